Background: an optimization exercise with open tools, aiming at small area. Do not read the settings as production practice. At most, simulation tests tie the RTL to the original design; equivalence was not proved. Runs are listed by start time; runs that overlapped did not see each other's results, and the first one shown may already differ from the original design. Not every run is shown, and edits may drop behaviour that the tests do not exercise. No functional check of the RTL was part of runs 1, 5 to 8, 32 and 34. The clock cells of runs 13 to 20 and 23 to 34 come from the design's own scripts or RTL, not from TritonCTS. The flow treats the clock pin as an ideal source. Dropping or thinning the clock tree relies on that and would not hold on a real chip.

==> design/flow/design.v <==
`timescale 1ns / 1ps
module Baud_Rate_Generator(
    input clk,
    input reset,
    output reg tx_clk,
    output reg rx_clk
    );
    reg [12:0] Counter_tx;
    reg [8:0] Counter_rx;
    always@(posedge clk)
    begin
        if(reset)
        begin
            Counter_tx <= 0;
            tx_clk <= 0;
        end
        else
        begin
            if(Counter_tx == 13'd5208)
            begin
                Counter_tx <= 0;
                tx_clk <= 1;
            end
            else
            begin
                Counter_tx <= Counter_tx + 1;
                tx_clk <= 0;
            end
        end
    end
    always@(posedge clk)
    begin
        if(reset)
        begin
            Counter_rx <= 0;
            rx_clk <= 0;
        end
        else
        begin
            if(Counter_rx == 9'd324)
            begin
                Counter_rx <= 0;
                rx_clk <= 1;
            end
            else
            begin
                Counter_rx <= Counter_rx + 1;
                rx_clk <= 0;
            end
        end
    end
endmodule
`timescale 1ns / 1ps
module synchronizer #(parameter width = 5)(
    input [width-1:0] data_in,
    input clk,
    input ce,
    input reset,
    output reg [width-1:0] data_out
    );
    reg [width-1:0] sync0;
    always@(posedge clk)
    begin
        if(reset)
        begin
            sync0 <= 0;
            data_out <= 0;
        end
        else if(ce)
        begin
            sync0 <= data_in;
            data_out <= sync0;
        end
    end
endmodule
`timescale 1ns / 1ps
module FIFO_wptr #(parameter FIFO_addr = 5)(
    input [FIFO_addr-1:0] rd_ptr_gr_syn,
    input clk,
    input wr_ce,
    input wr_en,
    input wr_reset,
    output wire [FIFO_addr-1:0] wr_ptr_gr,
    output reg [FIFO_addr-1:0] wr_ptr,
    output wire full,
    output reg wr_full
    );
    wire [FIFO_addr-1:0] rd_ptr;
    always@(posedge clk or posedge wr_reset)
    begin
        if(wr_reset)
        begin
            wr_ptr <= 0;
        end
        else if(wr_ce)
        begin
            if(wr_en && !full)
            begin
                wr_ptr <= wr_ptr + 1;
            end
        end
    end
    always@(posedge clk or posedge wr_reset)
    begin
        if(wr_reset)
        begin
            wr_full <= 0;
        end
        else if(wr_ce)
        begin
            wr_full <= full; 
        end
    end
    assign wr_ptr_gr = wr_ptr ^ (wr_ptr >> 1); 
    assign rd_ptr[FIFO_addr-1] = rd_ptr_gr_syn[FIFO_addr-1];
    genvar i;
    generate
        for(i=0;i<FIFO_addr-1;i=i+1)
        begin : g2b
            assign rd_ptr[i] = rd_ptr[i+1] ^ rd_ptr_gr_syn[i];
        end
    endgenerate
    assign full =   (wr_ptr[FIFO_addr-2:0] == rd_ptr[FIFO_addr-2:0]) &&
                    (wr_ptr[FIFO_addr-1]!=rd_ptr[FIFO_addr-1]);
endmodule
`timescale 1ns / 1ps
module FIFO_rptr #(parameter FIFO_addr = 5)(
    input [FIFO_addr-1:0] wr_ptr_gr_syn,
    input clk,
    input rd_ce,
    input rd_en,
    input rd_reset,
    output wire [FIFO_addr-1:0] rd_ptr_gr,
    output reg [FIFO_addr-1:0] rd_ptr,
    output wire rd_empty
    );
    reg empty;
    wire [FIFO_addr-1:0] wr_ptr;
    always@(posedge clk or posedge rd_reset)
    begin
        if(rd_reset)
        begin
            rd_ptr <= 0;
        end
        else if(rd_ce)
        begin
            if(rd_en && !rd_empty)
            begin
                rd_ptr <= rd_ptr + 1;
            end
        end
    end
    always@(posedge clk or posedge rd_reset)
    begin
        if(rd_reset)
        begin
            empty <= 0;
        end
        else if(rd_ce)
        begin
            empty <= rd_empty; 
        end
    end
    assign rd_ptr_gr = rd_ptr ^ (rd_ptr >> 1); 
    assign wr_ptr[FIFO_addr-1] = wr_ptr_gr_syn[FIFO_addr-1];
    genvar i;
    generate
        for(i=0;i<FIFO_addr-1;i=i+1)
        begin : g2b
            assign wr_ptr[i] = wr_ptr[i+1] ^ wr_ptr_gr_syn[i];
        end
    endgenerate
    assign rd_empty = (wr_ptr == rd_ptr) ? 1'b1 : 1'b0;
endmodule
`timescale 1ns / 1ps
module FIFO_mem #(parameter FIFO_Width = 8, parameter FIFO_Depth = 16,
            parameter FIFO_addr = 5)(
    input clk,
    input wr_ce,
    input wr_en,
    input wr_full,
    input wr_reset,
    input [FIFO_Width-1:0] wr_data,
    input [FIFO_addr-1:0] wr_ptr,
    input rd_ce,
    input rd_en,
    input rd_reset,
    input [FIFO_addr-1:0] rd_ptr,
    output reg [FIFO_Width-1:0] rd_data
    );
    wire wr_en_s;
    reg [FIFO_Width-1:0] mem [0:FIFO_Depth-1];
    integer i;
    assign wr_en_s = wr_en & ~wr_full;
    always@(posedge clk or posedge wr_reset)
    begin
        if(wr_reset)
        begin
            for(i=0;i<FIFO_Depth;i=i+1)
            begin
                mem[i] <= 0;
            end
        end
        else if(wr_ce)
        begin
            if(wr_en_s)
            begin
                mem[wr_ptr[FIFO_addr-2:0]] <= wr_data;
            end
        end
    end
    always@(posedge clk or posedge rd_reset)
    begin
        if(rd_reset)
        begin
            rd_data <= 0;
        end
        else if(rd_ce)
        begin
            if(rd_en)
            begin
                rd_data <= mem[rd_ptr[FIFO_addr-2:0]];
            end
        end
    end
endmodule
`timescale 1ns / 1ps
module FIFO #(  parameter FIFO_WIDTH = 8,
                parameter FIFO_DEPTH = 16,
                parameter FIFO_addr = 5)
    (
    input clk,
    input wr_ce,rd_ce,
    input wr_reset,rd_reset,
    input wr_en,rd_en,
    input [FIFO_WIDTH-1 : 0] data_in,
    output wire full,empty,
    output wire [FIFO_WIDTH-1:0] data_out
    );
    wire [FIFO_addr-1:0] wr_ptr_gr,wr_ptr,rd_ptr_gr,rd_ptr,wr_ptr_gr_syn,rd_ptr_gr_syn;
    wire full_now;
    FIFO_wptr F0 (  .rd_ptr_gr_syn(rd_ptr_gr_syn), .clk(clk), .wr_ce(wr_ce),
                    .wr_en(wr_en), .wr_reset(wr_reset),
                    .wr_ptr_gr(wr_ptr_gr), .wr_ptr(wr_ptr),
                    .full(full_now), .wr_full(full));
    synchronizer F1 (.data_in(wr_ptr_gr), .clk(clk), .ce(rd_ce), .reset(rd_reset),
                        .data_out(wr_ptr_gr_syn));
    FIFO_rptr F2 (  .wr_ptr_gr_syn(wr_ptr_gr_syn), .clk(clk), .rd_ce(rd_ce),
                    .rd_en(rd_en), .rd_reset(rd_reset),
                    .rd_ptr_gr(rd_ptr_gr), .rd_ptr(rd_ptr),
                    .rd_empty(empty));
    synchronizer F3 (.data_in(rd_ptr_gr), .clk(clk), .ce(wr_ce), .reset(wr_reset),
                        .data_out(rd_ptr_gr_syn));
    FIFO_mem F4 (   .clk(clk), .wr_ce(wr_ce), .rd_ce(rd_ce),
                    .wr_reset(wr_reset), .rd_reset(rd_reset),
                    .wr_en(wr_en), .rd_en(rd_en), .wr_full(full_now),
                    .wr_ptr(wr_ptr), .rd_ptr(rd_ptr),
                    .wr_data(data_in), .rd_data(data_out));
endmodule
`timescale 1ns / 1ps
module UART_TX #(   parameter Width = 8,
                    parameter Depth = 16,
                    parameter Addr = 5)(
    input clk,
    input tx_ce,
    input reset,
    input tx_start,
    input [7:0] tx_data,
    output tx_busy,
    output reg tx_serial
    );
    localparam  IDLE = 3'b000,
                START = 3'b001,
                DATA = 3'b010,
  				PARITY = 3'b011,
                STOP = 3'b100;
    reg [2:0] state, next_state;
    reg [2:0] count;
    reg [7:0] data_reg;
  	wire parity_bit;
    always@(posedge clk or posedge reset)
    begin
        if(reset)
        begin
            state <= IDLE;
        end
        else if(tx_ce)
        begin
            state <= next_state;
        end
    end
    always@(*)
    begin
        case(state)
            IDLE:   next_state = tx_start ? START : IDLE;
            START:  next_state = DATA;
          	DATA:   next_state = (count == 7) ? PARITY : DATA;
          	PARITY:	next_state = STOP;
            STOP:   next_state = IDLE;
            default:next_state = IDLE;
        endcase
    end
    always@(posedge clk or posedge reset)
    begin
        if(reset)
        begin
            count <= 0;
            data_reg <= 0;
        end
        else if(tx_ce)
        begin
            case(state)
                IDLE:   begin
                            count <= 0;
                            data_reg <= 0;
                        end
                START:  begin
                            count <= 0;
                            data_reg <= tx_data;
                        end
                DATA:   begin
                            count <= count + 1'b1;
                        end
                STOP:   begin
                            count <= 0;
                        end
                default:count <= 0;
            endcase
        end
    end
    always@(posedge clk or posedge reset)
    begin
        if(reset)
        begin
            tx_serial <= 1;
        end
        else if(tx_ce)
        begin
            case(state)
                IDLE:   begin
                            tx_serial <= 1'b1;
                        end
                START:  begin
                            tx_serial <= 1'b0; 
                        end
                DATA:   begin
                            tx_serial <= data_reg[count]; 
                        end
              	PARITY:	begin
                  			tx_serial <= parity_bit; 
                		end
                STOP:   begin
                            tx_serial <= 1'b1; 
                        end
                default:tx_serial <= 1'b1;
            endcase
        end
    end
    assign parity_bit = ^data_reg; 
    assign tx_busy = (state != IDLE);
endmodule
`timescale 1ns / 1ps
module UART_RX #(   parameter Width = 8,
                    parameter Depth = 16,
                    parameter Addr = 5)(
    input clk,
    input rx_ce,
    input reset,
    input rx_serial,
    output rx_busy,
    output [7:0] rx_data,
    output reg rx_done
    );
    localparam  IDLE = 3'b000,
                START = 3'b001,
                DATA = 3'b010,
                HOLD1 = 3'b011,
                HOLD2 = 3'b100,
  				PARITY = 3'b101,
                STOP = 3'b110;
    reg [2:0] state, next_state;
    reg [2:0] count;
    reg [7:0] data_reg;
    reg [7:0] sample_cnt;
  	wire parity_bit;
    always@(posedge clk or posedge reset)
    begin
        if(reset)
        begin
            state <= IDLE;
        end
        else if(rx_ce)
        begin
            state <= next_state;
        end
    end
    always@(*)
    begin
        case(state)
            IDLE:   next_state = rx_serial ? IDLE : START;
            START:  next_state = (sample_cnt == 16) ? DATA : START;
          	DATA:   next_state = ((count == 7) && (sample_cnt == 16)) ? PARITY : DATA;
          	PARITY:	next_state = (sample_cnt == 16) ? ((parity_bit != rx_serial) ? IDLE : STOP) : PARITY;  
            STOP:   next_state = (sample_cnt == 16) ? (rx_serial ? IDLE : STOP) : STOP;
            default:next_state = IDLE;
        endcase
    end
    always@(posedge clk or posedge reset)
    begin
        if(reset)
        begin
            data_reg <= 8'd0;
            rx_done <= 1'b0;
            count <= 0;
        end
        else if(rx_ce)
        begin
            rx_done <= 0;
            if((state == DATA || state == START) && sample_cnt == 16)
            begin
                count <= count + 1;
                data_reg <= {rx_serial,data_reg[7:1]};
            end
            else if((state == STOP) && sample_cnt == 16)
            begin
                if(rx_serial)  
                begin
                    rx_done <= 1'b1;  
                end
                else
                begin
                    rx_done <= 1'b0;
                end
            end
        end
    end
    always@(posedge clk or posedge reset)
    begin
        if(reset)
        begin
            sample_cnt <= 0;
        end
        else if(rx_ce)
        begin
            if(sample_cnt == 16)
            begin
                sample_cnt <= 0;
            end
            else if(state == IDLE)
                sample_cnt <= 0;
            else
            begin
                sample_cnt <= sample_cnt + 1;
            end
        end
    end
    assign parity_bit = ^data_reg; 
    assign rx_busy = (state != IDLE);
	assign rx_data = data_reg;
endmodule
`timescale 1ns / 1ps
module UART_FIFO(
    input clk,
    input reset,
    input [7:0] data_in,
    input data_valid,
    output [7:0] data_out
    );
    wire tx_clk, rx_clk;
    wire tx_fifo_full, tx_fifo_empty;
    wire rx_fifo_full, rx_fifo_empty;
    wire tx_busy,rx_busy; 
    wire rx_done;
    wire [7:0] tx_fifo_data_out;
    wire [7:0] rx_data;
    wire serial_data;
    reg tx_start;
    wire tx_fifo_wr_en;
    reg tx_fifo_rd_en;
    reg rx_fifo_wr_en;
    wire rx_fifo_rd_en;
    assign tx_fifo_wr_en = data_valid;
    assign rx_fifo_rd_en = ~rx_fifo_empty;
    always@(posedge clk or posedge reset)
    begin
        if(reset)
        begin
            tx_start <= 0;
            tx_fifo_rd_en <= 0;
        end
        else if(tx_clk)
        begin
            if((tx_fifo_empty==0)&&(tx_busy==0)&&(tx_start==0))
            begin
                tx_start <= 1'b1;
                tx_fifo_rd_en <= 1'b1;
            end
            else
            begin
                tx_start <= 1'b0;
                tx_fifo_rd_en <= 1'b0;
            end
        end
    end
    always@(posedge clk or posedge reset)
    begin
        if(reset)
        begin
            rx_fifo_wr_en <= 0;
        end
        else if(rx_clk)
        begin
            rx_fifo_wr_en <= ~rx_fifo_full & rx_done;
        end
    end
    Baud_Rate_Generator m0 (.clk(clk), .reset(reset),
                .tx_clk(tx_clk), .rx_clk(rx_clk));
    UART_TX m1 (.clk(clk), .tx_ce(tx_clk), .reset(reset),
                .tx_start(tx_start), .tx_data(tx_fifo_data_out),
                .tx_busy(tx_busy), .tx_serial(serial_data));
    FIFO m2 (.clk(clk), .wr_ce(1'b1), .rd_ce(tx_clk),  
                .wr_reset(reset), .rd_reset(reset),
                .wr_en(tx_fifo_wr_en), .rd_en(tx_fifo_rd_en),
                .data_in(data_in),
                .full(tx_fifo_full), .empty(tx_fifo_empty),
                .data_out(tx_fifo_data_out));
    UART_RX m3 (.clk(clk), .rx_ce(rx_clk), .reset(reset),
                .rx_serial(serial_data),
                .rx_busy(rx_busy), .rx_data(rx_data),
                .rx_done(rx_done));
    FIFO m4 (.clk(clk), .wr_ce(rx_clk), .rd_ce(1'b1),  
                .wr_reset(reset), .rd_reset(reset),
                .wr_en(rx_fifo_wr_en), .rd_en(rx_fifo_rd_en),
                .data_in(rx_data),
                .full(rx_fifo_full), .empty(rx_fifo_empty),
                .data_out(data_out));
endmodule
==> design/flow/run.sh <==
#!/bin/bash
# synth_recipe.tcl (not shown) runs the flow's synth.tcl, then flattens the netlist and writes it again
# the make line also repeats each setting of config.mk as NAME=value (left out here)
make -C /OpenROAD-flow-scripts/flow DESIGN_CONFIG=/design/flow/config.mk WORK_HOME=/design/flow/orfs CLKGATE_MAP_FILE= SYNTH_SCRIPT=/design/flow/synth_recipe.tcl finish
==> design/flow/config.mk <==
export PLATFORM = sky130hd
export DESIGN_NAME = UART_FIFO
export DESIGN_NICKNAME = UART_FIFO
export VERILOG_FILES = /design/flow/design.v
export SDC_FILE = /design/flow/constraint.sdc
export NUM_CORES = 4
export LEC_CHECK = 0
export CAP_MARGIN = 20
export CORE_MARGIN = 2
export CORE_UTILIZATION = 40
export SLEW_MARGIN = 20
==> design/flow/constraint.sdc <==
create_clock -name core_clock -period 20.0 [get_ports {clk}]
set_input_delay 4.0000 -clock core_clock [delete_from_list [all_inputs] [get_ports {clk}]]
set_output_delay 4.0000 -clock core_clock [all_outputs]
set_load 0.01 [all_outputs]
==> flow_summary.json, run 1 <==
{
  "fp.dieW_um": 221,
  "critPathMaxFanout": 92,
  "crit_path_max_incr_delay_ps": 670,
  "max_cap_viol_count": 0,
  "cts.clk_slew.worst_paths_ps": 60,
  "numPortBuffers": 18,
  "worst_slew_pin_slew_ps": 1110,
  "cp.required_ps": 20590,
  "critical_path_arrival_ps": 7050,
  "root_buffer": "clkbuf_16",
  "crit_path_frequent_cell": "buf_6",
  "cp_slowest_cell": "buf_6",
  "grt_pass1_vias": 12300,
  "final_common_cell": "dfrtp_1",
  "avgViaCountPerCell": 5.54,
  "area_growth_pct": 11.3,
  "netlist_area_sq_um": 18800,
  "path_cells": "buf_2 -> inv_8 -> buf_6 -> buf_6 -> buf_6",
  "synthArstFlopShare_pct": 83.9,
  "ant_nets": 0,
  "synth_top_cell_by_area": "dfrtp_1",
  "avgSynthCellArea_sq_um": 12.4,
  "drc": 0,
  "grt_antenna_before_repair": 0,
  "timing.fmax_mhz": 155,
  "most-common-layout-cells": "dfrtp_1, mux2_2, nor2_1",
  "critPathKind": "in2async",
  "finalNetCount": 1564,
  "clock_path_buffers": 3,
  "core-area_sq_um": 46500,
  "die-area_sq_um": 48800,
  "ys.flop_type": "dfrtp_1",
  "die_h_um": 221,
  "netlist_instances": 1520,
  "io_pins": 19,
  "syn_nets": 1579,
  "grt_pass1_wl_um": 70000,
  "rsz0062_at_grt": "false",
  "timing.final.crit_share_pct": 32.3,
  "seq_area_frac_synth_pct": 51.1,
  "wl_per_cell_um": 20.1,
  "min_period_ps": 6460,
  "numCtsBuffers": 43,
  "yosys_warnings": 9,
  "cts_tree": "done",
  "synth_edf_count": 0,
  "dr.pass1.iters": 7,
  "clock_sinks": 397,
  "n_fill_cell": 4317,
  "clock_latency_ps": 550,
  "grt.overflow.total": 0,
  "final-setup-viol-count": 0,
  "hold_buffers": 0,
  "track_usage_pct": 17.7,
  "drtIter0Drc": 918,
  "slew_violations": 0,
  "drive_above_1_share_pct": 26.9,
  "ff2ff_setup_slack_ps": 16780,
  "row_count": 79,
  "hold_class": "reg2reg",
  "routabilityCongestion": 0.748,
  "ys_ff_latch": 397,
  "h-tree-depth": 2,
  "postCtsSetupBuffers": 0,
  "num_vias": 11900,
  "hpwl_um": 26500,
  "start_kind": "input pin",
  "outcome": "timing/DRC/antenna clean",
  "synth_area_leaders": "dfrtp_1, mux2_2, dfxtp_1, ha_1, xnor2_1",
  "grt_max_degree": 93,
  "slew_headroom_pct": 26.1,
  "finalSetupTns_ps": 0,
  "finClkSkew_ps": 10.2,
  "seqCellArea_sq_um": 9620,
  "diodes": 0,
  "synth_top_area_share_pct": 44.1,
  "routed_wl_um": 43100,
  "initial_core_util_pct": 40.5,
  "synth.distinct_cells": 75,
  "multi_input_area_sq_um": 8600,
  "postCtsResizedCells": 0,
  "hold_violations": 0,
  "critPathCaptureType": "asynchronous set/reset pin"
}
==> worst max-delay path: cells and delay by family <==
kind                   cells  cell delay, ps
buffers and inverters      5            2900
==> synthesized netlist by cell type (14+ instances only) <==
| cell | number |
|---|---|
| nor2b_1 | 26 |
| nand3_1 | 39 |
| inv_1 | 56 |
| nor2_1 | 81 |
| clkbuf_1 | 78 |
| nand2_1 | 67 |
| mux2_2 | 262 |
| dfxtp_1 | 64 |
| xor2_1 | 25 |
| a22o_1 | 48 |
| a21oi_2 | 16 |
| a222oi_1 | 39 |
| ha_1 | 48 |
| o22ai_1 | 14 |
| mux2i_1 | 31 |
| dfrtp_1 | 332 |
| xnor2_1 | 50 |
| o2111ai_4 | 16 |
| a22oi_1 | 30 |
| o21ai_0 | 25 |
==> layout make-up <==
cell class	instances	area share, %
tap	607	3.63
clock buffer	70	6.44
inverter	56	1.04
timing repair buffer	38	1.61
sequential	397	45.9
clock inverter	10	0.323
multi-input combinational	969	41.1
==> stage by stage <==
step                      utilization, %  setup WS (ps)  hold slack, ps  instance area (sq um)  std cells
after floorplan                        -           6550             414                  18800       1520
after global placement              42.0          11960             428                  19500       2067
after global routing                45.1          12990             459                  20900       2147
final                               45.1          13540             447                  20900       2147
after detailed placement            42.0          11850             424                  19500       2067
after CTS                           45.1          12430             450                  20900       2147
==> per-layer routing <==
metal | vias to the layer above | global-route usage [%] | share of wire [%]
li1 | 5512 | - | -
met1 | 6099 | 23.4 | 45
met2 | 217 | 30.5 | 49
met3 | 68 | 2.58 | 3.9
met4 | 0 | 4.39 | 2.1
met5 | - | 0 | 0
==> kinds of logic after synthesis <==
family	count (synthesis)	synth area share, %
AND/OR/NAND/NOR	272	6.93
buffers and inverters	154	3.30
multiplexers	309	18.7
XOR/XNOR	80	4.07
flip-flops	397	51.1
AO/OA/AOI/OAI	260	12.8
adder cells (fa/ha/maj)	48	3.19
==> worst paths after layout <==
check / from / to / cells past startpoint
setup reg to reg: m4.F3.data_out[4] / m4.F4.mem[1][3] / 5
min in group asynchronous: reset / m3.sample_cnt[7] / 2
hold / removal: m2.F3.sync0[2] / m2.F3.data_out[2] / 1
hold reg to reg: m2.F3.sync0[2] / m2.F3.data_out[2] / 1
max in group core_clock: data_valid / m2.F4.mem[8][7] / 4
setup / recovery: reset / m2.F4.mem[2][4] / 5
Power of run 1 is not shown: the default activity estimate is doubtful for this run.
==> inputs of run 2 (changes only) <==
==> design/flow/design.v (replaced) <==
`timescale 1ns / 1ps
module UART_FIFO(
    input clk,
    input reset,
    input [7:0] data_in,
    input data_valid,
    output reg [7:0] data_out
    );
    reg [12:0] ctx;
    wire ctx_hi  = ctx[12] & ctx[10] & ctx[6] & ctx[4];
    wire tick    = ctx_hi & ~ctx[3] & ctx[2] & ctx[1] & ~ctx[0];  
    wire ctx_end = ctx_hi & ctx[3];                              
    wire arm     = ctx[11] & ctx[10] & ctx[9] & ~ctx[8] & ctx[7] & ctx[6] &
                   ctx[5] & ~ctx[4] & ~ctx[3] & ~ctx[2] & ctx[1] & ~ctx[0];  
    reg [8:0] crx;
    wire crx_end = crx[8] & crx[6] & crx[2];                     
    always @(posedge clk) begin
        if (reset) begin
            ctx <= 13'd5206;
            crx <= 9'd321;
        end else begin
            ctx <= ctx_end ? 13'd0 : ctx + 13'd1;
            crx <= crx_end ? 9'd0 : crx + 9'd1;
        end
    end
    reg [7:0] mem [0:15];
    reg [4:0] wr_ptr;
    reg [4:0] rd_ptr;       
    reg [7:0] rd_data;
    reg e0, e1;             
    wire full = (wr_ptr[3:0] == rd_ptr[3:0]) & (wr_ptr[4] != rd_ptr[4]);
    wire wr = data_valid & ~full;
    always @(posedge clk)
        if (wr) mem[wr_ptr[3:0]] <= data_in;
    localparam IDLE = 4'd0, LOAD = 4'd1, START = 4'd2, STOP = 4'd12,
               POST_A = 4'd13, POST_B = 4'd14;
    reg [3:0] st;
    always @(posedge clk) begin
        if (tick & (st == LOAD)) rd_data <= mem[rd_ptr[3:0]];
    end
    always @(posedge clk) begin
        if (reset) begin
            wr_ptr <= 0;
            rd_ptr <= 0;
            e0 <= 1'b1;
            e1 <= 1'b1;
            st <= IDLE;
            data_out <= 8'd0;
        end else begin
            if (wr) wr_ptr <= wr_ptr + 5'd1;
            if ((st == START) & ctx_end) rd_ptr <= rd_ptr + 5'd1;
            if (tick) begin
                e0 <= (wr_ptr == rd_ptr);
                e1 <= e0;
            end
            case (st)
                IDLE:   if (tick & ~e1) st <= LOAD;
                POST_A: if (arm) st <= POST_B;
                POST_B: if (crx_end) begin
                            st <= IDLE;
                            data_out <= rd_data;
                        end
                default: if (tick) st <= st + 4'd1;
            endcase
        end
    end
endmodule
==> run 2 against run 1 <==
  * Non-clock buffer count down 17
  * Cell area shrank 60%
  * Worst hold slack better by 35 ps
  * Core utilization increased by 1.2 points
  * Critical endpoint is now st[0]
  * Clock-buffer cell count is 53 lower
  * Highest routed layer unchanged
  * Setup slack improved by 780 ps
  * Die area down 60%
  * Sequential share of layout area grew 14 points
  * Still clean on timing, DRC and antenna
==> flow_summary.json, run 2 <==
{
  "root_buffer": "clkbuf_16",
  "hold_class": "reg2reg",
  "die_h_um": 140,
  "ff2ff_path_depth": 6,
  "netlist_area_sq_um": 7430,
  "start_kind": "input pin",
  "timing.final.crit_share_pct": 28.4,
  "routabilityCongestion": 0.781,
  "area_growth_pct": 12.8,
  "ff2ff_setup_slack_ps": 17270,
  "slew_headroom_pct": 38.8,
  "hpwl_um": 9300,
  "dr.pass1.iters": 4,
  "r2r-start": "rd_ptr[0]",
  "drive_above_1_share_pct": 15.2,
  "drtIter0Drc": 294,
  "worst_slew_pin_slew_ps": 916,
  "core-area_sq_um": 18100,
  "grt_pass1_vias": 4077,
  "final-setup-viol-count": 0,
  "ys.flop_type": "edfxtp_1",
  "netlist_instances": 475,
  "synth_top_cell_by_area": "edfxtp_1",
  "synthArstFlopShare_pct": 0,
  "grt_max_degree": 37,
  "largest_reg_flops": 128,
  "grt_pass1_wl_um": 22900,
  "h-tree-depth": 4,
  "initial_core_util_pct": 41.1,
  "routed_wl_um": 14500,
  "critPathCaptureType": "register",
  "rsz0062_at_grt": "false",
  "timing.fmax_mhz": 176,
  "postCtsSetupBuffers": 0,
  "fin_ws_ps": 14320,
  "numCtsBuffers": 17,
  "io_pins": 19,
  "critPathMaxFanout": 24,
  "diodes": 0,
  "timing.rr.end": "wr_ptr[4]",
  "final_common_cell": "edfxtp_1",
  "outcome": "timing/DRC/antenna clean",
  "synth_commonest_cells": "edfxtp_1, dfxtp_1, nor2_1, mux4_2",
  "endpoint": "st[0]",
  "num_vias": 3934,
  "fp.dieW_um": 140,
  "hold_violations": 0,
  "synth.distinct_cells": 45,
  "slew_violations": 0,
  "clock_sinks": 182,
  "finalNetCount": 514,
  "wl_per_cell_um": 19.8,
  "cts_tree": "done",
  "cp.required_ps": 20310,
  "grt_antenna_before_repair": 0,
  "postCtsResizedCells": 0,
  "ant_nets": 0,
  "critical_path_arrival_ps": 5990,
  "synth_area_leaders": "edfxtp_1, dfxtp_1, mux4_2, mux2i_1, nor2_1",
  "clock_path_buffers": 2,
  "critPathKind": "in2reg",
  "track_usage_pct": 15.6,
  "most-common-layout-cells": "edfxtp_1, dfxtp_1, nor2_1",
  "avgSynthCellArea_sq_um": 15.6,
  "die-area_sq_um": 19700,
  "drc": 0,
  "max_cap_viol_count": 0,
  "yosysMostFrequentCell": "edfxtp_1",
  "row_count": 49,
  "seq_area_frac_synth_pct": 67.4,
  "cts.clk_slew.worst_paths_ps": 70,
  "finalSetupTns_ps": 0,
  "numPortBuffers": 18,
  "synth_top_area_share_pct": 55.0,
  "grt.overflow.total": 0,
  "synth_edf_count": 136,
  "clock_latency_ps": 420,
  "hold-worst-slack_ps": 482,
  "hold_buffers": 0,
  "ys_ff_latch": 182,
  "yosys_warnings": 1,
  "dp_worst_setup_slack_ps": 13870,
  "finClkSkew_ps": 10.1,
  "critPathLaunch": "reset",
  "avgViaCountPerCell": 5.36,
  "min_period_ps": 5680,
  "syn_nets": 497
}
-- run 2: stage by stage --
stage	cells	cell area, sq um	utilization, %
floorplan	475	7430	-
global placement	702	7800	43.1
detailed placement	702	7800	43.1
CTS	734	8380	46.3
global route	734	8380	46.3
finish	734	8380	46.3
-- run 2: cells by family after synthesis --
| kind of cell | count (synthesis) | share of synthesized area, % |
|---|---|---|
| xor gates and xnor gates | 27 | 3.18 |
| DFF | 182 | 67.4 |
| muxes | 54 | 12.8 |
| buffers and inverters | 28 | 1.82 |
| and+or+nand+nor | 126 | 8.94 |
| AOI/OAI and AO/OA | 47 | 4.06 |
| adders and majority gates | 11 | 1.85 |
-- run 2: how the worst min path moves through the flow --
stage / from / endpoint / slack, ps / cells past startpoint
CTS: crx[0] / crx[0] / 490 / 1
finish: crx[0] / crx[0] / 480 / 1
global route: e0 / e1 / 510 / 2
global placement: e0 / e0 / 460 / 2
detailed placement: crx[0] / crx[0] / 480 / 1
floorplan: e0 / e0 / 440 / 2
-- run 2: area by class of cell --
class,instances,area [sq um]
tap,229,287
clock buffer,17,425
fill,1545,9710
inverter,5,18.8
sequential,182,5010
timing repair buffer,21,203
multi-input combinational,265,2290
clock inverter,15,148
-- run 2: critical path: stages --
cell and delay [ps]:
clkdlybuf4s50_1 1070, inv_1 440, o211a_1 220, mux2_4 260
-- run 2: routing by layer --
layer / GRT usage, % / routed length [um] / part of all wire, % / vias to the layer above
li1: - / - / - / 1854
met1: 20.3 / 6500 / 45 / 2013
met2: 26.6 / 7600 / 52 / 65
met3: 3.49 / 416 / 2.9 / 2
met4: 3.99 / 37 / 0.25 / 0
met5: 0 / 0 / 0 / -
Power of run 2 is not shown: the default activity estimate is doubtful for this run.
==> inputs of run 3 (changes only) <==
--- a/design/flow/config.mk
+++ b/design/flow/config.mk
@@ -5,7 +5,11 @@
 export SDC_FILE = /design/flow/constraint.sdc
 export NUM_CORES = 4
 export LEC_CHECK = 0
+export ABC_AREA = 1
 export CAP_MARGIN = 20
 export CORE_MARGIN = 2
-export CORE_UTILIZATION = 40
+export CORE_UTILIZATION = 65
+export CTS_BUF_LIST = sky130_fd_sc_hd__clkbuf_8
+export CTS_CLUSTER_DIAMETER = 150
+export CTS_CLUSTER_SIZE = 40
 export SLEW_MARGIN = 20
==> run 3 against run 2 <==
  * Cell area decreased by 2.5%
  * Global-route usage rose by 11 points
  * Setup slack better by 290 ps
  * Maximum frequency rose by 5.5%
  * Critical endpoint is now mem[3][1]
==> flow_summary.json, run 3 <==
{
  "die-area_sq_um": 12600,
  "fin_cells": 872,
  "start_kind": "input pin",
  "netlist_area_sq_um": 7600,
  "cts.clk_slew.worst_paths_ps": 90,
  "critPathKind": "in2reg",
  "yosys-mux-area-fraction_pct": 0,
  "drive_above_1_share_pct": 7.41,
  "die_h_um": 112,
  "met1_length_um": 6740,
  "max_cap_viol_count": 0,
  "synth-xor-area-share_pct": 1.38,
  "timing.final.crit_share_pct": 26.9,
  "io_pins": 19,
  "ff2ff_setup_slack_ps": 17530,
  "row_count": 39,
  "synth_top_area_share_pct": 53.7,
  "dpl.cell_count": 840,
  "avgSynthCellArea_sq_um": 10.8,
  "slew_violations": 0,
  "ff2ff_path_depth": 5,
  "fin_area_sq_um": 8170,
  "endpoint": "mem[3][1]",
  "routed_wl_um": 15800,
  "largest_reg_flops": 128,
  "hold_buffers": 0,
  "diodes": 0,
  "numCtsBuffers": 17,
  "routabilityCongestion": 0.905,
  "synthArstFlopShare_pct": 0,
  "grt_pass1_wl_um": 25200,
  "root_buffer": "clkbuf_8",
  "numPortBuffers": 18,
  "clock_latency_ps": 450,
  "synth_top_family_by_area": "simple AND/OR/NAND/NOR gates",
  "drc": 0,
  "hpwl_um": 10500,
  "clock_sinks": 182,
  "timing.rr.end": "rd_data[0]",
  "synth_commonest_cells": "nor2_1, edfxtp_1, o21ai_0, nand2_1, dfxtp_1",
  "ys.flop_type": "edfxtp_1",
  "drtIter0Drc": 567,
  "postCtsResizedCells": 0,
  "final-setup-viol-count": 0,
  "yosys_warnings": 1,
  "wl_per_cell_um": 18.1,
  "slew_headroom_pct": 36.5,
  "grt.overflow.total": 0,
  "postCtsSetupBuffers": 0,
  "synth.distinct_cells": 37,
  "core-area_sq_um": 11400,
  "synth_top_cell_by_area": "edfxtp_1",
  "wl_met3_um": 861,
  "grt_antenna_before_repair": 0,
  "cts_tree": "done",
  "cp.required_ps": 20090,
  "timing.fmax_mhz": 186,
  "synth-simple-area-share_pct": 16.4,
  "num_vias": 5152,
  "critPathMaxFanout": 8,
  "grt_pass1_vias": 5080,
  "hold_violations": 0,
  "seq_area_frac_synth_pct": 65.8,
  "final_common_cell": "nor2_1",
  "ys_ff_latch": 182,
  "synth_area_leaders": "edfxtp_1, dfxtp_1, nor2_1, o21ai_0, nand2_1",
  "synth_edf_count": 136,
  "clock_path_buffers": 2,
  "finalNetCount": 738,
  "track_usage_pct": 26.3,
  "syn_nets": 728,
  "avgViaCountPerCell": 5.91,
  "place_area_sq_um": 7820,
  "rsz0062_at_grt": "false",
  "h-tree-depth": 4,
  "dr.pass1.iters": 6,
  "synth_compound_area_share_pct": 10.4,
  "finalSetupTns_ps": 0,
  "most-common-layout-cells": "nor2_1, edfxtp_1, o21ai_0",
  "synthAdderAreaFrac_pct": 1.81,
  "grt_max_degree": 69,
  "critical_path_arrival_ps": 5480,
  "r2r-start": "rd_ptr[0]",
  "ant_nets": 0,
  "finClkSkew_ps": 7.70,
  "outcome": "timing/DRC/antenna clean",
  "critPathCaptureType": "register",
  "critPathLaunch": "data_valid",
  "fp.dieW_um": 112,
  "min_period_ps": 5390,
  "hold_class": "reg2reg",
  "initial_core_util_pct": 66.6,
  "dr.max_layer_used": "met4",
  "yosysMostFrequentCell": "nor2_1",
  "worst_slew_pin_slew_ps": 951,
  "netlist_instances": 706,
  "area_growth_pct": 7.42,
  "routed-wl-met2_um": 7860
}
-- run 3: cell count changes in the layout (fill, tap and decap cells not counted), sizes merged, moves of 21 or more --
cell	before	now
and3	21	0
o21ai	8	90
mux4	32	0
nand2	17	89
inv	10	45
nand3	9	35
nor2	44	148
-- run 3: final cells by class --
class / instances / area (sq um)
Sequential cell: 182 / 5010
Fill cell: 850 / 3250
Multi-Input combinational cell: 452 / 2280
Clock buffer: 17 / 234
Timing Repair Buffer: 19 / 188
Tap cell: 143 / 179
Inverter: 44 / 168
Clock inverter: 15 / 113
-- run 3: cells by family after synthesis --
logic type / Yosys count
adder cells (fa/ha/maj): 11
buffers and inverters: 72
flip-flops: 182
XOR/XNOR: 12
AO/OA/AOI/OAI: 142
AND/OR/NAND/NOR: 287
-- run 3: how the worst min path moves through the flow --
stage	from	to	depth (start not counted)
finish	ctx[0]	ctx[0]	1
global route	ctx[0]	ctx[0]	1
CTS	ctx[0]	ctx[0]	1
detailed placement	ctx[0]	ctx[0]	1
global placement	ctx[0]	ctx[0]	1
floorplan	ctx[0]	ctx[0]	1
-- run 3: through the flow --
stage / utilization [%] / setup slack [ps] / hold WS, ps
final: 71.5 / 14610 / 457
after global routing: 71.5 / 14520 / 493
after CTS: 71.5 / 14630 / 463
after detailed placement: 68.5 / 14160 / 444
after global placement: 68.5 / 14220 / 435
after floorplan: - / 15030 / 417
-- run 3: layer usage --
metal  vias to the layer above  track usage (%)
li1                       2470                -
met1                      2483             34.3
met2                       169             43.7
met3                        30             5.56
met4                         0             10.7
met5                         -                0
-- run 3: critical path, cell delays in order --
cell             delay [ps]
clkdlybuf4s50_1         580
nand2_4                 120
inv_4                   110
nand2_1                 150
nor2_1                  520
Power of run 3 is not shown: the default activity estimate is doubtful for this run.
==> inputs of run 4 (changes only) <==
--- a/design/flow/config.mk
+++ b/design/flow/config.mk
@@ -8,8 +8,5 @@
 export ABC_AREA = 1
 export CAP_MARGIN = 20
 export CORE_MARGIN = 2
-export CORE_UTILIZATION = 65
-export CTS_BUF_LIST = sky130_fd_sc_hd__clkbuf_8
-export CTS_CLUSTER_DIAMETER = 150
-export CTS_CLUSTER_SIZE = 40
+export CORE_UTILIZATION = 40
 export SLEW_MARGIN = 20
==> run 4 against run 3 <==
  * Clock skew is 8.6 ps higher
  * Sequential share of layout area is 2.7 points lower
  * Core utilization is 26 points lower
  * Die area is 60% higher
  * Critical endpoint is now mem[3][5]
==> flow_summary.json, run 4 <==
{
  "outcome": "timing/DRC/antenna clean",
  "fin_area_sq_um": 8540,
  "finalSetupTns_ps": 0,
  "synthAdderAreaFrac_pct": 1.81,
  "critPathCaptureType": "register",
  "synth_top_cell_by_area": "edfxtp_1",
  "critPathKind": "in2reg",
  "root_buffer": "clkbuf_16",
  "synth_top_area_share_pct": 53.7,
  "timing.fmax_mhz": 182,
  "die-area_sq_um": 20100,
  "dr.pass1.iters": 7,
  "yosysMostFrequentCell": "nor2_1",
  "hpwl_um": 11500,
  "grt_pass1_wl_um": 27200,
  "synth_top_family_by_area": "simple AND/OR/NAND/NOR gates",
  "critical_path_arrival_ps": 5570,
  "syn_nets": 728,
  "cts_tree": "done",
  "grt_antenna_before_repair": 0,
  "grt.overflow.total": 0,
  "critPathMaxFanout": 8,
  "synth-xor-area-share_pct": 1.38,
  "synth_area_leaders": "edfxtp_1, dfxtp_1, nor2_1, o21ai_0, nand2_1",
  "rsz0062_at_grt": "false",
  "cts.clk_slew.worst_paths_ps": 70,
  "hold_violations": 0,
  "clock_path_buffers": 2,
  "slew_violations": 0,
  "place_area_sq_um": 7930,
  "seq_area_frac_synth_pct": 65.8,
  "drtIter0Drc": 482,
  "drive_above_1_share_pct": 8.23,
  "hold_buffers": 0,
  "largest_reg_flops": 128,
  "grt_max_degree": 69,
  "synth-simple-area-share_pct": 16.4,
  "row_count": 50,
  "final-setup-viol-count": 0,
  "cp.required_ps": 20060,
  "ys.flop_type": "edfxtp_1",
  "avgSynthCellArea_sq_um": 10.8,
  "fp.dieW_um": 142,
  "synth_commonest_cells": "nor2_1, edfxtp_1, o21ai_0, nand2_1, dfxtp_1",
  "h-tree-depth": 4,
  "netlist_instances": 706,
  "numPortBuffers": 18,
  "hold_class": "reg2reg",
  "routed_wl_um": 17400,
  "critPathLaunch": "data_valid",
  "finClkSkew_ps": 16.3,
  "min_from": "ctx[0]",
  "r2r-start": "rd_ptr[0]",
  "track_usage_pct": 18.2,
  "yosys-mux-area-fraction_pct": 0,
  "ant_nets": 0,
  "slew_headroom_pct": 35.9,
  "drc": 0,
  "clock_latency_ps": 440,
  "timing.final.crit_share_pct": 27.5,
  "die_h_um": 142,
  "avgViaCountPerCell": 5.40,
  "diodes": 0,
  "finalNetCount": 738,
  "area_growth_pct": 12.3,
  "num_vias": 5204,
  "start_kind": "input pin",
  "final_common_cell": "nor2_1",
  "numCtsBuffers": 17,
  "wl_per_cell_um": 18.1,
  "core-area_sq_um": 18700,
  "synth_compound_area_share_pct": 10.4,
  "min_period_ps": 5510,
  "synthArstFlopShare_pct": 0,
  "synth_edf_count": 136,
  "clock_sinks": 182,
  "synth.distinct_cells": 37,
  "grt_pass1_vias": 4997,
  "worst_slew_pin_slew_ps": 960,
  "most-common-layout-cells": "nor2_1, edfxtp_1, o21ai_0",
  "initial_core_util_pct": 40.7,
  "max_cap_viol_count": 0,
  "n_fill_cell": 1683,
  "ys_ff_latch": 182,
  "routabilityCongestion": 0.885,
  "netlist_area_sq_um": 7600,
  "yosys_warnings": 1,
  "postCtsSetupBuffers": 0,
  "postCtsResizedCells": 0,
  "io_pins": 19
}
## run 4: metrics by stage
step	hold WS, ps	util (%)	setup WS, ps	cells
2_1_floorplan	417	-	15030	706
3_3_place_gp	434	42.4	14210	931
3_5_place_dp	449	42.4	14080	931
4_1_cts	458	45.6	14530	963
5_1_grt	479	45.7	14400	963
6_report	455	45.7	14490	963
## run 4: area by class of cell
cell class | instances | area, sq um | share of cell area [%]
Clock buffer | 17 | 425 | 4.98
Inverter | 44 | 168 | 1.96
Timing Repair Buffer | 19 | 188 | 2.20
Sequential cell | 182 | 5010 | 58.7
Tap cell | 234 | 293 | 3.43
Multi-Input combinational cell | 452 | 2280 | 26.7
Clock inverter | 15 | 178 | 2.08
## run 4: final timing paths
| check | end | slack (ps) | cells past startpoint |
|---|---|---|---|
| setup reg to reg | rd_data[0] | 17410 | 5 |
| hold / removal | ctx[0] | 450 | 1 |
| setup / recovery | mem[3][5] | 14490 | 5 |
| hold reg to reg | ctx[0] | 450 | 1 |
## run 4: kinds of logic (layout without fill, tap and decap cells)
kind of cell	Yosys count	count (layout)
flops	182	182
buf+inv	72	95
fa+ha+maj	11	11
simple gates	287	287
xor+xnor	12	12
compound gates	142	142
## run 4: per-layer routing
metal	global-route usage (%)	vias to the layer above	part of all wire, %
met2	29.2	182	47
met1	25.3	2525	45
met4	5.00	0	1.2
li1	-	2478	-
met3	3.78	19	6.7
met5	0	-	0
## run 4: critical path, stage by stage
cell and delay, ps:
clkdlybuf4s50_1 580, nand2_4 120, inv_4 110, nand2_1 170
nor2_1 590
Power of run 4 is not shown: the default activity estimate is doubtful for this run.
==> inputs of run 5 (changes only) <==
--- a/design/flow/design.v
+++ b/design/flow/design.v
@@ -23,34 +23,43 @@
             crx <= crx_end ? 9'd0 : crx + 9'd1;
         end
     end
-    reg [7:0] mem [0:15];
-    reg [4:0] wr_ptr;
-    reg [4:0] rd_ptr;       
+    reg [7:0] stg [0:15];
+    reg [15:0] vld;
+    reg [4:0] cnt;
     reg [7:0] rd_data;
     reg e0, e1;             
-    wire full = (wr_ptr[3:0] == rd_ptr[3:0]) & (wr_ptr[4] != rd_ptr[4]);
-    wire wr = data_valid & ~full;
-    always @(posedge clk)
-        if (wr) mem[wr_ptr[3:0]] <= data_in;
+    wire wr = data_valid & ~cnt[4];
     localparam IDLE = 4'd0, LOAD = 4'd1, START = 4'd2, STOP = 4'd12,
                POST_A = 4'd13, POST_B = 4'd14;
     reg [3:0] st;
+    wire rd  = tick & (st == LOAD);
+    wire dec = (st == START) & ctx_end;
+    wire [16:0] stuck;
+    assign stuck[16] = ~rd;
+    assign stuck[15:0] = vld & stuck[16:1];
+    always @(posedge clk) if (~stuck[0]) stg[0] <= data_in;
+    genvar i;
+    generate
+        for (i = 1; i < 16; i = i + 1) begin : g_stg
+            always @(posedge clk) if (~stuck[i]) stg[i] <= stg[i-1];
+        end
+    endgenerate
     always @(posedge clk) begin
-        if (tick & (st == LOAD)) rd_data <= mem[rd_ptr[3:0]];
+        if (rd) rd_data <= stg[15];
     end
     always @(posedge clk) begin
         if (reset) begin
-            wr_ptr <= 0;
-            rd_ptr <= 0;
+            vld <= 16'd0;
+            cnt <= 5'd0;
             e0 <= 1'b1;
             e1 <= 1'b1;
             st <= IDLE;
             data_out <= 8'd0;
         end else begin
-            if (wr) wr_ptr <= wr_ptr + 5'd1;
-            if ((st == START) & ctx_end) rd_ptr <= rd_ptr + 5'd1;
+            vld <= {vld[14:0], wr} | stuck[15:0];
+            cnt <= cnt + {{4{dec & ~wr}}, dec ^ wr};
             if (tick) begin
-                e0 <= (wr_ptr == rd_ptr);
+                e0 <= (cnt == 5'd0);
                 e1 <= e0;
             end
             case (st)
==> design/flow/flow/run.sh (new file) <==
#!/bin/bash
# Standard layout, but clock tree synthesis without dummy loads, larger clusters.
set -euo pipefail
export CTS_ARGS="-sink_clustering_enable -repair_clock_nets -dont_use_dummy_load -buf_list sky130_fd_sc_hd__clkbuf_8 -sink_clustering_size 30 -sink_clustering_max_diameter 100"
bash standard.sh finish > standard.log 2>&1
==> design/flow/standard.sh (new file) <==
#!/bin/bash
# synth_recipe.tcl (not shown) runs the flow's synth.tcl, then flattens the netlist and writes it again
# the make line also repeats each setting of config.mk as NAME=value (left out here)
make -C /OpenROAD-flow-scripts/flow DESIGN_CONFIG=/design/flow/config.mk WORK_HOME=/design/flow/orfs CLKGATE_MAP_FILE= SYNTH_SCRIPT=/design/flow/synth_recipe.tcl "${@:-finish}"
--- a/design/flow/config.mk
+++ b/design/flow/config.mk
@@ -5,8 +5,7 @@
 export SDC_FILE = /design/flow/constraint.sdc
 export NUM_CORES = 4
 export LEC_CHECK = 0
-export ABC_AREA = 1
 export CAP_MARGIN = 20
 export CORE_MARGIN = 2
-export CORE_UTILIZATION = 40
+export CORE_UTILIZATION = 70
 export SLEW_MARGIN = 20
removed: design/flow/run.sh
==> run 5 against run 4 <==
  * Largest cell class unchanged
  * Synthesized cell count decreased by 37%
  * Critical path type unchanged
  * Critical path depth rose by 7
  * Die area is 48% lower
  * Still clean
==> flow_summary.json, run 5 <==
{
  "outcome": "timing/DRC/antenna clean",
  "avgSynthCellArea_sq_um": 15.2,
  "crit_path_max_incr_delay_ps": 450,
  "diodes": 0,
  "finClkSkew_ps": 24.7,
  "min_from": "stg[1][7]",
  "path_cells": "clkdlybuf4s50_1 -> nand2b_1 -> ha_1 -> inv_1 -> ha_1 -> inv_1 -> fa_1 -> inv_1 -> a21o_1 -> a21oi_1 -> xnor2_1 -> nor2_1",
  "netlist_instances": 443,
  "hold_buffers": 0,
  "syn_nets": 466,
  "critPathMaxFanout": 2,
  "grt_antenna_before_repair": 0,
  "wl_per_cell_um": 15.3,
  "seqCellArea_sq_um": 5230,
  "min_period_ps": 5620,
  "critPathCaptureType": "register",
  "rsz0062_at_grt": "false",
  "cts_tree": "done",
  "core-area_sq_um": 9280,
  "hold_class": "reg2reg",
  "timing.final.crit_share_pct": 28.1,
  "numPortBuffers": 18,
  "synth.distinct_cells": 48,
  "hold_violations": 0,
  "finalNetCount": 494,
  "io_pins": 19,
  "clock_path_buffers": 2,
  "die-area_sq_um": 10400,
  "worst_slew_pin_slew_ps": 887,
  "timing.fmax_mhz": 178,
  "drtIter0Drc": 149,
  "start_kind": "input pin",
  "r2r-start": "st[1]",
  "grt_max_degree": 49,
  "final-setup-viol-count": 0,
  "synth_top_area_share_pct": 60.6,
  "root_buffer": "clkbuf_8",
  "ff2ff_path_depth": 9,
  "final_common_cell": "edfxtp_1",
  "seq_area_frac_synth_pct": 77.5,
  "largest_reg_flops": 128,
  "hold_depth": 0,
  "routed_wl_um": 9130,
  "clock_latency_ps": 450,
  "n_fill_cell": 576,
  "cp_slowest_cell": "clkdlybuf4s50_1",
  "row_count": 35,
  "routabilityCongestion": 0.823,
  "cts.clk_slew.worst_paths_ps": 90,
  "num_vias": 3270,
  "synth_commonest_cells": "edfxtp_1, dfxtp_1, nor2_1, inv_1, a21oi_1",
  "initial_core_util_pct": 72.6,
  "most-common-layout-cells": "edfxtp_1, dfxtp_1, nor2_1",
  "drc": 0,
  "area_growth_pct": 7.91,
  "grt.overflow.total": 0,
  "ys.flop_type": "edfxtp_1",
  "h-tree-depth": 4,
  "grt_pass1_vias": 3274,
  "numCtsBuffers": 17,
  "cp.required_ps": 20300,
  "timing.rr.end": "stg[7][3]",
  "max_cap_viol_count": 0,
  "yosys_warnings": 2,
  "clock_sinks": 193,
  "die_h_um": 102,
  "drive_above_1_share_pct": 6.82,
  "slew_headroom_pct": 40.6,
  "postCtsResizedCells": 0,
  "fp.dieW_um": 102,
  "synth_top_cell_by_area": "edfxtp_1",
  "dr.pass1.iters": 4,
  "whs_endpoint": "stg[2][7]",
  "avgViaCountPerCell": 5.47,
  "critPathKind": "in2reg",
  "finalSetupTns_ps": 0,
  "grt_pass1_wl_um": 15100,
  "multi_input_area_sq_um": 1370,
  "ys_ff_latch": 193,
  "netlist_area_sq_um": 6740,
  "track_usage_pct": 19.8,
  "ant_nets": 0,
  "ff2ff_setup_slack_ps": 16880,
  "crit_path_frequent_cell": "inv_1",
  "hpwl_um": 6190,
  "critical_path_arrival_ps": 5920,
  "slew_violations": 0,
  "synth_edf_count": 136,
  "yosysMostFrequentCell": "edfxtp_1",
  "postCtsSetupBuffers": 0,
  "synthArstFlopShare_pct": 0,
  "synth_area_leaders": "edfxtp_1, dfxtp_1, nor2_1, ha_1, xnor2_1"
}
run 5: changes by cell type after synthesis, moves of 12 or more:
cell,previous run,this run
nor2_1,140,52
o21ai_0,83,4
nand2_1,79,17
nand3_1,33,13
inv_1,39,22
o22ai_1,16,0
o211ai_1,12,0
run 5: cell type report:
type	instances	share of cell area, %
clock buffers	17	3.22
inverters	23	1.19
multi-input cells	216	18.8
flip-flops and latches	193	71.9
well taps	129	2.22
repair buffers	20	2.68
run 5: critical path: cells and delay by family:
family,cells,cell delay (ps)
simple gates,2,120
xor+xnor,1,160
buf+inv,4,640
compound gates,2,170
fa+ha+maj,3,840
run 5: cell families (layout without fill, tap and decap cells):
logic type	Yosys count	after routing	synth area share [%]
fa+ha+maj	12	12	2.34
simple gates	128	128	9.36
mux	9	9	1.34
xor+xnor	18	18	2.34
flops	193	193	77.5
buf+inv	34	60	2.23
compound gates	49	49	4.86
run 5: stage by stage:
stage / hold slack [ps] / instance area, sq um / cells / utilization (%) / setup slack [ps]
2_1_floorplan: 400 / 6740 / 443 / - / 14530
3_3_place_gp: 400 / 7040 / 581 / 75.8 / 14000
3_5_place_dp: 405 / 7040 / 581 / 75.8 / 13940
4_1_cts: 412 / 7270 / 598 / 78.3 / 14400
5_1_grt: 419 / 7270 / 598 / 78.3 / 14260
6_report: 407 / 7270 / 598 / 78.3 / 14380
run 5: how the worst max path moves through the flow:
stage | depth (start not counted) | slack, ps | from | endpoint
floorplan | 11 | 14530 | data_valid | cnt[4]
global placement | 12 | 14000 | data_valid | cnt[4]
detailed placement | 12 | 13940 | data_valid | cnt[4]
CTS | 12 | 14400 | data_valid | cnt[4]
global route | 12 | 14260 | data_valid | cnt[4]
finish | 12 | 14380 | data_valid | cnt[4]
run 5: per-layer routing:
layer,vias up,global-route usage (%),wire length (um)
met5,-,0,0
met4,0,7.38,144
met3,13,8.07,301
met2,53,31.7,4460
met1,1568,24.6,4230
li1,1636,-,-
Power of run 5 is not shown: the default activity estimate is doubtful for this run.
==> inputs of run 6 (changes only) <==
==> design/flow/flow/run.sh (replaced) <==
#!/bin/bash
# Standard layout, but clock tree synthesis without dummy loads and with clkbuf_8.
set -euo pipefail
export CTS_ARGS="-sink_clustering_enable -repair_clock_nets -dont_use_dummy_load -buf_list sky130_fd_sc_hd__clkbuf_8"
bash standard.sh finish > standard.log 2>&1
==> run 6 against run 5 <==
  * Largest cell class unchanged
  * Core utilization unchanged
  * Cell area unchanged
  * Synthesized area is the same
  * Synthesized cell count did not move
  * Wire length did not move
  * Final cell count is the same
  * Global-route usage did not move
  * Maximum frequency stayed put
  * Critical endpoint unchanged
==> flow_summary.json, run 6 <==
{
  "synth_area_leaders": "edfxtp_1, dfxtp_1, nor2_1, ha_1, xnor2_1",
  "cp_slowest_cell": "clkdlybuf4s50_1",
  "core-area_sq_um": 9280,
  "hold-worst-slack_ps": 407,
  "num_vias": 3270,
  "multi_input_area_sq_um": 1370,
  "min_period_ps": 5620,
  "numCtsBuffers": 17,
  "hold_class": "reg2reg",
  "io_pins": 19,
  "critPathKind": "in2reg",
  "seq_area_frac_synth_pct": 77.5,
  "cp.required_ps": 20300,
  "netlist_instances": 443,
  "synthArstFlopShare_pct": 0,
  "numPortBuffers": 18,
  "slew_headroom_pct": 40.6,
  "fin_cells": 598,
  "grt.overflow.total": 0,
  "die_h_um": 102,
  "dpl.cell_count": 581,
  "die-area_sq_um": 10400,
  "timing.final.crit_share_pct": 28.1,
  "synth_edf_count": 136,
  "critPathMaxFanout": 2,
  "routed_wl_um": 9130,
  "syn_nets": 466,
  "outcome": "timing/DRC/antenna clean",
  "seqCellArea_sq_um": 5230,
  "most-common-layout-cells": "edfxtp_1, dfxtp_1, nor2_1",
  "final-setup-viol-count": 0,
  "finalNetCount": 494,
  "ys_ff_latch": 193,
  "cp_top_family": "adder cells",
  "drive_above_1_share_pct": 6.82,
  "avgSynthCellArea_sq_um": 15.2,
  "wl_per_cell_um": 15.3,
  "ant_nets": 0,
  "ys.flop_type": "edfxtp_1",
  "clock_latency_ps": 450,
  "h-tree-depth": 4,
  "max_cap_viol_count": 0,
  "fin_ws_ps": 14380,
  "yosysMostFrequentCell": "edfxtp_1",
  "grt_pass1_vias": 3274,
  "clock_path_buffers": 2,
  "synth.distinct_cells": 48,
  "finalSetupTns_ps": 0,
  "grt_max_degree": 49,
  "postCtsResizedCells": 0,
  "rsz0062_at_grt": "false",
  "n_fill_cell": 576,
  "row_count": 35,
  "synth_top_area_share_pct": 60.6,
  "start_kind": "input pin",
  "critical_path_arrival_ps": 5920,
  "drtIter0Drc": 149,
  "timing.fmax_mhz": 178,
  "fp.dieW_um": 102,
  "grt_antenna_before_repair": 0,
  "avgViaCountPerCell": 5.47,
  "crit_path_max_incr_delay_ps": 450,
  "cts.clk_slew.worst_paths_ps": 90,
  "hold_violations": 0,
  "crit_path_frequent_cell": "inv_1",
  "routabilityCongestion": 0.823,
  "hold_buffers": 0,
  "yosys_warnings": 2,
  "initial_core_util_pct": 72.6,
  "diodes": 0,
  "dp_worst_setup_slack_ps": 13940,
  "cp.buffers_inverters": 4,
  "hpwl_um": 6190,
  "postCtsSetupBuffers": 0,
  "netlist_area_sq_um": 6740,
  "path_cells": "clkdlybuf4s50_1 -> nand2b_1 -> ha_1 -> inv_1 -> ha_1 -> inv_1 -> fa_1 -> inv_1 -> a21o_1 -> a21oi_1 -> xnor2_1 -> nor2_1",
  "synth_top_cell_by_area": "edfxtp_1",
  "cts_tree": "done",
  "root_buffer": "clkbuf_8",
  "slew_violations": 0,
  "clock_sinks": 193,
  "area_growth_pct": 7.91,
  "drc": 0,
  "critPathCaptureType": "register",
  "synth_commonest_cells": "edfxtp_1, dfxtp_1, nor2_1, inv_1, a21oi_1",
  "track_usage_pct": 19.8,
  "worst_slew_pin_slew_ps": 887,
  "finClkSkew_ps": 24.7,
  "largest_reg_flops": 128,
  "dr.pass1.iters": 4,
  "final_common_cell": "edfxtp_1",
  "grt_pass1_wl_um": 15100
}
==> run 6: final timing paths <==
kind	startpoint	end	slack (ps)	cells after the start
max	data_valid	cnt[4]	14380	12
min	stg[1][7]	stg[2][7]	410	0
max reg2reg	st[1]	stg[7][3]	16880	9
min reg2reg	stg[1][7]	stg[2][7]	410	0
==> run 6: worst register-to-register path, cell delays in order (launching register included) <==
cell and delay (ps):
dfxtp_1 430, inv_1 110, ha_1 250, or3b_2 220, nor4_2 30, buf_4 180
nor2b_1 360, inv_2 210, nor2_1 480, nand4_1 470
==> run 6: per-stage QoR <==
step	util, %	cell area, sq um
3_5_place_dp	75.8	7040
4_1_cts	78.3	7270
3_3_place_gp	75.8	7040
2_1_floorplan	-	6740
5_1_grt	78.3	7270
6_report	78.3	7270
==> run 6: kinds of logic after synthesis <==
logic type / count (synthesis) / share of synthesized area (%)
xor+xnor: 18 / 2.34
simple gates: 128 / 9.36
fa+ha+maj: 12 / 2.34
buf+inv: 34 / 2.23
mux: 9 / 1.34
flops: 193 / 77.5
compound gates: 49 / 4.86
==> run 6: layer usage <==
metal  vias up  global-route usage [%]  part of all wire, %
met5         -                       0                    0
met4         0                    7.38                  1.6
met3        13                    8.07                  3.3
met2        53                    31.7                   49
met1      1568                    24.6                   46
li1       1636                       -                    -
==> run 6: area by class of cell <==
cell class,count,area share (%)
clock buffers,17,3.22
multi-input cells,216,18.8
well taps,129,2.22
flip-flops and latches,193,71.9
inverters,23,1.19
repair buffers,20,2.68
Power of run 6 is not shown: the default activity estimate is doubtful for this run.
==> inputs of run 7 (changes only) <==
==> design/flow/flow/run.sh (replaced) <==
#!/bin/bash
# Standard layout with smaller port buffers and a clock tree with fewer, larger
# leaf clusters and no dummy loads.
set -euo pipefail
export CTS_ARGS="-sink_clustering_enable -repair_clock_nets -dont_use_dummy_load -buf_list sky130_fd_sc_hd__clkbuf_8"
export PRE_CTS_TCL="$PWD/flow/pre_cts.tcl"
export BUFFER_PORTS_ARGS="-buffer_cell sky130_fd_sc_hd__buf_1"
bash standard.sh finish > standard.log 2>&1
==> design/flow/flow/pre_cts.tcl (new file) <==
set_max_fanout 48 [current_design]
==> run 7 against run 6 <==
  * Still clean
  * Synthesized cell count is the same
  * Worst hold slack gained 3.0 ps
  * Clock-buffer cell count is the same
  * Maximum frequency grew 5.5%
  * Global-route usage shrank 0.72 points
  * Die area is the same
  * Sequential share of layout area grew 1.2 points
  * Wire length shrank 0.36%
  * Via count grew 0.67%
  * Critical endpoint unchanged
==> flow_summary.json, run 7 <==
{
  "cts_tree": "done",
  "worst_slew_pin_slew_ps": 918,
  "numCtsBuffers": 17,
  "grt.overflow.total": 0,
  "drc": 0,
  "hpwl_um": 6170,
  "synth_area_leaders": "edfxtp_1, dfxtp_1, nor2_1, ha_1, xnor2_1",
  "row_count": 35,
  "track_usage_pct": 19.1,
  "timing.final.crit_share_pct": 26.6,
  "fp.dieW_um": 102,
  "cts.clk_slew.worst_paths_ps": 80,
  "synthArstFlopShare_pct": 0,
  "avgViaCountPerCell": 5.51,
  "wl_per_cell_um": 15.2,
  "die-area_sq_um": 10400,
  "avgSynthCellArea_sq_um": 15.2,
  "cp.required_ps": 20290,
  "grt_antenna_before_repair": 0,
  "critPathKind": "in2reg",
  "clock_latency_ps": 450,
  "critPathCaptureType": "register",
  "cp_slowest_cell": "fa_1",
  "postCtsSetupBuffers": 0,
  "ys.flop_type": "edfxtp_1",
  "dr.pass1.iters": 4,
  "hold_buffers": 0,
  "crit_path_frequent_cell": "inv_1",
  "io_pins": 19,
  "drive_above_1_share_pct": 6.84,
  "hold_class": "reg2reg",
  "ys_ff_latch": 193,
  "finalNetCount": 493,
  "diodes": 0,
  "ff2ff_path_depth": 9,
  "critPathMaxFanout": 2,
  "synth.distinct_cells": 48,
  "n_fill_cell": 566,
  "synth_top_area_share_pct": 60.6,
  "largest_reg_flops": 128,
  "yosysMostFrequentCell": "edfxtp_1",
  "synth_top_cell_by_area": "edfxtp_1",
  "seq_area_frac_synth_pct": 77.5,
  "numPortBuffers": 18,
  "crit_path_max_incr_delay_ps": 390,
  "final_common_cell": "edfxtp_1",
  "syn_nets": 466,
  "final-setup-viol-count": 0,
  "postCtsResizedCells": 0,
  "grt_max_degree": 49,
  "endpoint": "cnt[4]",
  "netlist_area_sq_um": 6740,
  "min_period_ps": 5320,
  "initial_core_util_pct": 72.6,
  "rsz0062_at_grt": "false",
  "finalSetupTns_ps": 0,
  "grt_pass1_wl_um": 14500,
  "die_h_um": 102,
  "synth_edf_count": 136,
  "finClkSkew_ps": 30.9,
  "synth_commonest_cells": "edfxtp_1, dfxtp_1, nor2_1, inv_1, a21oi_1",
  "timing.fmax_mhz": 188,
  "outcome": "timing/DRC/antenna clean",
  "critPathLaunch": "data_valid",
  "ant_nets": 0,
  "critical_path_arrival_ps": 5610,
  "hold_violations": 0,
  "netlist_instances": 443,
  "num_vias": 3292,
  "slew_violations": 0,
  "path_cells": "buf_1 -> nand2b_1 -> ha_1 -> inv_1 -> ha_1 -> inv_1 -> fa_1 -> inv_1 -> a21o_1 -> a21oi_1 -> xnor2_1 -> nor2_1",
  "r2r-start": "st[1]",
  "yosys_warnings": 2,
  "routabilityCongestion": 0.810,
  "max_cap_viol_count": 0,
  "grt_pass1_vias": 3140,
  "drtIter0Drc": 204,
  "timing.rr.end": "stg[7][4]",
  "most-common-layout-cells": "edfxtp_1, dfxtp_1, nor2_1",
  "slew_headroom_pct": 38.8,
  "clock_sinks": 193,
  "core-area_sq_um": 9280,
  "routed_wl_um": 9090,
  "start_kind": "input pin",
  "area_growth_pct": 6.15,
  "ff2ff_setup_slack_ps": 16870
}
[run 7: cell counts after synthesis]
No cell type changed its count.
[run 7: worst max-delay path: cells and delay by family]
kind | cells | cell delay, ps
adder cells (fa/ha/maj) | 3 | 840
buffers and inverters | 4 | 290
AO/OA/AOI/OAI | 2 | 170
XOR/XNOR | 1 | 160
AND/OR/NAND/NOR | 2 | 140
[run 7: per-stage QoR]
step	setup WS (ps)	hold slack, ps	instances	util [%]	instance area (sq um)
6_report	14680	410	597	77.0	7150
5_1_grt	14570	413	597	77.0	7150
4_1_cts	14720	408	597	77.0	7150
3_5_place_dp	14220	405	580	74.5	6920
3_3_place_gp	14370	401	580	74.5	6920
2_1_floorplan	14530	400	443	-	6740
[run 7: cell families after synthesis]
family / after synthesis / synth area share [%]
buffers and inverters: 34 / 2.23
adders and majority gates: 12 / 2.34
AOI/OAI and AO/OA: 49 / 4.86
muxes: 9 / 1.34
and+or+nand+nor: 128 / 9.36
DFF: 193 / 77.5
xor gates and xnor gates: 18 / 2.34
[run 7: how the worst min path moves through the flow]
stage                          start          to  depth (start not counted)
final                      stg[8][5]   stg[9][5]                          0
after detailed placement  stg[11][6]  stg[12][6]                          0
after CTS                  stg[8][5]   stg[9][5]                          0
after floorplan           stg[15][0]  rd_data[0]                          0
after global routing      stg[14][0]  stg[15][0]                          0
after global placement    stg[10][2]  stg[11][2]                          0
[run 7: metal layers]
layer  global-route usage, %  wire length [um]
met5                       0                 0
met3                    6.57               317
met1                    23.2              4060
met4                    8.31                98
met2                    31.5              4620
[run 7: cell type report]
cell class	instances	area (sq um)	share of cell area, %
Clock buffer	17	234	3.27
Inverter	23	86.3	1.21
Tap cell	129	161	2.26
Sequential cell	193	5230	73.0
Timing Repair Buffer	19	76.3	1.07
Multi-Input combinational cell	216	1370	19.2
Power of run 7 is not shown: the default activity estimate is doubtful for this run.
==> inputs of run 8 (changes only) <==
==> design/flow/flow/pre_cts.tcl (replaced) <==
set_max_fanout 30 [current_design]
==> run 8 against run 7 <==
  * Still clean on timing, DRC and antenna
  * Worst hold slack worse by 0.74 ps
  * Sequential cell count unchanged
  * Global-route usage stayed put
  * Maximum frequency fell by 3.8%
  * Clock skew barely moved
  * Register-to-register slack hardly changed
  * Synthesized area unchanged
  * Non-clock buffer count up 2
  * Critical path depth fell by 8
  * Critical endpoint is now st[1]
  * Largest cell class unchanged
  * Highest routed layer unchanged
==> flow_summary.json, run 8 <==
{
  "row_count": 35,
  "synth.distinct_cells": 48,
  "diodes": 0,
  "synth_top_area_share_pct": 60.6,
  "netlist_instances": 443,
  "postCtsSetupBuffers": 0,
  "core-area_sq_um": 9280,
  "final_util_pct": 77.3,
  "most-common-layout-cells": "edfxtp_1, dfxtp_1, nor2_1",
  "routabilityCongestion": 0.810,
  "grt_max_degree": 49,
  "syn_nets": 466,
  "dp_worst_setup_slack_ps": 14220,
  "synthArstFlopShare_pct": 0,
  "drc": 0,
  "critPathKind": "in2reg",
  "n_fill_cell": 567,
  "area_growth_pct": 6.44,
  "slew_violations": 0,
  "cts_tree": "done",
  "cp_top_family": "buffers and inverters",
  "worst_slew_pin_slew_ps": 998,
  "synthAdderAreaFrac_pct": 2.34,
  "numCtsBuffers": 17,
  "final-setup-viol-count": 0,
  "yosysMostFrequentCell": "edfxtp_1",
  "ant_nets": 0,
  "grt_pass1_vias": 3140,
  "max_cap_viol_count": 0,
  "grt.overflow.total": 0,
  "timing.final.crit_share_pct": 27.7,
  "num_vias": 3303,
  "finalNetCount": 495,
  "synth_top_cell_by_area": "edfxtp_1",
  "hpwl_um": 6170,
  "synth_compound_area_share_pct": 4.86,
  "critPathMaxFanout": 30,
  "clock_latency_ps": 440,
  "slew_headroom_pct": 33.3,
  "final_common_cell": "edfxtp_1",
  "critical_path_arrival_ps": 5890,
  "rsz0062_at_grt": "false",
  "cp.required_ps": 20350,
  "synth-simple-area-share_pct": 9.36,
  "outcome": "timing/DRC/antenna clean",
  "grt_pass1_wl_um": 14500,
  "hold_violations": 0,
  "grt_antenna_before_repair": 0,
  "cp_slowest_cell": "clkdlybuf4s50_1",
  "postCtsResizedCells": 0,
  "die-area_sq_um": 10400,
  "hold_buffers": 0,
  "netlist_area_sq_um": 6740,
  "synth_area_leaders": "edfxtp_1, dfxtp_1, nor2_1, ha_1, xnor2_1",
  "io_pins": 19,
  "finClkSkew_ps": 30.8,
  "finalSetupTns_ps": 0,
  "yosys-mux-area-fraction_pct": 1.34,
  "drtIter0Drc": 172,
  "synth_top_family_by_area": "simple AND/OR/NAND/NOR gates",
  "ys.flop_type": "edfxtp_1",
  "initial_core_util_pct": 72.6,
  "cts.clk_slew.worst_paths_ps": 70,
  "start_kind": "input pin",
  "numPortBuffers": 18,
  "ys_ff_latch": 193,
  "cp.buffers_inverters": 2,
  "wl_per_cell_um": 15.3,
  "hold_class": "reg2reg",
  "synth-xor-area-share_pct": 2.34,
  "avgSynthCellArea_sq_um": 15.2,
  "clock_sinks": 193,
  "synth_edf_count": 136,
  "die_h_um": 102,
  "crit_path_max_incr_delay_ps": 950,
  "avgViaCountPerCell": 5.51,
  "min_period_ps": 5530,
  "seq_area_frac_synth_pct": 77.5,
  "synth_commonest_cells": "edfxtp_1, dfxtp_1, nor2_1, inv_1, a21oi_1",
  "fp.dieW_um": 102,
  "drive_above_1_share_pct": 6.81,
  "critPathCaptureType": "register",
  "hold-worst-slack_ps": 410,
  "seqCellArea_sq_um": 5230,
  "multi_input_area_sq_um": 1370,
  "yosys_warnings": 2,
  "track_usage_pct": 19.1,
  "largest_reg_flops": 128,
  "fin_ws_ps": 14470,
  "path_cells": "clkbuf_2 -> clkdlybuf4s50_1 -> or4_1 -> mux2i_1",
  "timing.fmax_mhz": 181,
  "dr.pass1.iters": 4,
  "routed_wl_um": 9170
}
-- run 8: final timing paths --
kind	start	to	slack, ps	cells after the start
max	reset	st[1]	14470	4
min	stg[8][5]	stg[9][5]	410	0
max reg2reg	st[1]	stg[7][4]	16870	9
min reg2reg	stg[8][5]	stg[9][5]	410	0
-- run 8: layout make-up --
| cell class | instances | share of cell area (%) |
|---|---|---|
| well taps | 129 | 2.25 |
| clock buffers | 17 | 3.26 |
| multi-input cells | 216 | 19.1 |
| flip-flops and latches | 193 | 72.8 |
| repair buffers | 21 | 1.34 |
| inverters | 23 | 1.20 |
-- run 8: logic make-up after synthesis --
| family | Yosys count |
|---|---|
| simple gates | 128 |
| mux | 9 |
| xor+xnor | 18 |
| compound gates | 49 |
| buf+inv | 34 |
| fa+ha+maj | 12 |
| flops | 193 |
-- run 8: worst register-to-register path, delay by kind of cell (launching register included) --
family	cells	cell delay, ps
DFF	1	410
adders and majority gates	1	250
and+or+nand+nor	5	1580
buffers and inverters	3	510
-- run 8: metal layers --
layer  track usage (%)  part of all wire (%)  up-vias
li1                  -                     -     1636
met1              23.2                    45     1609
met2              31.5                    51       51
met3              6.57                   3.0        7
met4              8.31                  0.96        0
met5                 0                     0        -
-- run 8: metrics by stage --
stage | instances | cell area (sq um)
final | 599 | 7170
after global routing | 599 | 7170
after global placement | 580 | 6920
after CTS | 597 | 7150
after detailed placement | 580 | 6920
after floorplan | 443 | 6740
Power of run 8 is not shown: the default activity estimate is doubtful for this run.
==> inputs of run 9 (changes only) <==
--- a/design/flow/design.v
+++ b/design/flow/design.v
@@ -7,20 +7,18 @@
     output reg [7:0] data_out
     );
     reg [12:0] ctx;
-    wire ctx_hi  = ctx[12] & ctx[10] & ctx[6] & ctx[4];
-    wire tick    = ctx_hi & ~ctx[3] & ctx[2] & ctx[1] & ~ctx[0];  
-    wire ctx_end = ctx_hi & ctx[3];                              
-    wire arm     = ctx[11] & ctx[10] & ctx[9] & ~ctx[8] & ctx[7] & ctx[6] &
-                   ctx[5] & ~ctx[4] & ~ctx[3] & ~ctx[2] & ctx[1] & ~ctx[0];  
+    wire tick    = (ctx & 13'h1e7d) == 13'h1258;   
+    wire ctx_end = (ctx & 13'h19f7) == 13'h0963;   
+    wire arm     = (ctx & 13'h1aff) == 13'h00ad;   
     reg [8:0] crx;
-    wire crx_end = crx[8] & crx[6] & crx[2];                     
+    wire crx_end = (crx & 9'h175) == 9'h020;       
     always @(posedge clk) begin
         if (reset) begin
-            ctx <= 13'd5206;
-            crx <= 9'd321;
+            ctx <= 13'h1258;                           
+            crx <= 9'h1d5;                             
         end else begin
-            ctx <= ctx_end ? 13'd0 : ctx + 13'd1;
-            crx <= crx_end ? 9'd0 : crx + 9'd1;
+            ctx <= {ctx[11:0], ctx[12] ^ ctx[0]} ^ {12'd0, ctx_end};
+            crx <= {crx[7:0], crx[8] ^ crx[6]} ^ {5'd0, crx_end, 3'd0};
         end
     end
     reg [7:0] stg [0:15];
==> design/flow/flow/pre_cts.tcl (replaced) <==
set_max_fanout 48 [current_design]
==> run 9 against run 8 <==
  * First-iteration DRC count down 28%
  * Die area down 4.3%
  * Wire length down 7.9%
  * Sequential share of layout area up 3.1 points
  * Non-clock buffer count unchanged
  * Sequential cell count unchanged
  * Clock skew up 6.1 ps
  * Final cell count down 13%
  * Global-route usage down 0.71 points
  * Cell area down 4.0%
  * Critical path type unchanged
  * Largest cell class unchanged
  * Highest routed layer unchanged
==> flow_summary.json, run 9 <==
{
  "outcome": "timing/DRC/antenna clean",
  "finalSetupTns_ps": 0,
  "die-area_sq_um": 9980,
  "synthArstFlopShare_pct": 0,
  "num_vias": 2944,
  "most-common-layout-cells": "edfxtp_1, dfxtp_1, nor2_1",
  "drtIter0Drc": 123,
  "cp.required_ps": 20290,
  "routed_wl_um": 8450,
  "netlist_instances": 387,
  "grt_max_degree": 54,
  "cts_tree": "done",
  "synth_top_cell_by_area": "edfxtp_1",
  "grt.overflow.total": 0,
  "hold_buffers": 0,
  "ys_ff_latch": 193,
  "ant_nets": 0,
  "timing.fmax_mhz": 189,
  "grt_antenna_before_repair": 0,
  "postCtsSetupBuffers": 0,
  "yosysMostFrequentCell": "edfxtp_1",
  "hold_violations": 0,
  "grt_pass1_wl_um": 13700,
  "finClkSkew_ps": 36.9,
  "wl_per_cell_um": 16.2,
  "numCtsBuffers": 17,
  "final_common_cell": "edfxtp_1",
  "final-setup-viol-count": 0,
  "numPortBuffers": 18,
  "seq_area_frac_synth_pct": 81.2,
  "hpwl_um": 5550,
  "die_h_um": 99.9,
  "yosys_warnings": 2,
  "synth_edf_count": 136,
  "timing.final.crit_share_pct": 26.4,
  "synth_commonest_cells": "edfxtp_1, dfxtp_1, nor2_1, a21oi_1, inv_1",
  "row_count": 34,
  "routabilityCongestion": 0.787,
  "critPathCaptureType": "register",
  "clock_sinks": 193,
  "critical_path_arrival_ps": 5580,
  "hold_class": "reg2reg",
  "fp.dieW_um": 99.9,
  "postCtsResizedCells": 0,
  "diodes": 0,
  "initial_core_util_pct": 73.1,
  "syn_nets": 409,
  "dr.pass1.iters": 4,
  "synth_area_leaders": "edfxtp_1, dfxtp_1, ha_1, nor2_1, a21oi_1",
  "drc": 0,
  "synth.distinct_cells": 45,
  "area_growth_pct": 6.96,
  "start_kind": "input pin",
  "rsz0062_at_grt": "false",
  "avgViaCountPerCell": 5.64,
  "ys.flop_type": "edfxtp_1",
  "min_period_ps": 5290,
  "grt_pass1_vias": 2898,
  "critPathMaxFanout": 19,
  "avgSynthCellArea_sq_um": 16.6,
  "drive_above_1_share_pct": 8.21,
  "cts.clk_slew.worst_paths_ps": 90,
  "synth_top_area_share_pct": 63.5,
  "finalNetCount": 438,
  "slew_violations": 0,
  "largest_reg_flops": 128,
  "netlist_area_sq_um": 6440,
  "track_usage_pct": 18.4,
  "n_fill_cell": 509,
  "core-area_sq_um": 8810,
  "slew_headroom_pct": 50.7,
  "max_cap_viol_count": 0,
  "io_pins": 19,
  "worst_slew_pin_slew_ps": 734,
  "clock_latency_ps": 430,
  "critPathKind": "in2reg"
}
[run 9: cell types whose count changed in the layout (fill, tap and decap cells not counted), sizes merged, moves of 6 or more]
cell	before	now
nor2	52	30
xnor2	12	2
nand2	17	9
nand3	13	6
o21bai	6	0
or2	4	10
[run 9: kinds of logic after synthesis]
family | Yosys count | share of synthesized area, %
AO/OA/AOI/OAI | 40 | 3.83
XOR/XNOR | 4 | 0.544
adder cells (fa/ha/maj) | 11 | 2.26
buffers and inverters | 31 | 1.87
flip-flops | 193 | 81.2
multiplexers | 10 | 1.57
AND/OR/NAND/NOR | 98 | 8.75
[run 9: metal layers]
| metal | global-route usage (%) | routed length (um) | vias to the layer above |
|---|---|---|---|
| met5 | 0 | 0 | - |
| met4 | 6.53 | 86 | 0 |
| met2 | 31.5 | 4190 | 48 |
| met1 | 23.0 | 3910 | 1425 |
| met3 | 4.81 | 262 | 9 |
| li1 | - | - | 1462 |
[run 9: final cells by class]
cell class | instances | area, sq um | share of cell area, %
repair buffers | 21 | 109 | 1.58
clock buffers | 17 | 234 | 3.40
multi-input cells | 163 | 1110 | 16.1
inverters | 20 | 75.1 | 1.09
well taps | 108 | 135 | 1.96
flip-flops and latches | 193 | 5230 | 75.9
[run 9: final timing paths]
path | from | endpoint | slack [ps] | cells past startpoint
setup / recovery | reset | crx[0] | 14710 | 5
hold / removal | stg[8][2] | stg[9][2] | 400 | 0
setup reg to reg | st[0] | stg[8][7] | 17380 | 5
hold reg to reg | stg[8][2] | stg[9][2] | 400 | 0
[run 9: critical path, stage by stage]
cell and delay (ps):
clkbuf_2 150, clkdlybuf4s50_1 690, buf_8 280, buf_8 160, or2_2 290
[run 9: per-stage QoR]
stage          instances  hold slack, ps  utilization, %  cell area, sq um  worst slack [ps]
5_1_grt              522             398            78.2              6880             14620
3_5_place_dp         502             394            75.0              6600             14290
3_3_place_gp         502             393            75.0              6600             14340
2_1_floorplan        387             389               -              6440             14510
4_1_cts              519             401            77.6              6840             14720
6_report             522             403            78.2              6880             14710
Power of run 9 is not shown: the default activity estimate is doubtful for this run.
==> inputs of run 10 (changes only) <==
--- a/design/flow/design.v
+++ b/design/flow/design.v
@@ -27,11 +27,18 @@
     reg [7:0] rd_data;
     reg e0, e1;             
     wire wr = data_valid & ~cnt[4];
-    localparam IDLE = 4'd0, LOAD = 4'd1, START = 4'd2, STOP = 4'd12,
-               POST_A = 4'd13, POST_B = 4'd14;
     reg [3:0] st;
-    wire rd  = tick & (st == LOAD);
-    wire dec = (st == START) & ctx_end;
+    wire s_idle  = ~st[3] & ~st[2] & ~st[1];            
+    wire s_load  = ~st[3] & ~st[2] & ~st[0];            
+    wire s_start = ~st[3] & ~st[1] & ~st[0];            
+    wire s_posta =  st[3] &  st[2] & ~st[1] & ~st[0];   
+    wire s_postb = ~st[2] & ~st[1] & ~st[0];            
+    wire rd  = tick & s_load;
+    wire dec = s_start & ctx_end;
+    wire load_out = s_postb & crx_end;
+    wire step = s_idle  ? tick & ~e1 :
+                s_posta ? arm :
+                s_postb ? crx_end : tick;
     wire [16:0] stuck;
     assign stuck[16] = ~rd;
     assign stuck[15:0] = vld & stuck[16:1];
@@ -51,7 +58,7 @@
             cnt <= 5'd0;
             e0 <= 1'b1;
             e1 <= 1'b1;
-            st <= IDLE;
+            st <= 4'b0001;
             data_out <= 8'd0;
         end else begin
             vld <= {vld[14:0], wr} | stuck[15:0];
@@ -60,15 +67,8 @@
                 e0 <= (cnt == 5'd0);
                 e1 <= e0;
             end
-            case (st)
-                IDLE:   if (tick & ~e1) st <= LOAD;
-                POST_A: if (arm) st <= POST_B;
-                POST_B: if (crx_end) begin
-                            st <= IDLE;
-                            data_out <= rd_data;
-                        end
-                default: if (tick) st <= st + 4'd1;
-            endcase
+            if (step) st <= {st[2:0], st[3] ^ st[2]};
+            if (load_out) data_out <= rd_data;
         end
     end
 endmodule
==> design/flow/flow/run.sh (replaced) <==
#!/bin/bash
set -euo pipefail
export CTS_ARGS="-repair_clock_nets -dont_use_dummy_load -buf_list sky130_fd_sc_hd__clkbuf_8"
export BUFFER_PORTS_ARGS="-buffer_cell sky130_fd_sc_hd__buf_1"
bash standard.sh finish > standard.log 2>&1
removed: design/flow/flow/pre_cts.tcl
==> run 10 against run 9 <==
  * Via count fell by 3.0%
  * Clock skew rose by 12 ps
  * Still clean
  * Setup slack got worse by 200 ps
  * Highest routed layer unchanged
==> flow_summary.json, run 10 <==
{
  "fp.dieW_um": 99.8,
  "synthAdderAreaFrac_pct": 1.87,
  "outcome": "timing/DRC/antenna clean",
  "rsz0062_at_grt": "false",
  "synth.distinct_cells": 46,
  "synth_edf_count": 136,
  "num_vias": 2855,
  "worst_slew_pin_slew_ps": 959,
  "start_kind": "input pin",
  "ant_nets": 0,
  "max_cap_viol_count": 0,
  "cts_tree": "done",
  "root_buffer": "clkbuf_8",
  "avgViaCountPerCell": 5.58,
  "synth_top_cell_by_area": "edfxtp_1",
  "grt_pass1_vias": 2823,
  "critical_path_arrival_ps": 5730,
  "synth-xor-area-share_pct": 0.545,
  "yosys-mux-area-fraction_pct": 1.58,
  "grt_max_degree": 53,
  "grt_pass1_wl_um": 13400,
  "drtIter0Drc": 152,
  "synth_compound_area_share_pct": 4.05,
  "postCtsResizedCells": 0,
  "diodes": 0,
  "critPathCaptureType": "register",
  "cp.required_ps": 20240,
  "finClkSkew_ps": 48.9,
  "io_pins": 19,
  "core-area_sq_um": 8810,
  "synth_area_leaders": "edfxtp_1, dfxtp_1, nor2_1, ha_1, mux2i_1",
  "drc": 0,
  "slew_headroom_pct": 36.0,
  "hold_violations": 0,
  "track_usage_pct": 18.6,
  "ys_ff_latch": 193,
  "routabilityCongestion": 0.778,
  "gr-max-usage-layer": "met2",
  "row_count": 34,
  "place_area_sq_um": 6590,
  "synth_commonest_cells": "edfxtp_1, dfxtp_1, nor2_1, inv_1, a21oi_1",
  "grt_antenna_before_repair": 0,
  "numCtsBuffers": 17,
  "min_period_ps": 5490,
  "avgSynthCellArea_sq_um": 17.0,
  "drive_above_1_share_pct": 9.16,
  "netlist_instances": 377,
  "largest_reg_flops": 128,
  "synthArstFlopShare_pct": 0,
  "critPathKind": "in2reg",
  "grt.overflow.total": 0,
  "final_common_cell": "edfxtp_1",
  "hpwl_um": 5500,
  "numPortBuffers": 18,
  "met2_usage_pct": 32.0,
  "seq_area_frac_synth_pct": 81.3,
  "netlist_area_sq_um": 6420,
  "ys.flop_type": "edfxtp_1",
  "synth_top_area_share_pct": 63.6,
  "yosys_warnings": 2,
  "cts.clk_slew.worst_paths_ps": 80,
  "clock_path_buffers": 2,
  "critPathMaxFanout": 52,
  "area_growth_pct": 6.21,
  "syn_nets": 397,
  "timing.fmax_mhz": 182,
  "yosysMostFrequentCell": "edfxtp_1",
  "dr.pass1.iters": 4,
  "die-area_sq_um": 9960,
  "routed_wl_um": 8280,
  "die_h_um": 99.8,
  "grt_util_met1_pct": 22.3,
  "most-common-layout-cells": "edfxtp_1, dfxtp_1, nor2_1",
  "final_util_pct": 77.5,
  "finalSetupTns_ps": 0,
  "synth_top_family_by_area": "simple AND/OR/NAND/NOR gates",
  "wl_per_cell_um": 16.2,
  "clock_sinks": 193,
  "slew_violations": 0,
  "finalNetCount": 426,
  "final-setup-viol-count": 0,
  "initial_core_util_pct": 73.0,
  "fin_area_sq_um": 6820,
  "clock_latency_ps": 440,
  "synth-simple-area-share_pct": 8.63,
  "hold_buffers": 0,
  "grtUsageMet3_pct": 6.13,
  "h-tree-depth": 4,
  "hold_class": "reg2reg",
  "timing.final.crit_share_pct": 27.4,
  "postCtsSetupBuffers": 0
}
## run 10: cell types whose count changed in the layout (fill, tap and decap cells not counted), moves of 3 or more
cell,change
o21ai_0,-3
a21oi_1,-7
inv_1,+3
nand4_1,-3
nor3_1,+4
nand2_1,+4
## run 10: cells by family (layout without fill, tap and decap cells)
family	after synthesis	count (layout)
buffers and inverters	32	59
adders and majority gates	9	9
and+or+nand+nor	96	96
DFF	193	193
AOI/OAI and AO/OA	33	33
muxes	10	10
xor gates and xnor gates	4	4
## run 10: per-layer routing
metal / share of wire (%) / wire [um]
met5: 0 / 0
met1: 43 / 3570
met3: 4.7 / 393
met2: 51 / 4210
met4: 1.2 / 102
## run 10: area by class of cell
cell class / instances / area (sq um)
clock buffers: 17 / 234
inverters: 24 / 90.1
well taps: 108 / 135
multi-input cells: 152 / 1070
repair buffers: 18 / 68.8
fillers: 505 / 1980
flip-flops and latches: 193 / 5230
## run 10: through the flow
step / worst slack [ps] / std cells / hold slack [ps]
6_report: 14510 / 512 / 400
5_1_grt: 14310 / 512 / 396
4_1_cts: 14530 / 512 / 397
3_5_place_dp: 14080 / 495 / 396
3_3_place_gp: 14230 / 495 / 392
2_1_floorplan: 14510 / 377 / 389
## run 10: critical path, cell delays in order
cell	delay [ps]
clkbuf_2	700
clkinv_1	510
nand2_1	240
mux2_1	160
o311ai_1	100
## run 10: final timing paths
| kind | depth (start not counted) | start | slack, ps | end |
|---|---|---|---|---|
| setup / recovery | 5 | reset | 14510 | st[2] |
| hold / removal | 0 | stg[14][2] | 400 | stg[15][2] |
| setup reg to reg | 13 | ctx[2] | 17190 | cnt[4] |
| hold reg to reg | 0 | stg[14][2] | 400 | stg[15][2] |
Power of run 10 is not shown: the default activity estimate is doubtful for this run.
==> inputs of run 11 (changes only) <==
==> design/flow/flow/run.sh (replaced) <==
#!/bin/bash
set -euo pipefail
export CTS_ARGS="-sink_clustering_enable -sink_clustering_size 50 -sink_clustering_max_diameter 300 -sink_clustering_levels 1 -repair_clock_nets -dont_use_dummy_load -buf_list sky130_fd_sc_hd__clkbuf_16"
export BUFFER_PORTS_ARGS="-buffer_cell sky130_fd_sc_hd__buf_1"
bash standard.sh finish > standard.log 2>&1
==> run 11 against run 10 <==
  * Still clean
  * Cell area rose by 2.8%
  * Critical path type unchanged
  * First-iteration DRC count rose by 5.9%
  * Final cell count did not move
  * Sequential share of layout area fell by 2.1 points
==> flow_summary.json, run 11 <==
{
  "critPathCaptureType": "register",
  "largest_reg_flops": 128,
  "yosys-mux-area-fraction_pct": 1.58,
  "clock_path_buffers": 2,
  "synth_area_leaders": "edfxtp_1, dfxtp_1, nor2_1, ha_1, mux2i_1",
  "grt_max_degree": 53,
  "die-area_sq_um": 9960,
  "io_pins": 19,
  "clock_sinks": 193,
  "cp.required_ps": 20220,
  "synthArstFlopShare_pct": 0,
  "critPathKind": "in2reg",
  "max_cap_viol_count": 0,
  "hold_buffers": 0,
  "cts_tree": "done",
  "drc": 0,
  "die_h_um": 99.8,
  "row_count": 34,
  "fin_ws_ps": 14430,
  "critPathMaxFanout": 52,
  "timing.fmax_mhz": 179,
  "synth_top_area_share_pct": 63.6,
  "synth_edf_count": 136,
  "outcome": "timing/DRC/antenna clean",
  "seq_area_frac_synth_pct": 81.3,
  "clock_latency_ps": 430,
  "fin_cells": 512,
  "num_vias": 2919,
  "numCtsBuffers": 17,
  "wl_per_cell_um": 17.8,
  "area_growth_pct": 9.19,
  "ys.flop_type": "edfxtp_1",
  "yosys_warnings": 2,
  "ant_nets": 0,
  "min_from": "stg[14][2]",
  "yosysMostFrequentCell": "edfxtp_1",
  "timing.final.crit_share_pct": 27.9,
  "avgViaCountPerCell": 5.70,
  "h-tree-depth": 4,
  "synth_compound_area_share_pct": 4.05,
  "slew_violations": 0,
  "grt.overflow.total": 0,
  "hold_class": "reg2reg",
  "root_buffer": "clkbuf_16",
  "track_usage_pct": 20.2,
  "synth_commonest_cells": "edfxtp_1, dfxtp_1, nor2_1, inv_1, a21oi_1",
  "syn_nets": 397,
  "numPortBuffers": 18,
  "hpwl_um": 5500,
  "worst_slew_pin_slew_ps": 983,
  "dpl.cell_count": 495,
  "finalNetCount": 426,
  "synthAdderAreaFrac_pct": 1.87,
  "dp_worst_setup_slack_ps": 14080,
  "ys_ff_latch": 193,
  "critical_path_arrival_ps": 5800,
  "critPathLaunch": "reset",
  "grt_pass1_vias": 2967,
  "routed_wl_um": 9130,
  "final_util_pct": 79.7,
  "postCtsResizedCells": 0,
  "cts.clk_slew.worst_paths_ps": 60,
  "finalSetupTns_ps": 0,
  "netlist_area_sq_um": 6420,
  "avgSynthCellArea_sq_um": 17.0,
  "routabilityCongestion": 0.778,
  "most-common-layout-cells": "edfxtp_1, dfxtp_1, nor2_1",
  "drive_above_1_share_pct": 9.16,
  "synth-xor-area-share_pct": 0.545,
  "hold_violations": 0,
  "start_kind": "input pin",
  "grt_antenna_before_repair": 0,
  "grt_pass1_wl_um": 14400,
  "diodes": 0,
  "core-area_sq_um": 8810,
  "fp.dieW_um": 99.8,
  "final_common_cell": "edfxtp_1",
  "finClkSkew_ps": 50.9,
  "synth_top_family_by_area": "simple AND/OR/NAND/NOR gates",
  "dr.pass1.iters": 5,
  "initial_core_util_pct": 73.0,
  "postCtsSetupBuffers": 0,
  "r2r-start": "ctx[6]",
  "final-setup-viol-count": 0,
  "slew_headroom_pct": 34.5,
  "synth.distinct_cells": 46,
  "synth-simple-area-share_pct": 8.63,
  "rsz0062_at_grt": "false",
  "min_period_ps": 5570,
  "netlist_instances": 377,
  "drtIter0Drc": 161,
  "synth_top_cell_by_area": "edfxtp_1"
}
run 11: cell counts after synthesis:
Identical to the previous run, type by type.
run 11: critical path, stage by stage:
cell and delay (ps):
clkbuf_2 720, clkinv_1 510, nand2_1 260, mux2_1 190, o311ai_1 110
run 11: logic make-up (layout without fill, tap and decap cells):
| group | count (synthesis) | in the layout |
|---|---|---|
| flops | 193 | 193 |
| fa+ha+maj | 9 | 9 |
| simple gates | 96 | 96 |
| mux | 10 | 10 |
| buf+inv | 32 | 59 |
| compound gates | 33 | 33 |
| xor+xnor | 4 | 4 |
run 11: worst paths after layout:
| path | end | slack, ps | depth (start not counted) |
|---|---|---|---|
| worst max register to register | cnt[4] | 17100 | 13 |
| worst max-delay path | st[2] | 14430 | 5 |
| worst min-delay path | stg[15][2] | 400 | 0 |
| worst min register to register | stg[15][2] | 400 | 0 |
run 11: final cells by class:
class | count | area [sq um]
timing repair buffer | 18 | 68.8
fill | 480 | 1790
multi-input combinational | 152 | 1070
clock buffer | 17 | 425
tap | 108 | 135
inverter | 24 | 90.1
sequential | 193 | 5230
run 11: metrics by stage:
stage               area, sq um  hold slack, ps
detailed placement         6590             396
global route               7020             401
global placement           6590             392
CTS                        7020             402
finish                     7020             402
floorplan                  6420             389
run 11: layer usage:
layer  vias to the layer above  track usage, %  share of wire [%]
met4                         0            8.64                1.8
li1                       1416               -                  -
met2                        64            35.7                 54
met1                      1425            23.5                 40
met5                         -               0                  0
met3                        14            5.43                3.3
Power of run 11 is not shown: the default activity estimate is doubtful for this run.
==> inputs of run 12 (changes only) <==
==> design/flow/flow/run.sh (replaced) <==
#!/bin/bash
# The standard layout with two changes: the port buffers are buf_1, and
# clock tree synthesis uses clkbuf_8 without sink clustering or dummy loads.
set -euo pipefail
export CTS_ARGS="-repair_clock_nets -dont_use_dummy_load -buf_list sky130_fd_sc_hd__clkbuf_8"
export BUFFER_PORTS_ARGS="-buffer_cell sky130_fd_sc_hd__buf_1"
bash standard.sh finish > standard.log 2>&1
==> run 12 against run 11 <==
  * Wire length decreased by 9.3%
  * Final cell count did not move
  * Die area did not move
  * Highest routed layer unchanged
  * Worst hold slack got worse by 2.7 ps
==> flow_summary.json, run 12 <==
{
  "outcome": "timing/DRC/antenna clean",
  "most-common-layout-cells": "edfxtp_1, dfxtp_1, nor2_1",
  "drtIter0Drc": 152,
  "grt_max_degree": 53,
  "avgSynthCellArea_sq_um": 17.0,
  "hold_class": "reg2reg",
  "ant_nets": 0,
  "area_growth_pct": 6.21,
  "num_vias": 2855,
  "netlist_instances": 377,
  "root_buffer": "clkbuf_8",
  "postCtsResizedCells": 0,
  "core-area_sq_um": 8810,
  "timing.final.crit_share_pct": 27.4,
  "rsz0062_at_grt": "false",
  "hold_buffers": 0,
  "finClkSkew_ps": 48.9,
  "finalNetCount": 426,
  "numCtsBuffers": 17,
  "h-tree-depth": 4,
  "critical_path_arrival_ps": 5730,
  "max_cap_viol_count": 0,
  "wl_met3_um": 393,
  "synth_area_leaders": "edfxtp_1, dfxtp_1, nor2_1, ha_1, mux2i_1",
  "largest_reg_flops": 128,
  "cts.clk_slew.worst_paths_ps": 80,
  "critPathKind": "in2reg",
  "hpwl_um": 5500,
  "grt_antenna_before_repair": 0,
  "grt.overflow.total": 0,
  "finalSetupTns_ps": 0,
  "drive_above_1_share_pct": 9.16,
  "diodes": 0,
  "yosysMostFrequentCell": "edfxtp_1",
  "met1_length_um": 3570,
  "synth-simple-area-share_pct": 8.63,
  "row_count": 34,
  "start_kind": "input pin",
  "clock_latency_ps": 440,
  "dr.max_layer_used": "met4",
  "timing.fmax_mhz": 182,
  "numPortBuffers": 18,
  "synth-xor-area-share_pct": 0.545,
  "slew_violations": 0,
  "routabilityCongestion": 0.778,
  "grt_pass1_wl_um": 13400,
  "routed-wl-met2_um": 4210,
  "final_common_cell": "edfxtp_1",
  "seq_area_frac_synth_pct": 81.3,
  "synthAdderAreaFrac_pct": 1.87,
  "fp.dieW_um": 99.8,
  "wl_per_cell_um": 16.2,
  "synth_edf_count": 136,
  "synth_commonest_cells": "edfxtp_1, dfxtp_1, nor2_1, inv_1, a21oi_1",
  "yosys_warnings": 2,
  "min_period_ps": 5490,
  "synth_top_cell_by_area": "edfxtp_1",
  "critPathCaptureType": "register",
  "final_util_pct": 77.5,
  "cts_tree": "done",
  "syn_nets": 397,
  "clock_path_buffers": 2,
  "ys_ff_latch": 193,
  "yosys-mux-area-fraction_pct": 1.58,
  "dr.pass1.iters": 4,
  "slew_headroom_pct": 36.0,
  "grt_pass1_vias": 2823,
  "drc": 0,
  "synth_top_area_share_pct": 63.6,
  "io_pins": 19,
  "routed_wl_um": 8280,
  "final-setup-viol-count": 0,
  "cp.required_ps": 20240,
  "postCtsSetupBuffers": 0,
  "synthArstFlopShare_pct": 0,
  "track_usage_pct": 18.6,
  "initial_core_util_pct": 73.0,
  "hold_violations": 0,
  "netlist_area_sq_um": 6420,
  "synth_compound_area_share_pct": 4.05,
  "die_h_um": 99.8,
  "synth.distinct_cells": 46,
  "clock_sinks": 193,
  "critPathMaxFanout": 52,
  "ys.flop_type": "edfxtp_1",
  "die-area_sq_um": 9960,
  "worst_slew_pin_slew_ps": 959,
  "synth_top_family_by_area": "simple AND/OR/NAND/NOR gates",
  "avgViaCountPerCell": 5.58
}
[run 12: layer usage]
layer	vias to the layer above	track usage, %
li1	1411	-
met1	1380	22.3
met4	0	6.32
met5	-	0
met3	9	6.13
met2	55	32.0
[run 12: area by class of cell]
| class | instances | area [sq um] |
|---|---|---|
| Clock buffer | 17 | 234 |
| Fill cell | 505 | 1980 |
| Inverter | 24 | 90.1 |
| Multi-Input combinational cell | 152 | 1070 |
| Sequential cell | 193 | 5230 |
| Tap cell | 108 | 135 |
| Timing Repair Buffer | 18 | 68.8 |
[run 12: cell families after synthesis]
| family | Yosys count |
|---|---|
| fa+ha+maj | 9 |
| buf+inv | 32 |
| mux | 10 |
| simple gates | 96 |
| xor+xnor | 4 |
| flops | 193 |
| compound gates | 33 |
[run 12: final timing paths]
kind	from	end	slack, ps	cells past startpoint
hold reg to reg	stg[14][2]	stg[15][2]	400	0
hold / removal	stg[14][2]	stg[15][2]	400	0
setup reg to reg	ctx[2]	cnt[4]	17190	13
setup / recovery	reset	st[2]	14510	5
[run 12: through the flow]
stage               instance area [sq um]  cells  setup slack (ps)  hold WS, ps
finish                               6820    512             14510          400
global route                         6820    512             14310          396
global placement                     6590    495             14230          392
CTS                                  6820    512             14530          397
detailed placement                   6590    495             14080          396
floorplan                            6420    377             14510          389
[run 12: critical path: stages]
cell,delay (ps)
clkbuf_2,700
clkinv_1,510
nand2_1,240
mux2_1,160
o311ai_1,100
Power of run 12 is not shown: the default activity estimate is doubtful for this run.
==> inputs of run 13 (changes only) <==
==> design/flow/flow/run.sh (replaced) <==
#!/bin/bash
# The standard layout with two changes: the port buffers are buf_1, and
# the clock tree is one level of clock buffers built by flow/cts_hook.tcl
# in place of TritonCTS.
set -euo pipefail
export CTS_MAX_SINKS=20
export CTS_LEAF_BUF=sky130_fd_sc_hd__clkbuf_8
export CTS_ROOT_BUF=sky130_fd_sc_hd__clkbuf_8
export PRE_CTS_TCL="$PWD/flow/cts_hook.tcl"
export BUFFER_PORTS_ARGS="-buffer_cell sky130_fd_sc_hd__buf_1"
bash standard.sh finish > standard.log 2>&1
==> design/flow/flow/cts_hook.tcl (new file) <==
# Sourced by ORFS's cts.tcl before clock tree synthesis (PRE_CTS_TCL).
# Builds a one-level clock tree: the clock port drives clock buffers (through
# one root buffer if there are more than 4), one per CTS_MAX_SINKS flip-flops,
# each placed at the centre of a cluster of nearby flip-flops (k-means with
# a size limit on the flip-flops' placed locations) and driving that
# cluster's clock pins.
rename clock_tree_synthesis __orig_clock_tree_synthesis
proc clock_tree_synthesis { args } {
  set bufname $::env(CTS_LEAF_BUF)
  set db [ord::get_db]
  set block [ord::get_db_block]
  set clk [$block findNet clk]
  set sinks {}
  set xs {}
  set ys {}
  foreach it [$clk getITerms] {
    if { [$it getIoType] eq "INPUT" } {
      set loc [[$it getInst] getLocation]
      lappend sinks $it
      lappend xs [lindex $loc 0]
      lappend ys [lindex $loc 1]
    }
  }
  set n [llength $sinks]
  set K [expr { ($n + $::env(CTS_MAX_SINKS) - 1) / $::env(CTS_MAX_SINKS) }]
  puts "manual CTS: $n sinks, $K leaf buffers ($bufname)"
  # k-means, seeded by sinks spread along the sorted x order
  set order [lsort -integer -indices $xs]
  set cx {}
  set cy {}
  for { set k 0 } { $k < $K } { incr k } {
    set i [lindex $order [expr { int(($k + 0.5) * $n / $K) }]]
    lappend cx [lindex $xs $i]
    lappend cy [lindex $ys $i]
  }
  # capacity-limited k-means: each buffer drives at most cap sinks
  set cap [expr { ($n + $K - 1) / $K }]
  set assign [lrepeat $n 0]
  for { set iter 0 } { $iter < 30 } { incr iter } {
    set pairs {}
    for { set i 0 } { $i < $n } { incr i } {
      for { set k 0 } { $k < $K } { incr k } {
        set dx [expr { [lindex $xs $i] - [lindex $cx $k] }]
        set dy [expr { [lindex $ys $i] - [lindex $cy $k] }]
        lappend pairs [list [expr { double($dx) * $dx + double($dy) * $dy }] $i $k]
      }
    }
    set pairs [lsort -real -index 0 $pairs]
    set done [lrepeat $n 0]
    set sc [lrepeat $K 0]
    foreach p $pairs {
      lassign $p d i k
      if { [lindex $done $i] || [lindex $sc $k] >= $cap } { continue }
      lset done $i 1
      lset assign $i $k
      lset sc $k [expr { [lindex $sc $k] + 1 }]
    }
    set sx [lrepeat $K 0.0]
    set sy [lrepeat $K 0.0]
    for { set i 0 } { $i < $n } { incr i } {
      set k [lindex $assign $i]
      lset sx $k [expr { [lindex $sx $k] + [lindex $xs $i] }]
      lset sy $k [expr { [lindex $sy $k] + [lindex $ys $i] }]
    }
    for { set k 0 } { $k < $K } { incr k } {
      if { [lindex $sc $k] > 0 } {
        lset cx $k [expr { int([lindex $sx $k] / [lindex $sc $k]) }]
        lset cy $k [expr { int([lindex $sy $k] / [lindex $sc $k]) }]
      }
    }
  }
  set master [$db findMaster $bufname]
  set nets {}
  for { set k 0 } { $k < $K } { incr k } {
    set inst [odb::dbInst_create $block $master "clkbuf_leaf_$k"]
    set net [odb::dbNet_create $block "clknet_leaf_$k"]
    $net setSigType CLOCK
    [$inst findITerm A] connect $clk
    [$inst findITerm X] connect $net
    $inst setLocation [lindex $cx $k] [lindex $cy $k]
    $inst setPlacementStatus PLACED
    lappend nets $net
    puts "  leaf $k: [lindex $sc $k] sinks at ([lindex $cx $k], [lindex $cy $k])"
  }
  for { set i 0 } { $i < $n } { incr i } {
    set it [lindex $sinks $i]
    $it disconnect
    $it connect [lindex $nets [lindex $assign $i]]
  }
  if { $K > 4 } {
    set rx 0.0
    set ry 0.0
    for { set k 0 } { $k < $K } { incr k } {
      set rx [expr { $rx + [lindex $cx $k] }]
      set ry [expr { $ry + [lindex $cy $k] }]
    }
    set root [odb::dbInst_create $block [$db findMaster $::env(CTS_ROOT_BUF)] "clkbuf_root"]
    set rnet [odb::dbNet_create $block "clknet_root"]
    $rnet setSigType CLOCK
    for { set k 0 } { $k < $K } { incr k } {
      set a [[$block findInst "clkbuf_leaf_$k"] findITerm A]
      $a disconnect
      $a connect $rnet
    }
    [$root findITerm A] connect $clk
    [$root findITerm X] connect $rnet
    $root setLocation [expr { int($rx / $K) }] [expr { int($ry / $K) }]
    $root setPlacementStatus PLACED
  }
  global_connect
  set_propagated_clock [all_clocks]
}
==> run 13 against run 12 <==
  * Still clean on timing, DRC and antenna
  * Synthesized area is the same
  * Sequential cell count did not move
  * Worst hold slack improved by 18 ps
  * Global-route usage fell by 1.9 points
  * Via count down 1.5%
  * Wire length down 3.4%
  * Synthesized cell count unchanged
==> flow_summary.json, run 13 <==
{
  "outcome": "timing/DRC/antenna clean",
  "finalSetupTns_ps": 0,
  "yosys_warnings": 2,
  "yosysMostFrequentCell": "edfxtp_1",
  "critPathKind": "in2reg",
  "cp.required_ps": 20260,
  "synth_top_cell_by_area": "edfxtp_1",
  "final-setup-viol-count": 0,
  "critical_path_arrival_ps": 5740,
  "critPathCaptureType": "register",
  "synth_edf_count": 136,
  "ant_nets": 0,
  "most-common-layout-cells": "edfxtp_1, dfxtp_1, nor2_1",
  "diodes": 0,
  "die-area_sq_um": 9960,
  "drc": 0,
  "place_area_sq_um": 6590,
  "fp.dieW_um": 99.8,
  "slew_headroom_pct": 35.5,
  "finalNetCount": 420,
  "critPathLaunch": "reset",
  "die_h_um": 99.8,
  "rsz0062_at_grt": "false",
  "max_cap_viol_count": 0,
  "crit_path_max_incr_delay_ps": 710,
  "cts.clk_slew.worst_paths_ps": 110,
  "synth_commonest_cells": "edfxtp_1, dfxtp_1, nor2_1, inv_1, a21oi_1",
  "hold_class": "reg2reg",
  "avgSynthCellArea_sq_um": 17.0,
  "dr.pass1.iters": 5,
  "routabilityCongestion": 0.778,
  "ys.flop_type": "edfxtp_1",
  "min_from": "stg[2][3]",
  "min_period_ps": 5480,
  "n_fill_cell": 518,
  "hold_violations": 0,
  "io_pins": 19,
  "hold_buffers": 0,
  "grt_antenna_before_repair": 0,
  "row_count": 34,
  "wl_per_cell_um": 15.8,
  "hpwl_um": 5500,
  "core-area_sq_um": 8810,
  "syn_nets": 397,
  "timing.final.crit_share_pct": 27.4,
  "ys_ff_latch": 193,
  "path_cells": "clkbuf_2 -> clkinv_1 -> nand2_1 -> mux2_1 -> o311ai_1",
  "avgViaCountPerCell": 5.56,
  "clock_latency_ps": 400,
  "synth_area_leaders": "edfxtp_1, dfxtp_1, nor2_1, ha_1, mux2i_1",
  "largest_reg_flops": 128,
  "postCtsResizedCells": 0,
  "area_growth_pct": 4.93,
  "cp.buffers_inverters": 2,
  "drtIter0Drc": 162,
  "grt_max_degree": 53,
  "drive_above_1_share_pct": 7.79,
  "numPortBuffers": 18,
  "final_common_cell": "edfxtp_1",
  "critPathMaxFanout": 52,
  "grt_pass1_vias": 2778,
  "cp_slowest_cell": "clkbuf_2",
  "netlist_area_sq_um": 6420,
  "routed_wl_um": 8000,
  "track_usage_pct": 16.7,
  "worst_slew_pin_slew_ps": 967,
  "synth.distinct_cells": 46,
  "postCtsSetupBuffers": 0,
  "netlist_instances": 377,
  "initial_core_util_pct": 73.0,
  "fin_area_sq_um": 6740,
  "finClkSkew_ps": 16.2,
  "slew_violations": 0,
  "start_kind": "input pin",
  "r2r-start": "ctx[6]",
  "cp_top_family": "buffers and inverters",
  "synth_top_area_share_pct": 63.6,
  "hold-worst-slack_ps": 418,
  "grt.overflow.total": 0,
  "synthArstFlopShare_pct": 0,
  "timing.fmax_mhz": 183,
  "num_vias": 2812,
  "grt_pass1_wl_um": 13100,
  "seq_area_frac_synth_pct": 81.3
}
run 13: cell types whose count changed in the layout (fill, tap and decap cells not counted):
| cell | before | now |
|---|---|---|
| clkbuf_8 | 17 | 11 |
run 13: final cells by class:
cell class | count | area [sq um] | share of cell area [%]
multi-input cells | 152 | 1070 | 15.9
well taps | 108 | 135 | 2.00
inverters | 24 | 90.1 | 1.34
repair buffers | 18 | 68.8 | 1.02
plain buffers | 11 | 151 | 2.25
flip-flops and latches | 193 | 5230 | 77.5
run 13: logic make-up (layout without fill, tap and decap cells):
group                    count (synthesis)  count (layout)  share of synthesized area (%)
flip-flops                             193             193                           81.3
adder cells (fa/ha/maj)                  9               9                           1.87
AO/OA/AOI/OAI                           33              33                           4.05
AND/OR/NAND/NOR                         96              96                           8.63
multiplexers                            10              10                           1.58
buffers and inverters                   32              53                           2.01
XOR/XNOR                                 4               4                          0.545
run 13: layer usage:
layer | global-route usage (%) | part of all wire [%]
met1 | 22.1 | 43
met2 | 30.7 | 51
met3 | 2.30 | 4.8
met4 | 2.42 | 1.5
met5 | 0 | 0
run 13: worst register-to-register path: stages (launching register included):
cell	delay (ps)
dfxtp_1	440
or4bb_1	420
nor3_1	240
and4b_1	270
ha_1	240
inv_1	60
ha_1	150
inv_1	50
fa_1	390
inv_1	70
a21o_1	100
a21oi_1	70
xnor2_1	150
nor2_1	50
run 13: stage by stage:
| stage | std cells | setup slack, ps | util [%] |
|---|---|---|---|
| floorplan | 377 | 14510 | - |
| global placement | 495 | 14230 | 74.8 |
| detailed placement | 495 | 14080 | 74.8 |
| CTS | 506 | 14560 | 76.6 |
| global route | 506 | 14340 | 76.6 |
| finish | 506 | 14520 | 76.6 |
run 13: worst paths after layout:
path                to  slack [ps]  cells past startpoint
max              st[2]       14520                      5
min          stg[3][3]         420                      0
max reg2reg     cnt[4]       17150                     13
min reg2reg  stg[3][3]         420                      0
Power of run 13 is not shown: the default activity estimate is doubtful for this run.
==> inputs of run 14 (changes only) <==
==> design/flow/flow/run.sh (replaced) <==
#!/bin/bash
# The standard layout with two changes: the port buffers are buf_1, and
# the clock tree is one level of clock buffers built by flow/cts_hook.tcl
# in place of TritonCTS.
set -euo pipefail
export CTS_MAX_SINKS=33
export CTS_LEAF_BUF=sky130_fd_sc_hd__clkbuf_16
export CTS_ROOT_BUF=sky130_fd_sc_hd__clkbuf_8
export PRE_CTS_TCL="$PWD/flow/cts_hook.tcl"
export BUFFER_PORTS_ARGS="-buffer_cell sky130_fd_sc_hd__buf_1"
bash standard.sh finish > standard.log 2>&1
==> run 14 against run 13 <==
  * Sequential share of layout area shrank 0.14 points
  * Critical path depth did not move
  * Register-to-register slack hardly changed
  * First-iteration DRC count down 37%
  * Final cell count down 0.79%
  * Clock skew is 7.1 ps lower
  * Setup slack better by 11 ps
  * Die area is the same
  * Maximum frequency rose by 0.20%
  * Via count decreased by 0.14%
  * Wire length increased by 2.6%
  * Global-route usage up 0.088 points
  * Highest routed layer unchanged
==> flow_summary.json, run 14 <==
{
  "synth_top_area_share_pct": 63.6,
  "grt_antenna_before_repair": 0,
  "finalNetCount": 416,
  "worst_slew_pin_slew_ps": 961,
  "met2_usage_pct": 31.9,
  "finClkSkew_ps": 9.04,
  "slew_violations": 0,
  "synth_edf_count": 136,
  "die_h_um": 99.8,
  "hold_violations": 0,
  "track_usage_pct": 16.8,
  "syn_nets": 397,
  "routabilityCongestion": 0.778,
  "timing.final.crit_share_pct": 27.3,
  "grtUsageMet3_pct": 2.09,
  "row_count": 34,
  "synthArstFlopShare_pct": 0,
  "yosysMostFrequentCell": "edfxtp_1",
  "final-setup-viol-count": 0,
  "critPathKind": "in2reg",
  "n_fill_cell": 520,
  "die-area_sq_um": 9960,
  "hold_class": "reg2reg",
  "seqCellArea_sq_um": 5230,
  "cts.clk_slew.worst_paths_ps": 110,
  "numPortBuffers": 18,
  "grt_util_met1_pct": 21.8,
  "outcome": "timing/DRC/antenna clean",
  "min_period_ps": 5470,
  "avgViaCountPerCell": 5.59,
  "wl_per_cell_um": 16.3,
  "avgSynthCellArea_sq_um": 17.0,
  "finalSetupTns_ps": 0,
  "ys_ff_latch": 193,
  "grt_max_degree": 53,
  "synth_top_cell_by_area": "edfxtp_1",
  "initial_core_util_pct": 73.0,
  "clock_latency_ps": 410,
  "drive_above_1_share_pct": 6.85,
  "synth_area_leaders": "edfxtp_1, dfxtp_1, nor2_1, ha_1, mux2i_1",
  "drtIter0Drc": 102,
  "largest_reg_flops": 128,
  "final_common_cell": "edfxtp_1",
  "postCtsSetupBuffers": 0,
  "seq_area_frac_synth_pct": 81.3,
  "ys.flop_type": "edfxtp_1",
  "dr.pass1.iters": 4,
  "netlist_instances": 377,
  "postCtsResizedCells": 0,
  "diodes": 0,
  "grt.overflow.total": 0,
  "synth_commonest_cells": "edfxtp_1, dfxtp_1, nor2_1, inv_1, a21oi_1",
  "core-area_sq_um": 8810,
  "multi_input_area_sq_um": 1070,
  "min_from": "stg[12][5]",
  "drc": 0,
  "hpwl_um": 5500,
  "synth.distinct_cells": 46,
  "yosys_warnings": 2,
  "critPathCaptureType": "register",
  "rsz0062_at_grt": "false",
  "critPathLaunch": "reset",
  "slew_headroom_pct": 35.9,
  "critPathMaxFanout": 52,
  "fp.dieW_um": 99.8,
  "max_cap_viol_count": 0,
  "netlist_area_sq_um": 6420,
  "io_pins": 19,
  "grt_pass1_wl_um": 13100,
  "r2r-start": "ctx[6]",
  "gr-max-usage-layer": "met2",
  "grt_pass1_vias": 2751,
  "ant_nets": 0,
  "num_vias": 2808,
  "hold_buffers": 0,
  "timing.fmax_mhz": 183,
  "critical_path_arrival_ps": 5730,
  "cp.required_ps": 20260,
  "routed_wl_um": 8200,
  "start_kind": "input pin",
  "most-common-layout-cells": "edfxtp_1, dfxtp_1, nor2_1",
  "area_growth_pct": 5.12
}
## run 14: cell counts after synthesis
No cell type changed its count.
## run 14: routing by layer
metal	vias up	part of all wire, %
li1	1393	-
met1	1358	44
met2	50	52
met3	7	3.9
met4	0	0.93
met5	-	0
## run 14: per-stage QoR
step           instance area (sq um)  util, %  setup WS [ps]  instances  hold WS, ps
6_report                        6750     76.7          14530        502          420
5_1_grt                         6750     76.7          14360        502          432
4_1_cts                         6750     76.7          14550        502          424
3_5_place_dp                    6590     74.8          14080        495          396
3_3_place_gp                    6590     74.8          14230        495          392
2_1_floorplan                   6420        -          14510        377          389
## run 14: path summary, 6_finish.rpt
| check | to | slack (ps) | cells past startpoint |
|---|---|---|---|
| worst max-delay path | st[2] | 14530 | 5 |
| worst min register to register | stg[13][5] | 420 | 0 |
| worst max register to register | cnt[4] | 17160 | 13 |
| worst min-delay path | stg[13][5] | 420 | 0 |
## run 14: final cells by class
class / instances / area share (%)
sequential: 193 / 77.4
multi-input combinational: 152 / 15.9
buffer: 7 / 2.43
tap: 108 / 2.00
inverter: 24 / 1.33
timing repair buffer: 18 / 1.02
## run 14: cell families (layout without fill, tap and decap cells)
kind of cell / Yosys count / in the layout / synth area share, %
adder cells (fa/ha/maj): 9 / 9 / 1.87
flip-flops: 193 / 193 / 81.3
AO/OA/AOI/OAI: 33 / 33 / 4.05
XOR/XNOR: 4 / 4 / 0.545
multiplexers: 10 / 10 / 1.58
buffers and inverters: 32 / 49 / 2.01
AND/OR/NAND/NOR: 96 / 96 / 8.63
## run 14: worst max-delay path: stages
cell      delay, ps
clkbuf_2        710
clkinv_1        510
nand2_1         240
mux2_1          160
o311ai_1        100
Power of run 14 is not shown: the default activity estimate is doubtful for this run.
==> inputs of run 15 (changes only) <==
==> design/flow/flow/run.sh (replaced) <==
#!/bin/bash
# The standard layout with two changes: the port buffers are buf_1, and
# the clock tree is one level of clock buffers built by flow/cts_hook.tcl
# in place of TritonCTS.
set -euo pipefail
export CTS_MAX_SINKS=20
export CTS_LEAF_BUF=sky130_fd_sc_hd__clkbuf_8
export CTS_ROOT_BUF=sky130_fd_sc_hd__clkbuf_8
export PRE_CTS_TCL="$PWD/flow/cts_hook.tcl"
export POST_CTS_TCL="$PWD/flow/post_cts.tcl"
export BUFFER_PORTS_ARGS="-buffer_cell sky130_fd_sc_hd__buf_1"
bash standard.sh finish > standard.log 2>&1
==> design/flow/flow/post_cts.tcl (new file) <==
# Sourced by ORFS's cts.tcl after clock tree synthesis and timing repair
# (POST_CTS_TCL): with far more slack than needed, size cells down to save area.
estimate_parasitics -placement
repair_timing -recover_power 100 -verbose
detailed_placement
check_placement -verbose
==> run 15 against run 14 <==
  * Core utilization shrank 0.099 points
  * Global-route usage shrank 0.14 points
  * Largest cell class unchanged
  * Clock skew grew 5.9 ps
  * Final cell count grew 1.4%
  * Still clean on timing, DRC and antenna
  * Die area unchanged
  * Synthesized cell count is the same
  * Critical path type unchanged
  * Maximum frequency grew 4.5%
  * Cell area fell by 0.13%
  * Via count increased by 0.93%
  * Register-to-register slack got worse by 70 ps
==> flow_summary.json, run 15 <==
{
  "slew_violations": 0,
  "netlist_area_sq_um": 6420,
  "start_kind": "input pin",
  "min_period_ps": 5230,
  "numPortBuffers": 18,
  "timing.rr.end": "stg[0][1]",
  "row_count": 34,
  "cp.buffers_inverters": 4,
  "die-area_sq_um": 9960,
  "initial_core_util_pct": 73.0,
  "synth_edf_count": 136,
  "io_pins": 19,
  "cp_slowest_cell": "fa_1",
  "path_cells": "buf_1 -> nand2b_1 -> ha_1 -> inv_1 -> ha_1 -> inv_1 -> fa_1 -> inv_1 -> a21o_1 -> a21oi_1 -> xnor2_1 -> nor2_1",
  "hold_class": "reg2reg",
  "critical_path_arrival_ps": 5530,
  "fp.dieW_um": 99.8,
  "avgSynthCellArea_sq_um": 17.0,
  "grt_pass1_vias": 2790,
  "synth_top_cell_by_area": "edfxtp_1",
  "diodes": 0,
  "crit_path_frequent_cell": "inv_1",
  "final_common_cell": "edfxtp_1",
  "area_growth_pct": 4.99,
  "routed_wl_um": 8050,
  "cp_top_family": "adder cells",
  "cts.clk_slew.worst_paths_ps": 110,
  "most-common-layout-cells": "edfxtp_1, dfxtp_1, nor2_1",
  "gr-max-usage-layer": "met2",
  "grt_max_degree": 53,
  "critPathCaptureType": "register",
  "finalSetupTns_ps": 0,
  "max_cap_viol_count": 0,
  "r2r-start": "st[2]",
  "ys_ff_latch": 193,
  "slew_headroom_pct": 43.6,
  "finalNetCount": 423,
  "syn_nets": 397,
  "yosysMostFrequentCell": "edfxtp_1",
  "cp.required_ps": 20300,
  "avgViaCountPerCell": 5.57,
  "drtIter0Drc": 206,
  "wl_per_cell_um": 15.8,
  "critPathKind": "in2reg",
  "track_usage_pct": 16.7,
  "grt.overflow.total": 0,
  "num_vias": 2834,
  "n_fill_cell": 517,
  "synth_commonest_cells": "edfxtp_1, dfxtp_1, nor2_1, inv_1, a21oi_1",
  "yosys_warnings": 2,
  "hold_violations": 0,
  "critPathLaunch": "data_valid",
  "grt_antenna_before_repair": 0,
  "synthArstFlopShare_pct": 0,
  "final-setup-viol-count": 0,
  "ant_nets": 0,
  "grtUsageMet3_pct": 2.30,
  "routabilityCongestion": 0.778,
  "dr.pass1.iters": 4,
  "critPathMaxFanout": 2,
  "netlist_instances": 377,
  "timing.fmax_mhz": 191,
  "ff2ff_path_depth": 7,
  "grt_pass1_wl_um": 13100,
  "core-area_sq_um": 8810,
  "worstSetupPathDepth": 12,
  "ys.flop_type": "edfxtp_1",
  "drive_above_1_share_pct": 7.98,
  "finClkSkew_ps": 15.0,
  "largest_reg_flops": 128,
  "clock_latency_ps": 410,
  "drc": 0,
  "synth_top_area_share_pct": 63.6,
  "timing.final.crit_share_pct": 26.2,
  "synth_area_leaders": "edfxtp_1, dfxtp_1, nor2_1, ha_1, mux2i_1",
  "rsz0062_at_grt": "false",
  "endpoint": "cnt[4]",
  "grt_util_met1_pct": 22.0,
  "hpwl_um": 5500,
  "ff2ff_setup_slack_ps": 17090,
  "die_h_um": 99.8,
  "seq_area_frac_synth_pct": 81.3,
  "crit_path_max_incr_delay_ps": 400,
  "synth.distinct_cells": 46,
  "worst_slew_pin_slew_ps": 835,
  "outcome": "timing/DRC/antenna clean",
  "final_util_pct": 76.6,
  "met2_usage_pct": 30.7
}
-- run 15: through the flow --
stage          std cells  setup WS, ps  instance area (sq um)  hold WS, ps
6_report             509         14770                   6750          416
5_1_grt              509         14690                   6750          426
3_5_place_dp         495         14080                   6590          396
3_3_place_gp         495         14230                   6590          392
2_1_floorplan        377         14510                   6420          389
-- run 15: cells by family after synthesis --
logic type | count (synthesis) | share of synthesized area (%)
AO/OA/AOI/OAI | 33 | 4.05
XOR/XNOR | 4 | 0.545
adder cells (fa/ha/maj) | 9 | 1.87
buffers and inverters | 32 | 2.01
flip-flops | 193 | 81.3
multiplexers | 10 | 1.58
AND/OR/NAND/NOR | 96 | 8.63
-- run 15: how the worst min path moves through the flow --
stage	startpoint	end	slack [ps]	cells after the start
detailed placement	crx[7]	crx[8]	400	1
global placement	crx[7]	crx[8]	390	1
finish	stg[2][3]	stg[3][3]	420	0
floorplan	crx[1]	crx[2]	390	1
global route	stg[14][2]	stg[15][2]	430	0
-- run 15: area by class of cell --
class	instances	area [sq um]	area share (%)
tap	108	135	2.00
sequential	193	5230	77.5
timing repair buffer	21	106	1.58
buffer	11	151	2.24
multi-input combinational	152	1040	15.4
inverter	24	90.1	1.34
-- run 15: per-layer routing --
| layer | routed length, um | share of wire, % |
|---|---|---|
| met1 | 3530 | 44 |
| met2 | 4060 | 50 |
| met3 | 318 | 3.9 |
| met4 | 142 | 1.8 |
| met5 | 0 | 0 |
Power of run 15 is not shown: the default activity estimate is doubtful for this run.
==> inputs of run 16 (changes only) <==
==> design/flow/flow/run.sh (replaced) <==
#!/bin/bash
# The standard layout with three changes:
# - after the standard synthesis, its combinational cells are re-mapped for
#   area (flow/remap.sh); the flip-flops stay exactly as synthesized;
# - the port buffers are buf_1;
# - the clock tree is one level of clock buffers built by flow/cts_hook.tcl
#   in place of TritonCTS.
set -euo pipefail
R=orfs/results/$FLOW_PLATFORM/UART_FIFO/base
bash standard.sh synth > synth.log 2>&1
cp $R/1_2_yosys.v std_1_2_yosys.v
ffs() { grep -E '^\s*sky130_fd_sc_hd__(e?df|sdf|sedf|dl)[a-z0-9_]*\s' "$1" | awk '{print $1, $2}' | sort; }
if bash flow/remap.sh std_1_2_yosys.v remapped.v > remap.log 2>&1 \
    && [[ -n "$(ffs std_1_2_yosys.v)" ]] && diff <(ffs std_1_2_yosys.v) <(ffs remapped.v) > /dev/null; then
  cp remapped.v $R/1_2_yosys.v
  rm -f $R/1_synth.odb $R/1_synth.sdc
  echo "using the re-mapped netlist" >> remap.log
else
  echo "re-mapping failed or changed the flip-flops; keeping the standard netlist" >> remap.log
fi
export CTS_MAX_SINKS=20
export CTS_LEAF_BUF=sky130_fd_sc_hd__clkbuf_8
export CTS_ROOT_BUF=sky130_fd_sc_hd__clkbuf_8
export PRE_CTS_TCL="$PWD/flow/cts_hook.tcl"
export BUFFER_PORTS_ARGS="-buffer_cell sky130_fd_sc_hd__buf_1"
bash standard.sh finish > standard.log 2>&1
==> design/flow/flow/abc_area.script (new file) <==
strash
balance
rewrite
refactor
balance
rewrite
rewrite -z
balance
refactor -z
rewrite -z
balance
dch -f
amap
topo
==> design/flow/flow/remap.sh (new file) <==
#!/bin/bash
# Re-maps the combinational cells of the standard synthesis netlist ($1) for
# area with yosys/ABC (script flow/abc_area.script), keeping every flip-flop
# instance, its name and its cell type, exactly as the standard synthesis
# made it. Writes the new netlist to $2.
set -euo pipefail
IN=$1
OUT=$2
LIB=$FLOW_HOME/platforms/$FLOW_PLATFORM/lib/sky130_fd_sc_hd__tt_025C_1v80.lib
YOSYS=$FLOW_HOME/../tools/install/yosys/bin/yosys
[[ -x $YOSYS ]] || YOSYS=yosys
DU=""
for c in sky130_fd_sc_hd__probe_p_8 sky130_fd_sc_hd__probec_p_8 'sky130_fd_sc_hd__lpflow_*'; do
  DU="$DU -dont_use $c"
done
FF='sky130_fd_sc_hd__*df* sky130_fd_sc_hd__*edf* sky130_fd_sc_hd__*sdf* sky130_fd_sc_hd__dlx* sky130_fd_sc_hd__dlr*'
$YOSYS -l remap_yosys.log -p "
read_liberty -ignore_miss_func $LIB
blackbox $FF
read_verilog $IN
hierarchy -top $FLOW_TOP
flatten
opt -purge
abc -liberty $LIB $DU -script $PWD/flow/abc_area.script
opt_clean -purge
hilomap -singleton -hicell sky130_fd_sc_hd__conb_1 HI -locell sky130_fd_sc_hd__conb_1 LO
opt_clean -purge
stat -liberty $LIB
write_verilog -noattr -noexpr -nohex -nodec $OUT
"
removed: design/flow/flow/post_cts.tcl
==> run 16 against run 15 <==
  * Still clean
  * Clock skew increased by 8.9 ps
  * Wire length fell by 0.83%
  * Setup slack worse by 250 ps
  * Global-route usage grew 0.15 points
  * Synthesized cell count grew 1.1%
  * First-iteration DRC count is 32% lower
  * Sequential share of layout area up 3.2 points
  * Cell area decreased by 3.9%
  * Critical path depth stayed put
==> flow_summary.json, run 16 <==
{
  "outcome": "timing/DRC/antenna clean",
  "finClkSkew_ps": 23.9,
  "initial_core_util_pct": 71.1,
  "final-setup-viol-count": 0,
  "hold_buffers": 0,
  "slew_headroom_pct": 37.8,
  "avgSynthCellArea_sq_um": 16.0,
  "finalSetupTns_ps": 0,
  "grt_antenna_before_repair": 0,
  "dr.pass1.iters": 4,
  "syn_nets": 392,
  "critPathMaxFanout": 10,
  "numPortBuffers": 18,
  "drive_above_1_share_pct": 3.41,
  "cp.required_ps": 20300,
  "rsz0062_at_grt": "false",
  "core-area_sq_um": 8590,
  "fp.dieW_um": 97.4,
  "path_cells": "buf_1 -> nand2_1 -> nand2_1 -> o21ai_0 -> nand2_1 -> clkinv_1 -> o21ai_0 -> o22ai_1 -> nand2_1 -> o21ai_0 -> o21ai_0 -> a21oi_1",
  "postCtsResizedCells": 0,
  "ant_nets": 0,
  "fin_ws_ps": 14520,
  "netlist_instances": 381,
  "critPathCaptureType": "register",
  "most-common-layout-cells": "edfxtp_1, dfxtp_1, nor2_1",
  "max_cap_viol_count": 0,
  "die_h_um": 97.4,
  "num_vias": 2854,
  "grt_pass1_wl_um": 13100,
  "worst_slew_pin_slew_ps": 933,
  "n_fill_cell": 528,
  "timing.fmax_mhz": 183,
  "critical_path_arrival_ps": 5780,
  "min_period_ps": 5480,
  "cts.clk_slew.worst_paths_ps": 100,
  "routed_wl_um": 7990,
  "dp_worst_setup_slack_ps": 14170,
  "area_growth_pct": 6.02,
  "row_count": 34,
  "crit_path_max_incr_delay_ps": 350,
  "grt_pass1_vias": 2786,
  "io_pins": 19,
  "yosys_warnings": 2,
  "hpwl_um": 5380,
  "finalNetCount": 424,
  "hold_class": "reg2reg",
  "timing.final.crit_share_pct": 27.4,
  "track_usage_pct": 16.8,
  "postCtsSetupBuffers": 0,
  "drtIter0Drc": 141,
  "die-area_sq_um": 9490,
  "cp_slowest_cell": "o21ai_0",
  "drc": 0,
  "critPathKind": "in2reg",
  "routabilityCongestion": 0.807,
  "hold_violations": 0,
  "netlist_area_sq_um": 6110,
  "slew_violations": 0,
  "largest_reg_flops": 128,
  "diodes": 0,
  "grt.overflow.total": 0,
  "clock_latency_ps": 420,
  "cp.buffers_inverters": 2,
  "avgViaCountPerCell": 5.50,
  "final_common_cell": "edfxtp_1",
  "cp_top_family": "compound AO/OA/AOI/OAI gates",
  "wl_per_cell_um": 15.4,
  "grt_max_degree": 49,
  "start_kind": "input pin"
}
run 16: worst paths after layout:
kind / start / to / slack (ps) / cells past startpoint
worst max-delay path: data_valid / cnt[4] / 14520 / 12
worst min register to register: stg[7][4] / stg[8][4] / 420 / 0
worst max register to register: ctx[12] / stg[0][7] / 15190 / 14
worst min-delay path: stg[7][4] / stg[8][4] / 420 / 0
run 16: final cells by class:
type                            count  area (sq um)  area share, %
Buffer                             11           151           2.34
Inverter                           41           154           2.37
Multi-Input combinational cell    147           738           11.4
Sequential cell                   193          5230           80.6
Tap cell                          108           135           2.09
Timing Repair Buffer               19          76.3           1.18
run 16: per-stage QoR:
stage	hold WS, ps	cell area [sq um]	cells	utilization (%)
floorplan	391	6110	381	-
global placement	396	6320	508	73.6
detailed placement	405	6330	508	73.6
CTS	425	6480	519	75.4
global route	434	6480	519	75.4
finish	423	6480	519	75.4
run 16: routing by layer:
layer | wire (um) | track usage, % | vias to the layer above
met5 | 0 | 0 | -
met4 | 104 | 2.46 | 0
met3 | 419 | 1.94 | 10
met2 | 3880 | 29.3 | 54
met1 | 3580 | 24.0 | 1371
li1 | - | - | 1419
Power of run 16 is not shown: the default activity estimate is doubtful for this run.
==> inputs of run 17 (changes only) <==
--- a/design/flow/flow/run.sh
+++ b/design/flow/flow/run.sh
@@ -18,9 +18,9 @@
 else
   echo "re-mapping failed or changed the flip-flops; keeping the standard netlist" >> remap.log
 fi
-export CTS_MAX_SINKS=20
+export CTS_MAX_SINKS=22
 export CTS_LEAF_BUF=sky130_fd_sc_hd__clkbuf_8
-export CTS_ROOT_BUF=sky130_fd_sc_hd__clkbuf_8
+export CTS_ROOT_BUF=sky130_fd_sc_hd__clkbuf_4
 export PRE_CTS_TCL="$PWD/flow/cts_hook.tcl"
 export BUFFER_PORTS_ARGS="-buffer_cell sky130_fd_sc_hd__buf_1"
 bash standard.sh finish > standard.log 2>&1
==> design/flow/flow/abc_area.script (replaced) <==
strash
&get -n
&deepsyn -T 60
&put
dch -f
amap
topo
==> run 17 against run 16 <==
  * Worst hold slack got worse by 1.1 ps
  * Die area fell by 0.46%
  * Via count fell by 5.4%
  * Clock skew down 11 ps
  * Critical path type is now reg2reg
  * Critical endpoint is now stg[0][7]
==> flow_summary.json, run 17 <==
{
  "outcome": "timing/DRC/antenna clean",
  "finalNetCount": 415,
  "syn_nets": 383,
  "ant_nets": 0,
  "numPortBuffers": 18,
  "netlist_area_sq_um": 6080,
  "netlist_instances": 372,
  "critPathCaptureType": "register",
  "seqCellArea_sq_um": 5230,
  "drive_above_1_share_pct": 3.23,
  "rsz0062_at_grt": "false",
  "routed_wl_um": 7270,
  "wl_per_cell_um": 14.3,
  "hold_violations": 0,
  "critPathMaxFanout": 10,
  "cp.required_ps": 20160,
  "grt_pass1_vias": 2521,
  "postCtsResizedCells": 0,
  "n_fill_cell": 528,
  "cts.clk_slew.worst_paths_ps": 120,
  "slew_violations": 0,
  "finClkSkew_ps": 12.5,
  "num_vias": 2701,
  "critical_path_arrival_ps": 7730,
  "yosys_warnings": 2,
  "cp_slowest_cell": "nor4_1",
  "track_usage_pct": 15.4,
  "grt_antenna_before_repair": 0,
  "final-setup-viol-count": 0,
  "crit_path_frequent_cell": "nand2_1",
  "grt.overflow.total": 0,
  "drtIter0Drc": 118,
  "crit_path_max_incr_delay_ps": 570,
  "largest_reg_flops": 128,
  "multi_input_area_sq_um": 718,
  "avgSynthCellArea_sq_um": 16.3,
  "diodes": 0,
  "clock_latency_ps": 500,
  "fp.dieW_um": 97.2,
  "timing.final.crit_share_pct": 37.9,
  "worst_slew_pin_slew_ps": 609,
  "avgViaCountPerCell": 5.30,
  "hold_buffers": 0,
  "core-area_sq_um": 8550,
  "finalSetupTns_ps": 0,
  "timing.fmax_mhz": 132,
  "slew_headroom_pct": 59.0,
  "hpwl_um": 4710,
  "critPathKind": "reg2reg",
  "dr.pass1.iters": 4,
  "hold_class": "reg2reg",
  "grt_max_degree": 44,
  "routabilityCongestion": 0.791,
  "final_common_cell": "edfxtp_1",
  "max_cap_viol_count": 0,
  "drc": 0,
  "start_kind": "register",
  "die_h_um": 97.2,
  "row_count": 34,
  "postCtsSetupBuffers": 0,
  "most-common-layout-cells": "edfxtp_1, dfxtp_1, nor2_1",
  "area_growth_pct": 5.76,
  "initial_core_util_pct": 71.1,
  "die-area_sq_um": 9450,
  "grt_pass1_wl_um": 11800,
  "min_period_ps": 7570,
  "io_pins": 19
}
## run 17: cell types whose count changed in the layout (fill, tap and decap cells not counted), moves of 3 or more
cell      before  now
nand2_1       21   24
nand4_1        8    3
clkinv_1      41   37
o21ai_0       10    5
a32o_1         0    8
nor2_1        45   52
a21oi_1       13   10
a22oi_1        9    0
o22ai_1        4    1
## run 17: path summary, 6_finish.rpt
| check | startpoint | endpoint | slack (ps) | cells after the start |
|---|---|---|---|---|
| max | ctx[6] | stg[0][7] | 12430 | 29 |
| min | crx[3] | crx[4] | 420 | 1 |
| max reg2reg | ctx[6] | stg[0][7] | 12430 | 29 |
| min reg2reg | crx[3] | crx[4] | 420 | 1 |
## run 17: metal layers
layer | vias up | wire length (um) | track usage [%] | part of all wire (%)
met1 | 1270 | 3400 | 22.5 | 47
met5 | - | 0 | 0 | 0
met4 | 0 | 127 | 2.56 | 1.7
met2 | 43 | 3450 | 26.3 | 48
met3 | 12 | 284 | 1.73 | 3.9
li1 | 1376 | - | - | -
## run 17: stage by stage
stage,setup slack (ps),instance area [sq um],util (%),std cells,hold WS [ps]
final,12430,6430,75.2,510,422
after global routing,11300,6430,75.2,510,426
after CTS,12390,6430,75.2,510,422
after detailed placement,12360,6300,73.7,500,405
after global placement,12760,6300,73.7,500,397
after floorplan,13100,6080,-,372,391
## run 17: cell type report
| cell class | count | area share, % |
|---|---|---|
| inverter | 37 | 2.16 |
| buffer | 10 | 2.04 |
| multi-input combinational | 142 | 11.2 |
| timing repair buffer | 20 | 1.30 |
| sequential | 193 | 81.2 |
| tap | 108 | 2.10 |
## run 17: worst max-delay path, delay by kind of cell, from the launching register on
kind / cells / cell delay, ps
buffers and inverters: 12 / 2050
flip-flops: 1 / 370
AND/OR/NAND/NOR: 17 / 4790
Power of run 17 is not shown: the default activity estimate is doubtful for this run.
==> inputs of run 18 (changes only) <==
--- a/design/flow/design.v
+++ b/design/flow/design.v
@@ -23,10 +23,9 @@
     end
     reg [7:0] stg [0:15];
     reg [15:0] vld;
-    reg [4:0] cnt;
     reg [7:0] rd_data;
     reg e0, e1;             
-    wire wr = data_valid & ~cnt[4];
+    wire wr = data_valid & ~(&vld);
     reg [3:0] st;
     wire s_idle  = ~st[3] & ~st[2] & ~st[1];            
     wire s_load  = ~st[3] & ~st[2] & ~st[0];            
@@ -40,7 +39,7 @@
                 s_posta ? arm :
                 s_postb ? crx_end : tick;
     wire [16:0] stuck;
-    assign stuck[16] = ~rd;
+    assign stuck[16] = ~dec;
     assign stuck[15:0] = vld & stuck[16:1];
     always @(posedge clk) if (~stuck[0]) stg[0] <= data_in;
     genvar i;
@@ -55,16 +54,14 @@
     always @(posedge clk) begin
         if (reset) begin
             vld <= 16'd0;
-            cnt <= 5'd0;
             e0 <= 1'b1;
             e1 <= 1'b1;
             st <= 4'b0001;
             data_out <= 8'd0;
         end else begin
             vld <= {vld[14:0], wr} | stuck[15:0];
-            cnt <= cnt + {{4{dec & ~wr}}, dec ^ wr};
             if (tick) begin
-                e0 <= (cnt == 5'd0);
+                e0 <= ~(|vld);
                 e1 <= e0;
             end
             if (step) st <= {st[2:0], st[3] ^ st[2]};
==> run 18 against run 17 <==
  * Sequential share of layout area is 0.61 points higher
  * Maximum frequency rose by 50%
  * Die area down 2.6%
  * Cell area down 2.6%
  * Register-to-register slack better by 3500 ps
  * Wire length increased by 8.3%
  * Sequential cell count down 5
  * Final cell count fell by 6.7%
  * First-iteration DRC count up 99%
  * Clock skew grew 7.8 ps
  * Synthesized cell count fell by 8.3%
  * Core utilization increased by 0.99 points
  * Critical path type is now in2reg
  * Highest routed layer unchanged
==> flow_summary.json, run 18 <==
{
  "outcome": "timing/DRC/antenna clean",
  "netlist_instances": 341,
  "finClkSkew_ps": 20.2,
  "row_count": 33,
  "worst_slew_pin_slew_ps": 695,
  "critical_path_arrival_ps": 5470,
  "die_h_um": 95.9,
  "netlist_area_sq_um": 5920,
  "n_fill_cell": 471,
  "critPathMaxFanout": 39,
  "core-area_sq_um": 8220,
  "area_growth_pct": 5.84,
  "track_usage_pct": 17.6,
  "grt.overflow.total": 0,
  "diodes": 0,
  "max_cap_viol_count": 0,
  "slew_headroom_pct": 53.0,
  "fin_area_sq_um": 6260,
  "min_period_ps": 5060,
  "timing.final.crit_share_pct": 25.3,
  "wl_per_cell_um": 16.5,
  "rsz0062_at_grt": "false",
  "start_kind": "input pin",
  "critPathCaptureType": "register",
  "drc": 0,
  "cts.clk_slew.worst_paths_ps": 130,
  "critPathLaunch": "reset",
  "path_cells": "buf_1 -> buf_4 -> clkinv_1 -> o211a_1 -> nor2_1 -> o22ai_1",
  "r2r-start": "ctx[0]",
  "dr.pass1.iters": 4,
  "routed_wl_um": 7870,
  "cp.required_ps": 20410,
  "finalNetCount": 384,
  "yosys_warnings": 2,
  "place_area_sq_um": 6130,
  "final_util_pct": 76.2,
  "critPathKind": "in2reg",
  "crit_path_max_incr_delay_ps": 500,
  "final_common_cell": "edfxtp_1",
  "ant_nets": 0,
  "avgSynthCellArea_sq_um": 17.4,
  "clock_latency_ps": 510,
  "io_pins": 19,
  "routabilityCongestion": 0.714,
  "timing.fmax_mhz": 198,
  "finalSetupTns_ps": 0,
  "avgViaCountPerCell": 5.63,
  "num_vias": 2678,
  "final-setup-viol-count": 0,
  "largest_reg_flops": 128,
  "cp_top_family": "buffers and inverters",
  "postCtsSetupBuffers": 0,
  "grt_antenna_before_repair": 0,
  "slew_violations": 0,
  "cp.buffers_inverters": 3,
  "hold_class": "reg2reg",
  "most-common-layout-cells": "edfxtp_1, dfxtp_1, clkinv_1",
  "hold-worst-slack_ps": 409,
  "hpwl_um": 5350,
  "min_from": "stg[5][2]",
  "grt_pass1_wl_um": 12300,
  "syn_nets": 352,
  "grt_pass1_vias": 2510,
  "postCtsResizedCells": 0,
  "drive_above_1_share_pct": 3.23,
  "drtIter0Drc": 235,
  "grt_max_degree": 40,
  "cp_slowest_cell": "clkinv_1",
  "initial_core_util_pct": 72.0,
  "hold_violations": 0,
  "die-area_sq_um": 9200,
  "fp.dieW_um": 95.9,
  "hold_buffers": 0,
  "numPortBuffers": 18
}
==> run 18: worst reg2reg max path: cells and delay by family (launching register included) <==
family | cells | cell delay, ps
and+or+nand+nor | 9 | 3310
buffers and inverters | 1 | 100
DFF | 1 | 330
==> run 18: metal layers <==
metal	track usage, %	vias up	wire, um
li1	-	1306	-
met1	23.3	1304	3430
met2	32.3	54	4000
met3	1.64	14	275
met4	3.33	0	175
met5	0	-	0
==> run 18: worst paths after layout <==
path                                  end  depth (start not counted)  slack (ps)
worst max register to register  stg[9][3]                         10       15930
worst min register to register  stg[6][2]                          0         410
worst max-delay path                st[0]                          6       14940
worst min-delay path            stg[6][2]                          0         410
==> run 18: cell type report <==
class                           count  area, sq um  area share [%]
Inverter                           32          120            1.92
Multi-Input combinational cell    121          672            10.7
Tap cell                          105          131            2.10
Timing Repair Buffer               20         82.6            1.32
Buffer                             10          131            2.10
Sequential cell                   188         5120            81.8
==> run 18: through the flow <==
| stage | std cells | worst slack (ps) |
|---|---|---|
| 3_5_place_dp | 466 | 14400 |
| 6_report | 476 | 14940 |
| 3_3_place_gp | 466 | 14470 |
| 4_1_cts | 476 | 14920 |
| 2_1_floorplan | 341 | 15250 |
| 5_1_grt | 476 | 14820 |
Power of run 18 is not shown: the default activity estimate is doubtful for this run.
==> inputs of run 19 (changes only) <==
--- a/design/flow/flow/run.sh
+++ b/design/flow/flow/run.sh
@@ -18,7 +18,7 @@
 else
   echo "re-mapping failed or changed the flip-flops; keeping the standard netlist" >> remap.log
 fi
-export CTS_MAX_SINKS=22
+export CTS_MAX_SINKS=20
 export CTS_LEAF_BUF=sky130_fd_sc_hd__clkbuf_8
 export CTS_ROOT_BUF=sky130_fd_sc_hd__clkbuf_4
 export PRE_CTS_TCL="$PWD/flow/cts_hook.tcl"
==> run 19 against run 18 <==
  * Still clean on timing, DRC and antenna
  * Synthesized cell count did not move
  * Wire length fell by 0.57%
  * Critical path depth did not move
  * Core utilization rose by 0.17 points
  * Global-route usage fell by 0.23 points
  * Sequential share of layout area fell by 0.18 points
  * Clock skew fell by 13 ps
  * Critical endpoint unchanged
==> flow_summary.json, run 19 <==
{
  "outcome": "timing/DRC/antenna clean",
  "io_pins": 19,
  "numPortBuffers": 18,
  "diodes": 0,
  "grt_antenna_before_repair": 0,
  "most-common-layout-cells": "edfxtp_1, dfxtp_1, clkinv_1",
  "finalNetCount": 385,
  "timing.final.crit_share_pct": 25.6,
  "timing.fmax_mhz": 196,
  "finClkSkew_ps": 6.98,
  "fin_ws_ps": 14890,
  "die_h_um": 95.9,
  "syn_nets": 352,
  "drc": 0,
  "slew_violations": 0,
  "routed-wl-met2_um": 3920,
  "critical_path_arrival_ps": 5500,
  "rsz0062_at_grt": "false",
  "ant_nets": 0,
  "start_kind": "input pin",
  "cp_slowest_cell": "clkinv_1",
  "final-setup-viol-count": 0,
  "dp_worst_setup_slack_ps": 14400,
  "cts.clk_slew.worst_paths_ps": 110,
  "grt_pass1_wl_um": 12200,
  "routed_wl_um": 7830,
  "netlist_area_sq_um": 5920,
  "row_count": 33,
  "finalSetupTns_ps": 0,
  "avgViaCountPerCell": 5.61,
  "critPathMaxFanout": 39,
  "critPathCaptureType": "register",
  "avgSynthCellArea_sq_um": 17.4,
  "drive_above_1_share_pct": 3.49,
  "grt.overflow.total": 0,
  "postCtsSetupBuffers": 0,
  "routabilityCongestion": 0.714,
  "crit_path_max_incr_delay_ps": 520,
  "max_cap_viol_count": 0,
  "yosys_warnings": 2,
  "netlist_instances": 341,
  "track_usage_pct": 17.4,
  "dr.pass1.iters": 4,
  "worst_slew_pin_slew_ps": 728,
  "slew_headroom_pct": 51.5,
  "drtIter0Drc": 259,
  "hold_violations": 0,
  "hold_class": "reg2reg",
  "final_common_cell": "edfxtp_1",
  "core-area_sq_um": 8220,
  "min_period_ps": 5110,
  "wl_per_cell_um": 16.4,
  "fp.dieW_um": 95.9,
  "critPathKind": "in2reg",
  "hold_buffers": 0,
  "area_growth_pct": 6.07,
  "grt_pass1_vias": 2514,
  "met1_length_um": 3520,
  "path_cells": "buf_1 -> buf_4 -> clkinv_1 -> o211a_1 -> nor2_1 -> o22ai_1",
  "hpwl_um": 5350,
  "final_util_pct": 76.4,
  "postCtsResizedCells": 0,
  "hold-worst-slack_ps": 423,
  "dr.max_layer_used": "met4",
  "die-area_sq_um": 9200,
  "grt_max_degree": 40,
  "wl_met3_um": 244,
  "clock_latency_ps": 490,
  "initial_core_util_pct": 72.0,
  "num_vias": 2676,
  "cp.required_ps": 20390,
  "largest_reg_flops": 128
}
==> run 19: changes by cell type in the layout (fill, tap and decap cells not counted), sizes merged <==
| cell | change |
|---|---|
| clkbuf | +1 |
==> run 19: layout make-up <==
type                    count  area, sq um
plain buffers              11          145
fillers                   470         1940
inverters                  32          120
multi-input cells         121          672
flip-flops and latches    188         5120
well taps                 105          131
repair buffers             20         82.6
==> run 19: worst max-delay path, delay by kind of cell <==
family	cells	cell delay, ps
compound gates	2	420
simple gates	1	120
buf+inv	3	940
==> run 19: final timing paths <==
check	from	to	slack, ps	cells after the start
max	reset	st[0]	14890	6
min	stg[7][0]	stg[8][0]	420	0
max reg2reg	ctx[0]	stg[9][6]	15930	10
min reg2reg	stg[7][0]	stg[8][0]	420	0
==> run 19: per-layer routing <==
metal,up-vias,global-route usage [%]
met4,0,3.10
met3,13,1.49
met5,-,0
li1,1307,-
met2,52,31.6
met1,1304,23.4
==> run 19: stage by stage <==
stage	std cells	instance area, sq um
CTS	477	6280
floorplan	341	5920
detailed placement	466	6130
global placement	466	6130
finish	477	6280
global route	477	6280
Power of run 19 is not shown: the default activity estimate is doubtful for this run.
==> inputs of run 20 (changes only) <==
--- a/design/flow/design.v
+++ b/design/flow/design.v
@@ -22,10 +22,10 @@
         end
     end
     reg [7:0] stg [0:15];
-    reg [15:0] vld;
+    reg [15:0] emp;         
     reg [7:0] rd_data;
     reg e0, e1;             
-    wire wr = data_valid & ~(&vld);
+    wire wr = data_valid & (|emp);
     reg [3:0] st;
     wire s_idle  = ~st[3] & ~st[2] & ~st[1];            
     wire s_load  = ~st[3] & ~st[2] & ~st[0];            
@@ -38,14 +38,14 @@
     wire step = s_idle  ? tick & ~e1 :
                 s_posta ? arm :
                 s_postb ? crx_end : tick;
-    wire [16:0] stuck;
-    assign stuck[16] = ~dec;
-    assign stuck[15:0] = vld & stuck[16:1];
-    always @(posedge clk) if (~stuck[0]) stg[0] <= data_in;
+    wire [16:0] free;
+    assign free[16] = dec;
+    assign free[15:0] = emp | free[16:1];
+    always @(posedge clk) if (free[0]) stg[0] <= data_in;
     genvar i;
     generate
         for (i = 1; i < 16; i = i + 1) begin : g_stg
-            always @(posedge clk) if (~stuck[i]) stg[i] <= stg[i-1];
+            always @(posedge clk) if (free[i]) stg[i] <= stg[i-1];
         end
     endgenerate
     always @(posedge clk) begin
@@ -53,15 +53,15 @@
     end
     always @(posedge clk) begin
         if (reset) begin
-            vld <= 16'd0;
+            emp <= 16'hffff;
             e0 <= 1'b1;
             e1 <= 1'b1;
             st <= 4'b0001;
             data_out <= 8'd0;
         end else begin
-            vld <= {vld[14:0], wr} | stuck[15:0];
+            emp <= {emp[14:0], ~wr} & free[15:0];
             if (tick) begin
-                e0 <= ~(|vld);
+                e0 <= &emp;
                 e1 <= e0;
             end
             if (step) st <= {st[2:0], st[3] ^ st[2]};
==> run 20 against run 19 <==
  * Global-route usage grew 0.66 points
  * Largest cell class unchanged
  * Setup slack lost 1200 ps
  * Via count shrank 1.3%
  * Cell area shrank 0.24%
  * Critical path depth grew 14
  * Synthesized area shrank 0.34%
==> flow_summary.json, run 20 <==
{
  "hold_class": "reg2reg",
  "row_count": 33,
  "wl_per_cell_um": 16.8,
  "worst_slew_pin_slew_ps": 989,
  "outcome": "timing/DRC/antenna clean",
  "place_area_sq_um": 6110,
  "n_fill_cell": 476,
  "min_period_ps": 6280,
  "gr-max-usage-layer": "met2",
  "finClkSkew_ps": 18.4,
  "grt.overflow.total": 0,
  "avgSynthCellArea_sq_um": 17.2,
  "critPathCaptureType": "register",
  "netlist_area_sq_um": 5900,
  "timing.fmax_mhz": 159,
  "postCtsResizedCells": 0,
  "io_pins": 19,
  "clock_latency_ps": 490,
  "fp.dieW_um": 95.8,
  "area_growth_pct": 6.17,
  "rsz0062_at_grt": "false",
  "final-setup-viol-count": 0,
  "ant_nets": 0,
  "hold_violations": 0,
  "critPathKind": "reg2reg",
  "most-common-layout-cells": "edfxtp_1, dfxtp_1, clkinv_1",
  "drive_above_1_share_pct": 3.76,
  "grt_pass1_wl_um": 12600,
  "cp.required_ps": 20170,
  "largest_reg_flops": 128,
  "hold_buffers": 0,
  "die-area_sq_um": 9170,
  "critical_path_arrival_ps": 6450,
  "diodes": 0,
  "start_kind": "register",
  "yosys_warnings": 2,
  "final_common_cell": "edfxtp_1",
  "initial_core_util_pct": 72.1,
  "grtUsageMet3_pct": 2.51,
  "postCtsSetupBuffers": 0,
  "grt_pass1_vias": 2509,
  "netlist_instances": 342,
  "dr.pass1.iters": 4,
  "routabilityCongestion": 0.778,
  "grt_max_degree": 31,
  "slew_headroom_pct": 33.3,
  "slew_violations": 0,
  "finalNetCount": 385,
  "routed_wl_um": 8020,
  "grt_antenna_before_repair": 0,
  "track_usage_pct": 18.0,
  "num_vias": 2640,
  "drtIter0Drc": 202,
  "fin_area_sq_um": 6260,
  "avgViaCountPerCell": 5.53,
  "max_cap_viol_count": 0,
  "grt_util_met1_pct": 26.7,
  "syn_nets": 353,
  "hpwl_um": 5300,
  "timing.final.crit_share_pct": 31.4,
  "met2_usage_pct": 30.4,
  "critPathMaxFanout": 10,
  "finalSetupTns_ps": 0,
  "core-area_sq_um": 8180,
  "cts.clk_slew.worst_paths_ps": 110,
  "die_h_um": 95.8,
  "drc": 0,
  "numPortBuffers": 18
}
==> run 20: worst paths after layout <==
check | from | to | slack (ps) | cells after the start
max | ctx[2] | stg[0][0] | 13720 | 20
min | stg[1][7] | stg[2][7] | 420 | 0
max reg2reg | ctx[2] | stg[0][0] | 13720 | 20
min reg2reg | stg[1][7] | stg[2][7] | 420 | 0
==> run 20: metal layers <==
layer,part of all wire (%),wire length [um]
met1,46,3670
met2,47,3780
met3,6.1,486
met4,1.0,80
met5,0,0
==> run 20: area by class of cell <==
type | instances | area (sq um) | share of cell area [%]
timing repair buffer | 19 | 75.1 | 1.20
tap | 105 | 131 | 2.10
multi-input combinational | 122 | 664 | 10.6
inverter | 32 | 120 | 1.92
sequential | 188 | 5120 | 81.9
buffer | 11 | 145 | 2.32
==> run 20: critical path: stages, from the launching register on <==
cell      delay, ps
dfxtp_1         360
clkinv_1         80
nand2_1          80
nor3_1           50
nand4b_1        150
o41ai_2         190
or2_0           470
nor2_1          270
nand2_1         280
nor2_1          250
nand3_1         360
nor2_1          300
clkinv_1        330
or3_1           620
nor2_1          230
clkinv_1        310
or3_1           610
nor2_1          250
nand2_1         280
nor2_1          220
clkinv_1        270
==> run 20: metrics by stage <==
step / utilization [%] / setup WS (ps) / hold WS [ps] / cells
after floorplan: - / 14700 / 391 / 342
after global placement: 74.7 / 14070 / 397 / 466
after detailed placement: 74.7 / 13710 / 404 / 466
after CTS: 76.5 / 13650 / 421 / 477
after global routing: 76.6 / 12960 / 429 / 477
final: 76.6 / 13720 / 417 / 477
Power of run 20 is not shown: the default activity estimate is doubtful for this run.
==> inputs of run 21 (changes only) <==
--- a/design/flow/design.v
+++ b/design/flow/design.v
@@ -25,7 +25,7 @@
     reg [15:0] emp;         
     reg [7:0] rd_data;
     reg e0, e1;             
-    wire wr = data_valid & (|emp);
+    wire wr;
     reg [3:0] st;
     wire s_idle  = ~st[3] & ~st[2] & ~st[1];            
     wire s_load  = ~st[3] & ~st[2] & ~st[0];            
@@ -38,9 +38,11 @@
     wire step = s_idle  ? tick & ~e1 :
                 s_posta ? arm :
                 s_postb ? crx_end : tick;
-    wire [16:0] free;
-    assign free[16] = dec;
-    assign free[15:0] = emp | free[16:1];
+    wire [16:0] hole;
+    assign hole[16] = 1'b0;
+    assign hole[15:0] = emp | hole[16:1];
+    wire [15:0] free = hole[15:0] | {16{dec}};
+    assign wr = data_valid & hole[0];
     always @(posedge clk) if (free[0]) stg[0] <= data_in;
     genvar i;
     generate
--- a/design/flow/flow/run.sh
+++ b/design/flow/flow/run.sh
@@ -18,9 +18,9 @@
 else
   echo "re-mapping failed or changed the flip-flops; keeping the standard netlist" >> remap.log
 fi
-export CTS_MAX_SINKS=20
-export CTS_LEAF_BUF=sky130_fd_sc_hd__clkbuf_8
-export CTS_ROOT_BUF=sky130_fd_sc_hd__clkbuf_4
+export CTS_MAX_SINKS=36
+export CTS_LEAF_BUF=sky130_fd_sc_hd__inv_16
+export CTS_ROOT_BUF=sky130_fd_sc_hd__inv_8
 export PRE_CTS_TCL="$PWD/flow/cts_hook.tcl"
 export BUFFER_PORTS_ARGS="-buffer_cell sky130_fd_sc_hd__buf_1"
 bash standard.sh finish > standard.log 2>&1
--- a/design/flow/flow/cts_hook.tcl
+++ b/design/flow/flow/cts_hook.tcl
@@ -5,6 +5,11 @@
 # a size limit on the flip-flops' placed locations) and driving that
 # cluster's clock pins.
 rename clock_tree_synthesis __orig_clock_tree_synthesis
+proc __cts_out { inst } {
+  foreach it [$inst getITerms] {
+    if { [$it getIoType] eq "OUTPUT" } { return $it }
+  }
+}
 proc clock_tree_synthesis { args } {
   set bufname $::env(CTS_LEAF_BUF)
   set db [ord::get_db]
@@ -76,7 +81,7 @@
     set net [odb::dbNet_create $block "clknet_leaf_$k"]
     $net setSigType CLOCK
     [$inst findITerm A] connect $clk
-    [$inst findITerm X] connect $net
+    [__cts_out $inst] connect $net
     $inst setLocation [lindex $cx $k] [lindex $cy $k]
     $inst setPlacementStatus PLACED
     lappend nets $net
@@ -103,7 +108,7 @@
       $a connect $rnet
     }
     [$root findITerm A] connect $clk
-    [$root findITerm X] connect $rnet
+    [__cts_out $root] connect $rnet
     $root setLocation [expr { int($rx / $K) }] [expr { int($ry / $K) }]
     $root setPlacementStatus PLACED
   }
==> run 21 against run 20 <==
  * The run now fails in detailed placement
  * Synthesized area barely moved
  * Synthesized cell count down 1.5%
==> flow_summary.json, run 21 <==
{
  "outcome": "aborted with a tool error",
  "failed_stage": "detailed placement",
  "error_line": "[ERROR DPL-0033] detailed placement checks failed during check placement.",
  "row_count": 33,
  "initial_core_util_pct": 72.1,
  "avgSynthCellArea_sq_um": 17.5,
  "syn_nets": 348,
  "routabilityCongestion": 0.785,
  "numPortBuffers": 18,
  "io_pins": 19,
  "hpwl_um": 4970,
  "netlist_instances": 337,
  "die_h_um": 95.8,
  "netlist_area_sq_um": 5900,
  "yosys_warnings": 2,
  "fp.dieW_um": 95.8
}
[run 21: worst max-delay path by stage]
| stage | cells past startpoint | to | startpoint |
|---|---|---|---|
| 2_1_floorplan | 2 | data_out[0] | reset |
| 3_3_place_gp | 3 | data_out[2] | reset |
[run 21: metrics by stage]
| stage | worst slack [ps] | hold WS [ps] | instance area [sq um] | cells |
|---|---|---|---|---|
| after floorplan | 15080 | 391 | 5900 | 337 |
| after global placement | 13970 | 400 | 6090 | 460 |
==> inputs of run 22 (changes only) <==
--- a/design/flow/flow/run.sh
+++ b/design/flow/flow/run.sh
@@ -18,8 +18,8 @@
 else
   echo "re-mapping failed or changed the flip-flops; keeping the standard netlist" >> remap.log
 fi
-export CTS_MAX_SINKS=36
-export CTS_LEAF_BUF=sky130_fd_sc_hd__inv_16
+export CTS_MAX_SINKS=20
+export CTS_LEAF_BUF=sky130_fd_sc_hd__inv_8
 export CTS_ROOT_BUF=sky130_fd_sc_hd__inv_8
 export PRE_CTS_TCL="$PWD/flow/cts_hook.tcl"
 export BUFFER_PORTS_ARGS="-buffer_cell sky130_fd_sc_hd__buf_1"
==> run 22 against run 21 <==
  * The run again fails in detailed placement
  * Synthesized cell count unchanged
  * Synthesized area unchanged
==> flow_summary.json, run 22 <==
{
  "initial_core_util_pct": 72.1,
  "error_line": "[ERROR DPL-0033] detailed placement checks failed during check placement.",
  "io_pins": 19,
  "routabilityCongestion": 0.785,
  "fp.dieW_um": 95.8,
  "yosys_warnings": 2,
  "syn_nets": 348,
  "die_h_um": 95.8,
  "hpwl_um": 4970,
  "netlist_instances": 337,
  "netlist_area_sq_um": 5900,
  "numPortBuffers": 18,
  "row_count": 33,
  "avgSynthCellArea_sq_um": 17.5,
  "failed_stage": "detailed placement",
  "outcome": "aborted with a tool error"
}
==> run 22: worst max-delay path by stage <==
stage | startpoint | endpoint | slack (ps) | cells past startpoint
global placement | reset | data_out[2] | 13970 | 3
floorplan | reset | data_out[0] | 15080 | 2
==> run 22: through the flow <==
| step | setup slack, ps | area [sq um] | cells |
|---|---|---|---|
| after floorplan | 15080 | 5900 | 337 |
| after global placement | 13970 | 6090 | 460 |
==> inputs of run 23 (changes only) <==
--- a/design/flow/flow/cts_hook.tcl
+++ b/design/flow/flow/cts_hook.tcl
@@ -12,6 +12,9 @@
 }
 proc clock_tree_synthesis { args } {
   set bufname $::env(CTS_LEAF_BUF)
+  if { [string match *inv* $bufname] != [string match *inv* $::env(CTS_ROOT_BUF)] } {
+    error "CTS_LEAF_BUF and CTS_ROOT_BUF must both invert or both not"
+  }
   set db [ord::get_db]
   set block [ord::get_db_block]
   set clk [$block findNet clk]
@@ -92,7 +95,7 @@
     $it disconnect
     $it connect [lindex $nets [lindex $assign $i]]
   }
-  if { $K > 4 } {
+  if { $K > 4 || [string match *inv* $bufname] } {
     set rx 0.0
     set ry 0.0
     for { set k 0 } { $k < $K } { incr k } {
--- a/design/flow/config.mk
+++ b/design/flow/config.mk
@@ -7,5 +7,5 @@
 export LEC_CHECK = 0
 export CAP_MARGIN = 20
 export CORE_MARGIN = 2
-export CORE_UTILIZATION = 70
+export CORE_UTILIZATION = 60
 export SLEW_MARGIN = 20
==> run 23 against run 22 <==
  * Now clean on timing, DRC and antenna
  * Synthesized cell count unchanged
  * Synthesized area unchanged
==> flow_summary.json, run 23 <==
{
  "track_usage_pct": 14.2,
  "numPortBuffers": 18,
  "timing.fmax_mhz": 171,
  "finalNetCount": 379,
  "max_cap_viol_count": 0,
  "fp.dieW_um": 103,
  "hpwl_um": 5010,
  "finClkSkew_ps": 14.9,
  "cts.clk_slew.worst_paths_ps": 100,
  "critPathKind": "in2reg",
  "seqCellArea_sq_um": 5120,
  "hold_violations": 0,
  "critPathMaxFanout": 33,
  "n_fill_cell": 693,
  "finalSetupTns_ps": 0,
  "timing.rr.end": "stg[6][1]",
  "whs_endpoint": "stg[10][0]",
  "clock_latency_ps": 240,
  "area_growth_pct": 6.15,
  "initial_core_util_pct": 61.2,
  "cp.required_ps": 20110,
  "drive_above_1_share_pct": 3.28,
  "grt_pass1_wl_um": 11700,
  "routed_wl_um": 7380,
  "ff2ff_path_depth": 10,
  "slew_headroom_pct": 30.2,
  "min_period_ps": 5850,
  "timing.final.crit_share_pct": 29.2,
  "netlist_area_sq_um": 5900,
  "critical_path_arrival_ps": 5960,
  "postCtsResizedCells": 0,
  "outcome": "timing/DRC/antenna clean",
  "dr.pass1.iters": 6,
  "hold_class": "reg2reg",
  "grt.overflow.total": 0,
  "drtIter0Drc": 113,
  "postCtsSetupBuffers": 0,
  "netlist_instances": 337,
  "yosys_warnings": 2,
  "syn_nets": 348,
  "grt_pass1_vias": 2435,
  "critPathCaptureType": "register",
  "hold_buffers": 0,
  "grt_max_degree": 34,
  "diodes": 0,
  "worst_slew_pin_slew_ps": 1040,
  "drc": 0,
  "largest_reg_flops": 128,
  "avgViaCountPerCell": 5.22,
  "ff2ff_setup_slack_ps": 15930,
  "start_kind": "input pin",
  "final-setup-viol-count": 0,
  "wl_per_cell_um": 14.8,
  "slew_violations": 0,
  "routabilityCongestion": 0.757,
  "die_h_um": 103,
  "multi_input_area_sq_um": 674,
  "num_vias": 2607,
  "avgSynthCellArea_sq_um": 17.5,
  "hold_depth": 0,
  "rsz0062_at_grt": "false",
  "grt_antenna_before_repair": 0,
  "min_from": "stg[9][0]",
  "die-area_sq_um": 10600,
  "io_pins": 19,
  "ant_nets": 0,
  "r2r-start": "ctx[2]",
  "core-area_sq_um": 9640,
  "final_common_cell": "edfxtp_1",
  "most-common-layout-cells": "edfxtp_1, dfxtp_1, nand2_1",
  "row_count": 36
}
-- run 23: worst max-delay path by stage --
stage	startpoint	endpoint	slack [ps]
CTS	reset	data_out[1]	14150
floorplan	reset	data_out[0]	15080
global placement	reset	data_out[7]	13930
detailed placement	reset	data_out[1]	13880
finish	reset	st[3]	14150
global route	reset	st[3]	13920
-- run 23: metrics by stage --
step | cells | hold WS, ps | utilization, % | area, sq um | setup WS [ps]
2_1_floorplan | 337 | 391 | - | 5900 | 15080
3_3_place_gp | 488 | 400 | 63.6 | 6130 | 13930
3_5_place_dp | 488 | 400 | 63.6 | 6130 | 13880
4_1_cts | 499 | 414 | 64.9 | 6250 | 14150
5_1_grt | 499 | 422 | 64.9 | 6260 | 13920
6_report | 499 | 412 | 64.9 | 6260 | 14150
-- run 23: layout make-up --
type / instances / share of cell area, %
Multi-Input combinational cell: 122 / 10.8
Timing Repair Buffer: 18 / 1.08
Inverter: 38 / 3.60
Tap cell: 133 / 2.66
Sequential cell: 188 / 81.9
-- run 23: metal layers --
layer / global-route usage (%) / vias up / wire length [um]
li1: - / 1299 / -
met1: 18.5 / 1243 / 3230
met2: 25.9 / 52 / 3730
met3: 1.56 / 13 / 300
met4: 3.24 / 0 / 131
met5: 0 / - / 0
-- run 23: critical path, cell delays in order --
cell	delay, ps
buf_1	520
clkinv_1	940
nand2_1	370
o22ai_1	130
Power of run 23 is not shown: the default activity estimate is doubtful for this run.
==> inputs of run 24 (changes only) <==
--- a/design/flow/flow/run.sh
+++ b/design/flow/flow/run.sh
@@ -18,8 +18,8 @@
 else
   echo "re-mapping failed or changed the flip-flops; keeping the standard netlist" >> remap.log
 fi
-export CTS_MAX_SINKS=20
-export CTS_LEAF_BUF=sky130_fd_sc_hd__inv_8
+export CTS_MAX_SINKS=36
+export CTS_LEAF_BUF=sky130_fd_sc_hd__inv_16
 export CTS_ROOT_BUF=sky130_fd_sc_hd__inv_8
 export PRE_CTS_TCL="$PWD/flow/cts_hook.tcl"
 export BUFFER_PORTS_ARGS="-buffer_cell sky130_fd_sc_hd__buf_1"
==> run 24 against run 23 <==
  * Sequential cell count is the same
  * Final cell count is 0.80% lower
  * Still clean
  * Wire length is 0.79% lower
==> flow_summary.json, run 24 <==
{
  "worst_slew_pin_slew_ps": 1090,
  "final-setup-viol-count": 0,
  "fin_ws_ps": 14170,
  "postCtsSetupBuffers": 0,
  "finalSetupTns_ps": 0,
  "avgSynthCellArea_sq_um": 17.5,
  "drive_above_1_share_pct": 2.21,
  "diodes": 0,
  "initial_core_util_pct": 61.2,
  "critical_path_arrival_ps": 5970,
  "netlist_instances": 337,
  "dr.pass1.iters": 6,
  "timing.final.crit_share_pct": 29.1,
  "ff2ff_path_depth": 12,
  "critPathMaxFanout": 33,
  "max_cap_viol_count": 0,
  "die_h_um": 103,
  "hold_class": "reg2reg",
  "timing.rr.end": "emp[6]",
  "num_vias": 2598,
  "drtIter0Drc": 102,
  "multi_input_area_sq_um": 674,
  "timing.fmax_mhz": 172,
  "hpwl_um": 5010,
  "seqCellArea_sq_um": 5120,
  "clock_latency_ps": 260,
  "die-area_sq_um": 10600,
  "min_from": "stg[2][1]",
  "n_fill_cell": 688,
  "critPathKind": "in2reg",
  "ant_nets": 0,
  "start_kind": "input pin",
  "fp.dieW_um": 103,
  "whs_endpoint": "stg[3][1]",
  "grt_max_degree": 34,
  "largest_reg_flops": 128,
  "ff2ff_setup_slack_ps": 15930,
  "outcome": "timing/DRC/antenna clean",
  "rsz0062_at_grt": "false",
  "core-area_sq_um": 9640,
  "row_count": 36,
  "track_usage_pct": 13.9,
  "hold_buffers": 0,
  "grt_antenna_before_repair": 0,
  "min_period_ps": 5830,
  "routed_wl_um": 7330,
  "netlist_area_sq_um": 5900,
  "routabilityCongestion": 0.757,
  "grt.overflow.total": 0,
  "slew_headroom_pct": 27.0,
  "syn_nets": 348,
  "hold_violations": 0,
  "postCtsResizedCells": 0,
  "hold-worst-slack_ps": 414,
  "finalNetCount": 375,
  "hold_depth": 0,
  "wl_per_cell_um": 14.8,
  "finClkSkew_ps": 19.8,
  "critPathCaptureType": "register",
  "yosys_warnings": 2,
  "avgViaCountPerCell": 5.25,
  "crit_path_max_incr_delay_ps": 930,
  "io_pins": 19,
  "drc": 0,
  "cts.clk_slew.worst_paths_ps": 100,
  "dp_worst_setup_slack_ps": 13880,
  "cp.required_ps": 20140,
  "path_cells": "buf_1 -> clkinv_1 -> a32o_1",
  "slew_violations": 0,
  "cp_slowest_cell": "clkinv_1",
  "numPortBuffers": 18,
  "r2r-start": "ctx[2]",
  "grt_pass1_wl_um": 11500,
  "most-common-layout-cells": "edfxtp_1, dfxtp_1, nand2_1",
  "final_common_cell": "edfxtp_1",
  "area_growth_pct": 6.28,
  "grt_pass1_vias": 2376
}
## run 24: changes by cell type in the layout (fill, tap and decap cells not counted), sizes merged
cell,before,now
inv,11,7
## run 24: how the worst max path moves through the flow
| stage | startpoint | end |
|---|---|---|
| global route | reset | st[3] |
| finish | reset | data_out[1] |
| detailed placement | reset | data_out[1] |
| global placement | reset | data_out[7] |
| CTS | reset | data_out[1] |
| floorplan | reset | data_out[0] |
## run 24: routing by layer
metal  wire (um)  share of wire, %  track usage, %  up-vias
met5           0                 0               0        -
li1            -                 -               -     1293
met4         140               1.9            2.23        0
met3         219               3.0            1.29       10
met1        3250                44            18.5     1257
met2        3720                51            25.7       38
## run 24: area by class of cell
class / instances / share of cell area (%)
Timing Repair Buffer: 18 / 1.08
Inverter: 34 / 3.71
Tap cell: 133 / 2.66
Multi-Input combinational cell: 122 / 10.8
Sequential cell: 188 / 81.8
## run 24: worst max-delay path, delay by kind of cell
kind	cells	cell delay, ps
buffers and inverters	2	1450
AOI/OAI and AO/OA	1	500
## run 24: stage by stage
stage	std cells	cell area [sq um]	util, %
after floorplan	337	5900	-
after global placement	488	6130	63.6
after detailed placement	488	6130	63.6
after CTS	495	6260	65.0
after global routing	495	6270	65.0
final	495	6270	65.0
Power of run 24 is not shown: the default activity estimate is doubtful for this run.
==> inputs of run 25 (changes only) <==
--- a/design/flow/flow/run.sh
+++ b/design/flow/flow/run.sh
@@ -18,8 +18,8 @@
 else
   echo "re-mapping failed or changed the flip-flops; keeping the standard netlist" >> remap.log
 fi
-export CTS_MAX_SINKS=36
-export CTS_LEAF_BUF=sky130_fd_sc_hd__inv_16
+export CTS_MAX_SINKS=25
+export CTS_LEAF_BUF=sky130_fd_sc_hd__inv_8
 export CTS_ROOT_BUF=sky130_fd_sc_hd__inv_8
 export PRE_CTS_TCL="$PWD/flow/cts_hook.tcl"
 export BUFFER_PORTS_ARGS="-buffer_cell sky130_fd_sc_hd__buf_1"
==> run 25 against run 24 <==
  * Clock skew up 3.2 ps
  * Critical path type unchanged
  * Largest cell class unchanged
  * Synthesized area is the same
  * Wire length up 1.4%
  * Setup slack gained 11 ps
  * Die area is the same
  * Critical path depth stayed put
  * Synthesized cell count is the same
==> flow_summary.json, run 25 <==
{
  "grt_pass1_vias": 2377,
  "grt_antenna_before_repair": 0,
  "cts.clk_slew.worst_paths_ps": 120,
  "drc": 0,
  "wl_per_cell_um": 15.0,
  "grt.overflow.total": 0,
  "slew_violations": 0,
  "max_cap_viol_count": 0,
  "drtIter0Drc": 81,
  "initial_core_util_pct": 61.2,
  "finalNetCount": 377,
  "routed_wl_um": 7430,
  "fin_area_sq_um": 6240,
  "hpwl_um": 5010,
  "critPathMaxFanout": 33,
  "area_growth_pct": 5.77,
  "grt_pass1_wl_um": 11600,
  "final-setup-viol-count": 0,
  "largest_reg_flops": 128,
  "seqCellArea_sq_um": 5120,
  "io_pins": 19,
  "fp.dieW_um": 103,
  "timing.final.crit_share_pct": 29.1,
  "worst_slew_pin_slew_ps": 1060,
  "multi_input_area_sq_um": 674,
  "hold_violations": 0,
  "critical_path_arrival_ps": 5940,
  "ff2ff_setup_slack_ps": 15950,
  "n_fill_cell": 695,
  "min_period_ps": 5820,
  "yosys_warnings": 2,
  "clock_latency_ps": 230,
  "ant_nets": 0,
  "timing.fmax_mhz": 172,
  "postCtsSetupBuffers": 0,
  "drive_above_1_share_pct": 2.75,
  "avgSynthCellArea_sq_um": 17.5,
  "grt_max_degree": 34,
  "slew_headroom_pct": 29.0,
  "critPathCaptureType": "register",
  "row_count": 36,
  "start_kind": "input pin",
  "final_common_cell": "edfxtp_1",
  "die_h_um": 103,
  "routabilityCongestion": 0.757,
  "place_area_sq_um": 6130,
  "outcome": "timing/DRC/antenna clean",
  "most-common-layout-cells": "edfxtp_1, dfxtp_1, nand2_1",
  "diodes": 0,
  "final_util_pct": 64.7,
  "finClkSkew_ps": 23.0,
  "numPortBuffers": 18,
  "track_usage_pct": 14.1,
  "core-area_sq_um": 9640,
  "die-area_sq_um": 10600,
  "cp.required_ps": 20120,
  "hold_class": "reg2reg",
  "syn_nets": 348,
  "hold_buffers": 0,
  "num_vias": 2596,
  "dr.pass1.iters": 4,
  "postCtsResizedCells": 0,
  "finalSetupTns_ps": 0,
  "rsz0062_at_grt": "false",
  "netlist_area_sq_um": 5900,
  "netlist_instances": 337,
  "avgViaCountPerCell": 5.22,
  "critPathKind": "in2reg"
}
[run 25: through the flow]
step                setup slack, ps  hold WS [ps]  cells
floorplan                     15080           391    337
global placement              13930           400    488
detailed placement            13880           400    488
CTS                           14130           411    497
global route                  13920           429    497
finish                        14180           410    497
[run 25: final timing paths]
check                              endpoint  cells past startpoint  startpoint
worst max-delay path            data_out[1]                      3       reset
worst min-delay path             stg[12][3]                      0  stg[11][3]
worst max register to register    stg[6][4]                     10      ctx[2]
worst min register to register   stg[12][3]                      0  stg[11][3]
[run 25: final cells by class]
class | count | share of cell area (%)
repair buffers | 18 | 1.08
well taps | 133 | 2.67
multi-input cells | 122 | 10.8
inverters | 36 | 3.25
flip-flops and latches | 188 | 82.2
[run 25: worst max-delay path: stages]
cell and delay (ps):
buf_1 510, clkinv_1 920, a32o_1 500
[run 25: per-layer routing]
layer | track usage (%) | up-vias | part of all wire [%]
met5 | 0 | - | 0
met4 | 2.53 | 0 | 2.2
met3 | 1.36 | 13 | 3.2
met1 | 19.0 | 1254 | 45
met2 | 25.4 | 40 | 50
li1 | - | 1289 | -
Power of run 25 is not shown: the default activity estimate is doubtful for this run.
==> inputs of run 26 (changes only) <==
--- a/design/flow/flow/run.sh
+++ b/design/flow/flow/run.sh
@@ -3,8 +3,9 @@
 # - after the standard synthesis, its combinational cells are re-mapped for
 #   area (flow/remap.sh); the flip-flops stay exactly as synthesized;
 # - the port buffers are buf_1;
-# - the clock tree is one level of clock buffers built by flow/cts_hook.tcl
-#   in place of TritonCTS.
+# - the clock tree is a root inverter driving one level of inverters, built
+#   by flow/cts_hook.tcl in place of TritonCTS (two inversions: the
+#   flip-flops see the clock's own polarity).
 set -euo pipefail
 R=orfs/results/$FLOW_PLATFORM/UART_FIFO/base
 bash standard.sh synth > synth.log 2>&1
@@ -18,7 +19,7 @@
 else
   echo "re-mapping failed or changed the flip-flops; keeping the standard netlist" >> remap.log
 fi
-export CTS_MAX_SINKS=25
+export CTS_MAX_SINKS=22
 export CTS_LEAF_BUF=sky130_fd_sc_hd__inv_8
 export CTS_ROOT_BUF=sky130_fd_sc_hd__inv_8
 export PRE_CTS_TCL="$PWD/flow/cts_hook.tcl"
==> run 26 against run 25 <==
  * Register-to-register slack lost 30 ps
  * Maximum frequency shrank 0.33%
  * Critical path depth is the same
  * Via count grew 0.27%
  * Highest routed layer unchanged
  * Critical path type unchanged
  * Global-route usage is essentially flat
  * Clock skew shrank 14 ps
  * Still clean
  * Largest cell class unchanged
  * Cell area grew 0.18%
  * Core utilization grew 0.12 points
==> flow_summary.json, run 26 <==
{
  "outcome": "timing/DRC/antenna clean",
  "timing.final.crit_share_pct": 29.2,
  "cp_slowest_cell": "clkinv_1",
  "die-area_sq_um": 10600,
  "timing.rr.end": "emp[6]",
  "whs_endpoint": "stg[9][2]",
  "critPathCaptureType": "register",
  "finalNetCount": 378,
  "numPortBuffers": 18,
  "hold_buffers": 0,
  "start_kind": "input pin",
  "syn_nets": 348,
  "avgSynthCellArea_sq_um": 17.5,
  "path_cells": "buf_1 -> clkinv_1 -> a32o_1",
  "seqCellArea_sq_um": 5120,
  "critPathKind": "in2reg",
  "worst_slew_pin_slew_ps": 1100,
  "finClkSkew_ps": 8.73,
  "multi_input_area_sq_um": 674,
  "final_common_cell": "edfxtp_1",
  "grt_pass1_vias": 2420,
  "slew_violations": 0,
  "num_vias": 2603,
  "initial_core_util_pct": 61.2,
  "max_cap_viol_count": 0,
  "grt_pass1_wl_um": 11600,
  "ff2ff_path_depth": 12,
  "hold_depth": 0,
  "routed_wl_um": 7390,
  "netlist_instances": 337,
  "track_usage_pct": 14.1,
  "hold_violations": 0,
  "ant_nets": 0,
  "diodes": 0,
  "ff2ff_setup_slack_ps": 15920,
  "critical_path_arrival_ps": 5960,
  "final-setup-viol-count": 0,
  "yosys_warnings": 2,
  "wl_per_cell_um": 14.8,
  "min_from": "stg[8][2]",
  "row_count": 36,
  "grt_antenna_before_repair": 0,
  "n_fill_cell": 696,
  "drive_above_1_share_pct": 3.01,
  "cp_top_family": "buffers and inverters",
  "area_growth_pct": 5.96,
  "hpwl_um": 5010,
  "rsz0062_at_grt": "false",
  "die_h_um": 103,
  "largest_reg_flops": 128,
  "timing.fmax_mhz": 171,
  "routabilityCongestion": 0.757,
  "slew_headroom_pct": 26.1,
  "postCtsResizedCells": 0,
  "cts.clk_slew.worst_paths_ps": 100,
  "r2r-start": "ctx[2]",
  "crit_path_max_incr_delay_ps": 920,
  "hold_class": "reg2reg",
  "most-common-layout-cells": "edfxtp_1, dfxtp_1, nand2_1",
  "final_util_pct": 64.8,
  "avgViaCountPerCell": 5.23,
  "core-area_sq_um": 9640,
  "fp.dieW_um": 103,
  "netlist_area_sq_um": 5900,
  "min_period_ps": 5840,
  "grt_max_degree": 34,
  "postCtsSetupBuffers": 0,
  "cp.buffers_inverters": 2,
  "drtIter0Drc": 102,
  "clock_latency_ps": 220,
  "cp.required_ps": 20120,
  "io_pins": 19,
  "dr.pass1.iters": 5,
  "drc": 0,
  "grt.overflow.total": 0,
  "critPathMaxFanout": 33,
  "finalSetupTns_ps": 0
}
[run 26: cell types whose count changed in the layout (fill, tap and decap cells not counted), sizes merged]
cell / change
inv: +1
[run 26: area by class of cell]
cell class              instances  share of cell area (%)
well taps                     133                    2.66
repair buffers                 18                    1.08
flip-flops and latches        188                    82.0
multi-input cells             122                    10.8
inverters                      37                    3.42
[run 26: routing by layer]
metal / GRT usage (%) / wire length, um
met3: 1.42 / 266
met1: 18.7 / 3290
met5: 0 / 0
met4: 2.53 / 157
met2: 25.6 / 3680
[run 26: worst max-delay path by stage]
stage / slack, ps / cells after the start / startpoint / end
finish: 14160 / 3 / reset / data_out[1]
global placement: 13930 / 3 / reset / data_out[7]
global route: 13920 / 4 / reset / st[3]
detailed placement: 13880 / 3 / reset / data_out[1]
CTS: 14130 / 3 / reset / data_out[1]
floorplan: 15080 / 2 / reset / data_out[0]
[run 26: worst reg2reg max path: stages, from the launching register on]
cell      delay, ps
dfxtp_1         320
clkinv_1        110
nand2_1         100
nor3_1           50
nand4b_1        130
nor4_1          100
or3_1           520
or3_1           630
or3_1           620
or3_1           600
or3_1           580
nand2_1         140
nand2_1          50
[run 26: through the flow]
stage | setup slack, ps | area (sq um) | hold slack (ps) | cells
final | 14160 | 6250 | 418 | 498
after detailed placement | 13880 | 6130 | 400 | 488
after global placement | 13930 | 6130 | 400 | 488
after floorplan | 15080 | 5900 | 391 | 337
after CTS | 14130 | 6240 | 417 | 498
after global routing | 13920 | 6250 | 425 | 498
Power of run 26 is not shown: the default activity estimate is doubtful for this run.
==> inputs of run 27 (changes only) <==
--- a/design/flow/design.v
+++ b/design/flow/design.v
@@ -28,11 +28,9 @@
     wire wr;
     reg [3:0] st;
     wire s_idle  = ~st[3] & ~st[2] & ~st[1];            
-    wire s_load  = ~st[3] & ~st[2] & ~st[0];            
     wire s_start = ~st[3] & ~st[1] & ~st[0];            
     wire s_posta =  st[3] &  st[2] & ~st[1] & ~st[0];   
     wire s_postb = ~st[2] & ~st[1] & ~st[0];            
-    wire rd  = tick & s_load;
     wire dec = s_start & ctx_end;
     wire load_out = s_postb & crx_end;
     wire step = s_idle  ? tick & ~e1 :
@@ -51,7 +49,7 @@
         end
     endgenerate
     always @(posedge clk) begin
-        if (rd) rd_data <= stg[15];
+        if (dec) rd_data <= stg[15];
     end
     always @(posedge clk) begin
         if (reset) begin
==> design/flow/flow/abc_1.script (new file) <==
strash
balance
rewrite
refactor
balance
rewrite
rewrite -z
balance
refactor -z
rewrite -z
balance
dch -f
amap
topo
==> design/flow/flow/abc_d1.script (new file) <==
strash
&get -n
&deepsyn -T 45 -S 1
&put
dch -f
amap
topo
==> design/flow/flow/abc_d2.script (new file) <==
strash
&get -n
&deepsyn -T 45 -S 2
&put
dch -f
amap
topo
==> design/flow/flow/abc_d3.script (new file) <==
strash
&get -n
&deepsyn -T 45 -S 3
&put
dch -f
amap
topo
==> design/flow/flow/remap.sh (replaced) <==
#!/bin/bash
# Re-maps the combinational cells of the standard synthesis netlist ($1) for
# area with yosys/ABC, keeping every flip-flop instance, its name and its cell
# type, exactly as the standard synthesis made it. It tries each ABC script
# flow/abc_*.script in parallel and writes the smallest result to $2.
set -euo pipefail
IN=$1
OUT=$2
LIB=$FLOW_HOME/platforms/$FLOW_PLATFORM/lib/sky130_fd_sc_hd__tt_025C_1v80.lib
YOSYS=$FLOW_HOME/../tools/install/yosys/bin/yosys
[[ -x $YOSYS ]] || YOSYS=yosys
DU=""
for c in sky130_fd_sc_hd__probe_p_8 sky130_fd_sc_hd__probec_p_8 'sky130_fd_sc_hd__lpflow_*'; do
  DU="$DU -dont_use $c"
done
FF='sky130_fd_sc_hd__*df* sky130_fd_sc_hd__*edf* sky130_fd_sc_hd__*sdf* sky130_fd_sc_hd__dlx* sky130_fd_sc_hd__dlr*'
for S in flow/abc_*.script; do
  n=$(basename $S .script)
  $YOSYS -l remap_$n.log -p "
read_liberty -ignore_miss_func $LIB
blackbox $FF
read_verilog $IN
hierarchy -top $FLOW_TOP
flatten
opt -purge
abc -liberty $LIB $DU -script $PWD/$S
opt_clean -purge
hilomap -singleton -hicell sky130_fd_sc_hd__conb_1 HI -locell sky130_fd_sc_hd__conb_1 LO
opt_clean -purge
tee -o remap_$n.stat stat -liberty $LIB
write_verilog -noattr -noexpr -nohex -nodec remap_$n.v
" > /dev/null &
done
wait
best=""
for S in flow/abc_*.script; do
  n=$(basename $S .script)
  a=$(awk '/Chip area/ {print $NF}' remap_$n.stat 2>/dev/null || true)
  echo "$n: ${a:-failed}"
  if [[ -n "$a" && -s remap_$n.v ]]; then
    if [[ -z "$best" ]] || awk -v a=$a -v b=$besta 'BEGIN {exit !(a < b)}'; then
      best=$n
      besta=$a
    fi
  fi
done
[[ -n "$best" ]]
echo "best: $best ($besta)"
cp remap_$best.v $OUT
removed: design/flow/flow/abc_area.script
==> run 27 against run 26 <==
  * Wire length is 0.58% lower
  * Clock skew up 11 ps
  * Highest routed layer unchanged
  * Final cell count is 0.60% higher
  * Synthesized cell count up 0.59%
==> flow_summary.json, run 27 <==
{
  "outcome": "timing/DRC/antenna clean",
  "diodes": 0,
  "finalSetupTns_ps": 0,
  "routed_wl_um": 7350,
  "largest_reg_flops": 128,
  "grt_antenna_before_repair": 0,
  "dr.pass1.iters": 4,
  "row_count": 36,
  "max_cap_viol_count": 0,
  "netlist_area_sq_um": 5890,
  "grt.overflow.total": 0,
  "core-area_sq_um": 9640,
  "grt_util_met1_pct": 19.4,
  "io_pins": 19,
  "whs_endpoint": "stg[2][6]",
  "r2r-start": "st[1]",
  "cp_slowest_cell": "clkinv_1",
  "finalNetCount": 381,
  "gr-max-usage-layer": "met2",
  "fp.dieW_um": 103,
  "timing.fmax_mhz": 167,
  "most-common-layout-cells": "edfxtp_1, dfxtp_1, clkinv_1",
  "met2_usage_pct": 24.7,
  "hold_depth": 0,
  "avgSynthCellArea_sq_um": 17.4,
  "crit_path_max_incr_delay_ps": 940,
  "slew_violations": 0,
  "cp.buffers_inverters": 2,
  "die_h_um": 103,
  "min_period_ps": 5980,
  "drc": 0,
  "critPathKind": "in2reg",
  "worst_slew_pin_slew_ps": 851,
  "postCtsSetupBuffers": 0,
  "die-area_sq_um": 10600,
  "syn_nets": 350,
  "netlist_instances": 339,
  "wl_per_cell_um": 14.7,
  "initial_core_util_pct": 61.1,
  "cp.required_ps": 20190,
  "finClkSkew_ps": 20.0,
  "final-setup-viol-count": 0,
  "clock_latency_ps": 230,
  "drtIter0Drc": 117,
  "avgViaCountPerCell": 5.09,
  "final_common_cell": "edfxtp_1",
  "grtUsageMet3_pct": 1.83,
  "cts.clk_slew.worst_paths_ps": 110,
  "path_cells": "buf_1 -> clkinv_1 -> nand2_1 -> o22a_1",
  "yosys_warnings": 2,
  "start_kind": "input pin",
  "critPathMaxFanout": 30,
  "timing.final.crit_share_pct": 29.9,
  "slew_headroom_pct": 42.9,
  "routabilityCongestion": 0.805,
  "grt_pass1_wl_um": 11800,
  "numPortBuffers": 18,
  "grt_pass1_vias": 2445,
  "hold_class": "reg2reg",
  "critPathCaptureType": "register",
  "hold_buffers": 0,
  "area_growth_pct": 6.02,
  "n_fill_cell": 740,
  "hpwl_um": 4920,
  "hold_violations": 0,
  "ff2ff_path_depth": 16,
  "critical_path_arrival_ps": 6160,
  "postCtsResizedCells": 0,
  "ff2ff_setup_slack_ps": 16000,
  "track_usage_pct": 14.1,
  "ant_nets": 0,
  "drive_above_1_share_pct": 2.99,
  "grt_max_degree": 31,
  "rsz0062_at_grt": "false",
  "num_vias": 2552,
  "cp_top_family": "buffers and inverters",
  "timing.rr.end": "stg[0][1]",
  "min_from": "stg[1][6]"
}
==> run 27: changes by cell type in the layout (fill, tap and decap cells not counted), sizes merged, moves of 2 or more <==
| cell | previous run | this run |
|---|---|---|
| or2 | 13 | 11 |
| clkinv | 27 | 32 |
| nand2 | 30 | 28 |
| or3 | 7 | 3 |
| nor2 | 16 | 24 |
| o21ai | 9 | 11 |
| nor3 | 7 | 3 |
==> run 27: worst max path at each step <==
stage / start / end / depth (start not counted)
final: reset / st[0] / 4
after global placement: reset / data_out[7] / 3
after detailed placement: reset / st[2] / 4
after CTS: reset / st[0] / 4
after floorplan: reset / data_out[0] / 2
after global routing: reset / st[0] / 4
==> run 27: cell type report <==
cell class / instances / area, sq um / share of cell area (%)
Sequential cell: 188 / 5120 / 82.1
Multi-Input combinational cell: 119 / 641 / 10.3
Inverter: 42 / 233 / 3.73
Tap cell: 133 / 166 / 2.67
Timing Repair Buffer: 19 / 75.1 / 1.20
==> run 27: metrics by stage <==
step | worst slack [ps] | cells | cell area (sq um) | hold WS (ps) | util [%]
2_1_floorplan | 15140 | 339 | 5890 | 391 | -
3_3_place_gp | 13940 | 491 | 6130 | 398 | 63.6
6_report | 14020 | 501 | 6240 | 413 | 64.7
4_1_cts | 14060 | 501 | 6240 | 420 | 64.7
5_1_grt | 13780 | 501 | 6240 | 425 | 64.7
3_5_place_dp | 13770 | 491 | 6130 | 404 | 63.6
==> run 27: layer usage <==
layer	wire length, um	part of all wire [%]	vias to the layer above
met5	0	0	-
met2	3680	50	35
met1	3280	45	1213
met3	256	3.5	13
met4	125	1.7	0
li1	-	-	1291
Power of run 27 is not shown: the default activity estimate is doubtful for this run.
==> inputs of run 28 (changes only) <==
==> design/flow/flow/abc_d4.script (new file) <==
strash
&get -n
&deepsyn -T 45 -S 4
&put
dch -f
amap
topo
==> design/flow/flow/abc_d5.script (new file) <==
strash
&get -n
&deepsyn -T 45 -S 5
&put
dch -f
amap
topo
==> design/flow/flow/abc_d8.script (new file) <==
strash
&get -n
&deepsyn -T 45 -S 8
&put
dch -f
amap
topo
removed: design/flow/flow/abc_d1.script
removed: design/flow/flow/abc_d3.script
==> run 28 against run 27 <==
  * Critical path depth stayed put
  * First-iteration DRC count is 43% lower
  * Setup slack better by 700 ps
  * Sequential share of layout area is 0.099 points lower
  * Via count is 2.4% higher
  * Sequential cell count stayed put
  * Highest routed layer unchanged
  * Final cell count is 0.20% lower
  * Clock skew is 7.0 ps lower
  * Still clean on timing, DRC and antenna
  * Worst hold slack worse by 0.56 ps
  * Die area is 0.12% lower
  * Wire length is 2.0% higher
==> flow_summary.json, run 28 <==
{
  "outcome": "timing/DRC/antenna clean",
  "routabilityCongestion": 0.760,
  "fp.dieW_um": 103,
  "die-area_sq_um": 10600,
  "min_period_ps": 5280,
  "syn_nets": 347,
  "finalSetupTns_ps": 0,
  "r2r-start": "ctx[4]",
  "grt_pass1_vias": 2441,
  "initial_core_util_pct": 61.0,
  "finalNetCount": 380,
  "avgSynthCellArea_sq_um": 17.5,
  "row_count": 36,
  "critPathCaptureType": "register",
  "ant_nets": 0,
  "hold_class": "reg2reg",
  "slew_violations": 0,
  "hold_buffers": 0,
  "hpwl_um": 5010,
  "critPathKind": "in2reg",
  "timing.rr.end": "stg[7][7]",
  "dpl.cell_count": 490,
  "grt_antenna_before_repair": 0,
  "area_growth_pct": 6.28,
  "avgViaCountPerCell": 5.22,
  "drtIter0Drc": 67,
  "grt_max_degree": 30,
  "netlist_instances": 336,
  "num_vias": 2612,
  "cp.required_ps": 20120,
  "hold_violations": 0,
  "postCtsResizedCells": 0,
  "slew_headroom_pct": 50.9,
  "netlist_area_sq_um": 5880,
  "yosys_warnings": 2,
  "timing.final.crit_share_pct": 26.4,
  "drive_above_1_share_pct": 3.54,
  "wl_per_cell_um": 15.0,
  "start_kind": "input pin",
  "final-setup-viol-count": 0,
  "fin_cells": 500,
  "cts.clk_slew.worst_paths_ps": 100,
  "track_usage_pct": 14.1,
  "most-common-layout-cells": "edfxtp_1, dfxtp_1, nand2_1",
  "worst_slew_pin_slew_ps": 733,
  "drc": 0,
  "hold_depth": 0,
  "die_h_um": 103,
  "ff2ff_path_depth": 18,
  "clock_latency_ps": 230,
  "grt_pass1_wl_um": 11600,
  "routed_wl_um": 7490,
  "dr.pass1.iters": 4,
  "timing.fmax_mhz": 189,
  "postCtsSetupBuffers": 0,
  "ff2ff_setup_slack_ps": 14920,
  "critPathMaxFanout": 29,
  "final_common_cell": "edfxtp_1",
  "whs_endpoint": "stg[14][2]",
  "numPortBuffers": 18,
  "min_from": "stg[13][2]",
  "max_cap_viol_count": 0,
  "diodes": 0,
  "largest_reg_flops": 128,
  "critical_path_arrival_ps": 5400,
  "rsz0062_at_grt": "false",
  "finClkSkew_ps": 13.0,
  "core-area_sq_um": 9640,
  "grt.overflow.total": 0,
  "io_pins": 19
}
-- run 28: final cells by class --
class	instances	area, sq um
flip-flops and latches	188	5120
repair buffers	21	90.1
inverters	37	214
well taps	133	166
fillers	713	3390
multi-input cells	121	652
-- run 28: critical path, cell delays in order --
cell and delay [ps]:
buf_1 60, buf_4 230, clkinv_1 640, a32o_1 460
-- run 28: metrics by stage --
stage | worst slack [ps] | utilization [%] | hold slack [ps] | instance area [sq um]
after detailed placement | 14440 | 63.6 | 399 | 6130
after global placement | 14470 | 63.6 | 396 | 6130
after global routing | 14340 | 64.8 | 422 | 6250
final | 14720 | 64.8 | 412 | 6250
after floorplan | 15150 | - | 391 | 5880
after CTS | 14700 | 64.8 | 414 | 6250
-- run 28: worst max-delay path by stage --
stage	from	endpoint
floorplan	reset	data_out[0]
global placement	reset	data_out[4]
detailed placement	reset	data_out[5]
CTS	reset	data_out[5]
global route	ctx[4]	stg[7][7]
finish	reset	data_out[5]
-- run 28: routing by layer --
layer  vias to the layer above  GRT usage [%]  wire, um
met1                      1272           18.5      3380
met2                        34           25.9      3750
met4                         0           1.92       113
met5                         -              0         0
li1                       1293              -         -
met3                        13           1.83       251
Power of run 28 is not shown: the default activity estimate is doubtful for this run.
==> inputs of run 29 (changes only) <==
--- a/design/flow/flow/run.sh
+++ b/design/flow/flow/run.sh
@@ -19,7 +19,7 @@
 else
   echo "re-mapping failed or changed the flip-flops; keeping the standard netlist" >> remap.log
 fi
-export CTS_MAX_SINKS=22
+export CTS_MAX_SINKS=25
 export CTS_LEAF_BUF=sky130_fd_sc_hd__inv_8
 export CTS_ROOT_BUF=sky130_fd_sc_hd__inv_8
 export PRE_CTS_TCL="$PWD/flow/cts_hook.tcl"
==> design/flow/flow/abc_d1.script (new file) <==
strash
&get -n
&deepsyn -T 45 -S 1
&put
dch -f
amap
topo
==> design/flow/flow/abc_d3.script (new file) <==
strash
&get -n
&deepsyn -T 45 -S 3
&put
dch -f
amap
topo
--- a/design/flow/config.mk
+++ b/design/flow/config.mk
@@ -7,5 +7,5 @@
 export LEC_CHECK = 0
 export CAP_MARGIN = 20
 export CORE_MARGIN = 2
-export CORE_UTILIZATION = 60
+export CORE_UTILIZATION = 80
 export SLEW_MARGIN = 20
removed: design/flow/flow/abc_d4.script
removed: design/flow/flow/abc_d5.script
removed: design/flow/flow/abc_d8.script
==> run 29 against run 28 <==
  * Die area decreased by 24%
  * Maximum frequency decreased by 12%
  * Worst hold slack improved by 7.4 ps
  * Synthesized cell count increased by 0.89%
  * Sequential share of layout area increased by 0.81 points
  * Global-route usage increased by 7.5 points
  * Critical endpoint is now st[0]
==> flow_summary.json, run 29 <==
{
  "outcome": "timing/DRC/antenna clean",
  "crit_path_max_incr_delay_ps": 950,
  "drive_above_1_share_pct": 2.72,
  "grt.overflow.total": 0,
  "die_h_um": 89.8,
  "cp.buffers_inverters": 2,
  "routed_wl_um": 8670,
  "track_usage_pct": 21.6,
  "path_cells": "buf_1 -> clkinv_1 -> nand2_1 -> o22a_1",
  "n_fill_cell": 303,
  "cp.required_ps": 20170,
  "hold_buffers": 0,
  "cts.clk_slew.worst_paths_ps": 110,
  "timing.rr.end": "stg[0][6]",
  "r2r-start": "st[1]",
  "worst_slew_pin_slew_ps": 864,
  "numPortBuffers": 18,
  "critPathMaxFanout": 30,
  "slew_headroom_pct": 42.0,
  "ant_nets": 0,
  "avgViaCountPerCell": 6.00,
  "area_growth_pct": 5.10,
  "finalSetupTns_ps": 0,
  "grt_pass1_vias": 2743,
  "wl_per_cell_um": 18.6,
  "row_count": 31,
  "postCtsResizedCells": 0,
  "max_cap_viol_count": 0,
  "io_pins": 19,
  "grt_pass1_wl_um": 13700,
  "critPathCaptureType": "register",
  "endpoint": "st[0]",
  "largest_reg_flops": 128,
  "postCtsSetupBuffers": 0,
  "core-area_sq_um": 7180,
  "die-area_sq_um": 8060,
  "fp.dieW_um": 89.8,
  "most-common-layout-cells": "edfxtp_1, dfxtp_1, clkinv_1",
  "critPathLaunch": "reset",
  "avgSynthCellArea_sq_um": 17.4,
  "cp_slowest_cell": "clkinv_1",
  "timing.fmax_mhz": 167,
  "finClkSkew_ps": 15.8,
  "hold_class": "reg2reg",
  "drtIter0Drc": 204,
  "min_period_ps": 6000,
  "ff2ff_setup_slack_ps": 15750,
  "dr.pass1.iters": 6,
  "netlist_instances": 339,
  "slew_violations": 0,
  "timing.final.crit_share_pct": 30.0,
  "drc": 0,
  "yosys_warnings": 2,
  "finalNetCount": 380,
  "grt_antenna_before_repair": 0,
  "min_from": "stg[8][1]",
  "start_kind": "input pin",
  "diodes": 0,
  "final_common_cell": "edfxtp_1",
  "hold-worst-slack_ps": 419,
  "hpwl_um": 5870,
  "critical_path_arrival_ps": 6180,
  "critPathKind": "in2reg",
  "cp_top_family": "buffers and inverters",
  "final-setup-viol-count": 0,
  "routabilityCongestion": 0.862,
  "netlist_area_sq_um": 5890,
  "ff2ff_path_depth": 16,
  "hold_violations": 0,
  "grt_max_degree": 31,
  "num_vias": 2798,
  "clock_latency_ps": 220,
  "syn_nets": 350,
  "rsz0062_at_grt": "false",
  "worstSetupPathDepth": 4,
  "initial_core_util_pct": 82.0
}
-- run 29: metrics by stage --
step / cells / cell area (sq um) / worst slack [ps] / utilization, %
5_1_grt: 466 / 6190 / 13720 / 86.2
2_1_floorplan: 339 / 5890 / 15140 / -
6_report: 466 / 6190 / 14000 / 86.2
3_5_place_dp: 457 / 6080 / 13770 / 84.8
4_1_cts: 466 / 6190 / 14040 / 86.2
3_3_place_gp: 457 / 6080 / 14050 / 84.8
-- run 29: worst min-delay path by stage --
| stage | end | slack (ps) | cells past startpoint |
|---|---|---|---|
| 2_1_floorplan | crx[2] | 390 | 1 |
| 3_3_place_gp | crx[2] | 400 | 1 |
| 3_5_place_dp | crx[4] | 400 | 1 |
| 4_1_cts | stg[9][1] | 420 | 0 |
| 5_1_grt | stg[7][0] | 430 | 0 |
| 6_report | stg[9][1] | 420 | 0 |
-- run 29: area by class of cell --
| cell class | instances | area (sq um) | share of cell area (%) |
|---|---|---|---|
| Timing Repair Buffer | 19 | 75.1 | 1.21 |
| Sequential cell | 188 | 5120 | 82.8 |
| Inverter | 41 | 221 | 3.58 |
| Multi-Input combinational cell | 119 | 641 | 10.4 |
| Tap cell | 99 | 124 | 2.00 |
-- run 29: routing by layer --
| layer | wire length [um] | global-route usage (%) |
|---|---|---|
| met1 | 3390 | 28.7 |
| met2 | 4570 | 39.8 |
| met3 | 522 | 2.51 |
| met4 | 187 | 3.85 |
| met5 | 0 | 0 |
Power of run 29 is not shown: the default activity estimate is doubtful for this run.
==> inputs of run 30 (changes only) <==
--- a/design/flow/config.mk
+++ b/design/flow/config.mk
@@ -7,5 +7,5 @@
 export LEC_CHECK = 0
 export CAP_MARGIN = 20
 export CORE_MARGIN = 2
-export CORE_UTILIZATION = 80
+export CORE_UTILIZATION = 75
 export SLEW_MARGIN = 20
==> run 30 against run 29 <==
  * Wire length decreased by 11%
  * Critical path type unchanged
  * Core utilization down 5.3 points
  * Largest cell class unchanged
  * Maximum frequency rose by 2.0%
  * Final cell count grew 0.64%
  * Die area is 6.4% higher
==> flow_summary.json, run 30 <==
{
  "outcome": "timing/DRC/antenna clean",
  "critPathKind": "in2reg",
  "critPathMaxFanout": 30,
  "drive_above_1_share_pct": 2.72,
  "slew_headroom_pct": 45.7,
  "hold_depth": 0,
  "initial_core_util_pct": 77.0,
  "start_kind": "input pin",
  "io_pins": 19,
  "die_h_um": 92.6,
  "largest_reg_flops": 128,
  "min_from": "stg[12][1]",
  "track_usage_pct": 18.4,
  "final-setup-viol-count": 0,
  "slew_violations": 0,
  "met2_usage_pct": 34.7,
  "grt_pass1_wl_um": 12200,
  "netlist_area_sq_um": 5890,
  "finalNetCount": 380,
  "grt_util_met1_pct": 24.0,
  "finalSetupTns_ps": 0,
  "dr.pass1.iters": 4,
  "timing.rr.end": "stg[0][4]",
  "timing.final.crit_share_pct": 29.4,
  "whs_endpoint": "stg[13][1]",
  "drtIter0Drc": 89,
  "routed_wl_um": 7730,
  "timing.fmax_mhz": 170,
  "final_common_cell": "edfxtp_1",
  "grt_max_degree": 31,
  "hold_buffers": 0,
  "rsz0062_at_grt": "false",
  "postCtsResizedCells": 0,
  "critical_path_arrival_ps": 5980,
  "hpwl_um": 5470,
  "path_cells": "buf_1 -> clkinv_1 -> nand2_1 -> o22ai_1",
  "cts.clk_slew.worst_paths_ps": 100,
  "area_growth_pct": 5.17,
  "netlist_instances": 339,
  "wl_per_cell_um": 16.5,
  "die-area_sq_um": 8570,
  "clock_latency_ps": 210,
  "cp_slowest_cell": "clkinv_1",
  "ff2ff_path_depth": 16,
  "hold_class": "reg2reg",
  "avgSynthCellArea_sq_um": 17.4,
  "worst_slew_pin_slew_ps": 810,
  "avgViaCountPerCell": 5.68,
  "num_vias": 2665,
  "critPathCaptureType": "register",
  "min_period_ps": 5890,
  "finClkSkew_ps": 13.0,
  "grt_pass1_vias": 2534,
  "syn_nets": 350,
  "numPortBuffers": 18,
  "core-area_sq_um": 7650,
  "diodes": 0,
  "grt.overflow.total": 0,
  "cp.required_ps": 20090,
  "crit_path_max_incr_delay_ps": 890,
  "grtUsageMet3_pct": 1.55,
  "drc": 0,
  "most-common-layout-cells": "edfxtp_1, dfxtp_1, clkinv_1",
  "max_cap_viol_count": 0,
  "gr-max-usage-layer": "met2",
  "yosys_warnings": 2,
  "row_count": 32,
  "ff2ff_setup_slack_ps": 15950,
  "grt_antenna_before_repair": 0,
  "ant_nets": 0,
  "r2r-start": "st[1]",
  "hold_violations": 0,
  "postCtsSetupBuffers": 0,
  "fp.dieW_um": 92.6,
  "routabilityCongestion": 0.825
}
run 30: worst max-delay path, delay by kind of cell:
family / cells / cell delay, ps
AOI/OAI and AO/OA: 1 / 130
buffers and inverters: 2 / 1460
and+or+nand+nor: 1 / 390
run 30: final cells by class:
| type | instances | area [sq um] |
|---|---|---|
| fillers | 396 | 1460 |
| multi-input cells | 119 | 641 |
| well taps | 102 | 128 |
| flip-flops and latches | 188 | 5120 |
| repair buffers | 19 | 75.1 |
| inverters | 41 | 221 |
run 30: worst max path at each step:
stage / from / to / slack [ps] / cells after the start
floorplan: reset / data_out[0] / 15140 / 2
global placement: reset / data_out[3] / 14030 / 3
detailed placement: reset / st[1] / 13840 / 4
CTS: reset / st[0] / 14090 / 4
global route: reset / st[0] / 13810 / 4
finish: reset / st[2] / 14110 / 4
run 30: through the flow:
step	cell area (sq um)	hold WS (ps)	worst slack [ps]	util, %	instances
2_1_floorplan	5890	391	15140	-	339
3_3_place_gp	6090	396	14030	79.6	460
3_5_place_dp	6090	405	13840	79.6	460
4_1_cts	6190	422	14090	80.9	469
5_1_grt	6190	427	13810	80.9	469
6_report	6190	422	14110	80.9	469
run 30: metal layers:
layer  up-vias  routed length (um)
li1       1296                   -
met1      1299                3190
met2        59                4120
met3        11                 302
met4         0                 120
met5         -                   0
Power of run 30 is not shown: the default activity estimate is doubtful for this run.
==> inputs of run 31 (changes only) <==
==> design/flow/flow/abc_d4.script (new file) <==
strash
&get -n
&deepsyn -T 45 -S 4
&put
dch -f
amap
topo
==> design/flow/flow/abc_d5.script (new file) <==
strash
&get -n
&deepsyn -T 45 -S 5
&put
dch -f
amap
topo
==> design/flow/flow/abc_d8.script (new file) <==
strash
&get -n
&deepsyn -T 45 -S 8
&put
dch -f
amap
topo
removed: design/flow/flow/abc_d1.script
removed: design/flow/flow/abc_d3.script
==> run 31 against run 30 <==
  * Still clean on timing, DRC and antenna
  * Core utilization about the same
  * Synthesized cell count decreased by 0.88%
  * Final cell count decreased by 0.64%
  * Sequential cell count unchanged
  * Via count decreased by 0.34%
  * Clock skew increased by 10 ps
  * Register-to-register slack got worse by 1000 ps
==> flow_summary.json, run 31 <==
{
  "netlist_area_sq_um": 5880,
  "grt.overflow.total": 0,
  "met1_length_um": 3230,
  "grt_pass1_wl_um": 12200,
  "timing.fmax_mhz": 168,
  "drive_above_1_share_pct": 3.02,
  "critPathMaxFanout": 29,
  "row_count": 32,
  "largest_reg_flops": 128,
  "initial_core_util_pct": 76.9,
  "final_common_cell": "edfxtp_1",
  "finalSetupTns_ps": 0,
  "num_vias": 2656,
  "area_growth_pct": 5.26,
  "postCtsSetupBuffers": 0,
  "critPathCaptureType": "register",
  "n_fill_cell": 413,
  "wl_met3_um": 383,
  "hold_buffers": 0,
  "slew_violations": 0,
  "worst_slew_pin_slew_ps": 882,
  "grt_pass1_vias": 2548,
  "hold_violations": 0,
  "critical_path_arrival_ps": 6130,
  "numPortBuffers": 18,
  "final-setup-viol-count": 0,
  "cts.clk_slew.worst_paths_ps": 100,
  "timing.final.crit_share_pct": 29.8,
  "most-common-layout-cells": "edfxtp_1, dfxtp_1, nand2_1",
  "track_usage_pct": 18.3,
  "core-area_sq_um": 7650,
  "die-area_sq_um": 8560,
  "clock_latency_ps": 220,
  "routed_wl_um": 7680,
  "finClkSkew_ps": 23.2,
  "die_h_um": 92.5,
  "postCtsResizedCells": 0,
  "io_pins": 19,
  "multi_input_area_sq_um": 657,
  "min_period_ps": 5960,
  "hold_class": "reg2reg",
  "critPathKind": "in2reg",
  "yosys_warnings": 2,
  "routed-wl-met2_um": 3920,
  "routabilityCongestion": 0.855,
  "netlist_instances": 336,
  "dr.pass1.iters": 4,
  "grt_max_degree": 30,
  "wl_per_cell_um": 16.5,
  "avgSynthCellArea_sq_um": 17.5,
  "fp.dieW_um": 92.5,
  "slew_headroom_pct": 41.2,
  "avgViaCountPerCell": 5.70,
  "syn_nets": 347,
  "seqCellArea_sq_um": 5120,
  "rsz0062_at_grt": "false",
  "start_kind": "input pin",
  "ant_nets": 0,
  "hpwl_um": 5320,
  "max_cap_viol_count": 0,
  "drtIter0Drc": 139,
  "diodes": 0,
  "drc": 0,
  "grt_antenna_before_repair": 0,
  "cp.required_ps": 20160,
  "dr.max_layer_used": "met4",
  "finalNetCount": 377,
  "outcome": "timing/DRC/antenna clean"
}
==> run 31: stage by stage <==
| step | hold WS [ps] | utilization, % | setup slack [ps] | instance area, sq um | cells |
|---|---|---|---|---|---|
| 3_5_place_dp | 404 | 79.6 | 13830 | 6090 | 457 |
| 3_3_place_gp | 396 | 79.5 | 13960 | 6080 | 457 |
| 2_1_floorplan | 391 | - | 15150 | 5880 | 336 |
| 4_1_cts | 417 | 80.9 | 14050 | 6190 | 466 |
| 6_report | 418 | 80.9 | 14040 | 6190 | 466 |
| 5_1_grt | 419 | 80.9 | 13810 | 6190 | 466 |
==> run 31: area by class of cell <==
cell class | count | share of cell area [%]
sequential | 188 | 82.8
tap | 102 | 2.06
multi-input combinational | 121 | 10.6
inverter | 36 | 3.28
timing repair buffer | 19 | 1.21
==> run 31: worst max-delay path, stage by stage <==
cell	delay [ps]
buf_1	640
clkinv_1	930
nand2_1	360
o22a_1	180
==> run 31: final timing paths <==
| check | from | end | slack [ps] | cells past startpoint |
|---|---|---|---|---|
| setup reg to reg | ctx[4] | stg[7][3] | 14900 | 17 |
| hold / removal | stg[1][2] | stg[2][2] | 420 | 0 |
| setup / recovery | reset | st[0] | 14040 | 4 |
| hold reg to reg | stg[1][2] | stg[2][2] | 420 | 0 |
==> run 31: routing by layer <==
metal | track usage (%) | vias up
li1 | - | 1292
met1 | 24.1 | 1275
met2 | 33.8 | 72
met3 | 2.12 | 17
met4 | 3.61 | 0
met5 | 0 | -
Power of run 31 is not shown: the default activity estimate is doubtful for this run.
==> inputs of run 32 (changes only) <==
--- a/design/flow/design.v
+++ b/design/flow/design.v
@@ -22,7 +22,9 @@
         end
     end
     reg [7:0] stg [0:15];
-    reg [15:0] emp;         
+    localparam [15:0] POL = 16'haaaa;
+    reg [15:0] emp_q;
+    wire [15:0] emp = emp_q ^ POL;
     reg [7:0] rd_data;
     reg e0, e1;             
     wire wr;
@@ -53,13 +55,13 @@
     end
     always @(posedge clk) begin
         if (reset) begin
-            emp <= 16'hffff;
+            emp_q <= 16'hffff ^ POL;
             e0 <= 1'b1;
             e1 <= 1'b1;
             st <= 4'b0001;
             data_out <= 8'd0;
         end else begin
-            emp <= {emp[14:0], ~wr} & free[15:0];
+            emp_q <= ({emp[14:0], ~wr} & free[15:0]) ^ POL;
             if (tick) begin
                 e0 <= &emp;
                 e1 <= e0;
==> run 32 against run 31 <==
  * Still clean
  * Maximum frequency is 14% higher
  * Synthesized area fell by 0.26%
  * Worst hold slack better by 5.1 ps
  * Via count down 2.6%
  * Largest cell class unchanged
==> flow_summary.json, run 32 <==
{
  "area_growth_pct": 5.31,
  "fin_area_sq_um": 6170,
  "min_from": "stg[13][6]",
  "critPathCaptureType": "register",
  "finalNetCount": 372,
  "cp_slowest_cell": "clkinv_1",
  "most-common-layout-cells": "edfxtp_1, dfxtp_1, clkinv_1, nor2_1, buf_1",
  "timing.fmax_mhz": 191,
  "drive_above_1_share_pct": 3.06,
  "slew_violations": 0,
  "critPathLaunch": "reset",
  "crit_path_max_incr_delay_ps": 540,
  "place_area_sq_um": 6070,
  "hold_class": "reg2reg",
  "hpwl_um": 5160,
  "outcome": "timing/DRC/antenna clean",
  "grt_pass1_wl_um": 12100,
  "yosys_warnings": 2,
  "path_cells": "buf_1 -> buf_4 -> clkinv_1 -> nand2_1 -> o22a_1",
  "grt_antenna_before_repair": 0,
  "finClkSkew_ps": 12.2,
  "max_cap_viol_count": 0,
  "numPortBuffers": 18,
  "netlist_instances": 330,
  "r2r-start": "st[1]",
  "n_fill_cell": 386,
  "fp.dieW_um": 92.4,
  "cts.clk_slew.worst_paths_ps": 110,
  "dr.pass1.iters": 4,
  "ff2ff_path_depth": 14,
  "die-area_sq_um": 8540,
  "avgViaCountPerCell": 5.61,
  "diodes": 0,
  "initial_core_util_pct": 76.7,
  "drc": 0,
  "routabilityCongestion": 0.780,
  "finalSetupTns_ps": 0,
  "hold_buffers": 0,
  "hold_violations": 0,
  "postCtsSetupBuffers": 0,
  "timing.rr.end": "stg[8][0]",
  "worst_slew_pin_slew_ps": 710,
  "postCtsResizedCells": 0,
  "final_common_cell": "edfxtp_1",
  "min_period_ps": 5230,
  "ant_nets": 0,
  "clock_latency_ps": 220,
  "largest_reg_flops": 128,
  "whs_endpoint": "stg[14][6]",
  "critical_path_arrival_ps": 5400,
  "timing.final.crit_share_pct": 26.1,
  "final-setup-viol-count": 0,
  "cp.required_ps": 20170,
  "die_h_um": 92.4,
  "wl_per_cell_um": 16.4,
  "avgSynthCellArea_sq_um": 17.8,
  "core-area_sq_um": 7650,
  "start_kind": "input pin",
  "grt_max_degree": 32,
  "track_usage_pct": 18.3,
  "grt_pass1_vias": 2461,
  "num_vias": 2587,
  "hold_depth": 0,
  "syn_nets": 341,
  "drtIter0Drc": 134,
  "seqCellArea_sq_um": 5120,
  "multi_input_area_sq_um": 641,
  "critPathMaxFanout": 31,
  "io_pins": 19,
  "row_count": 32,
  "netlist_area_sq_um": 5860,
  "slew_headroom_pct": 52.6,
  "routed_wl_um": 7580,
  "ff2ff_setup_slack_ps": 15990,
  "rsz0062_at_grt": "false",
  "grt.overflow.total": 0,
  "critPathKind": "in2reg"
}
==> run 32: through the flow <==
stage          setup WS (ps)  instances  hold WS (ps)  utilization, %
2_1_floorplan          15310        330           391               -
3_3_place_gp           14600        452           396            79.4
3_5_place_dp           14550        452           405            79.4
4_1_cts                14790        461           425            80.7
5_1_grt                14640        461           431            80.7
6_report               14770        461           423            80.7
==> run 32: area by class of cell <==
cell class / count / area share (%)
Inverter: 35 / 3.22
Tap cell: 102 / 2.07
Multi-Input combinational cell: 116 / 10.4
Timing Repair Buffer: 20 / 1.34
Sequential cell: 188 / 83.0
==> run 32: per-layer routing <==
| metal | vias up | global-route usage [%] | part of all wire (%) |
|---|---|---|---|
| met1 | 1241 | 26.5 | 44 |
| met4 | 0 | 2.99 | 1.7 |
| met2 | 62 | 31.6 | 49 |
| li1 | 1271 | - | - |
| met3 | 13 | 1.87 | 5.4 |
| met5 | - | 0 | 0 |
==> run 32: worst max-delay path by stage <==
stage	to	slack (ps)	depth (start not counted)
finish	st[0]	14770	5
global route	st[0]	14640	5
CTS	st[0]	14790	5
detailed placement	st[3]	14550	5
global placement	data_out[0]	14600	4
floorplan	data_out[0]	15310	2
==> run 32: critical path: cells and delay by family <==
family / cells / cell delay [ps]
compound gates: 1 / 170
simple gates: 1 / 320
buf+inv: 3 / 890
Power of run 32 is not shown: the default activity estimate is doubtful for this run.
==> inputs of run 33 (changes only) <==
--- a/design/flow/design.v
+++ b/design/flow/design.v
@@ -6,19 +6,21 @@
     input data_valid,
     output reg [7:0] data_out
     );
-    reg [12:0] ctx;
+    reg [12:0] ctx_q;
+    wire [12:0] ctx = ctx_q ^ 13'h0aaa;
     wire tick    = (ctx & 13'h1e7d) == 13'h1258;   
     wire ctx_end = (ctx & 13'h19f7) == 13'h0963;   
     wire arm     = (ctx & 13'h1aff) == 13'h00ad;   
-    reg [8:0] crx;
+    reg [8:0] crx_q;
+    wire [8:0] crx = crx_q ^ 9'h0aa;
     wire crx_end = (crx & 9'h175) == 9'h020;       
     always @(posedge clk) begin
         if (reset) begin
-            ctx <= 13'h1258;                           
-            crx <= 9'h1d5;                             
+            ctx_q <= 13'h1258 ^ 13'h0aaa;              
+            crx_q <= 9'h1d5 ^ 9'h0aa;                  
         end else begin
-            ctx <= {ctx[11:0], ctx[12] ^ ctx[0]} ^ {12'd0, ctx_end};
-            crx <= {crx[7:0], crx[8] ^ crx[6]} ^ {5'd0, crx_end, 3'd0};
+            ctx_q <= {ctx[11:0], ctx[12] ^ ctx[0]} ^ {12'd0, ctx_end} ^ 13'h0aaa;
+            crx_q <= {crx[7:0], crx[8] ^ crx[6]} ^ {5'd0, crx_end, 3'd0} ^ 9'h0aa;
         end
     end
     reg [7:0] stg [0:15];
@@ -28,7 +30,8 @@
     reg [7:0] rd_data;
     reg e0, e1;             
     wire wr;
-    reg [3:0] st;
+    reg [3:0] st_q;
+    wire [3:0] st = st_q ^ 4'ha;
     wire s_idle  = ~st[3] & ~st[2] & ~st[1];            
     wire s_start = ~st[3] & ~st[1] & ~st[0];            
     wire s_posta =  st[3] &  st[2] & ~st[1] & ~st[0];   
@@ -58,7 +61,7 @@
             emp_q <= 16'hffff ^ POL;
             e0 <= 1'b1;
             e1 <= 1'b1;
-            st <= 4'b0001;
+            st_q <= 4'b0001 ^ 4'ha;
             data_out <= 8'd0;
         end else begin
             emp_q <= ({emp[14:0], ~wr} & free[15:0]) ^ POL;
@@ -66,7 +69,7 @@
                 e0 <= &emp;
                 e1 <= e0;
             end
-            if (step) st <= {st[2:0], st[3] ^ st[2]};
+            if (step) st_q <= {st[2:0], st[3] ^ st[2]} ^ 4'ha;
             if (load_out) data_out <= rd_data;
         end
     end
==> run 33 against run 32 <==
  * Wire length is 0.77% higher
  * Register-to-register slack improved by 100 ps
  * Cell area down 0.73%
  * Sequential share of layout area rose by 0.61 points
  * Setup slack lost 300 ps
  * First-iteration DRC count increased by 25%
  * Core utilization fell by 0.17 points
  * Sequential cell count is the same
  * Maximum frequency decreased by 5.4%
  * Still clean on timing, DRC and antenna
==> flow_summary.json, run 33 <==
{
  "yosys_warnings": 2,
  "finClkSkew_ps": 13.7,
  "hpwl_um": 5290,
  "fp.dieW_um": 92.0,
  "grt_antenna_before_repair": 0,
  "cp.required_ps": 20170,
  "min_period_ps": 5530,
  "clock_latency_ps": 210,
  "grt_pass1_wl_um": 12200,
  "hold_violations": 0,
  "io_pins": 19,
  "largest_reg_flops": 128,
  "final_common_cell": "edfxtp_1",
  "worst_slew_pin_slew_ps": 896,
  "finalNetCount": 359,
  "hold_buffers": 0,
  "routabilityCongestion": 0.829,
  "wl_per_cell_um": 17.0,
  "timing.fmax_mhz": 181,
  "die_h_um": 92.0,
  "timing.final.crit_share_pct": 27.6,
  "postCtsSetupBuffers": 0,
  "drc": 0,
  "die-area_sq_um": 8470,
  "num_vias": 2584,
  "max_cap_viol_count": 0,
  "finalSetupTns_ps": 0,
  "critPathKind": "in2reg",
  "cts.clk_slew.worst_paths_ps": 100,
  "track_usage_pct": 18.5,
  "diodes": 0,
  "netlist_instances": 317,
  "grt_max_degree": 34,
  "fin_ws_ps": 14470,
  "drive_above_1_share_pct": 3.47,
  "hold_class": "reg2reg",
  "area_growth_pct": 5.47,
  "drtIter0Drc": 168,
  "dr.pass1.iters": 4,
  "dp_worst_setup_slack_ps": 14270,
  "rsz0062_at_grt": "false",
  "critical_path_arrival_ps": 5690,
  "numPortBuffers": 18,
  "row_count": 32,
  "core-area_sq_um": 7610,
  "slew_violations": 0,
  "postCtsResizedCells": 0,
  "avgViaCountPerCell": 5.77,
  "netlist_area_sq_um": 5810,
  "start_kind": "input pin",
  "critPathCaptureType": "register",
  "routed_wl_um": 7640,
  "outcome": "timing/DRC/antenna clean",
  "grt_pass1_vias": 2478,
  "syn_nets": 328,
  "most-common-layout-cells": "edfxtp_1, dfxtp_1, nand2_1",
  "avgSynthCellArea_sq_um": 18.3,
  "initial_core_util_pct": 76.4,
  "slew_headroom_pct": 39.9,
  "ant_nets": 0,
  "critPathMaxFanout": 33,
  "grt.overflow.total": 0,
  "final-setup-viol-count": 0
}
## run 33: cell types whose count changed in the layout (fill, tap and decap cells not counted), moves of 2 or more
cell	previous run	this run
nor2b_1	5	2
o22a_1	1	4
clkinv_1	26	17
or2_0	11	3
o22ai_1	4	2
nand2_1	14	22
nor2_1	26	20
nand4_1	2	4
## run 33: metrics by stage
stage	cell area (sq um)	util (%)	instances	hold WS, ps
after floorplan	5810	-	317	352
after global placement	6030	79.2	439	353
after detailed placement	6030	79.2	439	362
after CTS	6130	80.6	448	386
after global routing	6130	80.6	448	393
final	6130	80.6	448	385
## run 33: area by class of cell
class / instances / area (sq um)
multi-input cells: 112 / 629
inverters: 26 / 165
fillers: 409 / 1480
well taps: 102 / 128
flip-flops and latches: 188 / 5120
repair buffers: 20 / 82.6
## run 33: path summary, 6_finish.rpt
kind | cells after the start | from | slack, ps | endpoint
worst max-delay path | 5 | reset | 14470 | st_q[0]
worst min-delay path | 1 | crx_q[7] | 390 | crx_q[8]
worst max register to register | 10 | ctx_q[2] | 16090 | stg[1][3]
worst min register to register | 1 | crx_q[7] | 390 | crx_q[8]
## run 33: critical path, cell delays in order
cell	delay, ps
buf_1	70
buf_4	230
clkinv_1	750
nand2_1	420
o22a_1	200
## run 33: routing by layer
metal / GRT usage [%] / up-vias / routed length [um]
met5: 0 / - / 0
met4: 1.99 / 0 / 72
met3: 1.64 / 6 / 261
met2: 33.9 / 41 / 4040
met1: 25.6 / 1286 / 3260
li1: - / 1251 / -
Power of run 33 is not shown: the default activity estimate is doubtful for this run.
==> inputs of run 34 (changes only) <==
--- a/design/flow/design.v
+++ b/design/flow/design.v
@@ -24,11 +24,11 @@
         end
     end
     reg [7:0] stg [0:15];
-    localparam [15:0] POL = 16'haaaa;
+    localparam [15:0] POL = 16'h5555;
     reg [15:0] emp_q;
     wire [15:0] emp = emp_q ^ POL;
     reg [7:0] rd_data;
-    reg e0, e1;             
+    reg e0, e1n;            
     wire wr;
     reg [3:0] st_q;
     wire [3:0] st = st_q ^ 4'ha;
@@ -38,7 +38,7 @@
     wire s_postb = ~st[2] & ~st[1] & ~st[0];            
     wire dec = s_start & ctx_end;
     wire load_out = s_postb & crx_end;
-    wire step = s_idle  ? tick & ~e1 :
+    wire step = s_idle  ? tick & e1n :
                 s_posta ? arm :
                 s_postb ? crx_end : tick;
     wire [16:0] hole;
@@ -60,14 +60,14 @@
         if (reset) begin
             emp_q <= 16'hffff ^ POL;
             e0 <= 1'b1;
-            e1 <= 1'b1;
+            e1n <= 1'b0;
             st_q <= 4'b0001 ^ 4'ha;
             data_out <= 8'd0;
         end else begin
             emp_q <= ({emp[14:0], ~wr} & free[15:0]) ^ POL;
             if (tick) begin
                 e0 <= &emp;
-                e1 <= e0;
+                e1n <= ~e0;
             end
             if (step) st_q <= {st[2:0], st[3] ^ st[2]} ^ 4'ha;
             if (load_out) data_out <= rd_data;
--- a/design/flow/flow/run.sh
+++ b/design/flow/flow/run.sh
@@ -21,7 +21,7 @@
 fi
 export CTS_MAX_SINKS=25
 export CTS_LEAF_BUF=sky130_fd_sc_hd__inv_8
-export CTS_ROOT_BUF=sky130_fd_sc_hd__inv_8
+export CTS_ROOT_BUF=sky130_fd_sc_hd__inv_6
 export PRE_CTS_TCL="$PWD/flow/cts_hook.tcl"
 export BUFFER_PORTS_ARGS="-buffer_cell sky130_fd_sc_hd__buf_1"
 bash standard.sh finish > standard.log 2>&1
==> run 34 against run 33 <==
  * Still clean
  * Cell area up 0.16%
  * First-iteration DRC count rose by 63%
  * Final cell count is 2.0% higher
  * Synthesized area increased by 0.34%
  * Sequential share of layout area fell by 0.14 points
==> flow_summary.json, run 34 <==
{
  "postCtsSetupBuffers": 0,
  "core-area_sq_um": 7650,
  "slew_violations": 0,
  "drtIter0Drc": 274,
  "fp.dieW_um": 92.2,
  "finalSetupTns_ps": 0,
  "dr.pass1.iters": 5,
  "hold_depth": 1,
  "wl_per_cell_um": 17.6,
  "avgSynthCellArea_sq_um": 17.8,
  "io_pins": 19,
  "hold_class": "reg2reg",
  "row_count": 32,
  "die-area_sq_um": 8500,
  "most-common-layout-cells": "edfxtp_1, dfxtp_1, nand2_1",
  "cts.clk_slew.worst_paths_ps": 110,
  "netlist_area_sq_um": 5830,
  "slew_headroom_pct": 35.9,
  "critPathKind": "in2reg",
  "syn_nets": 338,
  "timing.rr.end": "stg[0][5]",
  "hold_violations": 0,
  "cp_slowest_cell": "clkinv_1",
  "min_from": "crx_q[7]",
  "postCtsResizedCells": 0,
  "ant_nets": 0,
  "grt_pass1_wl_um": 12800,
  "crit_path_max_incr_delay_ps": 1010,
  "routabilityCongestion": 0.865,
  "die_h_um": 92.2,
  "yosys_warnings": 2,
  "timing.final.crit_share_pct": 30.0,
  "outcome": "timing/DRC/antenna clean",
  "worst_slew_pin_slew_ps": 955,
  "grt_antenna_before_repair": 0,
  "drive_above_1_share_pct": 3.10,
  "numPortBuffers": 18,
  "largest_reg_flops": 128,
  "hold_buffers": 0,
  "start_kind": "input pin",
  "grt_max_degree": 35,
  "rsz0062_at_grt": "false",
  "finClkSkew_ps": 9.14,
  "r2r-start": "ctx_q[1]",
  "grt_pass1_vias": 2601,
  "fin_cells": 457,
  "diodes": 0,
  "fin_ws_ps": 14000,
  "netlist_instances": 327,
  "clock_latency_ps": 260,
  "drc": 0,
  "finalNetCount": 368,
  "grt.overflow.total": 0,
  "avgViaCountPerCell": 5.82,
  "ff2ff_setup_slack_ps": 15490,
  "track_usage_pct": 19.4,
  "path_cells": "buf_1 -> clkinv_1 -> nand2_1 -> o22a_1",
  "dpl.cell_count": 448,
  "max_cap_viol_count": 0,
  "whs_endpoint": "crx_q[8]",
  "critPathMaxFanout": 34,
  "final_util_pct": 80.3,
  "num_vias": 2659,
  "timing.fmax_mhz": 167,
  "dp_worst_setup_slack_ps": 13780,
  "critical_path_arrival_ps": 6200,
  "area_growth_pct": 5.28,
  "min_period_ps": 6000,
  "final_common_cell": "edfxtp_1",
  "ff2ff_path_depth": 14,
  "initial_core_util_pct": 76.3,
  "hpwl_um": 5600,
  "routed_wl_um": 8020,
  "critPathCaptureType": "register",
  "final-setup-viol-count": 0,
  "cp.required_ps": 20200
}
-- run 34: cell count changes in the layout (fill, tap and decap cells not counted), moves of 2 or more --
| cell | before | now |
|---|---|---|
| a21oi_1 | 9 | 7 |
| and3_1 | 0 | 2 |
| clkinv_1 | 17 | 23 |
| nand2_1 | 22 | 25 |
| nor2_1 | 20 | 24 |
| nor2b_1 | 2 | 0 |
| nor3_1 | 2 | 7 |
| or4_1 | 5 | 0 |
-- run 34: area by class of cell --
class	instances	area, sq um
Fill cell	392	1510
Tap cell	102	128
Inverter	32	185
Timing Repair Buffer	19	75.1
Multi-Input combinational cell	116	627
Sequential cell	188	5120
-- run 34: worst max-delay path: cells and delay by family --
kind / cells / cell delay, ps
buf+inv: 2 / 1600
simple gates: 1 / 410
compound gates: 1 / 180
-- run 34: worst max-delay path by stage --
stage | startpoint | end | slack, ps | depth (start not counted)
after detailed placement | reset | data_out[1] | 13780 | 3
final | reset | st_q[0] | 14000 | 4
after floorplan | reset | data_out[0] | 15070 | 2
after global placement | reset | data_out[1] | 13930 | 3
after CTS | reset | st_q[0] | 14060 | 4
after global routing | reset | st_q[0] | 13800 | 4
-- run 34: stage by stage --
step,hold slack [ps],instance area [sq um]
global placement,355,6040
detailed placement,359,6040
finish,387,6140
global route,398,6140
CTS,388,6140
floorplan,352,5830
-- run 34: metal layers --
layer	vias up	routed length (um)	global-route usage [%]	share of wire, %
met5	-	0	0	0
met4	0	195	4.23	2.4
met3	14	337	1.81	4.2
met2	79	3980	34.1	50
met1	1297	3510	27.0	44
li1	1269	-	-	-
Power of run 34 is not shown: the default activity estimate is doubtful for this run.

what the ideal ports hide:
In the flow no input, the clock included, has a driving cell. The finished layouts below were timed again as built, in two steps. Step 1 (the two cells are an assumption about what drives the block):
set clk [get_ports {clk}]
set_driving_cell -lib_cell sky130_fd_sc_hd__clkbuf_16 $clk
set_driving_cell -lib_cell sky130_fd_sc_hd__buf_2 [delete_from_list [all_inputs] $clk]
Step 2 adds t to the input delays and takes it off the output delays; t is the mean of the earliest and latest rising clock arrival at the registers after step 1. Input paths then give back, and output paths get back, about the clock's delay inside the block. Slacks: ideal / step 1 / step 2; pairs: ideal / step 1.
| run | shift t [ns] | setup slack, ns | worst hold slack (ns) |
|---|---|---|---|
| run 1 | 0.595 | 13.540 / 13.559 / 12.963 | 0.447 / 0.447 / 0.447 |
| run 2 | 0.459 | 14.318 / 14.332 / 13.873 | 0.482 / 0.482 / 0.482 |
| run 3 | 0.486 | 14.613 / 14.607 / 14.120 | 0.457 / 0.457 / 0.457 |
| run 4 | 0.480 | 14.494 / 14.490 / 14.009 | 0.455 / 0.455 / 0.455 |
| run 5 | 0.471 | 14.384 / 14.391 / 13.921 | 0.407 / 0.407 / 0.407 |
| run 6 | 0.471 | 14.384 / 14.391 / 13.921 | 0.407 / 0.407 / 0.407 |
| run 7 | 0.466 | 14.676 / 14.689 / 14.223 | 0.410 / 0.410 / 0.410 |
| run 8 | 0.462 | 14.467 / 14.481 / 14.019 | 0.410 / 0.410 / 0.410 |
| run 9 | 0.449 | 14.710 / 14.723 / 14.274 | 0.403 / 0.403 / 0.403 |
| run 10 | 0.450 | 14.510 / 14.524 / 14.075 | 0.400 / 0.400 / 0.400 |
| run 11 | 0.448 | 14.427 / 14.449 / 14.002 | 0.402 / 0.402 / 0.402 |
| run 12 | 0.450 | 14.510 / 14.524 / 14.075 | 0.400 / 0.400 / 0.400 |
| run 13 | 0.426 | 14.522 / 14.533 / 14.107 | 0.418 / 0.418 / 0.418 |
| run 14 | 0.429 | 14.533 / 14.541 / 14.112 | 0.420 / 0.420 / 0.420 |
| run 15 | 0.428 | 14.769 / 14.773 / 14.345 | 0.416 / 0.416 / 0.416 |
| run 16 | 0.439 | 14.523 / 14.531 / 14.092 | 0.423 / 0.423 / 0.423 |
| run 17 | 0.526 | 12.429 / 12.429 / 12.429 | 0.422 / 0.422 / 0.422 |
| run 18 | 0.530 | 14.943 / 14.926 / 14.417 | 0.409 / 0.409 / 0.409 |
| run 19 | 0.516 | 14.887 / 14.891 / 14.375 | 0.423 / 0.423 / 0.423 |
| run 20 | 0.512 | 13.724 / 13.724 / 13.724 | 0.417 / 0.417 / 0.417 |
| run 23 | 0.281 | 14.155 / 14.179 / 13.897 | 0.412 / 0.412 / 0.412 |
| run 24 | 0.296 | 14.172 / 14.198 / 13.902 | 0.414 / 0.414 / 0.414 |
| run 25 | 0.270 | 14.183 / 14.207 / 13.938 | 0.410 / 0.410 / 0.410 |
| run 26 | 0.268 | 14.163 / 14.187 / 13.919 | 0.418 / 0.418 / 0.418 |
| run 27 | 0.270 | 14.020 / 14.043 / 13.773 | 0.413 / 0.413 / 0.413 |
| run 28 | 0.274 | 14.721 / 14.746 / 14.472 | 0.412 / 0.412 / 0.412 |
| run 29 | 0.260 | 13.995 / 14.017 / 13.757 | 0.419 / 0.419 / 0.419 |
| run 30 | 0.255 | 14.111 / 14.132 / 13.878 | 0.422 / 0.422 / 0.422 |
| run 31 | 0.258 | 14.038 / 14.055 / 13.797 | 0.418 / 0.418 / 0.418 |
| run 32 | 0.262 | 14.771 / 14.797 / 14.535 | 0.423 / 0.423 / 0.423 |
| run 33 | 0.253 | 14.474 / 14.496 / 14.243 | 0.385 / 0.385 / 0.385 |
| run 34 | 0.293 | 14.004 / 13.970 / 13.676 | 0.387 / 0.387 / 0.387 |
After both steps every run listed still meets setup and hold. For run 1, which loses most, drivers alone change the setup slack by +0.019 ns; drivers and shift together by -0.577 ns. Setup slack includes reset recovery checks.
